From an optimization exercise on the open Yosys and OpenROAD flow, aimed at small area, a short achievable clock period and few clock cycles; shortcuts taken in it are not production practice. RTL that was checked went through simulation tests only; none was proved equivalent to the original. The runs stand in the order in which they began. Some may have run side by side, so a run need not build on the results above it, and the first need not be the original design. The series may have gaps, and a smaller design here may also do less where the tests do not look. Function not checked in runs 2 to 7, 10, 11, 17, 19, 21 and 27: the RTL went through the layout flow alone.

==> design/flow/config.mk <==
export PLATFORM = sky130hd
export DESIGN_NAME = top
export DESIGN_NICKNAME = top
export VERILOG_FILES = /design/flow/design.v
export SDC_FILE = /design/flow/constraint.sdc
export NUM_CORES = 4
export LEC_CHECK = 0
export CAP_MARGIN = 20
export CORE_MARGIN = 2
export CORE_UTILIZATION = 40
export PLACE_DENSITY = 0.45
export SLEW_MARGIN = 20
==> design/flow/constraint.sdc <==
create_clock -name core_clock -period 10.0 [get_ports {clk}]
set_input_delay 2.0000 -clock core_clock [delete_from_list [all_inputs] [get_ports {clk}]]
set_output_delay 2.0000 -clock core_clock [all_outputs]
set_load 0.01 [all_outputs]
==> design/flow/design.v <==
`timescale 1ns / 1ps
module data_memory(
    input clk,
    input signed [1:0] wrdata,
    input [8:0] wraddr,
	input [8:0] rdaddr,
    input we,
    input rd,
    output signed [1:0] rddata
    );
    reg signed [1:0] mem [0:255];
    always @(posedge clk)
    begin
        if (we)
           mem[wraddr] <= wrdata;
    end
    assign rddata = (rd)?mem[rdaddr]:2'b00;
endmodule
`timescale 1ns / 1ps
module b12_memory(
    input clk,
    input signed [15:0] b12_wrdata,
    input [4:0] wr_b12addr,
	input [4:0] rd_b12addr,
    input we,
    input rd,
    output signed [15:0] b12_rddata 
    );
    reg signed [15:0] mem [0:19];
    always @(posedge clk)
    begin
        if (we)
           mem[wr_b12addr] <= b12_wrdata;
    end
    assign b12_rddata = (rd)?mem[rd_b12addr]:16'h0000;
endmodule
`timescale 1ns / 1ps
module b23_memory(
    input clk,
    input signed [15:0] b23_wrdata,
    input [3:0] wr_b23addr,
	input [3:0] rd_b23addr,
    input we,
    input rd,
    output signed [15:0] b23_rddata
    );
    reg signed [15:0] mem [0:9];
    always @(posedge clk)
    begin
        if (we)
           mem[wr_b23addr] <= b23_wrdata;
    end
    assign b23_rddata = (rd)?mem[rd_b23addr]:16'h0000;
endmodule
`timescale 1ns / 1ps
module adder(
    input signed[15:0] a,
    input signed[15:0] b,
    output signed[15:0] out
    );
    assign out = a+b;
endmodule
`timescale 1ns / 1ps
module adder32bit(
    input signed [31:0] a,
    input signed [15:0] b,
    output signed [31:0] out
    );
    wire signed [25:0] z;
    wire signed [31:0] k;
    assign z = {b,10'b0};
    assign k = {{6{z[25]}},z};
    assign out = a+k;
endmodule
`timescale 1ns / 1ps
module leakyrelu(
    input signed [15:0] a,
    output reg signed [15:0] out
    );
    always @(a)
    begin
        if(a[15])
           out = a>>>3;
        else
           out = a;
    end
endmodule
`timescale 1ns / 1ps
module leakyrelu32bit(
    input signed [31:0] a,
    output reg signed [31:0] out
    );
    always @(a)
    begin
        if(a[31])
           out = a>>>3;
        else
           out = a;
    end
endmodule
`timescale 1ns / 1ps
module stage1(
input clk,  
input reset,
input start,
input signed [15:0] w12_rddata,  
output [12:0] w12_rdaddr,  
input [4:0] wr_b12addr,  
input [8:0] wraddr,  
input signed [15:0] b12_wrdata,  
input signed [1:0] wrdata,  
input we_data,  
input we_b12,  
output [319:0] stage2_in_bus,  
output reg stage1_done  
);
reg signed [15:0] stage2_in [0:19];
reg signed [15:0] z2 [0:19];  
reg signed [15:0] hidlayer_out;  
reg signed [1:0]  data;  
reg signed [15:0] w12 [0:19];  
reg signed [15:0] b12;
wire signed [15:0] stage1_out;  
parameter RESET = 1'b0;
parameter MULT  = 1'b1;
parameter ADD_RESET = 1'b0;
parameter ADD = 1'b1;
reg state;  
reg add_state;
reg stage1_mac_done;  
reg stage1_mac_delay;  
wire signed [15:0] w12wire;
wire signed [15:0] b12wire;
wire signed [1:0] data_i;
reg [8:0] i; 
reg [4:0] k; 
reg [4:0] l; 
wire [12:0] b12_addr;
integer j;
always @(posedge clk)
begin
    if (reset)
    begin
        i <= 9'b0;   
        k <= 5'b0;   
		for (j = 0; j < 20; j = j + 1) begin
               z2[j] <= 16'b0;   
        end
        state <= RESET;
        stage1_mac_done <= 1'b0;
    end
    else begin
    case(state)       
        RESET:begin
           if(start)
            begin
				i <= 9'b0;   
				k <= 5'b0;   
				for (j = 0; j < 20; j = j + 1) begin
					z2[j] <= 16'b0;   
				end
                state <= MULT;
				stage1_mac_done<=1'b0;
            end 
        end
        MULT:begin
            if(i[8]==1'b1)   
            begin
                stage1_mac_done <= 1'b1;
                state <= RESET;
            end
            else if(k==5'b10100)  
            begin
                z2[0] <= data*w12[0]+z2[0];   
                z2[1] <= data*w12[1]+z2[1];
                z2[2] <= data*w12[2]+z2[2];
                z2[3] <= data*w12[3]+z2[3];
                z2[4] <= data*w12[4]+z2[4];
                z2[5] <= data*w12[5]+z2[5];
                z2[6] <= data*w12[6]+z2[6];
                z2[7] <= data*w12[7]+z2[7];
                z2[8] <= data*w12[8]+z2[8];
                z2[9] <= data*w12[9]+z2[9];
                z2[10] <= data*w12[10]+z2[10];
                z2[11] <= data*w12[11]+z2[11];
                z2[12] <= data*w12[12]+z2[12];
                z2[13] <= data*w12[13]+z2[13];
                z2[14] <= data*w12[14]+z2[14];
                z2[15] <= data*w12[15]+z2[15];
                z2[16] <= data*w12[16]+z2[16];
                z2[17] <= data*w12[17]+z2[17];
                z2[18] <= data*w12[18]+z2[18];
                z2[19] <= data*w12[19]+z2[19];
                i <= i+1'b1;
                k <= 5'b0;
            end
            else
            begin
                w12[k] <= w12wire;  
                data <= data_i;  
                k <= k+1'b1;  
            end
        end
    endcase
  end
 end
assign b12_addr = 13'b0000100000000*k+i;  
assign w12_rdaddr = b12_addr;  
assign w12wire = w12_rddata;
data_memory a2 (clk,wrdata,wraddr, i,we_data,1'b1,data_i);  
  always @(posedge clk)
  begin
     if (reset)
        stage1_mac_delay <= 1'b0;
    else
        stage1_mac_delay <= stage1_mac_done;
 end
b12_memory a3 (clk,b12_wrdata,wr_b12addr,l,we_b12,1'b1,b12wire);  
always @(posedge clk)   
begin
    if (reset)
    begin
        l <= 5'b0;
        add_state <= ADD_RESET;
        stage1_done <= 1'b0;
    end
    else begin
    case (add_state)
    ADD_RESET: begin
        if(!stage1_mac_delay && stage1_mac_done)
        begin
			l <= 5'b0;
            stage1_done <= 1'b0;
            add_state <= ADD;
        end
    end
    ADD: begin
        if (l==5'b10100)
            begin
                stage1_done <= 1'b1;
                add_state <= ADD_RESET;
            end
        else
            begin
                l <= l+1'b1;
            end
    end
    endcase
    end
end
 adder u1 (z2[l], b12wire, stage1_out);  
leakyrelu u2 (stage1_out, hidlayer_out);  
always @(posedge clk)
 begin
    if (reset)
    begin
        for (j = 0; j < 20; j = j + 1) begin
             stage2_in[j] <= 16'b0;
        end
    end
    else
      stage2_in[l] <= hidlayer_out;   
 end
genvar g;
generate
  for (g = 0; g < 20; g = g + 1) begin : g_out
    assign stage2_in_bus[16*g+15:16*g] = stage2_in[g];
  end
endgenerate
endmodule
`timescale 1ns / 1ps
module inhiddenout(
input clk,  
input reset,
input [319:0] stage2_in_bus,  
input stage1_done,  
input [3:0] wr_b23addr,  
input signed [15:0] b23_wrdata,  
input b23_we,  
output [7:0] w23_rdaddr,  
input signed [15:0] w23_rddata,  
output [319:0] finalout_bus,  
output reg stage2_done  
);
wire signed [15:0] stage2_in [0:19];
reg signed [31:0] finalout [0:9];
reg signed [31:0] z3 [0:9];  
reg signed [15:0] w23 [0:9];  
reg signed [15:0] hid;  
parameter S2_RESET = 2'b00;
parameter S2_MULT = 2'b01;
parameter S2_ADD = 2'b10;
reg [1:0] state;
reg stage1_done_delay;
reg [4:0] j;  
reg [3:0] k;  
reg [3:0] n;  
wire signed [15:0] b23wire;
wire signed [31:0] sum_out;
wire signed [31:0] relu_out;
integer m;
genvar g;
generate
  for (g = 0; g < 20; g = g + 1) begin : g_in
    assign stage2_in[g] = stage2_in_bus[16*g+15:16*g];
  end
  for (g = 0; g < 10; g = g + 1) begin : g_out
    assign finalout_bus[32*g+31:32*g] = finalout[g];
  end
endgenerate
assign w23_rdaddr = 8'd20*k+j;  
always @(posedge clk)
begin
    if (reset)
        stage1_done_delay <= 1'b0;
    else
        stage1_done_delay <= stage1_done;
end
b23_memory a4 (clk,b23_wrdata,wr_b23addr,n,b23_we,1'b1,b23wire);  
adder32bit u3 (z3[n], b23wire, sum_out);  
leakyrelu32bit u4 (sum_out, relu_out);  
always @(posedge clk)
begin
    if (reset)
    begin
        j <= 5'b0;
        k <= 4'b0;
        n <= 4'b0;
        state <= S2_RESET;
        stage2_done <= 1'b0;
        for (m = 0; m < 10; m = m + 1) begin
            z3[m] <= 32'b0;
            finalout[m] <= 32'b0;
        end
    end
    else begin
    case (state)
    S2_RESET: begin
        if (!stage1_done_delay && stage1_done)
        begin
            j <= 5'b0;
            k <= 4'b0;
            n <= 4'b0;
            for (m = 0; m < 10; m = m + 1) begin
                z3[m] <= 32'b0;
            end
            stage2_done <= 1'b0;
            state <= S2_MULT;
        end
    end
    S2_MULT: begin
        if (j == 5'b10100)  
        begin
            n <= 4'b0;
            state <= S2_ADD;
        end
        else if (k == 4'b1010)  
        begin
            for (m = 0; m < 10; m = m + 1) begin
                z3[m] <= hid*w23[m] + z3[m];
            end
            j <= j + 1'b1;
            k <= 4'b0;
        end
        else
        begin
            w23[k] <= w23_rddata;
            hid <= stage2_in[j];
            k <= k + 1'b1;
        end
    end
    S2_ADD: begin
        if (n == 4'b1010)
        begin
            stage2_done <= 1'b1;
            state <= S2_RESET;
        end
        else
        begin
            finalout[n] <= relu_out;
            n <= n + 1'b1;
        end
    end
    default: state <= S2_RESET;
    endcase
    end
end
endmodule
`timescale 1ns / 1ps
module finalstage(
input clk,  
input reset,
input start,  
input [319:0] stage3_in_bus,  
input stage2_done,  
output reg done,  
output reg [9:0] onehot_enc  
);
reg signed [31:0] final_out; 
wire signed [31:0] stage3_in [0:9];
genvar g;
generate
  for (g = 0; g < 10; g = g + 1) begin : g_in
    assign stage3_in[g] = stage3_in_bus[32*g+31:32*g];
  end
endgenerate
reg stage3_maxval_state;
reg stage2_done_delay;
parameter STAGE3_RESET = 1'b0;
parameter STAGE3_MAXVAL = 1'b1;
reg [3:0] z;
reg [3:0] max_out;
 always @(posedge clk)
 begin
    if (reset)
        stage2_done_delay <= 1'b0;
    else
        stage2_done_delay <= stage2_done;
 end
 always @(posedge clk) 
 begin
    if(reset)
    begin
        stage3_maxval_state <= STAGE3_RESET;
		z<=4'b0;		
        max_out <= 4'b0;
        onehot_enc <= 10'b0;
        done <= 1'b0;
    end
    else begin
    case (stage3_maxval_state)
    STAGE3_RESET:begin
        if(!stage2_done_delay && stage2_done)
        begin
			z<=4'b0;		
			max_out <= 4'b0;
            done <= 1'b0;
            stage3_maxval_state <= STAGE3_MAXVAL;
        end
        else if(start)
            done <= 1'b0;
    end
    STAGE3_MAXVAL:begin
       if(z==4'b1010)
        begin
            done <= 1'b1;
            onehot_enc <= 10'b0000000001<<max_out;
            stage3_maxval_state <= STAGE3_RESET;
        end
        else
        begin
		    if(stage3_in[z]>stage3_in[max_out])
		    begin
		      max_out <= z;
		    end
            z<= z+1'b1;
        end
    end
   endcase
   end
 end
endmodule
`timescale 1ns / 1ps
module top(
input clk,
input reset,
input start,
input signed [1:0] wrdata,
input signed [15:0] b12_wrdata,
input signed [15:0] b23_wrdata,
input [4:0] wr_b12addr,  
input [8:0] wraddr,  
input [3:0] wr_b23addr,  
input we_data,
input we_b12,
input b23_we,
output [12:0] w12_rdaddr,  
input signed [15:0] w12_rddata,  
output [7:0] w23_rdaddr,  
input signed [15:0] w23_rddata,  
output done,
output [9:0] onehot_enc 
);
wire [319:0] stage2_in;
wire [319:0] finalout;
wire stage1_done,stage2_done;
stage1 c1 (clk,reset,start,w12_rddata,w12_rdaddr,wr_b12addr,wraddr,b12_wrdata,wrdata,we_data,we_b12,stage2_in,stage1_done);
inhiddenout c2 (clk,reset,stage2_in,stage1_done,wr_b23addr,b23_wrdata,b23_we,w23_rdaddr,w23_rddata,finalout,stage2_done);
finalstage  c3 (clk,reset,start,finalout,stage2_done,done,onehot_enc);
endmodule
==> design/flow/run.sh <==
#!/bin/bash
# synth_recipe.tcl (not shown) runs the flow's synth.tcl, then flattens the netlist and writes it again
# the make line also repeats each setting of config.mk as NAME=value (left out here)
make -C /OpenROAD-flow-scripts/flow DESIGN_CONFIG=/design/flow/config.mk WORK_HOME=/design/flow/orfs CLKGATE_MAP_FILE= SYNTH_SCRIPT=/design/flow/synth_recipe.tcl finish
==> reports/metrics.yaml, run 1 <==
finalCritPeriodShare_pct: 83.0
avgSynthCellArea_um2: 10.6
synth_edf_count: 2130
ys_async_sr_fraction_pct: 0
clk_pin_slew_ns: 0.06
worst_slew_pin_slew_ns: 1.25
vias_per_cell: 5.40
setup_viol: 0
synth-simple-area-share_pct: 11.9
crit_start: "c2.n[1]"
track_usage_pct: 26.4
max_clock_freq_mhz: 120
antenna_left: 0
fin_nets: 27900
use_met3_pct: 3.09
die_y_um: 791
area_growth_pct: 9.16
tns_ns: 0
grt_pass1_wl_um: 1220000
synth_top_family_by_area: "adder cells"
ys_seq_area_share_pct: 31.5
finalHoldViolations: 0
grt_max_degree: 155
syn_inst: 23400
drive_above_1_share_pct: 6.74
io_buffers: 120
ctsRootBufferMaster: "clkbuf_16"
reg2reg_depth: 17
crit_end: "c2.finalout[8][30]"
met2_usage_pct: 43.5
worst_clock_skew_ns: 0.0575
synth_mux_area_share_pct: 3.41
cts.sinks: 2841
cts_buffer_depth: 4
fp.dieArea_mm2: 0.626
drtIter0Drc: 13400
max_cap_violations: 0
drv_slew: 0
ys.flop_type: "edfxtp_1"
mostFrequentLayoutCells: "inv_1, fa_1, nand2_1"
end_kind: "register"
arrival_ns: 9.00
ff2ff_setup_slack_ns: 1.70
cts_tree: "done"
busiest_layer: "met2"
via_count: 171000
cts_setup_buffers: 0
layout_commonest_cell: "inv_1"
wl_per_cell_um: 26.0
initial_core_util_pct: 40.1
gr-total-overflow: 0
worstPathRequired_ns: 10.70
synth-compound-area-share_pct: 9.16
drc: 0
numCtsBuffers: 357
grt_setup_unrepaired: "no"
reg2reg_to: "c2.finalout[8][30]"
yosys.area_share.xor_xnor_pct: 2.56
gp_congestion: 0.878
worst-setup-path-type: "reg -> reg"
io_pins: 122
h-tree-depth: 5
fin_crit_ns: 8.30
nFillCells: 59500
cts_hold_buffers: 0
dp_hpwl_um: 583000
synth_fp_nets: 28200
antenna_found_initial: 58
synth-adder-area-share_pct: 33.2
min_path_type: "reg -> reg"
multi_input_area_mm2: 0.150
ys_warn_count: 12
dieWidth_um: 791
grt_pass1_vias: 179000
seqCellArea_mm2: 0.0782
insertion_delay_ns: 1.01
critical_path_peak_fanout: 28
critPathLaunchType: "register"
ys_ff_latch: 2841
met1_usage_pct: 37.1
first_pass_iters: 9
ys_types: 95
reg2reg_from: "c2.n[1]"
totalWireLength_um: 823000
ctsResizeCount: 0
slew_headroom_pct: 16.4
status: "finished clean"
core_mm2: 0.618
fp-row-count: 289
syn_area_mm2: 0.248
-- per-stage QoR --
step | utilization [%] | cells | hold slack [ns] | worst slack, ns | cell area, µm²
6_report | 43.8 | 31700 | 0.448 | 1.70 | 271000
5_1_grt | 43.8 | 31600 | 0.463 | 1.62 | 271000
4_1_cts | 43.8 | 31600 | 0.445 | 1.93 | 271000
3_5_place_dp | 41.9 | 31000 | 0.432 | 1.97 | 259000
3_3_place_gp | 41.9 | 31000 | 0.425 | 1.78 | 259000
2_1_floorplan | - | 23400 | 0.412 | 3.19 | 248000
-- worst min-delay path by stage --
stage	startpoint	end	slack, ns	depth (start not counted)
2_1_floorplan	c1.z2[0][15]	c1.z2[0][15]	0.41	1
3_3_place_gp	c1.z2[0][15]	c1.z2[0][15]	0.43	1
3_5_place_dp	c1.z2[0][15]	c1.z2[0][15]	0.43	1
4_1_cts	c1.z2[0][15]	c1.z2[0][15]	0.45	1
5_1_grt	c3.onehot_enc[9]	c3.onehot_enc[9]	0.46	2
6_report	c1.z2[0][15]	c1.z2[0][15]	0.45	1
-- layer usage --
layer | share of wire, % | vias to the layer above
met1 | 44 | 89100
met4 | 3.0 | 16
li1 | - | 76700
met3 | 5.5 | 866
met5 | 0.013 | -
met2 | 47 | 4461
-- worst max-delay path, cell delays in order (launching register included) --
cell      delay, ns
dfxtp_1        0.52
inv_1          0.14
ha_1           0.49
and2_2         0.32
buf_4          0.28
a22oi_1        0.94
nand2_1        0.39
a221oi_1       0.81
nand3_1        0.55
ha_1           0.45
or2_2          0.30
or4b_1         0.53
and3_1         0.21
o311ai_2       0.35
a21oi_1        0.13
o41ai_2        0.50
xor2_2         0.84
a21oi_1        0.15
-- logic make-up (layout without fill, tap and decap cells) --
kind of cell | Yosys count | count (layout)
flip-flops | 2841 | 2841
adder cells (fa/ha/maj) | 4643 | 4643
buffers and inverters | 5438 | 5477
AO/OA/AOI/OAI | 3315 | 3315
multiplexers | 465 | 465
XOR/XNOR | 725 | 725
AND/OR/NAND/NOR | 6021 | 6021
other | 0 | 31
-- synth_stat cells (all sizes together) (30+ instances only) --
| cell | instances | area, µm² |
|---|---|---|
| mux2 | 50 | 563 |
| o22ai | 253 | 1580 |
| or3 | 88 | 551 |
| a22o | 208 | 1820 |
| a222oi | 121 | 1210 |
| mux2i | 117 | 1170 |
| nor2b | 90 | 563 |
| o22a | 30 | 263 |
| o21a | 65 | 488 |
| a21o | 225 | 1690 |
| and3 | 86 | 538 |
| dfxtp | 711 | 14200 |
| o21ai | 557 | 2840 |
| nor3 | 324 | 1710 |
| nand2 | 2325 | 8730 |
| and2 | 1305 | 8160 |
| nor4 | 33 | 206 |
| ha | 1419 | 17800 |
| nand2b | 447 | 2800 |
| buf | 124 | 623 |
| o31ai | 66 | 495 |
| a31oi | 71 | 444 |
| nand3 | 282 | 1470 |
| inv | 4296 | 16100 |
| clkbuf | 1018 | 3820 |
| a211oi | 111 | 838 |
| a21oi | 753 | 3900 |
| or2 | 52 | 325 |
| xnor2 | 457 | 4000 |
| edfxtp | 2130 | 64000 |
| fa | 3224 | 64500 |
| a22oi | 305 | 2290 |
| a221oi | 159 | 1390 |
| o211ai | 63 | 478 |
| o32ai | 33 | 289 |
| nand4 | 87 | 544 |
| xor2 | 268 | 2350 |
| o21bai | 41 | 308 |
| nor2 | 806 | 3030 |
| mux4 | 298 | 6710 |
-- sequential cells by signal (all words and copies together) (netlist names), 9 cells and up, named ones only --
name and count:
c1.stage2_in 320, c2.a4.mem 160, c2.z3 320, c2.hid 16, c2.w23 160, c1.z2 320, c1.a2.mem 512, c1.a3.mem 320
c2.finalout 320, c1.i 9, c1.w12 320, c3.onehot_enc 10
-- cell type report --
type,count,share of cell area [%]
Clock buffer,471,3.62
Clock inverter,184,0.673
Inverter,4296,5.96
Multi-Input combinational cell,15200,55.4
Antenna cell,31,0.0287
Tap cell,8148,3.77
Timing Repair Buffer,526,1.70
Sequential cell,2841,28.9
Testbench counts, summed over its fixed seeds: cycles 283,248.
Power of run 1 is not shown: the default activity estimate is doubtful for this run.
==> run 2, diff against run 1 <==
==> design/flow/design.v (replaced) <==
`timescale 1ns / 1ps
module top(
input clk,
input reset,
input start,
input signed [1:0] wrdata,
input signed [15:0] b12_wrdata,
input signed [15:0] b23_wrdata,
input [4:0] wr_b12addr,
input [8:0] wraddr,
input [3:0] wr_b23addr,
input we_data,
input we_b12,
input b23_we,
output [12:0] w12_rdaddr,
input signed [15:0] w12_rddata,
output [7:0] w23_rdaddr,
input signed [15:0] w23_rddata,
output reg done,
output reg [9:0] onehot_enc
);
genvar gi;
integer j;
wire [511:0] imgv;
generate for (gi = 0; gi < 256; gi = gi + 1) begin : g_img
  reg [1:0] px;
  always @(posedge clk)
    if (we_data && wraddr[7:0] == gi) px <= wrdata;
  assign imgv[2*gi+1:2*gi] = px;
end endgenerate
wire [319:0] b12v;
generate for (gi = 0; gi < 20; gi = gi + 1) begin : g_b12
  reg [15:0] e;
  always @(posedge clk)
    if (we_b12 && wr_b12addr == gi) e <= b12_wrdata;
  assign b12v[16*gi+15:16*gi] = e;
end endgenerate
wire [159:0] b23v;
generate for (gi = 0; gi < 10; gi = gi + 1) begin : g_b23
  reg [15:0] e;
  always @(posedge clk)
    if (b23_we && wr_b23addr == gi) e <= b23_wrdata;
  assign b23v[16*gi+15:16*gi] = e;
end endgenerate
function [3:0] enc16(input [15:0] oh);
  integer q;
  begin
    enc16 = 4'd0;
    for (q = 0; q < 16; q = q + 1)
      if (oh[q]) enc16 = enc16 | q[3:0];
  end
endfunction
function [15:0] relu16(input [15:0] s);
  relu16 = s[15] ? {{3{1'b1}}, s[15:3]} : s;
endfunction
function [31:0] relu32(input [31:0] s);
  relu32 = s[31] ? {{3{1'b1}}, s[31:3]} : s;
endfunction
reg factive;       
reg [4:0] fh;      
reg ffirst;        
reg [3:0] grp;     
reg [31:0] rem;    
reg outstanding;   
wire [15:0] gnz;
generate for (gi = 0; gi < 16; gi = gi + 1) begin : g_gnz
  assign gnz[gi] = |imgv[32*gi+31:32*gi];
end endgenerate
wire [15:0] gfirst_oh = gnz & (~gnz + 16'd1);
wire [15:0] gm = gnz & (16'hFFFE << grp);
wire has_ng = |gm;
wire [15:0] gnext_oh = gm & (~gm + 16'd1);
wire [15:0] gsel_oh = (factive && has_ng) ? gnext_oh : gfirst_oh;
wire [3:0] gsel_idx = enc16(gsel_oh);
reg [31:0] gsel_data;
always @* begin
  gsel_data = 32'd0;
  for (j = 0; j < 16; j = j + 1)
    gsel_data = gsel_data | ({32{gsel_oh[j]}} & imgv[32*j +: 32]);
end
wire [15:0] nzr;
wire [15:0] low;
wire [31:0] low2;
generate for (gi = 0; gi < 16; gi = gi + 1) begin : g_nzr
  assign nzr[gi] = rem[2*gi] | rem[2*gi+1];
  assign low2[2*gi+1:2*gi] = {2{low[gi]}};
end endgenerate
assign low = nzr & (~nzr + 16'd1);
wire lig = ~|(nzr & ~low);              
wire [3:0] pidx = enc16(low);
reg [1:0] xv;
always @* begin
  xv = 2'b00;
  for (j = 0; j < 16; j = j + 1)
    xv = xv | ({2{low[j]}} & rem[2*j +: 2]);
end
wire tok_last = lig & ~has_ng;          
wire emit = factive & ~(tok_last & outstanding);
wire take;                              
always @(posedge clk) begin
  if (reset) begin
    factive <= 1'b0;
  end else if (start) begin
    factive <= 1'b1;
    fh <= 5'd0;
    ffirst <= 1'b1;
    grp <= gsel_idx;
    rem <= gsel_data;
  end else if (emit) begin
    if (lig) begin
      grp <= gsel_idx;
      rem <= gsel_data;
    end else
      rem <= rem & ~low2;
    ffirst <= tok_last;
    if (tok_last) begin
      fh <= fh + 5'd1;
      if (fh == 5'd19) factive <= 1'b0;
    end
  end
end
always @(posedge clk) begin
  if (reset || start) outstanding <= 1'b0;
  else if (emit && tok_last) outstanding <= 1'b1;
  else if (take) outstanding <= 1'b0;
end
reg [12:0] a12;
reg [1:0] x1, x2;
reg first1, last1, first2, last2, last3;
reg [4:0] h2;
reg [15:0] wq, acc, pending;
reg pend_v;
assign w12_rdaddr = a12;
always @(posedge clk) begin
  a12 <= {fh, grp, pidx};
  wq <= w12_rddata;
  h2 <= a12[12:8];
  x2 <= x1;
  if (reset) begin
    x1 <= 2'b00; first1 <= 1'b0; last1 <= 1'b0;
    first2 <= 1'b0; last2 <= 1'b0; last3 <= 1'b0;
  end else begin
    x1 <= emit ? xv : 2'b00;
    first1 <= emit & ffirst;
    last1 <= emit & tok_last;
    first2 <= first1;
    last2 <= last1;
    last3 <= last2;
  end
end
wire [15:0] b12sel = b12v[16*h2 +: 16];
wire [15:0] tsel = x2[0] ? wq : {wq[14:0], 1'b0};
wire [15:0] term = (x2 == 2'b00) ? 16'd0 : (x2[1] ? ~tsel : tsel);
always @(posedge clk)
  acc <= (first2 ? b12sel : acc) + term + {15'd0, x2[1]};
always @(posedge clk) begin
  if (last3) pending <= relu16(acc);
  if (reset || start) pend_v <= 1'b0;
  else if (last3) pend_v <= 1'b1;
  else if (take) pend_v <= 1'b0;
end
reg [3:0] na;         
reg busy;             
reg [1:0] kc;         
reg [4:0] fh2;        
reg [7:0] a23;
reg [15:0] cur;       
reg [4:0] chq;
reg vB, initB, finalB, initC, finalC, finalD;
reg [1:0] kB, kC;
reg [19:0] prodq;
reg [31:0] accr [0:9];
reg [31:0] best;
assign w23_rdaddr = a23;
wire wrap = (na == 4'd9);
wire [3:0] na_n = wrap ? 4'd0 : na + 4'd1;
wire cont = busy && (kc != 2'd3);
assign take = wrap && !cont && pend_v && !reset && !start;
wire [4:0] fh2_n = (reset || start) ? 5'd31 : (take ? fh2 + 5'd1 : fh2);
function [7:0] times20(input [3:0] n);
  times20 = {n, 4'b0} + {2'b0, n, 2'b0};
endfunction
always @(posedge clk) begin
  if (reset) na <= 4'd0;
  else na <= na_n;
  fh2 <= fh2_n;
  a23 <= times20(na_n) + {3'b0, fh2_n};
  if (reset || start) begin
    busy <= 1'b0;
  end else if (wrap) begin
    if (cont) kc <= kc + 2'd1;
    else if (pend_v) begin busy <= 1'b1; kc <= 2'd0; end
    else busy <= 1'b0;
  end
  if (busy && kc == 2'd0 && na == 4'd0) cur <= pending;
end
always @(posedge clk) begin
  case (kc)
    2'd0: chq <= {w23_rddata[3:0], 1'b0};
    2'd1: chq <= w23_rddata[7:3];
    2'd2: chq <= w23_rddata[11:7];
    default: chq <= w23_rddata[15:11];
  endcase
  kB <= kc;
  if (reset) begin
    vB <= 1'b0; initB <= 1'b0; finalB <= 1'b0;
  end else begin
    vB <= busy;
    initB <= busy && fh2 == 5'd0 && kc == 2'd0;
    finalB <= busy && fh2 == 5'd19 && kc == 2'd3;
  end
end
function [19:0] booth2(input [15:0] a, input [4:0] c);
  reg [17:0] ae, p0, p1;
  reg s10, s20, s11, s21;
  begin
    ae = {{2{a[15]}}, a};
    s10 = c[1] ^ c[0];
    s20 = (c[2] & ~c[1] & ~c[0]) | (~c[2] & c[1] & c[0]);
    s11 = c[3] ^ c[2];
    s21 = (c[4] & ~c[3] & ~c[2]) | (~c[4] & c[3] & c[2]);
    p0 = ({18{s10}} & ae) | ({18{s20}} & {ae[16:0], 1'b0});
    p1 = ({18{s11}} & ae) | ({18{s21}} & {ae[16:0], 1'b0});
    if (c[2]) p0 = ~p0;
    if (c[4]) p1 = ~p1;
    booth2 = {{2{p0[17]}}, p0} + {p1, 2'b00} + {19'd0, c[2]} + {17'd0, c[4], 2'b00};
  end
endfunction
always @(posedge clk) begin
  prodq <= vB ? booth2(cur, chq) : 20'd0;
  kC <= kB;
  if (reset) begin
    initC <= 1'b0; finalC <= 1'b0;
  end else begin
    initC <= initB;
    finalC <= finalB;
  end
end
wire [3:0] nC = (na >= 4'd2) ? na - 4'd2 : na + 4'd8;
wire [15:0] b23sel = b23v[16*nC +: 16];
wire [31:0] addA = initC ? {{6{b23sel[15]}}, b23sel, 10'd0} : accr[0];
wire [31:0] pext = {{12{prodq[19]}}, prodq};
wire [31:0] addB = pext << {kC, 2'b00};
always @(posedge clk) begin
  for (j = 0; j < 9; j = j + 1) accr[j] <= accr[j+1];
  accr[9] <= addA + addB;
end
wire [3:0] nD = (na >= 4'd3) ? na - 4'd3 : na + 4'd7;
wire [31:0] fo = relu32(accr[9]);
always @(posedge clk) begin
  if (reset) finalD <= 1'b0;
  else finalD <= finalC;
  if (reset || start) done <= 1'b0;
  else if (finalD) begin
    if (nD == 4'd0 || $signed(fo) > $signed(best)) begin
      best <= fo;
      onehot_enc <= 10'd1 << nD;
    end
    if (nD == 4'd9) done <= 1'b1;
  end
end
endmodule
==> reports/metrics.yaml, run 2 <==
largest_register_ff_count: 512
numCtsBuffers: 168
vias_per_cell: 5.67
worst-setup-path-type: "reg -> reg"
synth_top_area_share_pct: 53.7
syn_inst: 4484
worstPathRequired_ns: 10.58
drtIter0Drc: 4033
arrival_ns: 6.28
cts_hold_buffers: 0
ys_ff_latch: 1544
grt_max_degree: 202
worst_slew_pin_slew_ns: 1.21
synth_edf_count: 1110
ys_types: 95
ctsRootBufferMaster: "clkbuf_16"
cts.sinks: 1544
slew_headroom_pct: 19.2
dp_hpwl_um: 121000
gp_congestion: 0.911
ys_top_cells_by_area: "edfxtp_1, dfxtp_1, mux4_2"
fp-row-count: 144
gr-total-overflow: 0
clk_pin_slew_ns: 0.06
end_kind: "register"
synth_fp_nets: 4714
mostFrequentLayoutCells: "edfxtp_1, nor2_1, dfxtp_1"
io_buffers: 120
totalWireLength_um: 177000
avgSynthCellArea_um2: 13.8
setup_viol: 0
area_growth_pct: 14.9
cts_tree: "done"
antenna_left: 0
yosysMostFrequentCell: "edfxtp_1"
ctsResizeCount: 0
finalHoldViolations: 0
fin_nets: 4862
via_count: 38700
fin_crit_ns: 5.71
cts_setup_buffers: 0
min_path_type: "reg -> reg"
fp.dieArea_mm2: 0.158
status: "finished clean"
layout_commonest_cell: "edfxtp_1"
critical_path_peak_fanout: 17
grt_pass1_wl_um: 259000
drv_slew: 0
synth_common_cells: "edfxtp_1, nor2_1, dfxtp_1"
cts_buffer_depth: 3
top_regs: "g_img.px: 512 flops, accr: 320 flops, g_b12.e: 320 flops"
dieWidth_um: 398
wl_per_cell_um: 26.0
grt_pass1_vias: 37900
ys_async_sr_fraction_pct: 0
syn_area_mm2: 0.0620
first_pass_iters: 8
ys.flop_type: "edfxtp_1"
antenna_found_initial: 6
ys_warn_count: 2
drc: 0
worst_clock_skew_ns: 0.0258
h-tree-depth: 4
critPathLaunchType: "register"
max_clock_freq_mhz: 175
drive_above_1_share_pct: 12.8
nFillCells: 13700
ys_seq_area_share_pct: 67.7
core_mm2: 0.154
die_y_um: 398
initial_core_util_pct: 40.3
top_register: "g_img.px"
insertion_delay_ns: 0.80
tns_ns: 0
yosys.area.top_type: "edfxtp_1"
max_cap_violations: 0
grt_setup_unrepaired: "no"
track_usage_pct: 22.2
io_pins: 122
finalCritPeriodShare_pct: 57.1
## run 2: area by class of cell
class,instances,area (µm²),share of cell area (%)
Antenna cell,1,2.50,0.00351
Multi-Input combinational cell,2609,18900,26.5
Clock buffer,213,4610,6.47
Clock inverter,92,925,1.30
Timing Repair Buffer,211,1910,2.69
Tap cell,2044,2560,3.59
Inverter,98,368,0.516
Sequential cell,1544,42000,59.0
## run 2: kinds of logic after synthesis
| family | after synthesis | share of synthesized area [%] |
|---|---|---|
| DFF | 1544 | 67.7 |
| and+or+nand+nor | 1340 | 10.4 |
| AOI/OAI and AO/OA | 819 | 9.22 |
| buffers and inverters | 331 | 2.13 |
| muxes | 212 | 6.15 |
| adders and majority gates | 170 | 3.37 |
| xor gates and xnor gates | 68 | 0.960 |
## run 2: layer usage
| metal | up-vias | track usage (%) | part of all wire, % |
|---|---|---|---|
| met4 | 2 | 5.84 | 2.4 |
| li1 | 17700 | - | - |
| met1 | 19500 | 31.5 | 45 |
| met2 | 1237 | 35.3 | 47 |
| met3 | 251 | 3.89 | 6.3 |
| met5 | - | 0 | 0.0073 |
## run 2: path summary, 6_finish.rpt
kind | startpoint | endpoint | slack [ns] | cells past startpoint
max | g_img[64].px[0] | rem[4] | 4.29 | 10
min reg2reg | accr[5][21] | accr[4][21] | 0.32 | 0
min | accr[5][21] | accr[4][21] | 0.32 | 0
max reg2reg | g_img[64].px[0] | rem[4] | 4.29 | 10
## run 2: worst max-delay path: stages (launching register included)
cell      delay [ns]
edfxtp_1        0.40
nor4_1          0.58
nand4_1         0.49
or4_1           0.82
nor4b_4         0.64
and2_1          0.26
nand3_2         0.14
o32ai_2         0.80
or2_1           0.74
a222oi_1        0.23
a31oi_1         0.38
## run 2: per-stage QoR
step	hold WS, ns	instances	setup slack [ns]	area (µm²)	util, %
floorplan	0.310	4484	4.41	62000	-
global placement	0.310	6502	4.08	65700	42.6
detailed placement	0.312	6504	4.08	65700	42.7
CTS	0.323	6809	4.22	71300	46.3
global route	0.327	6811	3.96	71300	46.3
finish	0.321	6812	4.29	71300	46.3
Power of run 2 is not shown: the default activity estimate is doubtful for this run.
==> run 3, diff against run 2 <==
--- a/design/flow/design.v
+++ b/design/flow/design.v
@@ -63,4 +63,6 @@
 reg [31:0] rem;    
 reg outstanding;   
+reg start_q;       
+always @(posedge clk) start_q <= start & ~reset;
 wire [15:0] gnz;
 generate for (gi = 0; gi < 16; gi = gi + 1) begin : g_gnz
@@ -101,5 +103,5 @@
   if (reset) begin
     factive <= 1'b0;
-  end else if (start) begin
+  end else if (start_q) begin
     factive <= 1'b1;
     fh <= 5'd0;
@@ -121,5 +123,5 @@
 end
 always @(posedge clk) begin
-  if (reset || start) outstanding <= 1'b0;
+  if (reset || start_q) outstanding <= 1'b0;
   else if (emit && tok_last) outstanding <= 1'b1;
   else if (take) outstanding <= 1'b0;
@@ -128,5 +130,5 @@
 reg [1:0] x1, x2;
 reg first1, last1, first2, last2, last3;
-reg [4:0] h2;
+reg [15:0] b12q;
 reg [15:0] wq, acc, pending;
 reg pend_v;
@@ -135,5 +137,5 @@
   a12 <= {fh, grp, pidx};
   wq <= w12_rddata;
-  h2 <= a12[12:8];
+  b12q <= b12v[16*a12[12:8] +: 16];
   x2 <= x1;
   if (reset) begin
@@ -149,12 +151,11 @@
   end
 end
-wire [15:0] b12sel = b12v[16*h2 +: 16];
 wire [15:0] tsel = x2[0] ? wq : {wq[14:0], 1'b0};
 wire [15:0] term = (x2 == 2'b00) ? 16'd0 : (x2[1] ? ~tsel : tsel);
 always @(posedge clk)
-  acc <= (first2 ? b12sel : acc) + term + {15'd0, x2[1]};
+  acc <= (first2 ? b12q : acc) + term + {15'd0, x2[1]};
 always @(posedge clk) begin
   if (last3) pending <= relu16(acc);
-  if (reset || start) pend_v <= 1'b0;
+  if (reset || start_q) pend_v <= 1'b0;
   else if (last3) pend_v <= 1'b1;
   else if (take) pend_v <= 1'b0;
@@ -176,6 +177,6 @@
 wire [3:0] na_n = wrap ? 4'd0 : na + 4'd1;
 wire cont = busy && (kc != 2'd3);
-assign take = wrap && !cont && pend_v && !reset && !start;
-wire [4:0] fh2_n = (reset || start) ? 5'd31 : (take ? fh2 + 5'd1 : fh2);
+assign take = wrap && !cont && pend_v;
+wire [4:0] fh2_t = take ? fh2 + 5'd1 : fh2;
 function [7:0] times20(input [3:0] n);
   times20 = {n, 4'b0} + {2'b0, n, 2'b0};
@@ -184,7 +185,7 @@
   if (reset) na <= 4'd0;
   else na <= na_n;
-  fh2 <= fh2_n;
-  a23 <= times20(na_n) + {3'b0, fh2_n};
-  if (reset || start) begin
+  fh2 <= (reset || start_q) ? 5'd31 : fh2_t;
+  a23 <= times20(na_n) + {3'b0, fh2_t};
+  if (reset || start_q) begin
     busy <= 1'b0;
   end else if (wrap) begin
@@ -237,7 +238,8 @@
   end
 end
-wire [3:0] nC = (na >= 4'd2) ? na - 4'd2 : na + 4'd8;
-wire [15:0] b23sel = b23v[16*nC +: 16];
-wire [31:0] addA = initC ? {{6{b23sel[15]}}, b23sel, 10'd0} : accr[0];
+reg [15:0] b23q;
+wire [3:0] nB = (na >= 4'd1) ? na - 4'd1 : 4'd9;
+always @(posedge clk) b23q <= b23v[16*nB +: 16];
+wire [31:0] addA = initC ? {{6{b23q[15]}}, b23q, 10'd0} : accr[0];
 wire [31:0] pext = {{12{prodq[19]}}, prodq};
 wire [31:0] addB = pext << {kC, 2'b00};
==> reports/metrics.yaml, run 3 <==
drtIter0Drc: 4435
status: "finished clean"
syn_area_mm2: 0.0629
fin_nets: 4938
hold_depth: 0
fp-row-count: 145
core_mm2: 0.156
min_from: "accr[8][16]"
cts_buffer_depth: 3
synth_common_cells: "edfxtp_1, dfxtp_1, nor2_1"
synth-simple-area-share_pct: 10.1
max_cap_violations: 0
ys_async_sr_fraction_pct: 0
grt_max_degree: 108
worst-setup-path-type: "reg -> reg"
reg2reg_depth: 12
drv_slew: 0
first_pass_iters: 8
worstPathRequired_ns: 10.61
grt_pass1_wl_um: 272000
synth_top_family_by_area: "simple AND/OR/NAND/NOR gates"
ff2ff_setup_slack_ns: 4.09
dieWidth_um: 401
tns_ns: 0
yosys.area.top_type: "edfxtp_1"
layout_commonest_cell: "edfxtp_1"
die_y_um: 401
dp_hpwl_um: 129000
synth_fp_nets: 4786
end_kind: "register"
cts_hold_buffers: 0
via_count: 39800
reg2reg_to: "rem[14]"
yosysMostFrequentCell: "edfxtp_1"
antenna_found_initial: 9
worst_slew_pin_slew_ns: 1.18
insertion_delay_ns: 0.79
min_path_type: "reg -> reg"
top_regs: "g_img.px: 512 flops, accr: 320 flops, g_b12.e: 320 flops"
seqCellArea_mm2: 0.0426
initial_core_util_pct: 40.3
ctsResizeCount: 0
cp_slowest_cell: "o21ai_0"
fp.dieArea_mm2: 0.161
setup_viol: 0
totalWireLength_um: 189000
arrival_ns: 6.52
nFillCells: 14000
ys_seq_area_share_pct: 67.7
worst_clock_skew_ns: 0.0515
track_usage_pct: 23.0
drc: 0
crit_path_max_incr_delay_ns: 0.96
gp_congestion: 0.918
fin_crit_ns: 5.91
cts_setup_buffers: 0
syn_inst: 4561
vias_per_cell: 5.75
avgSynthCellArea_um2: 13.8
clk_pin_slew_ns: 0.06
synth-adder-area-share_pct: 3.18
drive_above_1_share_pct: 12.6
h-tree-depth: 4
cts.sinks: 1574
io_pins: 122
ys_ff_latch: 1574
wl_per_cell_um: 27.3
gr-total-overflow: 0
synth_mux_area_share_pct: 6.65
antenna_left: 0
finalHoldViolations: 0
cts_tree: "done"
slew_headroom_pct: 21.6
placed_cells: 6599
ctsRootBufferMaster: "clkbuf_16"
synth_edf_count: 1110
ys_top_cells_by_area: "edfxtp_1, dfxtp_1, mux4_2"
mostFrequentLayoutCells: "edfxtp_1, dfxtp_1, nor2_1"
top_register: "g_img.px"
grt_pass1_vias: 39200
ys_types: 92
crit_chain: "nor4_1 -> nand4_1 -> o21ai_0 -> o2111ai_1 -> nor4_4 -> and2_1 -> nor3_1 -> nor3_4 -> buf_4 -> a222oi_1 -> and3_1 -> a41oi_1"
synth-compound-area-share_pct: 9.24
synth_top_area_share_pct: 53.0
io_buffers: 120
max_clock_freq_mhz: 169
yosys.area_share.xor_xnor_pct: 1.02
multi_input_area_mm2: 0.0193
finalNonFillerCells: 6917
numCtsBuffers: 169
ys.flop_type: "edfxtp_1"
critPathLaunchType: "register"
reg2reg_from: "g_img[80].px[1]"
hold_path_end: "accr[7][16]"
grt_setup_unrepaired: "no"
area_growth_pct: 14.4
largest_register_ff_count: 512
ys_warn_count: 2
finalCritPeriodShare_pct: 59.1
critical_path_peak_fanout: 18
-- run 3: per-stage QoR --
stage	hold WS, ns	instance area [µm²]	worst slack [ns]	util [%]
detailed placement	0.312	66700	4.37	42.7
global placement	0.310	66700	4.40	42.7
global route	0.319	72000	4.05	46.1
finish	0.320	72000	4.09	46.1
floorplan	0.310	62900	4.56	-
CTS	0.315	72000	4.31	46.1
-- run 3: routing by layer --
| metal | GRT usage (%) | wire length, µm |
|---|---|---|
| met1 | 32.0 | 82300 |
| met2 | 36.6 | 87400 |
| met3 | 4.75 | 13900 |
| met4 | 6.48 | 4950 |
| met5 | 0 | 26 |
-- run 3: logic make-up after synthesis --
| group | after synthesis |
|---|---|
| mux | 264 |
| simple gates | 1312 |
| fa+ha+maj | 163 |
| xor+xnor | 73 |
| flops | 1574 |
| compound gates | 845 |
| buf+inv | 330 |
-- run 3: worst max-delay path, delay by kind of cell, from the launching register on --
| family | cells | cell delay [ns] |
|---|---|---|
| flip-flops | 1 | 0.42 |
| AO/OA/AOI/OAI | 4 | 1.78 |
| buffers and inverters | 1 | 0.43 |
| AND/OR/NAND/NOR | 7 | 3.09 |
-- run 3: how the worst max path moves through the flow --
stage / start / end / slack [ns] / cells after the start
detailed placement: g_img[80].px[1] / rem[14] / 4.37 / 12
finish: g_img[80].px[1] / rem[14] / 4.09 / 12
floorplan: accr[9][31] / best[0] / 4.56 / 14
global placement: g_img[157].px[0] / rem[14] / 4.40 / 12
global route: g_img[80].px[1] / rem[13] / 4.05 / 12
CTS: g_img[157].px[0] / rem[14] / 4.31 / 12
-- run 3: final cells by class --
class,count,area share [%]
inverter,96,0.500
sequential,1574,59.2
multi-input combinational,2657,26.7
clock buffer,225,6.42
clock inverter,88,0.907
tap,2058,3.57
timing repair buffer,215,2.67
antenna,4,0.0139
Power of run 3 is not shown: the default activity estimate is doubtful for this run.
==> run 4, diff against run 3 <==
--- a/design/flow/config.mk
+++ b/design/flow/config.mk
@@ -6,7 +6,9 @@
 export NUM_CORES = 4
 export LEC_CHECK = 0
+export ABC_CLOCK_PERIOD_IN_PS = 3000
 export CAP_MARGIN = 20
 export CORE_MARGIN = 2
 export CORE_UTILIZATION = 40
 export PLACE_DENSITY = 0.45
+export SETUP_SLACK_MARGIN = 5
 export SLEW_MARGIN = 20
==> reports/metrics.yaml, run 4 <==
status: "finished clean"
io_buffers: 120
slew_headroom_pct: 27.6
syn_area_mm2: 0.0629
cts.sinks: 1574
drv_slew: 0
critical_path_peak_fanout: 34
yosysMostFrequentCell: "edfxtp_1"
cpLargestDelayFamily: "simple AND/OR/NAND/NOR gates"
min_from: "accr[7][4]"
layout_commonest_cell: "edfxtp_1"
grt_max_degree: 128
reg2reg_from: "g_img[3].px[0]"
antenna_found_initial: 8
initial_core_util_pct: 40.3
crit_path_max_incr_delay_ns: 0.76
setup_viol: 0
synth_edf_count: 1110
synth_fp_nets: 4786
mostFrequentLayoutCells: "edfxtp_1, dfxtp_1, nor2_1"
grt_setup_unrepaired: "yes"
ctsRootBufferMaster: "clkbuf_16"
arrival_ns: 5.56
worst_slew_pin_slew_ns: 1.08
ys_ff_latch: 1574
avgSynthCellArea_um2: 13.8
synth_mux_area_share_pct: 6.65
grt_pass1_wl_um: 271000
drc: 0
fin_crit_ns: 5.07
track_usage_pct: 22.9
synth_top_area_share_pct: 53.0
reg2reg_depth: 11
first_pass_iters: 8
clk_pin_slew_ns: 0.06
finalHoldViolations: 0
ys_types: 92
via_count: 39800
critPathLaunchType: "register"
gr-total-overflow: 0
max_clock_freq_mhz: 197
seqCellArea_mm2: 0.0426
finalCritPeriodShare_pct: 50.7
die_y_um: 401
crit_buf_inv: 1
yosys.area_share.xor_xnor_pct: 1.02
largest_register_ff_count: 512
top_register: "g_img.px"
worst_path_most_repeated_cell: "nand4_1"
worst_clock_skew_ns: 0.0341
worstPathRequired_ns: 10.49
ys_top_cells_by_area: "edfxtp_1, dfxtp_1, mux4_2"
fp.dieArea_mm2: 0.161
ff2ff_setup_slack_ns: 4.93
hold_depth: 0
cp_slowest_cell: "nor4_1"
synth_common_cells: "edfxtp_1, dfxtp_1, nor2_1"
numCtsBuffers: 171
vias_per_cell: 5.74
fp-row-count: 145
tns_ns: 0
min_path_type: "reg -> reg"
worst-setup-path-type: "reg -> reg"
syn_inst: 4561
multi_input_area_mm2: 0.0194
insertion_delay_ns: 0.79
wl_per_cell_um: 27.0
yosys.area.top_type: "edfxtp_1"
gp_congestion: 0.890
reg2reg_to: "rem[0]"
io_pins: 122
drtIter0Drc: 4459
ys_seq_area_share_pct: 67.7
core_mm2: 0.156
ys_warn_count: 2
synth-simple-area-share_pct: 10.1
ys.flop_type: "edfxtp_1"
fin_nets: 4950
ys_async_sr_fraction_pct: 0
antenna_left: 0
area_growth_pct: 15.2
end_kind: "register"
synth-compound-area-share_pct: 9.24
hold_path_end: "accr[6][4]"
drive_above_1_share_pct: 13.4
crit_chain: "nor4_1 -> nand4_1 -> nor2_1 -> nand3_1 -> nor3_1 -> nand4_1 -> a221oi_4 -> buf_4 -> a22oi_1 -> and3_1 -> a41oi_1"
timing.hold.ws_ns: 0.315
dp_hpwl_um: 128000
totalWireLength_um: 187000
top_regs: "g_img.px: 512 flops, accr: 320 flops, g_b12.e: 320 flops"
cts_tree: "done"
nFillCells: 14000
h-tree-depth: 4
synth-adder-area-share_pct: 3.18
synth_top_family_by_area: "simple AND/OR/NAND/NOR gates"
grt_pass1_vias: 39200
max_cap_violations: 0
worst-path-stages: 11
cts_buffer_depth: 3
dieWidth_um: 401
-- run 4: area by class of cell --
| type | count | share of cell area [%] |
|---|---|---|
| flip-flops and latches | 1574 | 58.8 |
| repair buffers | 225 | 2.76 |
| inverters | 96 | 0.497 |
| diodes | 3 | 0.0104 |
| multi-input cells | 2657 | 26.7 |
| clock inverters | 72 | 0.989 |
| clock buffers | 237 | 6.70 |
| well taps | 2058 | 3.55 |
-- run 4: cells by family (layout without fill, tap and decap cells) --
logic type      count (synthesis)  count (layout)
compound gates                845             845
xor+xnor                       73              73
fa+ha+maj                     163             163
buf+inv                       330             630
flops                        1574            1574
mux                           264             264
other cells                     0               3
simple gates                 1312            1312
-- run 4: metrics by stage --
step / setup WS (ns) / instance area, µm² / util, % / instances
CTS: 5.01 / 72400 / 46.4 / 6916
global route: 5.00 / 72500 / 46.4 / 6919
finish: 4.93 / 72500 / 46.4 / 6922
detailed placement: 4.23 / 66700 / 42.7 / 6602
floorplan: 5.49 / 63000 / - / 4561
global placement: 4.26 / 66700 / 42.7 / 6602
-- run 4: worst max-delay path by stage --
stage	startpoint	endpoint	slack (ns)
after floorplan	accr[9][31]	best[0]	5.49
after global placement	g_img[64].px[1]	rem[14]	4.26
after detailed placement	g_img[64].px[1]	rem[14]	4.23
after CTS	g_img[168].px[0]	rem[22]	5.01
after global routing	g_img[56].px[0]	rem[0]	5.00
final	g_img[3].px[0]	rem[0]	4.93
-- run 4: metal layers --
layer	share of wire [%]	vias to the layer above	global-route usage (%)	wire [µm]
li1	-	18000	-	-
met1	44	20000	32.2	81900
met2	46	1493	36.0	85600
met3	7.4	307	4.42	13800
met4	3.0	0	7.09	5600
met5	0	-	0	0
-- run 4: what timing repair did --
item,in CTS,in global routing
hold endpoints to repair,0,0
gates resized for setup,19,9
setup endpoints to repair,34,25
hold buffers,0,0
pin swaps,2,3
setup buffers,5,3
-- run 4: worst register-to-register path, cell delays in order, from the launching register on --
cell      delay (ns)
edfxtp_1        0.47
nor4_1          0.76
nand4_1         0.24
nor2_1          0.45
nand3_1         0.35
nor3_1          0.56
nand4_1         0.24
a221oi_4        0.28
buf_4           0.51
a22oi_1         0.23
and3_1          0.23
a41oi_1         0.46
Power of run 4 is not shown: the default activity estimate is doubtful for this run.
==> run 5, diff against run 4 <==
--- a/design/flow/design.v
+++ b/design/flow/design.v
@@ -51,4 +51,38 @@
   end
 endfunction
+function [15:0] lowest16(input [15:0] v);
+  reg [15:0] below;
+  integer q, d;
+  begin
+    below = {v[14:0], 1'b0};
+    for (d = 1; d < 16; d = d * 2)
+      for (q = 15; q >= 0; q = q - 1)
+        if (q >= d) below[q] = below[q] | below[q-d];
+    lowest16 = v & ~below;
+  end
+endfunction
+function [32:0] ksadd(input [31:0] a, input [31:0] b, input cin);
+  reg [31:0] g, p, gg, pp, ng, np;
+  integer q, d;
+  begin
+    p = a ^ b;
+    g = a & b;
+    g[0] = g[0] | (p[0] & cin);
+    gg = g;
+    pp = p;
+    for (d = 1; d < 32; d = d * 2) begin
+      ng = gg;
+      np = pp;
+      for (q = 0; q < 32; q = q + 1)
+        if (q >= d) begin
+          ng[q] = gg[q] | (pp[q] & gg[q-d]);
+          np[q] = pp[q] & pp[q-d];
+        end
+      gg = ng;
+      pp = np;
+    end
+    ksadd = {gg[31], p ^ {gg[30:0], cin}};
+  end
+endfunction
 function [15:0] relu16(input [15:0] s);
   relu16 = s[15] ? {{3{1'b1}}, s[15:3]} : s;
@@ -62,22 +96,27 @@
 reg [3:0] grp;     
 reg [31:0] rem;    
+reg cur_last;      
+reg [15:0] gnx;    
+reg [15:0] gpend;  
+reg [15:0] gnz_q;  
 reg outstanding;   
-reg start_q;       
-always @(posedge clk) start_q <= start & ~reset;
+reg start_q, start_qq;
+always @(posedge clk) begin
+  start_q <= start & ~reset;
+  start_qq <= start_q & ~reset;
+end
 wire [15:0] gnz;
 generate for (gi = 0; gi < 16; gi = gi + 1) begin : g_gnz
   assign gnz[gi] = |imgv[32*gi+31:32*gi];
 end endgenerate
-wire [15:0] gfirst_oh = gnz & (~gnz + 16'd1);
-wire [15:0] gm = gnz & (16'hFFFE << grp);
-wire has_ng = |gm;
-wire [15:0] gnext_oh = gm & (~gm + 16'd1);
-wire [15:0] gsel_oh = (factive && has_ng) ? gnext_oh : gfirst_oh;
-wire [3:0] gsel_idx = enc16(gsel_oh);
-reg [31:0] gsel_data;
+always @(posedge clk) gnz_q <= gnz;
+wire [15:0] gfirst = lowest16(gnz_q);
+wire [15:0] gplow = lowest16(gpend);
+wire has_ng = |gpend;
+reg [31:0] gnx_data;
 always @* begin
-  gsel_data = 32'd0;
+  gnx_data = 32'd0;
   for (j = 0; j < 16; j = j + 1)
-    gsel_data = gsel_data | ({32{gsel_oh[j]}} & imgv[32*j +: 32]);
+    gnx_data = gnx_data | ({32{gnx[j]}} & imgv[32*j +: 32]);
 end
 wire [15:0] nzr;
@@ -88,5 +127,5 @@
   assign low2[2*gi+1:2*gi] = {2{low[gi]}};
 end endgenerate
-assign low = nzr & (~nzr + 16'd1);
+assign low = lowest16(nzr);
 wire lig = ~|(nzr & ~low);              
 wire [3:0] pidx = enc16(low);
@@ -97,22 +136,33 @@
     xv = xv | ({2{low[j]}} & rem[2*j +: 2]);
 end
-wire tok_last = lig & ~has_ng;          
+wire tok_last = lig & cur_last;         
 wire emit = factive & ~(tok_last & outstanding);
+wire load = start_qq | (emit & lig);    
 wire take;                              
+always @(posedge clk) begin
+  if (load) begin
+    grp <= enc16(gnx);
+    rem <= gnx_data;
+    cur_last <= ~has_ng;
+  end else if (emit)
+    rem <= rem & ~low2;
+  if (load ? has_ng : factive) begin
+    if (load) begin
+      gnx <= gplow;
+      gpend <= gpend & ~gplow;
+    end
+  end else begin
+    gnx <= gfirst;
+    gpend <= gnz_q & ~gfirst;
+  end
+end
 always @(posedge clk) begin
   if (reset) begin
     factive <= 1'b0;
-  end else if (start_q) begin
+  end else if (start_qq) begin
     factive <= 1'b1;
     fh <= 5'd0;
     ffirst <= 1'b1;
-    grp <= gsel_idx;
-    rem <= gsel_data;
   end else if (emit) begin
-    if (lig) begin
-      grp <= gsel_idx;
-      rem <= gsel_data;
-    end else
-      rem <= rem & ~low2;
     ffirst <= tok_last;
     if (tok_last) begin
@@ -154,5 +204,5 @@
 wire [15:0] term = (x2 == 2'b00) ? 16'd0 : (x2[1] ? ~tsel : tsel);
 always @(posedge clk)
-  acc <= (first2 ? b12q : acc) + term + {15'd0, x2[1]};
+  acc <= ksadd({16'd0, first2 ? b12q : acc}, {16'd0, term}, x2[1]);
 always @(posedge clk) begin
   if (last3) pending <= relu16(acc);
@@ -215,4 +265,6 @@
   reg [17:0] ae, p0, p1;
   reg s10, s20, s11, s21;
+  reg [19:0] o0, o1, o2, sv, cv;
+  reg [32:0] sum;
   begin
     ae = {{2{a[15]}}, a};
@@ -225,5 +277,11 @@
     if (c[2]) p0 = ~p0;
     if (c[4]) p1 = ~p1;
-    booth2 = {{2{p0[17]}}, p0} + {p1, 2'b00} + {19'd0, c[2]} + {17'd0, c[4], 2'b00};
+    o0 = {{2{p0[17]}}, p0};
+    o1 = {p1, 2'b00};
+    o2 = {17'd0, c[4], 1'b0, c[2]};
+    sv = o0 ^ o1 ^ o2;
+    cv = (o0 & o1) | (o0 & o2) | (o1 & o2);
+    sum = ksadd({12'd0, sv}, {12'd0, cv[18:0], 1'b0}, 1'b0);
+    booth2 = sum[19:0];
   end
 endfunction
@@ -244,10 +302,13 @@
 wire [31:0] pext = {{12{prodq[19]}}, prodq};
 wire [31:0] addB = pext << {kC, 2'b00};
+wire [32:0] sum_c = ksadd(addA, addB, 1'b0);
 always @(posedge clk) begin
   for (j = 0; j < 9; j = j + 1) accr[j] <= accr[j+1];
-  accr[9] <= addA + addB;
+  accr[9] <= sum_c[31:0];
 end
 wire [3:0] nD = (na >= 4'd3) ? na - 4'd3 : na + 4'd7;
 wire [31:0] fo = relu32(accr[9]);
+wire [32:0] cmp = ksadd({~best[31], best[30:0]}, ~{~fo[31], fo[30:0]}, 1'b1);
+wire gt = ~cmp[32];
 always @(posedge clk) begin
   if (reset) finalD <= 1'b0;
@@ -255,5 +316,5 @@
   if (reset || start) done <= 1'b0;
   else if (finalD) begin
-    if (nD == 4'd0 || $signed(fo) > $signed(best)) begin
+    if (nD == 4'd0 || gt) begin
       best <= fo;
       onehot_enc <= 10'd1 << nD;
--- a/design/flow/config.mk
+++ b/design/flow/config.mk
@@ -6,5 +6,4 @@
 export NUM_CORES = 4
 export LEC_CHECK = 0
-export ABC_CLOCK_PERIOD_IN_PS = 3000
 export CAP_MARGIN = 20
 export CORE_MARGIN = 2
==> reports/metrics.yaml, run 5 <==
top_register: "g_img.px"
fin_nets: 5037
antenna_left: 0
track_usage_pct: 22.3
via_count: 39600
drive_above_1_share_pct: 11.6
fp-row-count: 146
worst_slew_pin_slew_ns: 1.05
io_buffers: 120
tns_ns: 0
reg2reg_depth: 11
grt_pass1_wl_um: 266000
syn_inst: 4669
ctsRootBufferMaster: "clkbuf_16"
initial_core_util_pct: 40.2
finalHoldViolations: 0
yosysMostFrequentCell: "edfxtp_1"
drtIter0Drc: 3729
end_kind: "register"
numCtsBuffers: 173
reg2reg_to: "gnx[2]"
totalWireLength_um: 184000
hold_depth: 0
slew_headroom_pct: 29.2
critPathLaunchType: "register"
avgSynthCellArea_um2: 13.6
area_growth_pct: 14.7
synth_fp_nets: 4893
synth_common_cells: "edfxtp_1, nor2_1, dfxtp_1"
ys_top_cells_by_area: "edfxtp_1, dfxtp_1, mux4_2"
dieWidth_um: 403
ys_async_sr_fraction_pct: 0
arrival_ns: 5.09
worstPathRequired_ns: 10.46
mostFrequentLayoutCells: "edfxtp_1, dfxtp_1, nor2_1"
first_pass_iters: 5
worst_clock_skew_ns: 0.0300
ys_ff_latch: 1623
max_clock_freq_mhz: 216
io_pins: 122
insertion_delay_ns: 0.81
synth_mux_area_share_pct: 5.80
cts_tree: "done"
cts.sinks: 1623
drc: 0
antenna_found_initial: 5
finalCritPeriodShare_pct: 46.3
grt_setup_unrepaired: "yes"
die_y_um: 403
grt_pass1_vias: 38500
synth_top_family_by_area: "simple AND/OR/NAND/NOR gates"
h-tree-depth: 4
synth_top_area_share_pct: 53.9
critical_path_peak_fanout: 34
wl_per_cell_um: 26.2
largest_register_ff_count: 512
ff2ff_setup_slack_ns: 5.37
yosys.area.top_type: "edfxtp_1"
cts_hold_buffers: 0
hold_path_end: "accr[0][21]"
ys_types: 81
core_mm2: 0.158
fp.dieArea_mm2: 0.162
reg2reg_from: "rem[3]"
clk_pin_slew_ns: 0.06
synth-adder-area-share_pct: 2.93
syn_area_mm2: 0.0636
status: "finished clean"
worst-setup-path-type: "reg -> reg"
fin_crit_ns: 4.63
synth-simple-area-share_pct: 10.7
min_path_type: "reg -> reg"
yosys.area_share.xor_xnor_pct: 0.977
synth-compound-area-share_pct: 8.53
top_regs: "g_img.px: 512 flops, accr: 320 flops, g_b12.e: 320 flops"
ys_seq_area_share_pct: 69.0
gp_congestion: 0.891
vias_per_cell: 5.63
dp_hpwl_um: 120000
setup_viol: 0
grt_max_degree: 136
drv_slew: 0
ys.flop_type: "edfxtp_1"
synth_edf_count: 1142
ys_warn_count: 2
min_from: "accr[1][21]"
gr-total-overflow: 0
layout_commonest_cell: "edfxtp_1"
max_cap_violations: 0
cts_buffer_depth: 3
[run 5: changes by cell type after synthesis, sizes merged, moves of 27 or more]
cell,before,now
a222oi,67,4
a22oi,85,158
mux2,73,42
nand3,79,177
mux2i,76,126
nor2,459,486
a21oi,197,133
mux4,115,87
edfxtp,1110,1142
[run 5: area by class of cell]
| type | instances | area [µm²] |
|---|---|---|
| diodes | 2 | 5.00 |
| clock buffers | 229 | 4820 |
| clock inverters | 94 | 774 |
| fillers | 14200 | 85200 |
| inverters | 98 | 368 |
| multi-input cells | 2700 | 18600 |
| flip-flops and latches | 1623 | 43900 |
| well taps | 2072 | 2590 |
| repair buffers | 217 | 1940 |
[run 5: worst max-delay path, stage by stage, from the launching register on]
cell and delay (ns):
edfxtp_1 0.46, nor4_1 0.66, nand3_1 0.34, nor3_2 0.35, a21oi_1 0.19, nor4b_1 0.60
a21boi_0 0.24, buf_4 0.23, a21oi_2 0.07, buf_4 0.27, nand2_1 0.47, buf_4 0.39
[run 5: how the worst max path moves through the flow]
| stage | start | end | cells after the start |
|---|---|---|---|
| 6_report | rem[3] | gnx[2] | 11 |
| 5_1_grt | chq[0] | prodq[18] | 15 |
| 4_1_cts | accr[9][31] | best[20] | 13 |
| 3_5_place_dp | reset | best[1] | 9 |
| 3_3_place_gp | reset | best[1] | 9 |
| 2_1_floorplan | reset | best[0] | 6 |
[run 5: cell families (layout without fill, tap and decap cells)]
logic type               after synthesis  in the layout
XOR/XNOR                              71             71
adder cells (fa/ha/maj)              149            149
buffers and inverters                346            638
multiplexers                         255            255
AND/OR/NAND/NOR                     1421           1421
other                                  0              2
AO/OA/AOI/OAI                        804            804
flip-flops                          1623           1623
[run 5: metal layers]
layer  vias up  global-route usage, %  wire (µm)
met2      1389                   34.8      83800
li1      18100                      -          -
met3       319                   4.30      12600
met4         4                   8.29       7010
met1     19700                   30.9      80900
met5         -                  0.416        104
[run 5: through the flow]
step	cells	utilization, %	hold WS (ns)	worst slack, ns	cell area, µm²
floorplan	4669	-	0.310	5.51	63700
global placement	6707	42.6	0.310	4.91	67400
detailed placement	6709	42.6	0.312	4.93	67400
CTS	7032	46.1	0.309	5.14	73000
global route	7033	46.2	0.315	4.98	73000
finish	7035	46.2	0.311	5.37	73000
[run 5: timing repair]
item | in CTS | in global routing
resized for setup | 0 | 3
endpoints found under the setup margin | 0 | 57
setup buffers | 0 | 0
Power of run 5 is not shown: the default activity estimate is doubtful for this run.
==> run 6, diff against run 5 <==
--- a/design/flow/design.v
+++ b/design/flow/design.v
@@ -36,11 +36,4 @@
   assign b12v[16*gi+15:16*gi] = e;
 end endgenerate
-wire [159:0] b23v;
-generate for (gi = 0; gi < 10; gi = gi + 1) begin : g_b23
-  reg [15:0] e;
-  always @(posedge clk)
-    if (b23_we && wr_b23addr == gi) e <= b23_wrdata;
-  assign b23v[16*gi+15:16*gi] = e;
-end endgenerate
 function [3:0] enc16(input [15:0] oh);
   integer q;
@@ -94,29 +87,15 @@
 reg [4:0] fh;      
 reg ffirst;        
-reg [3:0] grp;     
+reg [15:0] goh;    
 reg [31:0] rem;    
-reg cur_last;      
-reg [15:0] gnx;    
-reg [15:0] gpend;  
-reg [15:0] gnz_q;  
 reg outstanding;   
-reg start_q, start_qq;
-always @(posedge clk) begin
-  start_q <= start & ~reset;
-  start_qq <= start_q & ~reset;
-end
-wire [15:0] gnz;
-generate for (gi = 0; gi < 16; gi = gi + 1) begin : g_gnz
-  assign gnz[gi] = |imgv[32*gi+31:32*gi];
-end endgenerate
-always @(posedge clk) gnz_q <= gnz;
-wire [15:0] gfirst = lowest16(gnz_q);
-wire [15:0] gplow = lowest16(gpend);
-wire has_ng = |gpend;
+reg start_q;
+always @(posedge clk) start_q <= start & ~reset;
+wire [15:0] gnext = {goh[14:0], goh[15]};
 reg [31:0] gnx_data;
 always @* begin
   gnx_data = 32'd0;
   for (j = 0; j < 16; j = j + 1)
-    gnx_data = gnx_data | ({32{gnx[j]}} & imgv[32*j +: 32]);
+    gnx_data = gnx_data | ({32{gnext[j]}} & imgv[32*j +: 32]);
 end
 wire [15:0] nzr;
@@ -130,4 +109,5 @@
 wire lig = ~|(nzr & ~low);              
 wire [3:0] pidx = enc16(low);
+wire [3:0] grp = enc16(goh);
 reg [1:0] xv;
 always @* begin
@@ -136,23 +116,17 @@
     xv = xv | ({2{low[j]}} & rem[2*j +: 2]);
 end
-wire tok_last = lig & cur_last;         
+wire tok_last = lig & goh[15];          
 wire emit = factive & ~(tok_last & outstanding);
-wire load = start_qq | (emit & lig);    
 wire take;                              
 always @(posedge clk) begin
-  if (load) begin
-    grp <= enc16(gnx);
-    rem <= gnx_data;
-    cur_last <= ~has_ng;
-  end else if (emit)
-    rem <= rem & ~low2;
-  if (load ? has_ng : factive) begin
-    if (load) begin
-      gnx <= gplow;
-      gpend <= gpend & ~gplow;
-    end
-  end else begin
-    gnx <= gfirst;
-    gpend <= gnz_q & ~gfirst;
+  if (start) begin
+    goh <= 16'd1;
+    rem <= imgv[31:0];
+  end else if (emit) begin
+    if (lig) begin
+      goh <= gnext;
+      rem <= gnx_data;
+    end else
+      rem <= rem & ~low2;
   end
 end
@@ -160,5 +134,5 @@
   if (reset) begin
     factive <= 1'b0;
-  end else if (start_qq) begin
+  end else if (start) begin
     factive <= 1'b1;
     fh <= 5'd0;
@@ -296,8 +270,15 @@
   end
 end
-reg [15:0] b23q;
-wire [3:0] nB = (na >= 4'd1) ? na - 4'd1 : 4'd9;
-always @(posedge clk) b23q <= b23v[16*nB +: 16];
-wire [31:0] addA = initC ? {{6{b23q[15]}}, b23q, 10'd0} : accr[0];
+reg [15:0] b23r [0:9];
+reg [3:0] wofs;       
+always @(posedge clk)
+  if (reset) wofs <= 4'd1;
+  else wofs <= (wofs == 4'd0) ? 4'd9 : wofs - 4'd1;
+wire [4:0] wsum = {1'b0, wr_b23addr} + {1'b0, wofs};
+wire [3:0] wslot = (wsum >= 5'd10) ? wsum[3:0] - 4'd10 : wsum[3:0];
+always @(posedge clk)
+  for (j = 0; j < 10; j = j + 1)
+    b23r[j] <= (b23_we && wslot == j) ? b23_wrdata : b23r[(j + 1) % 10];
+wire [31:0] addA = initC ? {{6{b23r[0][15]}}, b23r[0], 10'd0} : accr[0];
 wire [31:0] pext = {{12{prodq[19]}}, prodq};
 wire [31:0] addB = pext << {kC, 2'b00};
==> reports/metrics.yaml, run 6 <==
grt_setup_unrepaired: "yes"
avgSynthCellArea_um2: 14.0
cts.sinks: 1574
setup_viol: 0
ys_ff_latch: 1574
end_kind: "register"
max_cap_violations: 0
drive_above_1_share_pct: 15.3
wl_per_cell_um: 23.6
critical_path_peak_fanout: 16
tns_ns: 0
reg2reg_depth: 10
ys_top_cells_by_area: "edfxtp_1, dfxtp_1, mux2_2"
antenna_left: 0
ys_async_sr_fraction_pct: 0
drc: 0
cts_setup_buffers: 0
ctsRootBufferMaster: "clkbuf_16"
worst-setup-path-type: "in -> reg"
slew_headroom_pct: 29.9
grt_pass1_vias: 34900
cp_slowest_cell: "nand2_1"
clk_pin_slew_ns: 0.06
syn_inst: 4268
ys_warn_count: 3
track_usage_pct: 19.9
vias_per_cell: 5.42
drv_slew: 0
finalHoldViolations: 0
totalWireLength_um: 152000
dp_hpwl_um: 90800
hold_path_end: "accr[7][17]"
fin_crit_ns: 4.88
synth_edf_count: 946
gp_congestion: 0.790
yosysMostFrequentCell: "edfxtp_1"
cpLargestDelayFamily: "simple AND/OR/NAND/NOR gates"
initial_core_util_pct: 40.4
top_regs: "g_img.px: 512 flops, accr: 320 flops, g_b12.e: 320 flops"
finalCritPeriodShare_pct: 48.8
synth_top_area_share_pct: 47.5
mostFrequentLayoutCells: "edfxtp_1, dfxtp_1, nor2_1"
core_mm2: 0.148
h-tree-depth: 4
first_pass_iters: 6
fp.dieArea_mm2: 0.153
nFillCells: 13300
fin_nets: 4595
io_buffers: 120
crit_path_max_incr_delay_ns: 0.58
insertion_delay_ns: 0.77
synth_fp_nets: 4499
yosys.area.top_type: "edfxtp_1"
numCtsBuffers: 168
min_path_type: "reg -> reg"
arrival_ns: 5.53
layout_commonest_cell: "edfxtp_1"
crit_chain: "clkdlybuf4s50_1 -> ha_1 -> inv_1 -> fa_1 -> xnor2_1 -> inv_1 -> ha_1 -> o21ai_0 -> a21oi_1 -> o22ai_1 -> and3_1 -> nand2_1 -> mux2_2"
ys_seq_area_share_pct: 68.5
via_count: 34900
max_clock_freq_mhz: 205
die_y_um: 391
gr-total-overflow: 0
ys.flop_type: "edfxtp_1"
ff2ff_setup_slack_ns: 5.30
worstPathRequired_ns: 10.65
crit_buf_inv: 3
critPathLaunchType: "primary input"
synth_common_cells: "edfxtp_1, dfxtp_1, nor2_1"
drtIter0Drc: 2668
fp-row-count: 141
cts_hold_buffers: 0
grt_pass1_wl_um: 227000
cts_tree: "done"
top_register: "g_img.px"
grt_max_degree: 116
largest_register_ff_count: 512
antenna_found_initial: 2
reg2reg_to: "rem[25]"
io_pins: 122
ys_types: 78
syn_area_mm2: 0.0598
area_growth_pct: 14.9
min_from: "accr[8][17]"
dieWidth_um: 391
reg2reg_from: "rem[2]"
hold_depth: 0
worst_clock_skew_ns: 0.0416
status: "finished clean"
ctsResizeCount: 2
worst_slew_pin_slew_ns: 1.05
cts_buffer_depth: 3
[run 6: cell count changes in the layout (fill, tap and decap cells not counted), sizes merged, moves of 31 or more]
cell | previous run | this run
nor4 | 142 | 11
mux2i | 126 | 95
a22o | 51 | 113
edfxtp | 1142 | 946
buf | 99 | 65
dfxtp | 481 | 628
o21ai | 153 | 117
nand4 | 81 | 38
a22oi | 158 | 34
a221oi | 68 | 149
nor2 | 486 | 454
nand3 | 177 | 55
mux2 | 42 | 202
nand2 | 275 | 170
[run 6: area by class of cell]
cell class / count / area, µm² / share of cell area [%]
tap: 1930 / 2410 / 3.51
clock inverter: 73 / 795 / 1.16
antenna: 1 / 2.50 / 0.00364
sequential: 1574 / 41000 / 59.7
multi-input combinational: 2318 / 17600 / 25.6
timing repair buffer: 182 / 1670 / 2.43
clock buffer: 234 / 4780 / 6.95
inverter: 120 / 450 / 0.655
[run 6: worst max path at each step]
stage                  start     endpoint  slack (ns)  depth (start not counted)
6_report       wr_b23addr[0]   b23r[5][7]        5.12                         13
5_1_grt        wr_b23addr[0]   b23r[5][1]        4.86                         13
4_1_cts        wr_b23addr[0]   b23r[2][7]        5.05                         14
3_5_place_dp   wr_b23addr[0]  b23r[7][10]        4.13                         13
3_3_place_gp   wr_b23addr[0]   b23r[7][0]        4.16                         13
2_1_floorplan  wr_b23addr[0]  b23r[2][10]        5.13                         15
[run 6: layer usage]
layer  wire (µm)  up-vias  share of wire, %  global-route usage [%]
li1            -    16300                 -                       -
met2       71900      755                47                    32.1
met4        3650        2               2.4                    5.52
met3        6810      216               4.5                    3.20
met5          18        -             0.012                       0
met1       69500    17600                46                    27.8
[run 6: worst reg2reg max path: cells and delay by family, from the launching register on]
kind,cells,cell delay (ns)
compound gates,1,0.41
flops,1,0.49
simple gates,9,3.36
[run 6: metrics by stage]
stage	instances	setup WS [ns]	hold slack, ns	instance area [µm²]	utilization (%)
after CTS	6431	5.05	0.289	68700	46.4
after detailed placement	6124	4.13	0.312	63100	42.6
after floorplan	4268	5.13	0.310	59900	-
after global routing	6432	4.86	0.292	68700	46.4
after global placement	6123	4.16	0.310	63100	42.6
final	6432	5.12	0.289	68700	46.4
[run 6: logic make-up (layout without fill, tap and decap cells)]
logic type,Yosys count,in the layout,synth area share (%)
DFF,1574,1574,68.5
and+or+nand+nor,941,941,7.14
AOI/OAI and AO/OA,765,765,9.02
muxes,384,384,8.66
buffers and inverters,376,609,2.38
adders and majority gates,157,157,3.29
xor gates and xnor gates,71,71,1.04
other,0,1,0
Power of run 6 is not shown: the default activity estimate is doubtful for this run.
==> run 7, diff against run 6 <==
--- a/design/flow/design.v
+++ b/design/flow/design.v
@@ -151,5 +151,6 @@
   else if (take) outstanding <= 1'b0;
 end
-reg [12:0] a12;
+reg [12:0] a12;      
+reg [4:0] hp;        
 reg [1:0] x1, x2;
 reg first1, last1, first2, last2, last3;
@@ -161,5 +162,6 @@
   a12 <= {fh, grp, pidx};
   wq <= w12_rddata;
-  b12q <= b12v[16*a12[12:8] +: 16];
+  if (emit) hp <= fh;
+  b12q <= b12v[16*hp +: 16];
   x2 <= x1;
   if (reset) begin
@@ -191,5 +193,6 @@
 reg [7:0] a23;
 reg [15:0] cur;       
-reg [4:0] chq;
+reg [3:0] chq;
+reg [17:0] cur3;      
 reg vB, initB, finalB, initC, finalC, finalD;
 reg [1:0] kB, kC;
@@ -210,5 +213,5 @@
   else na <= na_n;
   fh2 <= (reset || start_q) ? 5'd31 : fh2_t;
-  a23 <= times20(na_n) + {3'b0, fh2_t};
+  a23 <= wrap ? {3'b0, fh2_t} : a23 + 8'd20;
   if (reset || start_q) begin
     busy <= 1'b0;
@@ -218,12 +221,15 @@
     else busy <= 1'b0;
   end
-  if (busy && kc == 2'd0 && na == 4'd0) cur <= pending;
+  if (busy && kc == 2'd0 && na == 4'd0) begin
+    cur <= pending;
+    cur3 <= ksadd({{16{pending[15]}}, pending}, {{15{pending[15]}}, pending, 1'b0}, 1'b0);
+  end
 end
 always @(posedge clk) begin
   case (kc)
-    2'd0: chq <= {w23_rddata[3:0], 1'b0};
-    2'd1: chq <= w23_rddata[7:3];
-    2'd2: chq <= w23_rddata[11:7];
-    default: chq <= w23_rddata[15:11];
+    2'd0: chq <= w23_rddata[3:0];
+    2'd1: chq <= w23_rddata[7:4];
+    2'd2: chq <= w23_rddata[11:8];
+    default: chq <= w23_rddata[15:12];
   endcase
   kB <= kc;
@@ -236,30 +242,32 @@
   end
 end
-function [19:0] booth2(input [15:0] a, input [4:0] c);
-  reg [17:0] ae, p0, p1;
-  reg s10, s20, s11, s21;
-  reg [19:0] o0, o1, o2, sv, cv;
+function [19:0] mul4(input [17:0] c1, input [17:0] c3, input [3:0] ch, input sgn);
+  reg [17:0] c2, m0, m1;
+  reg [19:0] o0, o1;
+  reg neg;
   reg [32:0] sum;
   begin
-    ae = {{2{a[15]}}, a};
-    s10 = c[1] ^ c[0];
-    s20 = (c[2] & ~c[1] & ~c[0]) | (~c[2] & c[1] & c[0]);
-    s11 = c[3] ^ c[2];
-    s21 = (c[4] & ~c[3] & ~c[2]) | (~c[4] & c[3] & c[2]);
-    p0 = ({18{s10}} & ae) | ({18{s20}} & {ae[16:0], 1'b0});
-    p1 = ({18{s11}} & ae) | ({18{s21}} & {ae[16:0], 1'b0});
-    if (c[2]) p0 = ~p0;
-    if (c[4]) p1 = ~p1;
-    o0 = {{2{p0[17]}}, p0};
-    o1 = {p1, 2'b00};
-    o2 = {17'd0, c[4], 1'b0, c[2]};
-    sv = o0 ^ o1 ^ o2;
-    cv = (o0 & o1) | (o0 & o2) | (o1 & o2);
-    sum = ksadd({12'd0, sv}, {12'd0, cv[18:0], 1'b0}, 1'b0);
-    booth2 = sum[19:0];
+    c2 = {c1[16:0], 1'b0};
+    case (ch[1:0])
+      2'd0: m0 = 18'd0;
+      2'd1: m0 = c1;
+      2'd2: m0 = c2;
+      default: m0 = c3;
+    endcase
+    neg = sgn & ch[3];
+    case (ch[3:2])
+      2'd0: m1 = 18'd0;
+      2'd1: m1 = c1;
+      2'd2: m1 = sgn ? ~c2 : c2;
+      default: m1 = sgn ? ~c1 : c3;
+    endcase
+    o0 = {{2{m0[17]}}, m0};
+    o1 = {m1, neg, neg};
+    sum = ksadd({12'd0, o0}, {12'd0, o1}, neg);
+    mul4 = sum[19:0];
   end
 endfunction
 always @(posedge clk) begin
-  prodq <= vB ? booth2(cur, chq) : 20'd0;
+  prodq <= vB ? mul4({{2{cur[15]}}, cur}, cur3, chq, kB == 2'd3) : 20'd0;
   kC <= kB;
   if (reset) begin
@@ -289,5 +297,5 @@
 end
 wire [3:0] nD = (na >= 4'd3) ? na - 4'd3 : na + 4'd7;
-wire [31:0] fo = relu32(accr[9]);
+wire [31:0] fo = {accr[9][31:3], accr[9][2:0] & {3{~accr[9][31]}}};
 wire [32:0] cmp = ksadd({~best[31], best[30:0]}, ~{~fo[31], fo[30:0]}, 1'b1);
 wire gt = ~cmp[32];
==> reports/metrics.yaml, run 7 <==
io_pins: 122
grt_pass1_vias: 35000
arrival_ns: 5.15
setup_viol: 0
worst_path_most_repeated_cell: "nor4_4"
drtIter0Drc: 2187
max_cap_violations: 0
worst-setup-path-type: "reg -> reg"
first_pass_iters: 5
crit_path_max_incr_delay_ns: 0.88
end_kind: "register"
dieWidth_um: 393
worst_slew_pin_slew_ns: 1.05
status: "finished clean"
ys_async_sr_fraction_pct: 0
tns_ns: 0
grt_max_degree: 96
cts_buffer_depth: 3
cts_hold_buffers: 0
grt_setup_unrepaired: "no"
numCtsBuffers: 174
synth_edf_count: 969
worstPathRequired_ns: 10.41
antenna_left: 0
crit_chain: "or4_1 -> nor4_4 -> nand3_2 -> maj3_2 -> nor4_4 -> buf_4 -> nand4b_1 -> a21oi_1"
cpLargestDelayFamily: "simple AND/OR/NAND/NOR gates"
avgSynthCellArea_um2: 14.2
top_register: "g_img.px"
crit_buf_inv: 1
initial_core_util_pct: 40.3
totalWireLength_um: 153000
largest_register_ff_count: 512
antenna_found_initial: 4
finalCritPeriodShare_pct: 47.4
layout_commonest_cell: "edfxtp_1"
clk_pin_slew_ns: 0.06
dp_hpwl_um: 94100
synth_top_area_share_pct: 48.2
core_mm2: 0.150
ys_ff_latch: 1594
area_growth_pct: 15.3
cp_slowest_cell: "a21oi_1"
vias_per_cell: 5.29
syn_area_mm2: 0.0604
gp_congestion: 0.814
fin_crit_ns: 4.74
cts_setup_buffers: 0
io_buffers: 120
drc: 0
track_usage_pct: 19.8
ys.flop_type: "edfxtp_1"
fin_nets: 4621
grt_pass1_wl_um: 227000
worst_clock_skew_ns: 0.0296
cts.sinks: 1594
slew_headroom_pct: 30.0
drive_above_1_share_pct: 15.5
yosysMostFrequentCell: "edfxtp_1"
wl_per_cell_um: 23.3
h-tree-depth: 4
ys_warn_count: 3
yosys.area.top_type: "edfxtp_1"
drv_slew: 0
critical_path_peak_fanout: 27
die_y_um: 393
critPathLaunchType: "register"
ys_types: 71
fp.dieArea_mm2: 0.154
finalHoldViolations: 0
synth_fp_nets: 4478
ys_seq_area_share_pct: 68.9
mostFrequentLayoutCells: "edfxtp_1, dfxtp_1, nor2_1"
min_path_type: "reg -> reg"
syn_inst: 4256
via_count: 34700
top_regs: "g_img.px: 512 flops, accr: 320 flops, g_b12.e: 320 flops"
ctsRootBufferMaster: "clkbuf_16"
fp-row-count: 142
cts_tree: "done"
ys_top_cells_by_area: "edfxtp_1, dfxtp_1, mux2_2"
max_clock_freq_mhz: 211
gr-total-overflow: 0
insertion_delay_ns: 0.79
synth_common_cells: "edfxtp_1, dfxtp_1, nor2_1"
-- run 7: timing repair --
item                                    CTS  global route
endpoints found under the setup margin    0            52
resized for setup                         0             4
endpoints found under the hold margin     0             0
-- run 7: kinds of logic (layout without fill, tap and decap cells) --
group / count (synthesis) / after routing / synth area share (%)
adder cells (fa/ha/maj): 134 / 134 / 2.83
AND/OR/NAND/NOR: 964 / 964 / 7.54
AO/OA/AOI/OAI: 755 / 755 / 8.86
flip-flops: 1594 / 1594 / 68.9
other: 0 / 2 / 0
multiplexers: 372 / 372 / 8.41
XOR/XNOR: 90 / 90 / 1.31
buffers and inverters: 347 / 629 / 2.16
-- run 7: worst register-to-register path: cells and delay by family, from the launching register on --
family / cells / cell delay [ns]
compound gates: 1 / 0.88
simple gates: 5 / 2.09
buf+inv: 1 / 0.42
fa+ha+maj: 1 / 0.44
flops: 1 / 0.52
-- run 7: worst paths after layout --
check / startpoint / end / slack [ns] / cells past startpoint
hold reg to reg: accr[5][27] / accr[4][27] / 0.30 / 0
hold / removal: accr[5][27] / accr[4][27] / 0.30 / 0
setup reg to reg: rem[6] / fh[0] / 5.26 / 8
setup / recovery: rem[6] / fh[0] / 5.26 / 8
-- run 7: metal layers --
metal,GRT usage [%],wire [µm]
met2,31.9,72000
met5,0,13
met3,3.27,6950
met4,5.29,3390
met1,27.7,70700
-- run 7: final cells by class --
| type | count | area (µm²) |
|---|---|---|
| Tap cell | 2016 | 2520 |
| Clock buffer | 257 | 4960 |
| Inverter | 119 | 447 |
| Multi-Input combinational cell | 2315 | 17600 |
| Antenna cell | 2 | 5.00 |
| Timing Repair Buffer | 195 | 1790 |
| Clock inverter | 58 | 681 |
| Sequential cell | 1594 | 41600 |
| Fill cell | 13400 | 80300 |
-- run 7: through the flow --
stage               instance area (µm²)  hold slack, ns  setup WS [ns]  cells  utilization [%]
global placement                  63900           0.310           4.27   6237             42.6
detailed placement                63900           0.312           4.21   6237             42.6
finish                            69600           0.305           5.26   6556             46.4
global route                      69600           0.322           5.03   6555             46.4
CTS                               69600           0.304           5.12   6552             46.4
floorplan                         60400           0.310           5.02   4256                -
Power of run 7 is not shown: the default activity estimate is doubtful for this run.
==> run 8, diff against run 7 <==
--- a/design/flow/design.v
+++ b/design/flow/design.v
@@ -21,5 +21,5 @@
 );
 genvar gi;
-integer j;
+integer j, k;
 wire [511:0] imgv;
 generate for (gi = 0; gi < 256; gi = gi + 1) begin : g_img
@@ -55,4 +55,47 @@
   end
 endfunction
+function amo16(input [15:0] v);
+  reg [7:0] a1, o1;
+  reg [3:0] a2, o2;
+  reg [1:0] a3, o3;
+  integer q;
+  begin
+    for (q = 0; q < 8; q = q + 1) begin
+      a1[q] = ~(v[2*q] & v[2*q+1]);
+      o1[q] = v[2*q] | v[2*q+1];
+    end
+    for (q = 0; q < 4; q = q + 1) begin
+      a2[q] = a1[2*q] & a1[2*q+1] & ~(o1[2*q] & o1[2*q+1]);
+      o2[q] = o1[2*q] | o1[2*q+1];
+    end
+    for (q = 0; q < 2; q = q + 1) begin
+      a3[q] = a2[2*q] & a2[2*q+1] & ~(o2[2*q] & o2[2*q+1]);
+      o3[q] = o2[2*q] | o2[2*q+1];
+    end
+    amo16 = a3[0] & a3[1] & ~(o3[0] & o3[1]);
+  end
+endfunction
+function sgt32(input [31:0] a, input [31:0] b);
+  reg [31:0] g, e;
+  reg [31:0] ng, ne;
+  integer q, w;
+  begin
+    g = a & ~b;
+    e = ~(a ^ b);
+    g[31] = ~a[31] & b[31];
+    for (w = 1; w < 32; w = w * 2) begin
+      ng = g;
+      ne = e;
+      for (q = 0; q < 32; q = q + 2 * w)
+        if (q + w < 32) begin
+          ng[q] = g[q+w] | (e[q+w] & g[q]);
+          ne[q] = e[q+w] & e[q];
+        end
+      g = ng;
+      e = ne;
+    end
+    sgt32 = g[0];
+  end
+endfunction
 function [32:0] ksadd(input [31:0] a, input [31:0] b, input cin);
   reg [31:0] g, p, gg, pp, ng, np;
@@ -107,5 +150,5 @@
 end endgenerate
 assign low = lowest16(nzr);
-wire lig = ~|(nzr & ~low);              
+wire lig = amo16(nzr);                  
 wire [3:0] pidx = enc16(low);
 wire [3:0] grp = enc16(goh);
@@ -279,13 +322,22 @@
 end
 reg [15:0] b23r [0:9];
-reg [3:0] wofs;       
+reg [9:0] wrot;
 always @(posedge clk)
-  if (reset) wofs <= 4'd1;
-  else wofs <= (wofs == 4'd0) ? 4'd9 : wofs - 4'd1;
-wire [4:0] wsum = {1'b0, wr_b23addr} + {1'b0, wofs};
-wire [3:0] wslot = (wsum >= 5'd10) ? wsum[3:0] - 4'd10 : wsum[3:0];
+  if (reset) wrot <= 10'd2;
+  else wrot <= {wrot[0], wrot[9:1]};
+reg [9:0] wdec, wsel;
+always @* begin
+  for (j = 0; j < 10; j = j + 1)
+    wdec[j] = (wr_b23addr == j);
+  for (j = 0; j < 10; j = j + 1) begin
+    wsel[j] = 1'b0;
+    for (k = 0; k < 10; k = k + 1)
+      wsel[j] = wsel[j] | (wdec[k] & wrot[(j - k + 10) % 10]);
+    wsel[j] = wsel[j] & b23_we;
+  end
+end
 always @(posedge clk)
   for (j = 0; j < 10; j = j + 1)
-    b23r[j] <= (b23_we && wslot == j) ? b23_wrdata : b23r[(j + 1) % 10];
+    b23r[j] <= wsel[j] ? b23_wrdata : b23r[(j + 1) % 10];
 wire [31:0] addA = initC ? {{6{b23r[0][15]}}, b23r[0], 10'd0} : accr[0];
 wire [31:0] pext = {{12{prodq[19]}}, prodq};
@@ -298,6 +350,5 @@
 wire [3:0] nD = (na >= 4'd3) ? na - 4'd3 : na + 4'd7;
 wire [31:0] fo = {accr[9][31:3], accr[9][2:0] & {3{~accr[9][31]}}};
-wire [32:0] cmp = ksadd({~best[31], best[30:0]}, ~{~fo[31], fo[30:0]}, 1'b1);
-wire gt = ~cmp[32];
+wire gt = sgt32(fo, best);
 always @(posedge clk) begin
   if (reset) finalD <= 1'b0;
==> design/flow/flow/run.sh (new file) <==
#!/bin/bash
set -euo pipefail
MARGIN=6.5
sed "s/ CLKGATE_MAP_FILE= / CLKGATE_MAP_FILE= SETUP_SLACK_MARGIN=$MARGIN /" standard.sh > standard_margin.sh
grep -q "SETUP_SLACK_MARGIN=$MARGIN" standard_margin.sh
bash standard_margin.sh > standard_margin.log 2>&1
==> design/flow/standard.sh (new file) <==
#!/bin/bash
# synth_recipe.tcl (not shown) runs the flow's synth.tcl, then flattens the netlist and writes it again
# the make line also repeats each setting of config.mk as NAME=value (left out here)
make -C /OpenROAD-flow-scripts/flow DESIGN_CONFIG=/design/flow/config.mk WORK_HOME=/design/flow/orfs CLKGATE_MAP_FILE= SYNTH_SCRIPT=/design/flow/synth_recipe.tcl "${@:-finish}"
--- a/design/flow/config.mk
+++ b/design/flow/config.mk
@@ -10,4 +10,3 @@
 export CORE_UTILIZATION = 40
 export PLACE_DENSITY = 0.45
-export SETUP_SLACK_MARGIN = 5
 export SLEW_MARGIN = 20
removed: design/flow/run.sh
==> reports/metrics.yaml, run 8 <==
status: "finished clean"
worstPathRequired_ns: 10.45
synth_fp_nets: 4486
synth_common_cells: "edfxtp_1, dfxtp_1, nor2_1"
crit_start: "wraddr[1]"
via_count: 35700
antenna_found_initial: 6
largest_register_ff_count: 512
min_from: "accr[6][28]"
ys_seq_area_share_pct: 69.0
worst_slew_pin_slew_ns: 1.21
arrival_ns: 4.06
slew_headroom_pct: 19.5
max_cap_violations: 0
critical_path_peak_fanout: 15
io_pins: 122
worst-setup-path-type: "in -> reg"
grt_pass1_vias: 35500
initial_core_util_pct: 40.3
first_pass_iters: 7
finalCritPeriodShare_pct: 36.0
insertion_delay_ns: 0.78
ys_warn_count: 3
ys_top_cells_by_area: "edfxtp_1, dfxtp_1, mux2_2"
h-tree-depth: 4
numCtsBuffers: 172
mostFrequentLayoutCells: "edfxtp_1, dfxtp_1, nor2_1"
wl_per_cell_um: 23.9
ys_ff_latch: 1600
cts_buffer_depth: 3
area_growth_pct: 19.0
crit_end: "g_img[150].px[0]"
syn_inst: 4271
clk_pin_slew_ns: 0.06
grt_pass1_wl_um: 232000
tns_ns: 0
drv_slew: 0
synth_edf_count: 969
fp-row-count: 142
diodes: 0
setup_viol: 0
yosys.area.top_type: "edfxtp_1"
fp.dieArea_mm2: 0.154
ys_types: 72
min_path_type: "reg -> reg"
antenna_left: 0
cts_hold_buffers: 0
drtIter0Drc: 2670
worst_clock_skew_ns: 0.0292
totalWireLength_um: 158000
layout_commonest_cell: "edfxtp_1"
yosysMostFrequentCell: "edfxtp_1"
drc: 0
top_register: "g_img.px"
io_buffers: 120
gp_congestion: 0.826
dp_hpwl_um: 93000
fin_nets: 4685
syn_area_mm2: 0.0605
core_mm2: 0.150
ys.flop_type: "edfxtp_1"
fin_crit_ns: 3.60
track_usage_pct: 20.3
gr-total-overflow: 0
cts.sinks: 1600
end_kind: "register"
critPathLaunchType: "primary input"
grt_setup_unrepaired: "yes"
die_y_um: 393
reg2reg_to: "accr[9][30]"
ys_async_sr_fraction_pct: 0
top_regs: "g_img.px: 512 flops, accr: 320 flops, g_b12.e: 320 flops"
reg2reg_depth: 14
ctsRootBufferMaster: "clkbuf_16"
grt_max_degree: 100
avgSynthCellArea_um2: 14.2
max_clock_freq_mhz: 278
nFillCells: 13200
dieWidth_um: 393
vias_per_cell: 5.38
cts_tree: "done"
reg2reg_from: "kC[1]"
finalHoldViolations: 0
ff2ff_setup_slack_ns: 6.49
synth_top_area_share_pct: 48.1
drive_above_1_share_pct: 19.8
==> run 8: worst min-delay path by stage <==
stage	end	slack, ns	cells past startpoint
finish	accr[5][28]	0.32	0
CTS	accr[1][13]	0.32	0
global route	accr[3][5]	0.33	0
global placement	accr[4][4]	0.31	0
floorplan	accr[0][0]	0.31	0
detailed placement	accr[0][19]	0.31	0
==> run 8: critical path: stages <==
cell	delay, ns
clkdlybuf4s15_1	0.71
nor2b_1	0.41
nand2_1	0.54
nor2_1	0.38
==> run 8: logic make-up (layout without fill, tap and decap cells) <==
kind of cell / after synthesis / count (layout) / share of synthesized area, %
buffers and inverters: 353 / 694 / 2.21
DFF: 1600 / 1600 / 69.0
and+or+nand+nor: 968 / 968 / 7.37
xor gates and xnor gates: 90 / 90 / 1.30
AOI/OAI and AO/OA: 779 / 780 / 9.36
adders and majority gates: 125 / 125 / 2.64
muxes: 356 / 356 / 8.14
==> run 8: what timing repair did <==
action / in CTS / in global routing
pin swaps: 22 / 48
gates resized for setup: 181 / 107
cloned: 6 / 4
buffers inserted: 37 / 31
endpoints found under the setup margin: 859 / 615
==> run 8: layer usage <==
metal	track usage (%)	share of wire (%)	routed length (µm)
met5	0	0.0082	13
met1	28.5	46	72800
met3	3.54	4.7	7460
met4	5.52	2.4	3810
met2	32.3	47	74300
==> run 8: cell type report <==
class | count | area (µm²) | share of cell area (%)
Clock inverter | 70 | 529 | 0.735
Sequential cell | 1600 | 41800 | 58.1
Multi-Input combinational cell | 2319 | 19100 | 26.5
Tap cell | 2016 | 2520 | 3.51
Inverter | 116 | 439 | 0.610
Clock buffer | 247 | 4910 | 6.83
Timing Repair Buffer | 261 | 2690 | 3.74
==> run 8: per-stage QoR <==
step                hold WS [ns]  setup WS, ns  instances  util [%]  cell area (µm²)
floorplan                  0.310          6.24       4271         -            61600
detailed placement         0.312          5.13       6234      43.1            64700
global placement           0.310          5.14       6234      43.1            64700
finish                     0.319          6.40       6629      48.0            72000
CTS                        0.320          6.30       6594      47.4            71100
global route               0.327          6.38       6629      48.0            72000
Testbench counts for the RTL of run 8, summed over its fixed seeds: cycles 98,484.
Power of run 8 is not shown: the default activity estimate is doubtful for this run.
==> run 9, diff against run 8 <==
--- a/design/flow/config.mk
+++ b/design/flow/config.mk
@@ -9,4 +9,7 @@
 export CORE_MARGIN = 2
 export CORE_UTILIZATION = 40
+export CTS_BUF_LIST = sky130_fd_sc_hd__clkbuf_8
+export CTS_CLUSTER_DIAMETER = 60
+export CTS_CLUSTER_SIZE = 20
 export PLACE_DENSITY = 0.45
 export SLEW_MARGIN = 20
==> reports/metrics.yaml, run 9 <==
critical_path_peak_fanout: 16
io_pins: 122
numCtsBuffers: 137
arrival_ns: 4.31
max_cap_violations: 0
antenna_left: 0
grt_pass1_vias: 35100
gr-total-overflow: 0
initial_core_util_pct: 40.3
max_clock_freq_mhz: 266
critPathLaunchType: "primary input"
crit_chain: "clkdlybuf4s50_1 -> nor2b_1 -> nand3_4 -> nor2_1"
syn_area_mm2: 0.0605
totalWireLength_um: 157000
end_kind: "register"
ys_ff_latch: 1600
slew_headroom_pct: 29.7
drc: 0
area_growth_pct: 14.6
ys_seq_area_share_pct: 69.0
worstPathRequired_ns: 10.55
yosys.area.top_type: "edfxtp_1"
largest_register_ff_count: 512
synth_edf_count: 969
ys_types: 72
top_register: "g_img.px"
setup_viol: 0
ys.flop_type: "edfxtp_1"
cpLargestDelayFamily: "simple AND/OR/NAND/NOR gates"
min_path_type: "reg -> reg"
h-tree-depth: 4
first_pass_iters: 5
top_regs: "g_img.px: 512 flops, accr: 320 flops, g_b12.e: 320 flops"
vias_per_cell: 5.40
grt_pass1_wl_um: 231000
cp_slowest_cell: "clkdlybuf4s50_1"
synth_fp_nets: 4486
syn_inst: 4271
yosysMostFrequentCell: "edfxtp_1"
cts.sinks: 1600
tns_ns: 0
fp.dieArea_mm2: 0.154
ctsRootBufferMaster: "clkbuf_8"
drv_slew: 0
finalCritPeriodShare_pct: 37.5
mostFrequentLayoutCells: "edfxtp_1, dfxtp_1, nor2_1"
finalHoldViolations: 0
die_y_um: 393
crit_path_max_incr_delay_ns: 0.68
track_usage_pct: 20.2
via_count: 35300
cts_tree: "done"
layout_commonest_cell: "edfxtp_1"
insertion_delay_ns: 0.88
grt_max_degree: 100
nFillCells: 13500
dieWidth_um: 393
worst_slew_pin_slew_ns: 1.05
synth_top_area_share_pct: 48.1
fin_crit_ns: 3.75
gp_congestion: 0.826
fp-row-count: 142
worst-setup-path-type: "in -> reg"
worst_clock_skew_ns: 0.0451
grt_setup_unrepaired: "yes"
ys_async_sr_fraction_pct: 0
core_mm2: 0.150
avgSynthCellArea_um2: 14.2
fin_nets: 4636
io_buffers: 120
synth_common_cells: "edfxtp_1, dfxtp_1, nor2_1"
drtIter0Drc: 2732
crit_buf_inv: 1
placed_cells: 6234
cts_buffer_depth: 3
dp_hpwl_um: 93000
ys_top_cells_by_area: "edfxtp_1, dfxtp_1, mux2_2"
drive_above_1_share_pct: 19.9
wl_per_cell_um: 24.1
status: "finished clean"
antenna_found_initial: 6
clk_pin_slew_ns: 0.12
ys_warn_count: 3
finalNonFillerCells: 6546
run 9: layout make-up:
class	count	area, µm²	area share [%]
flip-flops and latches	1600	41800	60.3
multi-input cells	2319	19000	27.4
well taps	2016	2520	3.64
repair buffers	247	2330	3.37
clock buffers	146	2010	2.90
clock inverters	99	1190	1.72
inverters	116	439	0.634
diodes	3	7.51	0.0108
run 9: through the flow:
step	util (%)	hold WS, ns	area [µm²]	setup WS [ns]
5_1_grt	46.2	0.328	69300	6.21
2_1_floorplan	-	0.310	61600	6.24
4_1_cts	45.7	0.327	68600	6.29
6_report	46.2	0.322	69300	6.25
3_3_place_gp	43.1	0.310	64700	5.14
3_5_place_dp	43.1	0.312	64700	5.13
run 9: worst register-to-register path, cell delays in order, from the launching register on:
cell	delay (ns)
dfxtp_2	0.36
buf_12	0.14
buf_8	0.13
buf_6	0.12
a211oi_4	0.24
a21oi_4	0.06
ha_4	0.26
and4_4	0.18
nand2_1	0.10
a211oi_2	0.05
o31a_1	0.32
o41a_1	0.38
a41o_1	0.23
a311o_1	0.36
nor4b_4	0.17
or3_1	0.30
run 9: worst paths after layout:
check,startpoint,endpoint,depth (start not counted),slack [ns]
min,accr[2][4],accr[1][4],0,0.32
max reg2reg,kC[1],accr[9][30],15,6.51
max,wraddr[7],g_img[189].px[1],4,6.25
min reg2reg,accr[2][4],accr[1][4],0,0.32
run 9: per-layer routing:
layer	vias up	share of wire (%)	global-route usage, %
met5	-	0	0
met4	0	2.3	5.27
met3	228	4.5	3.18
met2	753	47	32.3
met1	17900	46	28.5
li1	16400	-	-
run 9: kinds of logic after synthesis:
family / Yosys count / synth area share [%]
buffers and inverters: 353 / 2.21
adders and majority gates: 125 / 2.64
AOI/OAI and AO/OA: 779 / 9.36
xor gates and xnor gates: 90 / 1.30
muxes: 356 / 8.14
DFF: 1600 / 69.0
and+or+nand+nor: 968 / 7.37
run 9: what timing repair did:
action,CTS,global route
cloned,4,5
endpoints found under the setup margin,586,515
pin swaps,19,39
setup buffers,33,22
gates resized for setup,260,90
hold buffers,0,0
Power of run 9 is not shown: the default activity estimate is doubtful for this run.
==> run 10, diff against run 9 <==
--- a/design/flow/design.v
+++ b/design/flow/design.v
@@ -22,9 +22,19 @@
 genvar gi;
 integer j, k;
+reg wv_img, wv_b12, wv_b23;
+reg [7:0] wa;
+reg [15:0] wd;
+always @(posedge clk) begin
+  wv_img <= we_data;
+  wv_b12 <= we_b12;
+  wv_b23 <= b23_we;
+  wa <= we_data ? wraddr[7:0] : (we_b12 ? {3'b0, wr_b12addr} : {4'b0, wr_b23addr});
+  wd <= we_data ? {{14{wrdata[1]}}, wrdata} : (we_b12 ? b12_wrdata : b23_wrdata);
+end
 wire [511:0] imgv;
 generate for (gi = 0; gi < 256; gi = gi + 1) begin : g_img
   reg [1:0] px;
   always @(posedge clk)
-    if (we_data && wraddr[7:0] == gi) px <= wrdata;
+    if (wv_img && wa == gi) px <= wd[1:0];
   assign imgv[2*gi+1:2*gi] = px;
 end endgenerate
@@ -33,5 +43,5 @@
   reg [15:0] e;
   always @(posedge clk)
-    if (we_b12 && wr_b12addr == gi) e <= b12_wrdata;
+    if (wv_b12 && wa[4:0] == gi) e <= wd;
   assign b12v[16*gi+15:16*gi] = e;
 end endgenerate
@@ -163,5 +173,5 @@
 wire take;                              
 always @(posedge clk) begin
-  if (start) begin
+  if (start_q) begin
     goh <= 16'd1;
     rem <= imgv[31:0];
@@ -177,5 +187,5 @@
   if (reset) begin
     factive <= 1'b0;
-  end else if (start) begin
+  end else if (start_q) begin
     factive <= 1'b1;
     fh <= 5'd0;
@@ -329,15 +339,15 @@
 always @* begin
   for (j = 0; j < 10; j = j + 1)
-    wdec[j] = (wr_b23addr == j);
+    wdec[j] = (wa[3:0] == j);
   for (j = 0; j < 10; j = j + 1) begin
     wsel[j] = 1'b0;
     for (k = 0; k < 10; k = k + 1)
       wsel[j] = wsel[j] | (wdec[k] & wrot[(j - k + 10) % 10]);
-    wsel[j] = wsel[j] & b23_we;
+    wsel[j] = wsel[j] & wv_b23;
   end
 end
 always @(posedge clk)
   for (j = 0; j < 10; j = j + 1)
-    b23r[j] <= wsel[j] ? b23_wrdata : b23r[(j + 1) % 10];
+    b23r[j] <= wsel[j] ? wd : b23r[(j + 1) % 10];
 wire [31:0] addA = initC ? {{6{b23r[0][15]}}, b23r[0], 10'd0} : accr[0];
 wire [31:0] pext = {{12{prodq[19]}}, prodq};
--- a/design/flow/config.mk
+++ b/design/flow/config.mk
@@ -9,7 +9,7 @@
 export CORE_MARGIN = 2
 export CORE_UTILIZATION = 40
-export CTS_BUF_LIST = sky130_fd_sc_hd__clkbuf_8
-export CTS_CLUSTER_DIAMETER = 60
-export CTS_CLUSTER_SIZE = 20
+export CTS_BUF_LIST = sky130_fd_sc_hd__clkbuf_16
+export CTS_CLUSTER_DIAMETER = 100
+export CTS_CLUSTER_SIZE = 30
 export PLACE_DENSITY = 0.45
 export SLEW_MARGIN = 20
==> reports/metrics.yaml, run 10 <==
core_mm2: 0.152
worst_clock_skew_ns: 0.0396
numCtsBuffers: 67
ys.flop_type: "edfxtp_1"
syn_inst: 4380
grt_pass1_vias: 35400
cts_buffer_depth: 3
synth_edf_count: 969
io_buffers: 120
drv_slew: 0
drive_above_1_share_pct: 14.4
synth_top_area_share_pct: 47.3
dp_hpwl_um: 98800
wl_per_cell_um: 25.1
ys_warn_count: 3
totalWireLength_um: 164000
syn_area_mm2: 0.0615
avgSynthCellArea_um2: 14.1
ys_seq_area_share_pct: 68.7
initial_core_util_pct: 40.4
synth_mux_area_share_pct: 8.36
area_growth_pct: 10.6
mostFrequentLayoutCells: "edfxtp_1, dfxtp_1, nor2_1"
synth_common_cells: "edfxtp_1, dfxtp_1, nor2_1"
max_cap_violations: 0
max_clock_freq_mhz: 290
dieWidth_um: 396
worstPathRequired_ns: 10.58
fp-row-count: 143
via_count: 35700
top_register: "g_img.px"
grt_pass1_wl_um: 240000
vias_per_cell: 5.47
gp_congestion: 0.822
min_path_type: "reg -> reg"
critical_path_peak_fanout: 7
antenna_found_initial: 2
setup_viol: 0
h-tree-depth: 3
synth_fp_nets: 4595
yosys.area_share.xor_xnor_pct: 1.17
worst-setup-path-type: "reg -> reg"
cts_tree: "done"
ys_async_sr_fraction_pct: 0
synth-compound-area-share_pct: 9.45
die_y_um: 396
drc: 0
gr-total-overflow: 0
slew_headroom_pct: 17.7
insertion_delay_ns: 0.71
antenna_left: 0
ys_top_cells_by_area: "edfxtp_1, dfxtp_1, mux2_2"
clk_pin_slew_ns: 0.11
yosys.area.top_type: "edfxtp_1"
yosysMostFrequentCell: "edfxtp_1"
arrival_ns: 4.02
synth-simple-area-share_pct: 7.49
tns_ns: 0
finish.utilization_pct: 44.7
fp.dieArea_mm2: 0.157
finalCritPeriodShare_pct: 34.4
fin_nets: 4657
ys_ff_latch: 1627
end_kind: "register"
grt_setup_unrepaired: "yes"
fin_crit_ns: 3.44
ys_types: 73
finalHoldViolations: 0
cts.sinks: 1627
io_pins: 122
critPathLaunchType: "register"
first_pass_iters: 6
largest_register_ff_count: 512
synth_top_family_by_area: "compound AO/OA/AOI/OAI gates"
grt_max_degree: 204
layout_commonest_cell: "edfxtp_1"
cts_hold_buffers: 0
status: "finished clean"
top_regs: "g_img.px: 512 flops, accr: 320 flops, g_b12.e: 320 flops"
worst_slew_pin_slew_ns: 1.23
synth-adder-area-share_pct: 2.61
track_usage_pct: 20.5
ctsRootBufferMaster: "clkbuf_16"
drtIter0Drc: 2912
timing.hold.ws_ns: 0.321
run 10: cell types whose count changed after synthesis, sizes merged, moves of 13 or more:
| cell | change |
|---|---|
| nor2b | +26 |
| a211oi | +13 |
| o21ai | +26 |
| nor3 | -21 |
| nor2 | +40 |
| dfxtp | +27 |
| mux2i | +22 |
run 10: final timing paths:
kind                             startpoint          end  slack, ns  cells past startpoint
worst max-delay path                  kC[1]  accr[9][28]       6.56                     15
worst min-delay path            accr[1][10]  accr[0][10]       0.32                      0
worst max register to register        kC[1]  accr[9][28]       6.56                     15
worst min register to register  accr[1][10]  accr[0][10]       0.32                      0
run 10: final cells by class:
| cell class | instances | area (µm²) |
|---|---|---|
| antenna | 3 | 7.51 |
| sequential | 1627 | 42300 |
| clock buffer | 74 | 1850 |
| multi-input combinational | 2393 | 18300 |
| inverter | 106 | 398 |
| clock inverter | 48 | 273 |
| timing repair buffer | 247 | 2380 |
| fill | 13900 | 84400 |
| tap | 2030 | 2540 |
run 10: cell families after synthesis:
group | Yosys count
AO/OA/AOI/OAI | 807
AND/OR/NAND/NOR | 999
buffers and inverters | 361
multiplexers | 378
XOR/XNOR | 82
adder cells (fa/ha/maj) | 126
flip-flops | 1627
run 10: timing repair:
| item | CTS | global route |
|---|---|---|
| pin swaps | 6 | 16 |
| buffers inserted | 2 | 39 |
| endpoints found under the setup margin | 147 | 233 |
| resized for setup | 78 | 73 |
| cloned | 2 | 5 |
run 10: worst max-delay path, cell delays in order, from the launching register on:
cell and delay, ns:
dfxtp_4 0.37, buf_12 0.14, buf_6 0.14, buf_4 0.14, a211oi_2 0.16, a21oi_1 0.08
ha_2 0.21, a211o_1 0.29, a2111oi_4 0.38, o21a_1 0.22, o22a_1 0.14, o31a_1 0.20
a21oi_2 0.08, a41o_1 0.28, o41ai_2 0.39, xnor2_1 0.11
run 10: metal layers:
metal,vias to the layer above,part of all wire (%),track usage (%)
li1,16500,-,-
met1,18200,46,29.4
met2,846,48,33.8
met3,143,4.4,2.51
met4,0,1.7,3.77
met5,-,0,0
run 10: stage by stage:
step | setup slack (ns) | cell area, µm² | std cells
final | 6.56 | 68100 | 6528
after global routing | 6.34 | 68100 | 6525
after CTS | 6.50 | 67300 | 6480
after detailed placement | 5.33 | 65000 | 6354
after global placement | 5.34 | 65000 | 6354
after floorplan | 6.50 | 61600 | 4380
Power of run 10 is not shown: the default activity estimate is doubtful for this run.
==> run 11, diff against run 10 <==
--- a/design/flow/config.mk
+++ b/design/flow/config.mk
@@ -9,7 +9,4 @@
 export CORE_MARGIN = 2
 export CORE_UTILIZATION = 40
-export CTS_BUF_LIST = sky130_fd_sc_hd__clkbuf_16
-export CTS_CLUSTER_DIAMETER = 100
-export CTS_CLUSTER_SIZE = 30
 export PLACE_DENSITY = 0.45
 export SLEW_MARGIN = 20
==> reports/metrics.yaml, run 11 <==
yosysMostFrequentCell: "edfxtp_1"
antenna_left: 0
track_usage_pct: 20.8
finalNonFillerCells: 6729
dieWidth_um: 396
yosys.area.top_type: "edfxtp_1"
ys_top_cells_by_area: "edfxtp_1, dfxtp_1, mux2_2"
io_pins: 122
vias_per_cell: 5.41
placed_cells: 6354
synth_fp_nets: 4595
fp.dieArea_mm2: 0.157
mostFrequentLayoutCells: "edfxtp_1, dfxtp_1, nor2_1"
core_mm2: 0.152
syn_area_mm2: 0.0615
top_register: "g_img.px"
min_from: "accr[2][19]"
ys.flop_type: "edfxtp_1"
avgSynthCellArea_um2: 14.1
area_growth_pct: 16.3
layout_commonest_cell: "edfxtp_1"
reg2reg_to: "accr[9][28]"
initial_core_util_pct: 40.4
cts_hold_buffers: 0
status: "finished clean"
slew_headroom_pct: 22.9
top_regs: "g_img.px: 512 flops, accr: 320 flops, g_b12.e: 320 flops"
setup_viol: 0
largest_register_ff_count: 512
fin_crit_ns: 3.48
syn_inst: 4380
grt_setup_unrepaired: "yes"
worst-setup-path-type: "reg -> reg"
dp_hpwl_um: 98800
fin_nets: 4760
finalCritPeriodShare_pct: 34.8
ys_ff_latch: 1627
io_buffers: 120
finalHoldViolations: 0
gr-total-overflow: 0
reg2reg_depth: 15
ys_warn_count: 3
clk_pin_slew_ns: 0.06
hold_path_end: "accr[1][19]"
cts.sinks: 1627
first_pass_iters: 6
drc: 0
end_kind: "register"
max_cap_violations: 0
fp-row-count: 143
synth_top_area_share_pct: 47.3
reg2reg_from: "kC[1]"
worst_clock_skew_ns: 0.0243
arrival_ns: 4.14
drv_slew: 0
hold_depth: 0
totalWireLength_um: 166000
numCtsBuffers: 174
grt_pass1_wl_um: 244000
ys_async_sr_fraction_pct: 0
worst_slew_pin_slew_ns: 1.16
nFillCells: 13600
tns_ns: 0
critPathLaunchType: "register"
ctsRootBufferMaster: "clkbuf_16"
die_y_um: 396
max_clock_freq_mhz: 288
min_path_type: "reg -> reg"
synth_edf_count: 969
wl_per_cell_um: 24.7
antenna_found_initial: 3
via_count: 36400
gp_congestion: 0.822
ys_types: 73
worstPathRequired_ns: 10.66
synth_common_cells: "edfxtp_1, dfxtp_1, nor2_1"
critical_path_peak_fanout: 7
drive_above_1_share_pct: 17.3
h-tree-depth: 4
drtIter0Drc: 2916
ff2ff_setup_slack_ns: 6.52
insertion_delay_ns: 0.79
cts_buffer_depth: 3
grt_pass1_vias: 36500
cts_tree: "done"
grt_max_degree: 204
ys_seq_area_share_pct: 68.7
-- run 11: cell counts after synthesis --
No cell type changed its count.
-- run 11: cell type report --
type                    count  area, µm²  area share, %
clock buffers             268       5160           7.21
repair buffers            243       2350           3.29
diodes                      2       5.00        0.00699
multi-input cells        2393      18300           25.5
well taps                2030       2540           3.55
inverters                 106        398          0.556
flip-flops and latches   1627      42300           59.1
clock inverters            60        534          0.746
-- run 11: per-stage QoR --
stage | cell area [µm²] | util (%) | setup slack, ns | hold slack (ns)
2_1_floorplan | 61600 | - | 6.50 | 0.310
3_3_place_gp | 65000 | 42.7 | 5.34 | 0.310
3_5_place_dp | 65000 | 42.7 | 5.33 | 0.312
4_1_cts | 70900 | 46.5 | 6.50 | 0.308
5_1_grt | 71600 | 47.0 | 6.35 | 0.325
6_report | 71600 | 47.0 | 6.52 | 0.317
-- run 11: cells by family after synthesis --
logic type,after synthesis,synth area share (%)
AO/OA/AOI/OAI,807,9.45
buffers and inverters,361,2.25
multiplexers,378,8.36
flip-flops,1627,68.7
XOR/XNOR,82,1.17
AND/OR/NAND/NOR,999,7.49
adder cells (fa/ha/maj),126,2.61
-- run 11: worst max-delay path: stages (launching register included) --
cell,delay (ns)
dfxtp_4,0.35
buf_12,0.14
buf_6,0.12
nor2b_4,0.13
nand2_1,0.08
o21ai_2,0.08
ha_1,0.27
a211o_1,0.36
a2111oi_4,0.38
o21a_1,0.23
o22a_1,0.17
o31a_1,0.20
a21oi_2,0.08
a41o_1,0.27
o41ai_2,0.38
xnor2_1,0.11
-- run 11: repair_timing --
action | in CTS | in global routing
setup endpoints to repair | 143 | 259
pin swaps | 4 | 19
buffers inserted | 1 | 36
gates resized for setup | 88 | 77
gates cloned | 1 | 6
-- run 11: metal layers --
metal	up-vias	track usage (%)	wire length, µm
li1	16800	-	-
met1	18500	29.2	76800
met2	892	33.9	77900
met3	247	3.29	7720
met4	0	5.09	3880
met5	-	0	0
-- run 11: worst max path at each step --
stage / start / endpoint / slack [ns] / cells past startpoint
floorplan: reset / best[0] / 6.50 / 4
global placement: reset / best[12] / 5.34 / 6
detailed placement: reset / best[12] / 5.33 / 6
CTS: a23[4] / w23_rdaddr[4] / 6.50 / 1
global route: kC[1] / accr[9][28] / 6.35 / 15
finish: kC[1] / accr[9][28] / 6.52 / 15
Power of run 11 is not shown: the default activity estimate is doubtful for this run.
==> run 12, diff against run 11 <==
--- a/design/flow/design.v
+++ b/design/flow/design.v
@@ -39,11 +39,14 @@
   assign imgv[2*gi+1:2*gi] = px;
 end endgenerate
-wire [319:0] b12v;
-generate for (gi = 0; gi < 20; gi = gi + 1) begin : g_b12
-  reg [15:0] e;
-  always @(posedge clk)
-    if (wv_b12 && wa[4:0] == gi) e <= wd;
-  assign b12v[16*gi+15:16*gi] = e;
-end endgenerate
+reg [15:0] b12r [0:19];
+reg [4:0] r20;
+always @(posedge clk)
+  if (reset) r20 <= 5'd0;
+  else r20 <= (r20 == 5'd19) ? 5'd0 : r20 + 5'd1;
+wire [5:0] b12d = {1'b0, wa[4:0]} - {1'b0, r20} - 6'd1;
+wire [4:0] b12slot = b12d[5] ? b12d[4:0] + 5'd20 : b12d[4:0];
+always @(posedge clk)
+  for (j = 0; j < 20; j = j + 1)
+    b12r[j] <= (wv_b12 && b12slot == j) ? wd : b12r[(j + 1) % 20];
 function [3:0] enc16(input [15:0] oh);
   integer q;
@@ -170,5 +173,6 @@
 end
 wire tok_last = lig & goh[15];          
-wire emit = factive & ~(tok_last & outstanding);
+wire bnv_ok;                            
+wire emit = factive & ~(tok_last & outstanding) & ~(ffirst & ~bnv_ok);
 wire take;                              
 always @(posedge clk) begin
@@ -205,5 +209,6 @@
 end
 reg [12:0] a12;      
-reg [4:0] hp;        
+reg [15:0] bnext;    
+reg bnv;             
 reg [1:0] x1, x2;
 reg first1, last1, first2, last2, last3;
@@ -215,6 +220,5 @@
   a12 <= {fh, grp, pidx};
   wq <= w12_rddata;
-  if (emit) hp <= fh;
-  b12q <= b12v[16*hp +: 16];
+  b12q <= bnext;
   x2 <= x1;
   if (reset) begin
@@ -230,4 +234,11 @@
   end
 end
+wire [4:0] bp = ~factive ? 5'd0 : (ffirst ? fh : fh + 5'd1);
+assign bnv_ok = bnv;
+always @(posedge clk) begin
+  if (reset || wv_b12 || (emit && ffirst)) bnv <= 1'b0;
+  else if (~first1 && r20 == bp) bnv <= 1'b1;
+  if (~bnv && ~first1 && r20 == bp) bnext <= b12r[0];
+end
 wire [15:0] tsel = x2[0] ? wq : {wq[14:0], 1'b0};
 wire [15:0] term = (x2 == 2'b00) ? 16'd0 : (x2[1] ? ~tsel : tsel);
==> reports/metrics.yaml, run 12 <==
status: "finished clean"
numCtsBuffers: 173
ctsRootBufferMaster: "clkbuf_16"
crit_start: "a12[7]"
core_mm2: 0.152
syn_area_mm2: 0.0608
crit_buf_inv: 1
drtIter0Drc: 2518
gr-total-overflow: 0
wl_per_cell_um: 23.0
avgSynthCellArea_um2: 13.0
io_buffers: 120
synth_edf_count: 660
critical_path_peak_fanout: 1
crit_chain: "clkdlybuf4s15_1"
synth_fp_nets: 4902
fin_crit_ns: 3.41
totalWireLength_um: 160000
initial_core_util_pct: 40.2
tns_ns: 0
synth_top_area_share_pct: 32.6
nFillCells: 13900
end_kind: "output pin"
finalCritPeriodShare_pct: 34.1
top_register: "g_img.px"
cp_slowest_cell: "dfxtp_1"
setup_viol: 0
min_path_type: "reg -> reg"
cts_buffer_depth: 3
fin_nets: 5011
crit_path_max_incr_delay_ns: 0.37
drv_slew: 0
mostFrequentLayoutCells: "dfxtp_1, edfxtp_1, mux2_2"
yosys.area.top_type: "edfxtp_1"
max_clock_freq_mhz: 293
gp_congestion: 0.824
min_from: "accr[6][17]"
arrival_ns: 1.41
cts_tree: "done"
slew_headroom_pct: 29.8
io_pins: 122
cpLargestDelayFamily: "flip-flops"
fp.dieArea_mm2: 0.155
first_pass_iters: 5
dp_hpwl_um: 97300
ys.flop_type: "dfxtp_1"
track_usage_pct: 20.4
cts.sinks: 1644
drive_above_1_share_pct: 21.0
h-tree-depth: 4
clk_pin_slew_ns: 0.06
ys_warn_count: 4
die_y_um: 394
antenna_left: 0
fp-row-count: 143
yosysMostFrequentCell: "dfxtp_1"
vias_per_cell: 5.25
max_cap_violations: 0
grt_max_degree: 176
ys_types: 88
worstPathRequired_ns: 8.00
top_regs: "g_img.px: 512 flops, accr: 320 flops, b12r: 320 flops"
worst-setup-path-type: "reg -> out"
worst_clock_skew_ns: 0.0255
finalHoldViolations: 0
dieWidth_um: 394
reg2reg_from: "wa[1]"
antenna_found_initial: 1
insertion_delay_ns: 0.79
area_growth_pct: 15.8
worst_slew_pin_slew_ns: 1.05
grt_pass1_vias: 36700
syn_inst: 4679
synth_common_cells: "dfxtp_1, edfxtp_1, mux2_2"
via_count: 36600
critPathLaunchType: "register"
grt_pass1_wl_um: 240000
ys_seq_area_share_pct: 64.9
ys_ff_latch: 1644
layout_commonest_cell: "dfxtp_1"
ys_async_sr_fraction_pct: 0
drc: 0
ys_top_cells_by_area: "edfxtp_1, dfxtp_1, mux2_2"
diodes: 0
grt_setup_unrepaired: "yes"
largest_register_ff_count: 512
## run 12: cell count changes in the layout (fill, tap and decap cells not counted), sizes merged, moves of 51 or more
cell	previous run	this run
mux4	87	7
a221oi	145	59
dfxtp	658	984
a22oi	64	194
a22o	152	85
edfxtp	969	660
nor2	463	412
mux2	216	536
## run 12: area by class of cell
| class | count | area (µm²) | area share [%] |
|---|---|---|---|
| clock buffer | 249 | 5030 | 7.14 |
| clock inverter | 72 | 682 | 0.967 |
| inverter | 100 | 379 | 0.538 |
| multi-input combinational | 2657 | 20200 | 28.6 |
| sequential | 1644 | 39600 | 56.1 |
| tap | 2030 | 2540 | 3.60 |
| timing repair buffer | 212 | 2120 | 3.00 |
## run 12: cells by family after synthesis
group | share of synthesized area, %
flops | 64.9
buf+inv | 2.54
mux | 10.7
fa+ha+maj | 2.81
xor+xnor | 1.48
compound gates | 9.37
simple gates | 8.10
## run 12: worst paths after layout
check / end / slack (ns) / depth (start not counted)
setup / recovery: w12_rdaddr[7] / 6.59 / 1
hold / removal: accr[5][17] / 0.32 / 0
setup reg to reg: b12r[2][5] / 6.64 / 15
hold reg to reg: accr[5][17] / 0.32 / 0
## run 12: through the flow
| stage | std cells | hold slack (ns) | worst slack [ns] | instance area (µm²) | utilization [%] |
|---|---|---|---|---|---|
| after floorplan | 4679 | 0.310 | 6.51 | 60900 | - |
| after global placement | 6612 | 0.310 | 5.86 | 64000 | 42.2 |
| after detailed placement | 6612 | 0.312 | 5.81 | 64000 | 42.2 |
| after CTS | 6951 | 0.316 | 6.50 | 70200 | 46.3 |
| after global routing | 6964 | 0.325 | 6.36 | 70500 | 46.5 |
| final | 6964 | 0.317 | 6.59 | 70500 | 46.5 |
## run 12: repair_timing
action,in CTS,in global routing
hold buffers,0,0
pin swaps,16,9
buffers inserted,17,12
endpoints found under the setup margin,604,471
cloned,1,0
gates resized for setup,113,47
## run 12: per-layer routing
layer / share of wire [%] / global-route usage [%] / up-vias
met3: 5.2 / 3.63 / 193
met5: 0 / 0 / -
met2: 45 / 31.6 / 882
met1: 48 / 29.7 / 18200
met4: 1.8 / 4.81 / 0
li1: - / - / 17300
Testbench counts for the RTL of run 12, summed over its fixed seeds: cycles 98,484.
Power of run 12 is not shown: the default activity estimate is doubtful for this run.
==> run 13, diff against run 12 <==
==> design/flow/flow/run.sh (replaced) <==
#!/bin/bash
set -euo pipefail
MARGIN=7.0
sed "s/ CLKGATE_MAP_FILE= / CLKGATE_MAP_FILE= SETUP_SLACK_MARGIN=$MARGIN /" standard.sh > standard_margin.sh
grep -q "SETUP_SLACK_MARGIN=$MARGIN" standard_margin.sh
bash standard_margin.sh > standard_margin.log 2>&1
==> reports/metrics.yaml, run 13 <==
status: "finished clean"
yosysMostFrequentCell: "dfxtp_1"
crit_chain: "buf_2"
critPathLaunchType: "register"
ys_types: 88
largest_register_ff_count: 512
area_growth_pct: 22.9
setup_viol: 0
yosys.area.top_type: "edfxtp_1"
synth_top_area_share_pct: 32.6
worst_slew_pin_slew_ns: 1.12
ys_ff_latch: 1644
die_y_um: 394
top_register: "g_img.px"
insertion_delay_ns: 0.80
synth_common_cells: "dfxtp_1, edfxtp_1, mux2_2"
syn_area_mm2: 0.0608
max_cap_violations: 0
fp-row-count: 143
numCtsBuffers: 174
io_pins: 122
slew_headroom_pct: 25.5
gp_congestion: 0.833
crit_path_max_incr_delay_ns: 0.37
drc: 0
multi_input_area_mm2: 0.0222
fin_crit_ns: 3.29
max_clock_freq_mhz: 304
h-tree-depth: 4
avgSynthCellArea_um2: 13.0
drive_above_1_share_pct: 28.1
ys_warn_count: 4
mostFrequentLayoutCells: "dfxtp_1, edfxtp_1, nor2_1"
grt_pass1_wl_um: 248000
crit_buf_inv: 1
ys_seq_area_share_pct: 64.9
ys_async_sr_fraction_pct: 0
vias_per_cell: 5.27
core_mm2: 0.152
seqCellArea_mm2: 0.0396
dp_hpwl_um: 97700
grt_setup_unrepaired: "yes"
worst-setup-path-type: "reg -> out"
worst_clock_skew_ns: 0.0286
syn_inst: 4679
ctsRootBufferMaster: "clkbuf_16"
arrival_ns: 1.29
ys.flop_type: "dfxtp_1"
track_usage_pct: 21.2
cts_buffer_depth: 3
totalWireLength_um: 168000
wl_per_cell_um: 23.5
worstPathRequired_ns: 8.00
antenna_found_initial: 7
synth_fp_nets: 4902
cpLargestDelayFamily: "flip-flops"
first_pass_iters: 7
fin_nets: 5210
top_regs: "g_img.px: 512 flops, accr: 320 flops, b12r: 320 flops"
via_count: 37800
grt_max_degree: 94
cp_slowest_cell: "edfxtp_1"
clk_pin_slew_ns: 0.06
fp.dieArea_mm2: 0.155
finalCritPeriodShare_pct: 32.9
nFillCells: 13300
end_kind: "output pin"
min_path_type: "reg -> reg"
synth_edf_count: 660
grt_pass1_vias: 37500
drtIter0Drc: 2525
cts_tree: "done"
antenna_left: 0
finalHoldViolations: 0
io_buffers: 120
drv_slew: 0
gr-total-overflow: 0
initial_core_util_pct: 40.2
layout_commonest_cell: "dfxtp_1"
dieWidth_um: 394
tns_ns: 0
critical_path_peak_fanout: 1
cts.sinks: 1644
ys_top_cells_by_area: "edfxtp_1, dfxtp_1, mux2_2"
## run 13: changes by cell type in the layout (fill, tap and decap cells not counted), moves of 32 or more
cell    change
mux2_2    -162
ha_1       -34
buf_6      +47
buf_12     +32
mux2_4    +168
buf_4      +99
ha_4       +32
## run 13: cell type report
class / count / area share (%)
Antenna cell: 3 / 0.0100
Clock buffer: 255 / 6.58
Clock inverter: 70 / 0.794
Inverter: 100 / 0.515
Multi-Input combinational cell: 2665 / 29.7
Sequential cell: 1644 / 53.0
Tap cell: 2030 / 3.40
Timing Repair Buffer: 402 / 6.06
## run 13: metal layers
metal | vias up | global-route usage (%) | routed length [µm]
met5 | - | 0 | 0
met4 | 0 | 5.73 | 3910
met3 | 231 | 3.49 | 7960
met2 | 897 | 33.4 | 76700
met1 | 18900 | 30.3 | 79800
li1 | 17800 | - | -
## run 13: cells by family (layout without fill, tap and decap cells)
logic type               after synthesis  in the layout  synth area share, %
multiplexers                         570            570                 10.7
adder cells (fa/ha/maj)              134            134                 2.81
AO/OA/AOI/OAI                        821            821                 9.37
other                                  0              3                    0
buffers and inverters                379            827                 2.54
flip-flops                          1644           1644                 64.9
AND/OR/NAND/NOR                     1028           1037                 8.10
XOR/XNOR                             103            103                 1.48
## run 13: path summary, 6_finish.rpt
| check | endpoint | from | slack (ns) | depth (start not counted) |
|---|---|---|---|---|
| worst max-delay path | onehot_enc[5] | onehot_enc[5] | 6.71 | 1 |
| worst min-delay path | accr[5][22] | accr[6][22] | 0.31 | 0 |
| worst max register to register | b12r[6][14] | wa[1] | 6.73 | 19 |
| worst min register to register | accr[5][22] | accr[6][22] | 0.31 | 0 |
## run 13: repair_timing
item                                    4_1_cts  5_1_grt
endpoints found under the setup margin      872      629
cloned                                       28        7
hold buffers                                  0        0
gates resized for setup                     584      162
pin swaps                                    83      101
setup buffers                               125       66
## run 13: metrics by stage
step | std cells | utilization [%] | instance area [µm²] | hold WS [ns] | setup WS [ns]
6_report | 7169 | 49.4 | 74800 | 0.313 | 6.71
5_1_grt | 7166 | 49.4 | 74800 | 0.328 | 6.62
4_1_cts | 7093 | 48.4 | 73300 | 0.313 | 6.63
3_5_place_dp | 6615 | 42.3 | 64200 | 0.312 | 5.87
3_3_place_gp | 6615 | 42.3 | 64200 | 0.310 | 5.87
2_1_floorplan | 4679 | - | 61100 | 0.310 | 6.56
Power of run 13 is not shown: the default activity estimate is doubtful for this run.
==> run 14, diff against run 13 <==
==> design/flow/flow/run.sh (replaced) <==
#!/bin/bash
set -euo pipefail
MARGIN=6.5
sed "s/ CLKGATE_MAP_FILE= / CLKGATE_MAP_FILE= SETUP_SLACK_MARGIN=$MARGIN /" standard.sh > standard_margin.sh
grep -q "SETUP_SLACK_MARGIN=$MARGIN" standard_margin.sh
bash standard_margin.sh > standard_margin.log 2>&1
--- a/design/flow/config.mk
+++ b/design/flow/config.mk
@@ -9,4 +9,7 @@
 export CORE_MARGIN = 2
 export CORE_UTILIZATION = 40
+export CTS_BUF_LIST = sky130_fd_sc_hd__clkbuf_16
+export CTS_CLUSTER_DIAMETER = 90
+export CTS_CLUSTER_SIZE = 26
 export PLACE_DENSITY = 0.45
 export SLEW_MARGIN = 20
==> reports/metrics.yaml, run 14 <==
status: "finished clean"
ff2ff_setup_slack_ns: 6.62
cts_tree: "done"
syn_area_mm2: 0.0608
avgSynthCellArea_um2: 13.0
setup_slack_ns: 6.61
worst_slew_pin_slew_ns: 1.08
crit_chain: "dlygate4sd2_1"
max_cap_violations: 0
dieWidth_um: 394
pre_cts_ws_ns: 5.81
area_growth_pct: 10.4
antenna_found_initial: 1
fin_crit_ns: 3.39
finalHoldViolations: 0
fp-row-count: 143
crit_buf_inv: 1
antenna_left: 0
grt_setup_unrepaired: "yes"
timing.hold.ws_ns: 0.327
first_pass_iters: 6
min_from: "accr[7][10]"
slew_headroom_pct: 27.7
h-tree-depth: 3
die_y_um: 394
ys_ff_latch: 1644
synth_top_area_share_pct: 32.6
yosysMostFrequentCell: "dfxtp_1"
reg2reg_from: "wa[3]"
gp_congestion: 0.824
drv_slew: 0
reg2reg_depth: 9
cp_slowest_cell: "dfxtp_1"
cpLargestDelayFamily: "flip-flops"
syn_inst: 4679
nFillCells: 14100
insertion_delay_ns: 0.71
ys_seq_area_share_pct: 64.9
worst-setup-path-type: "reg -> out"
fin_nets: 4920
multi_input_area_mm2: 0.0202
dp_hpwl_um: 97300
numCtsBuffers: 77
fp.dieArea_mm2: 0.155
end_kind: "output pin"
wl_per_cell_um: 23.4
gr-total-overflow: 0
arrival_ns: 1.39
cts_buffer_depth: 3
worstPathRequired_ns: 8.00
grt_pass1_vias: 35700
ys.flop_type: "dfxtp_1"
largest_register_ff_count: 512
min_path_type: "reg -> reg"
hold_depth: 0
cts_hold_buffers: 0
grt_pass1_wl_um: 236000
synth_edf_count: 660
core_mm2: 0.152
worst_clock_skew_ns: 0.0408
max_clock_freq_mhz: 295
layout_commonest_cell: "dfxtp_1"
critical_path_peak_fanout: 1
drtIter0Drc: 2711
vias_per_cell: 5.32
clk_pin_slew_ns: 0.10
totalWireLength_um: 159000
top_register: "g_img.px"
finish.utilization_pct: 44.3
ys_top_cells_by_area: "edfxtp_1, dfxtp_1, mux2_2"
ys_types: 88
initial_core_util_pct: 40.2
grt_max_degree: 176
io_buffers: 120
hold_path_end: "accr[6][10]"
ys_warn_count: 4
yosys.area.top_type: "edfxtp_1"
cts.sinks: 1644
setup_viol: 0
tns_ns: 0
synth_fp_nets: 4902
track_usage_pct: 20.0
reg2reg_to: "b23r[9][7]"
diodes: 0
drive_above_1_share_pct: 18.4
mostFrequentLayoutCells: "dfxtp_1, edfxtp_1, mux2_2"
seqCellArea_mm2: 0.0396
via_count: 36100
crit_path_max_incr_delay_ns: 0.39
ctsRootBufferMaster: "clkbuf_16"
finalCritPeriodShare_pct: 33.9
ys_async_sr_fraction_pct: 0
io_pins: 122
synth_common_cells: "dfxtp_1, edfxtp_1, mux2_2"
drc: 0
top_regs: "g_img.px: 512 flops, accr: 320 flops, b12r: 320 flops"
critPathLaunchType: "register"
run 14: final cells by class:
class,instances,area share (%)
Multi-Input combinational cell,2657,30.0
Clock inverter,54,0.559
Tap cell,2030,3.78
Clock buffer,80,2.98
Timing Repair Buffer,217,3.22
Inverter,100,0.564
Sequential cell,1644,58.9
run 14: worst max path at each step:
stage | to | cells past startpoint | startpoint | slack [ns]
after floorplan | best[0] | 4 | reset | 6.51
after global placement | b12r[2][15] | 10 | wa[1] | 5.86
after detailed placement | b12r[2][2] | 13 | wa[1] | 5.81
after CTS | b12r[3][10] | 16 | wa[0] | 6.48
after global routing | prodq[19] | 17 | kB[1] | 6.37
final | w12_rdaddr[6] | 1 | a12[6] | 6.61
run 14: what timing repair did:
action	CTS	global route
setup endpoints to repair	605	486
pin swaps	15	7
endpoints found under the hold margin	0	0
setup buffers	17	15
gates cloned	1	2
gates resized for setup	99	43
run 14: metrics by stage:
step,cell area (µm²),instances
after global routing,67200,6782
after global placement,64000,6612
final,67200,6782
after CTS,66900,6764
after floorplan,60900,4679
after detailed placement,64000,6612
run 14: worst register-to-register path: cells and delay by family, from the launching register on:
kind | cells | cell delay (ns)
AND/OR/NAND/NOR | 4 | 1.55
multiplexers | 1 | 0.43
AO/OA/AOI/OAI | 2 | 0.47
buffers and inverters | 2 | 0.51
flip-flops | 1 | 0.33
run 14: per-layer routing:
metal,share of wire (%),global-route usage [%]
met1,49,29.6
met2,45,31.4
met3,5.1,2.72
met4,1.4,3.96
met5,0,0
run 14: cell families after synthesis:
| kind of cell | Yosys count | share of synthesized area [%] |
|---|---|---|
| simple gates | 1028 | 8.10 |
| fa+ha+maj | 134 | 2.81 |
| xor+xnor | 103 | 1.48 |
| mux | 570 | 10.7 |
| buf+inv | 379 | 2.54 |
| flops | 1644 | 64.9 |
| compound gates | 821 | 9.37 |
Power of run 14 is not shown: the default activity estimate is doubtful for this run.
==> run 15, diff against run 14 <==
--- a/design/flow/config.mk
+++ b/design/flow/config.mk
@@ -8,8 +8,8 @@
 export CAP_MARGIN = 20
 export CORE_MARGIN = 2
-export CORE_UTILIZATION = 40
+export CORE_UTILIZATION = 65
 export CTS_BUF_LIST = sky130_fd_sc_hd__clkbuf_16
 export CTS_CLUSTER_DIAMETER = 90
 export CTS_CLUSTER_SIZE = 26
-export PLACE_DENSITY = 0.45
+export PLACE_DENSITY = 0.72
 export SLEW_MARGIN = 20
==> reports/metrics.yaml, run 15 <==
critPathLaunchType: "register"
drive_above_1_share_pct: 17.4
nFillCells: 6659
dieWidth_um: 310
mostFrequentLayoutCells: "dfxtp_1, edfxtp_1, mux2_2"
largest_register_ff_count: 512
min_path_type: "reg -> reg"
cp_slowest_cell: "nor3_2"
via_count: 36500
grt_pass1_wl_um: 206000
critical_path_peak_fanout: 16
h-tree-depth: 3
ys_top_cells_by_area: "edfxtp_1, dfxtp_1, mux2_2"
fp.dieArea_mm2: 0.0961
worst_slew_pin_slew_ns: 1.09
antenna_left: 0
max_cap_violations: 0
drtIter0Drc: 3897
clk_pin_slew_ns: 0.10
dp_hpwl_um: 84800
initial_core_util_pct: 65.4
worstPathRequired_ns: 10.56
synth_fp_nets: 4902
grt_pass1_vias: 34600
ys_async_sr_fraction_pct: 0
worst-setup-path-type: "reg -> reg"
finalCritPeriodShare_pct: 35.3
crit_chain: "nand2b_1 -> nor3_2 -> a22o_1 -> a221oi_1 -> nand4_1 -> nand2_1 -> mux2_2"
vias_per_cell: 6.10
numCtsBuffers: 74
antenna_found_initial: 1
drv_slew: 0
ys_types: 88
top_register: "g_img.px"
first_pass_iters: 9
die_y_um: 310
fin_nets: 4908
status: "finished clean"
arrival_ns: 4.09
totalWireLength_um: 136000
layout_commonest_cell: "dfxtp_1"
yosys.area.top_type: "edfxtp_1"
syn_inst: 4679
track_usage_pct: 28.2
ff2ff_setup_slack_ns: 6.47
fin_crit_ns: 3.53
yosysMostFrequentCell: "dfxtp_1"
grt_setup_unrepaired: "yes"
max_clock_freq_mhz: 283
tns_ns: 0
gr-total-overflow: 0
crit_buf_inv: 0
ys_ff_latch: 1644
gp_congestion: 0.941
setup_viol: 0
io_buffers: 120
synth_top_area_share_pct: 32.6
cpLargestDelayFamily: "simple AND/OR/NAND/NOR gates"
wl_per_cell_um: 22.8
cts_buffer_depth: 3
area_growth_pct: 7.98
cts_tree: "done"
ctsRootBufferMaster: "clkbuf_16"
end_kind: "register"
io_pins: 122
synth_edf_count: 660
ys_warn_count: 4
fp-row-count: 112
syn_area_mm2: 0.0608
insertion_delay_ns: 0.69
cts_hold_buffers: 0
ys.flop_type: "dfxtp_1"
ys_seq_area_share_pct: 64.9
avgSynthCellArea_um2: 13.0
grt_max_degree: 116
finalHoldViolations: 0
worst_clock_skew_ns: 0.0420
synth_common_cells: "dfxtp_1, edfxtp_1, mux2_2"
core_mm2: 0.0930
slew_headroom_pct: 27.4
cts.sinks: 1644
diodes: 0
top_regs: "g_img.px: 512 flops, accr: 320 flops, b12r: 320 flops"
drc: 0
crit_path_max_incr_delay_ns: 0.92
[run 15: routing by layer]
| metal | share of wire, % | GRT usage, % | vias up |
|---|---|---|---|
| met4 | 3.0 | 7.84 | 0 |
| met5 | 0 | 0 | - |
| met3 | 8.4 | 4.13 | 229 |
| met1 | 43 | 41.5 | 17800 |
| li1 | - | - | 17000 |
| met2 | 45 | 44.0 | 1464 |
[run 15: cell families (layout without fill, tap and decap cells)]
kind of cell / count (synthesis) / in the layout / share of synthesized area, %
muxes: 570 / 570 / 10.7
xor gates and xnor gates: 103 / 103 / 1.48
adders and majority gates: 134 / 134 / 2.81
AOI/OAI and AO/OA: 821 / 821 / 9.37
and+or+nand+nor: 1028 / 1030 / 8.10
DFF: 1644 / 1644 / 64.9
buffers and inverters: 379 / 427 / 2.54
[run 15: final timing paths]
check	startpoint	end	depth (start not counted)
setup / recovery	wa[3]	b23r[9][5]	7
setup reg to reg	wa[3]	b23r[9][5]	7
hold reg to reg	accr[8][23]	accr[7][23]	0
hold / removal	accr[8][23]	accr[7][23]	0
[run 15: final cells by class]
| type | instances | area, µm² | area share [%] |
|---|---|---|---|
| inverters | 100 | 375 | 0.571 |
| flip-flops and latches | 1644 | 39600 | 60.2 |
| well taps | 1254 | 1570 | 2.39 |
| clock inverters | 44 | 221 | 0.337 |
| clock buffers | 76 | 1900 | 2.89 |
| multi-input cells | 2658 | 20100 | 30.6 |
| repair buffers | 207 | 1980 | 3.02 |
[run 15: metrics by stage]
stage	hold WS [ns]	utilization (%)	cell area (µm²)	worst slack, ns	cells
2_1_floorplan	0.310	-	60900	6.51	4679
3_3_place_gp	0.310	67.7	63000	5.63	5836
3_5_place_dp	0.312	67.7	63000	5.54	5836
4_1_cts	0.327	70.4	65500	6.50	5976
5_1_grt	0.337	70.6	65700	6.42	5983
6_report	0.318	70.6	65700	6.47	5983
[run 15: what timing repair did]
| item | in CTS | in global routing |
|---|---|---|
| endpoints found under the setup margin | 672 | 433 |
| buffers inserted | 18 | 6 |
| endpoints found under the hold margin | 0 | 0 |
| pin swaps | 13 | 6 |
| resized for setup | 85 | 38 |
| gates cloned | 2 | 0 |
[run 15: worst reg2reg max path, cell delays in order (launching register included)]
cell,delay [ns]
dfxtp_2,0.49
nand2b_1,0.48
nor3_2,0.92
a22o_1,0.27
a221oi_1,0.05
nand4_1,0.14
nand2_1,0.57
mux2_2,0.52
Power of run 15 is not shown: the default activity estimate is doubtful for this run.
==> run 16, diff against run 15 <==
--- a/design/flow/config.mk
+++ b/design/flow/config.mk
@@ -8,8 +8,8 @@
 export CAP_MARGIN = 20
 export CORE_MARGIN = 2
-export CORE_UTILIZATION = 65
+export CORE_UTILIZATION = 55
 export CTS_BUF_LIST = sky130_fd_sc_hd__clkbuf_16
-export CTS_CLUSTER_DIAMETER = 90
-export CTS_CLUSTER_SIZE = 26
-export PLACE_DENSITY = 0.72
+export CTS_CLUSTER_DIAMETER = 100
+export CTS_CLUSTER_SIZE = 32
+export PLACE_DENSITY = 0.6
 export SLEW_MARGIN = 20
==> reports/metrics.yaml, run 16 <==
status: "finished clean"
synth-compound-area-share_pct: 9.37
gr-total-overflow: 0
end_kind: "output pin"
cpLargestDelayFamily: "flip-flops"
syn_area_mm2: 0.0608
fp.dieArea_mm2: 0.113
fp-row-count: 122
layout_commonest_cell: "dfxtp_1"
dieWidth_um: 337
cts_hold_buffers: 0
ys_top_cells_by_area: "edfxtp_1, dfxtp_1, mux2_2"
top_register: "g_img.px"
min_path_type: "reg -> reg"
ys_async_sr_fraction_pct: 0
area_growth_pct: 8.27
mostFrequentLayoutCells: "dfxtp_1, edfxtp_1, mux2_2"
max_cap_violations: 0
top_regs: "g_img.px: 512 flops, accr: 320 flops, b12r: 320 flops"
ys.flop_type: "dfxtp_1"
grt_pass1_vias: 34900
crit_path_max_incr_delay_ns: 0.42
worst-setup-path-type: "reg -> out"
h-tree-depth: 2
ys_ff_latch: 1644
track_usage_pct: 24.8
drtIter0Drc: 3379
syn_inst: 4679
avgSynthCellArea_um2: 13.0
worst-path-stages: 1
ys_seq_area_share_pct: 64.9
via_count: 36100
ys_types: 88
numCtsBuffers: 59
slew_headroom_pct: 21.6
wl_per_cell_um: 22.8
io_buffers: 120
clk_pin_slew_ns: 0.11
drive_above_1_share_pct: 17.7
critPathLaunchType: "register"
yosys.area.top_type: "edfxtp_1"
synth_mux_area_share_pct: 10.7
synth-simple-area-share_pct: 8.10
hold_depth: 0
first_pass_iters: 6
vias_per_cell: 5.81
tns_ns: 0
antenna_left: 0
fin_crit_ns: 3.43
setup_viol: 0
grt_setup_unrepaired: "yes"
finalCritPeriodShare_pct: 34.3
cts_buffer_depth: 3
multi_input_area_mm2: 0.0202
totalWireLength_um: 141000
arrival_ns: 1.43
grt_max_degree: 116
nFillCells: 9048
max_clock_freq_mhz: 292
cts_tree: "done"
reg2reg_depth: 11
core_mm2: 0.110
dp_hpwl_um: 88600
crit_buf_inv: 1
synth_common_cells: "dfxtp_1, edfxtp_1, mux2_2"
worstPathRequired_ns: 8.00
synth_top_family_by_area: "multiplexers"
antenna_found_initial: 0
synth_edf_count: 660
ys_warn_count: 4
ctsRootBufferMaster: "clkbuf_16"
yosys.area_share.xor_xnor_pct: 1.48
grt_pass1_wl_um: 214000
io_pins: 122
worst_slew_pin_slew_ns: 1.17
fin_nets: 4904
insertion_delay_ns: 0.73
yosysMostFrequentCell: "dfxtp_1"
cts.sinks: 1644
synth-adder-area-share_pct: 2.81
drv_slew: 0
synth_top_area_share_pct: 32.6
synth_fp_nets: 4902
cp_slowest_cell: "dfxtp_4"
critical_path_peak_fanout: 1
seqCellArea_mm2: 0.0396
worst_clock_skew_ns: 0.0376
die_y_um: 337
drc: 0
largest_register_ff_count: 512
gp_congestion: 0.904
crit_chain: "dlygate4sd2_1"
initial_core_util_pct: 55.2
finalHoldViolations: 0
[run 16: changes by cell type in the layout (fill, tap and decap cells not counted), moves of 3 or more]
cell	delta
buf_4	+8
nand2_8	+3
nor3_1	-5
inv_1	-9
nor3_2	+4
nor2_1	-3
dfxtp_1	+4
buf_6	+4
clkbuf_16	-14
[run 16: metrics by stage]
step / hold slack [ns] / cells / instance area, µm² / setup WS, ns / util, %
2_1_floorplan: 0.310 / 4679 / 60900 / 6.51 / -
3_3_place_gp: 0.310 / 6078 / 63300 / 5.65 / 57.5
3_5_place_dp: 0.312 / 6078 / 63400 / 5.61 / 57.5
4_1_cts: 0.331 / 6192 / 65600 / 6.46 / 59.5
5_1_grt: 0.331 / 6207 / 65900 / 6.37 / 59.8
6_report: 0.325 / 6208 / 65900 / 6.57 / 59.8
[run 16: final timing paths]
check | to | slack, ns | startpoint
hold reg to reg | accr[1][16] | 0.33 | accr[2][16]
setup reg to reg | b12r[2][3] | 6.63 | wa[1]
hold / removal | accr[1][16] | 0.33 | accr[2][16]
setup / recovery | w12_rdaddr[9] | 6.57 | a12[9]
[run 16: what timing repair did]
item / 4_1_cts / 5_1_grt
setup buffers: 14 / 15
setup endpoints to repair: 610 / 517
gates cloned: 1 / 0
resized for setup: 100 / 41
pin swaps: 15 / 10
[run 16: final cells by class]
type                       count  share of cell area (%)
inverter                     100                   0.575
antenna                        1                 0.00380
clock buffer                  62                    2.36
multi-input combinational   2657                    30.7
tap                         1488                    2.83
clock inverter                37                   0.349
sequential                  1644                    60.1
timing repair buffer         219                    3.17
[run 16: metal layers]
metal / vias to the layer above / track usage (%) / share of wire [%]
met5: - / 0 / 0
met4: 0 / 5.36 / 1.9
met3: 142 / 3.80 / 7.3
met2: 1122 / 39.2 / 45
met1: 17800 / 36.4 / 45
li1: 17000 / - / -
[run 16: logic make-up (layout without fill, tap and decap cells)]
logic type               count (synthesis)  count (layout)
AO/OA/AOI/OAI                          821             821
XOR/XNOR                               103             103
adder cells (fa/ha/maj)                134             134
buffers and inverters                  379             418
flip-flops                            1644            1644
multiplexers                           570             570
other                                    0               1
AND/OR/NAND/NOR                       1028            1029
Power of run 16 is not shown: the default activity estimate is doubtful for this run.
==> run 17, diff against run 16 <==
--- a/design/flow/design.v
+++ b/design/flow/design.v
@@ -137,7 +137,4 @@
   relu16 = s[15] ? {{3{1'b1}}, s[15:3]} : s;
 endfunction
-function [31:0] relu32(input [31:0] s);
-  relu32 = s[31] ? {{3{1'b1}}, s[31:3]} : s;
-endfunction
 reg factive;       
 reg [4:0] fh;      
@@ -257,6 +254,6 @@
 reg [7:0] a23;
 reg [15:0] cur;       
-reg [3:0] chq;
-reg [17:0] cur3;      
+reg [5:0] chq;        
+reg [4:0] chunk;
 reg vB, initB, finalB, initC, finalC, finalD;
 reg [1:0] kB, kC;
@@ -270,7 +267,4 @@
 assign take = wrap && !cont && pend_v;
 wire [4:0] fh2_t = take ? fh2 + 5'd1 : fh2;
-function [7:0] times20(input [3:0] n);
-  times20 = {n, 4'b0} + {2'b0, n, 2'b0};
-endfunction
 always @(posedge clk) begin
   if (reset) na <= 4'd0;
@@ -287,14 +281,16 @@
   if (busy && kc == 2'd0 && na == 4'd0) begin
     cur <= pending;
-    cur3 <= ksadd({{16{pending[15]}}, pending}, {{15{pending[15]}}, pending, 1'b0}, 1'b0);
   end
 end
-always @(posedge clk) begin
+always @* begin
   case (kc)
-    2'd0: chq <= w23_rddata[3:0];
-    2'd1: chq <= w23_rddata[7:4];
-    2'd2: chq <= w23_rddata[11:8];
-    default: chq <= w23_rddata[15:12];
+    2'd0: chunk = {w23_rddata[3:0], 1'b0};
+    2'd1: chunk = w23_rddata[7:3];
+    2'd2: chunk = w23_rddata[11:7];
+    default: chunk = w23_rddata[15:11];
   endcase
+end
+always @(posedge clk) begin
+  chq <= {bsel(chunk[4:2]), bsel(chunk[2:0])};
   kB <= kc;
   if (reset) begin
@@ -306,32 +302,27 @@
   end
 end
-function [19:0] mul4(input [17:0] c1, input [17:0] c3, input [3:0] ch, input sgn);
-  reg [17:0] c2, m0, m1;
-  reg [19:0] o0, o1;
-  reg neg;
+function [19:0] booth2(input [15:0] a, input [5:0] d);
+  reg [17:0] ae, p0, p1;
+  reg [19:0] o0, o1, o2, sv, cv;
   reg [32:0] sum;
   begin
-    c2 = {c1[16:0], 1'b0};
-    case (ch[1:0])
-      2'd0: m0 = 18'd0;
-      2'd1: m0 = c1;
-      2'd2: m0 = c2;
-      default: m0 = c3;
-    endcase
-    neg = sgn & ch[3];
-    case (ch[3:2])
-      2'd0: m1 = 18'd0;
-      2'd1: m1 = c1;
-      2'd2: m1 = sgn ? ~c2 : c2;
-      default: m1 = sgn ? ~c1 : c3;
-    endcase
-    o0 = {{2{m0[17]}}, m0};
-    o1 = {m1, neg, neg};
-    sum = ksadd({12'd0, o0}, {12'd0, o1}, neg);
-    mul4 = sum[19:0];
+    ae = {{2{a[15]}}, a};
+    p0 = ({18{d[0]}} & ae) | ({18{d[1]}} & {ae[16:0], 1'b0});
+    p1 = ({18{d[3]}} & ae) | ({18{d[4]}} & {ae[16:0], 1'b0});
+    if (d[2]) p0 = ~p0;
+    if (d[5]) p1 = ~p1;
+    o0 = {{2{p0[17]}}, p0};
+    o1 = {p1, 1'b0, d[2]};
+    sv = o0 ^ o1;
+    cv = o0 & o1;
+    sum = ksadd({12'd0, sv}, {12'd0, cv[18:0], 1'b0} | {29'd0, d[5], 2'b00}, 1'b0);
+    booth2 = sum[19:0];
   end
 endfunction
+function [2:0] bsel(input [2:0] c);
+  bsel = {c[2], (c[2] & ~c[1] & ~c[0]) | (~c[2] & c[1] & c[0]), c[1] ^ c[0]};
+endfunction
 always @(posedge clk) begin
-  prodq <= vB ? mul4({{2{cur[15]}}, cur}, cur3, chq, kB == 2'd3) : 20'd0;
+  prodq <= vB ? booth2(cur, chq) : 20'd0;
   kC <= kB;
   if (reset) begin
--- a/design/flow/config.mk
+++ b/design/flow/config.mk
@@ -10,6 +10,6 @@
 export CORE_UTILIZATION = 55
 export CTS_BUF_LIST = sky130_fd_sc_hd__clkbuf_16
-export CTS_CLUSTER_DIAMETER = 100
-export CTS_CLUSTER_SIZE = 32
+export CTS_CLUSTER_DIAMETER = 90
+export CTS_CLUSTER_SIZE = 26
 export PLACE_DENSITY = 0.6
 export SLEW_MARGIN = 20
==> reports/metrics.yaml, run 17 <==
status: "finished clean"
fin_nets: 4749
top_regs: "g_img.px: 512 flops, accr: 320 flops, b12r: 320 flops"
vias_per_cell: 5.84
max_clock_freq_mhz: 291
initial_core_util_pct: 55.6
io_pins: 122
crit_buf_inv: 0
cp_slowest_cell: "edfxtp_1"
worstPathRequired_ns: 10.42
core_mm2: 0.107
nFillCells: 8560
grt_max_degree: 231
critical_path_peak_fanout: 33
tns_ns: 0
gr-total-overflow: 0
crit_path_max_incr_delay_ns: 0.54
drive_above_1_share_pct: 18.1
numCtsBuffers: 73
worst-setup-path-type: "reg -> reg"
finalHoldViolations: 0
die_y_um: 333
fp.dieArea_mm2: 0.111
fin_crit_ns: 3.43
synth_top_area_share_pct: 33.1
arrival_ns: 3.86
ys_async_sr_fraction_pct: 0
dp_hpwl_um: 85400
track_usage_pct: 24.5
yosysMostFrequentCell: "dfxtp_1"
slew_headroom_pct: 24.8
area_growth_pct: 8.78
worst_path_most_repeated_cell: "nand3_2"
ys.flop_type: "dfxtp_1"
fp-row-count: 120
min_path_type: "reg -> reg"
yosys.area.top_type: "dfxtp_1"
grt_pass1_vias: 33500
ys_seq_area_share_pct: 65.5
top_register: "g_img.px"
synth_fp_nets: 4743
insertion_delay_ns: 0.69
crit_chain: "nor4_4 -> nand3_2 -> or3_4 -> o21ai_2 -> nand3_2 -> nor2_1 -> a21oi_1 -> or2_4 -> nor2b_1"
ys_top_cells_by_area: "dfxtp_1, edfxtp_1, mux2_2"
antenna_left: 0
first_pass_iters: 6
ys_types: 85
ys_warn_count: 4
ys_ff_latch: 1630
drv_slew: 0
cts_buffer_depth: 3
totalWireLength_um: 139000
grt_setup_unrepaired: "yes"
dieWidth_um: 333
syn_area_mm2: 0.0597
ctsRootBufferMaster: "clkbuf_16"
worst_clock_skew_ns: 0.0307
largest_register_ff_count: 512
h-tree-depth: 3
critPathLaunchType: "register"
avgSynthCellArea_um2: 13.2
io_buffers: 120
setup_viol: 0
syn_inst: 4517
drtIter0Drc: 3315
via_count: 34900
cts.sinks: 1630
grt_pass1_wl_um: 207000
cpLargestDelayFamily: "simple AND/OR/NAND/NOR gates"
drc: 0
clk_pin_slew_ns: 0.10
layout_commonest_cell: "dfxtp_1"
mostFrequentLayoutCells: "dfxtp_1, edfxtp_1, mux2_2"
antenna_found_initial: 1
worst_slew_pin_slew_ns: 1.13
finalCritPeriodShare_pct: 34.3
cts_tree: "done"
max_cap_violations: 0
synth_common_cells: "dfxtp_1, edfxtp_1, mux2_2"
end_kind: "register"
gp_congestion: 0.884
synth_edf_count: 644
wl_per_cell_um: 23.2
## run 17: timing repair
action	in CTS	in global routing
gates cloned	0	3
resized for setup	93	54
setup endpoints to repair	373	412
pin swaps	7	14
setup buffers	10	11
hold buffers	0	0
## run 17: through the flow
step	area [µm²]	utilization (%)	worst slack [ns]	hold WS, ns	std cells
2_1_floorplan	59700	-	6.53	0.310	4517
3_3_place_gp	62100	57.8	5.77	0.310	5827
3_5_place_dp	62100	57.8	5.76	0.312	5827
4_1_cts	64500	60.1	6.35	0.326	5959
5_1_grt	64900	60.5	6.44	0.335	5973
6_report	64900	60.5	6.57	0.319	5974
## run 17: cell families (layout without fill, tap and decap cells)
| kind of cell | count (synthesis) | after routing | share of synthesized area, % |
|---|---|---|---|
| XOR/XNOR | 121 | 121 | 1.78 |
| buffers and inverters | 378 | 430 | 2.52 |
| AND/OR/NAND/NOR | 939 | 940 | 7.46 |
| adder cells (fa/ha/maj) | 137 | 137 | 2.93 |
| AO/OA/AOI/OAI | 739 | 739 | 8.90 |
| other | 0 | 1 | 0 |
| flip-flops | 1630 | 1630 | 65.5 |
| multiplexers | 573 | 573 | 10.9 |
## run 17: worst reg2reg max path: stages (launching register included)
cell and delay [ns]:
edfxtp_1 0.54, nor4_4 0.46, nand3_2 0.25, or3_4 0.47, o21ai_2 0.09, nand3_2 0.11
nor2_1 0.40, a21oi_1 0.19, or2_4 0.46, nor2b_1 0.22
## run 17: final timing paths
| check | to | slack (ns) | from | cells after the start |
|---|---|---|---|---|
| setup reg to reg | ffirst | 6.57 | rem[2] | 9 |
| hold reg to reg | accr[6][19] | 0.32 | accr[7][19] | 0 |
| setup / recovery | ffirst | 6.57 | rem[2] | 9 |
| hold / removal | accr[6][19] | 0.32 | accr[7][19] | 0 |
## run 17: metal layers
layer	GRT usage [%]	vias to the layer above	part of all wire, %
li1	-	16400	-
met1	35.8	17100	46
met2	37.7	1190	44
met3	4.31	173	7.7
met4	6.75	0	2.6
met5	0	-	0
## run 17: layout make-up
type,instances,area (µm²),share of cell area (%)
Sequential cell,1630,39100,60.3
Multi-Input combinational cell,2510,19500,30.0
Clock buffer,79,1980,3.05
Timing Repair Buffer,206,1970,3.04
Tap cell,1403,1760,2.70
Inverter,102,387,0.596
Clock inverter,43,208,0.320
Antenna cell,1,2.50,0.00386
Power of run 17 is not shown: the default activity estimate is doubtful for this run.
==> run 18, diff against run 17 <==
==> design/flow/design.v: back to that of run 12 <==
==> reports/metrics.yaml, run 18 <==
mostFrequentLayoutCells: "dfxtp_1, edfxtp_1, mux2_2"
finalCritPeriodShare_pct: 33.7
initial_core_util_pct: 55.2
area_growth_pct: 8.77
ys_warn_count: 4
worst_clock_skew_ns: 0.0401
drtIter0Drc: 3587
avgSynthCellArea_um2: 13.0
ys_seq_area_share_pct: 64.9
numCtsBuffers: 74
arrival_ns: 3.94
min_path_type: "reg -> reg"
critPathLaunchType: "register"
insertion_delay_ns: 0.68
fp-row-count: 122
drc: 0
syn_inst: 4679
slew_headroom_pct: 21.3
fin_crit_ns: 3.37
cts.sinks: 1644
die_y_um: 337
totalWireLength_um: 142000
tns_ns: 0
timing.hold.ws_ns: 0.315
syn_area_mm2: 0.0608
dieWidth_um: 337
track_usage_pct: 25.0
drt-met1-wl_um: 63900
vias_per_cell: 5.80
cts_hold_buffers: 0
ys_ff_latch: 1644
ys_top_cells_by_area: "edfxtp_1, dfxtp_1, mux2_2"
worstPathRequired_ns: 10.57
fin_nets: 4921
core_mm2: 0.110
worst-setup-path-type: "reg -> reg"
io_pins: 122
ys.flop_type: "dfxtp_1"
largest_register_ff_count: 512
met2WireLength_um: 63700
gp_congestion: 0.904
ctsRootBufferMaster: "clkbuf_16"
yosys.area.top_type: "edfxtp_1"
crit_chain: "buf_6 -> clkinvlp_4 -> fa_1 -> xnor2_2 -> ha_1 -> nor2_2 -> o21ai_0 -> nand3b_1 -> a21o_2 -> o31ai_4 -> nor3_4 -> buf_12 -> nand3_4 -> buf_12 -> mux2_4"
antenna_left: 0
ff2ff_setup_slack_ns: 6.63
drv_slew: 0
worst_slew_pin_slew_ns: 1.18
io_buffers: 120
crit_path_max_incr_delay_ns: 0.49
crit_buf_inv: 4
cts_tree: "done"
yosysMostFrequentCell: "dfxtp_1"
top_regs: "g_img.px: 512 flops, accr: 320 flops, b12r: 320 flops"
cts_buffer_depth: 3
grt_setup_unrepaired: "yes"
cpLargestDelayFamily: "buffers and inverters"
top_register: "g_img.px"
h-tree-depth: 3
grt_max_degree: 116
max_cap_violations: 0
status: "finished clean"
synth_fp_nets: 4902
dp_hpwl_um: 88600
antenna_found_initial: 1
grt_pass1_wl_um: 215000
layout_commonest_cell: "dfxtp_1"
clk_pin_slew_ns: 0.10
cp_slowest_cell: "fa_1"
worst_path_most_repeated_cell: "buf_12"
synth_edf_count: 660
max_clock_freq_mhz: 297
critical_path_peak_fanout: 16
synth_common_cells: "dfxtp_1, edfxtp_1, mux2_2"
setup_viol: 0
drive_above_1_share_pct: 17.8
fp.dieArea_mm2: 0.113
first_pass_iters: 6
route.met3.wl_um: 11200
end_kind: "register"
wl_per_cell_um: 22.8
grt_pass1_vias: 35000
gr-total-overflow: 0
synth_top_area_share_pct: 32.6
finalHoldViolations: 0
ys_async_sr_fraction_pct: 0
top_layer: "met4"
via_count: 36100
ys_types: 88
[run 18: repair_timing]
action	in CTS	in global routing
gates resized for setup	103	30
setup buffers	15	15
gates cloned	2	0
pin swaps	17	6
endpoints found under the setup margin	598	516
[run 18: routing by layer]
layer  GRT usage, %  up-vias
met3           5.00      181
met1           36.0    17700
met5              0        -
met4           6.11        0
li1               -    17000
met2           39.0     1199
[run 18: path summary, 6_finish.rpt]
check	cells after the start	from	end
max	15	wa[1]	b12r[6][8]
min	0	accr[2][4]	accr[1][4]
max reg2reg	15	wa[1]	b12r[6][8]
min reg2reg	0	accr[2][4]	accr[1][4]
[run 18: area by class of cell]
cell class / instances / area (µm²)
Antenna cell: 1 / 2.50
Clock buffer: 76 / 1900
Clock inverter: 44 / 225
Fill cell: 9015 / 44000
Inverter: 100 / 379
Multi-Input combinational cell: 2657 / 20100
Sequential cell: 1644 / 39600
Tap cell: 1488 / 1860
Timing Repair Buffer: 221 / 2100
[run 18: through the flow]
step | worst slack [ns] | utilization [%] | std cells | instance area, µm²
3_3_place_gp | 5.65 | 57.5 | 6078 | 63300
5_1_grt | 6.38 | 60.0 | 6230 | 66200
4_1_cts | 6.44 | 59.8 | 6215 | 65900
3_5_place_dp | 5.61 | 57.5 | 6078 | 63400
6_report | 6.63 | 60.1 | 6231 | 66200
2_1_floorplan | 6.51 | - | 4679 | 60900
[run 18: logic make-up after synthesis]
group	after synthesis	synth area share, %
XOR/XNOR	103	1.48
flip-flops	1644	64.9
multiplexers	570	10.7
AO/OA/AOI/OAI	821	9.37
buffers and inverters	379	2.54
AND/OR/NAND/NOR	1028	8.10
adder cells (fa/ha/maj)	134	2.81
Testbench counts for the RTL of run 18, summed over its fixed seeds: cycles 98,484.
Power of run 18 is not shown: the default activity estimate is doubtful for this run.
==> run 19, diff against run 18 <==
--- a/design/flow/design.v
+++ b/design/flow/design.v
@@ -29,8 +29,10 @@
   wv_b12 <= we_b12;
   wv_b23 <= b23_we;
-  wa <= we_data ? wraddr[7:0] : (we_b12 ? {3'b0, wr_b12addr} : {4'b0, wr_b23addr});
+  wa <= we_data ? wraddr[7:0] : (we_b12 ? {3'b0, wr_b12addr[0], wr_b12addr[4:1]} : {4'b0, wr_b23addr});
   wd <= we_data ? {{14{wrdata[1]}}, wrdata} : (we_b12 ? b12_wrdata : b23_wrdata);
 end
 wire [511:0] imgv;
+reg [15:0] b12e [0:9];    
+reg [15:0] b12o [0:9];
 generate for (gi = 0; gi < 256; gi = gi + 1) begin : g_img
   reg [1:0] px;
@@ -39,14 +41,4 @@
   assign imgv[2*gi+1:2*gi] = px;
 end endgenerate
-reg [15:0] b12r [0:19];
-reg [4:0] r20;
-always @(posedge clk)
-  if (reset) r20 <= 5'd0;
-  else r20 <= (r20 == 5'd19) ? 5'd0 : r20 + 5'd1;
-wire [5:0] b12d = {1'b0, wa[4:0]} - {1'b0, r20} - 6'd1;
-wire [4:0] b12slot = b12d[5] ? b12d[4:0] + 5'd20 : b12d[4:0];
-always @(posedge clk)
-  for (j = 0; j < 20; j = j + 1)
-    b12r[j] <= (wv_b12 && b12slot == j) ? wd : b12r[(j + 1) % 20];
 function [3:0] enc16(input [15:0] oh);
   integer q;
@@ -113,5 +105,5 @@
 function [32:0] ksadd(input [31:0] a, input [31:0] b, input cin);
   reg [31:0] g, p, gg, pp, ng, np;
-  integer q, d;
+  integer q, d, src;
   begin
     p = a ^ b;
@@ -124,7 +116,8 @@
       np = pp;
       for (q = 0; q < 32; q = q + 1)
-        if (q >= d) begin
-          ng[q] = gg[q] | (pp[q] & gg[q-d]);
-          np[q] = pp[q] & pp[q-d];
+        if ((q / d) % 2 == 1) begin
+          src = (q / d) * d - 1;
+          ng[q] = gg[q] | (pp[q] & gg[src]);
+          np[q] = pp[q] & pp[src];
         end
       gg = ng;
@@ -137,7 +130,4 @@
   relu16 = s[15] ? {{3{1'b1}}, s[15:3]} : s;
 endfunction
-function [31:0] relu32(input [31:0] s);
-  relu32 = s[31] ? {{3{1'b1}}, s[31:3]} : s;
-endfunction
 reg factive;       
 reg [4:0] fh;      
@@ -174,4 +164,5 @@
 wire tok_last = lig & goh[15];          
 wire bnv_ok;                            
+wire bhit;                              
 wire emit = factive & ~(tok_last & outstanding) & ~(ffirst & ~bnv_ok);
 wire take;                              
@@ -238,6 +229,6 @@
 always @(posedge clk) begin
   if (reset || wv_b12 || (emit && ffirst)) bnv <= 1'b0;
-  else if (~first1 && r20 == bp) bnv <= 1'b1;
-  if (~bnv && ~first1 && r20 == bp) bnext <= b12r[0];
+  else if (~first1 && bhit) bnv <= 1'b1;
+  if (~bnv && ~first1 && bhit) bnext <= bp[0] ? b12o[0] : b12e[0];
 end
 wire [15:0] tsel = x2[0] ? wq : {wq[14:0], 1'b0};
@@ -257,6 +248,6 @@
 reg [7:0] a23;
 reg [15:0] cur;       
-reg [3:0] chq;
-reg [17:0] cur3;      
+reg [5:0] chq;        
+reg [4:0] chunk;
 reg vB, initB, finalB, initC, finalC, finalD;
 reg [1:0] kB, kC;
@@ -270,7 +261,4 @@
 assign take = wrap && !cont && pend_v;
 wire [4:0] fh2_t = take ? fh2 + 5'd1 : fh2;
-function [7:0] times20(input [3:0] n);
-  times20 = {n, 4'b0} + {2'b0, n, 2'b0};
-endfunction
 always @(posedge clk) begin
   if (reset) na <= 4'd0;
@@ -287,14 +275,16 @@
   if (busy && kc == 2'd0 && na == 4'd0) begin
     cur <= pending;
-    cur3 <= ksadd({{16{pending[15]}}, pending}, {{15{pending[15]}}, pending, 1'b0}, 1'b0);
   end
 end
-always @(posedge clk) begin
+always @* begin
   case (kc)
-    2'd0: chq <= w23_rddata[3:0];
-    2'd1: chq <= w23_rddata[7:4];
-    2'd2: chq <= w23_rddata[11:8];
-    default: chq <= w23_rddata[15:12];
+    2'd0: chunk = {w23_rddata[3:0], 1'b0};
+    2'd1: chunk = w23_rddata[7:3];
+    2'd2: chunk = w23_rddata[11:7];
+    default: chunk = w23_rddata[15:11];
   endcase
+end
+always @(posedge clk) begin
+  chq <= {bsel(chunk[4:2]), bsel(chunk[2:0])};
   kB <= kc;
   if (reset) begin
@@ -306,32 +296,27 @@
   end
 end
-function [19:0] mul4(input [17:0] c1, input [17:0] c3, input [3:0] ch, input sgn);
-  reg [17:0] c2, m0, m1;
-  reg [19:0] o0, o1;
-  reg neg;
+function [19:0] booth2(input [15:0] a, input [5:0] d);
+  reg [17:0] ae, p0, p1;
+  reg [19:0] o0, o1, o2, sv, cv;
   reg [32:0] sum;
   begin
-    c2 = {c1[16:0], 1'b0};
-    case (ch[1:0])
-      2'd0: m0 = 18'd0;
-      2'd1: m0 = c1;
-      2'd2: m0 = c2;
-      default: m0 = c3;
-    endcase
-    neg = sgn & ch[3];
-    case (ch[3:2])
-      2'd0: m1 = 18'd0;
-      2'd1: m1 = c1;
-      2'd2: m1 = sgn ? ~c2 : c2;
-      default: m1 = sgn ? ~c1 : c3;
-    endcase
-    o0 = {{2{m0[17]}}, m0};
-    o1 = {m1, neg, neg};
-    sum = ksadd({12'd0, o0}, {12'd0, o1}, neg);
-    mul4 = sum[19:0];
+    ae = {{2{a[15]}}, a};
+    p0 = ({18{d[0]}} & ae) | ({18{d[1]}} & {ae[16:0], 1'b0});
+    p1 = ({18{d[3]}} & ae) | ({18{d[4]}} & {ae[16:0], 1'b0});
+    if (d[2]) p0 = ~p0;
+    if (d[5]) p1 = ~p1;
+    o0 = {{2{p0[17]}}, p0};
+    o1 = {p1, 1'b0, d[2]};
+    sv = o0 ^ o1;
+    cv = o0 & o1;
+    sum = ksadd({12'd0, sv}, {12'd0, cv[18:0], 1'b0} | {29'd0, d[5], 2'b00}, 1'b0);
+    booth2 = sum[19:0];
   end
 endfunction
+function [2:0] bsel(input [2:0] c);
+  bsel = {c[2], (c[2] & ~c[1] & ~c[0]) | (~c[2] & c[1] & c[0]), c[1] ^ c[0]};
+endfunction
 always @(posedge clk) begin
-  prodq <= vB ? mul4({{2{cur[15]}}, cur}, cur3, chq, kB == 2'd3) : 20'd0;
+  prodq <= vB ? booth2(cur, chq) : 20'd0;
   kC <= kB;
   if (reset) begin
@@ -355,10 +340,14 @@
     for (k = 0; k < 10; k = k + 1)
       wsel[j] = wsel[j] | (wdec[k] & wrot[(j - k + 10) % 10]);
-    wsel[j] = wsel[j] & wv_b23;
   end
 end
 always @(posedge clk)
-  for (j = 0; j < 10; j = j + 1)
-    b23r[j] <= wsel[j] ? wd : b23r[(j + 1) % 10];
+  for (j = 0; j < 10; j = j + 1) begin
+    b23r[j] <= (wv_b23 & wsel[j]) ? wd : b23r[(j + 1) % 10];
+    b12e[j] <= (wv_b12 & ~wa[4] & wsel[j]) ? wd : b12e[(j + 1) % 10];
+    b12o[j] <= (wv_b12 & wa[4] & wsel[j]) ? wd : b12o[(j + 1) % 10];
+  end
+wire [3:0] nhead = (na >= 4'd2) ? na - 4'd2 : na + 4'd8;
+assign bhit = (nhead == bp[4:1]);
 wire [31:0] addA = initC ? {{6{b23r[0][15]}}, b23r[0], 10'd0} : accr[0];
 wire [31:0] pext = {{12{prodq[19]}}, prodq};
==> reports/metrics.yaml, run 19 <==
status: "finished clean"
cts_buffer_depth: 3
setup_viol: 0
reg2reg_to: "b12o[3][5]"
reg2reg_depth: 8
cts.sinks: 1625
syn_area_mm2: 0.0590
min_path_type: "reg -> reg"
synth_common_cells: "dfxtp_1, edfxtp_1, mux2_2"
tns_ns: 0
critical_path_peak_fanout: 16
initial_core_util_pct: 55.2
top_register: "g_img.px"
dp_hpwl_um: 84000
ys_seq_area_share_pct: 66.1
h-tree-depth: 3
synth_edf_count: 644
synth_top_family_by_area: "multiplexers"
pre_cts_ws_ns: 5.89
hold_path_end: "accr[1][18]"
max_cap_violations: 0
hold_depth: 0
finalCritPeriodShare_pct: 34.1
drv_slew: 0
fp-row-count: 120
ctsRootBufferMaster: "clkbuf_16"
ys_types: 68
yosys.area.top_type: "dfxtp_1"
setup_slack_ns: 6.59
slew_headroom_pct: 17.2
grt_pass1_vias: 32400
die_y_um: 331
antenna_left: 0
min_from: "accr[2][18]"
synth-compound-area-share_pct: 8.24
critPathLaunchType: "register"
max_clock_freq_mhz: 293
drtIter0Drc: 3263
end_kind: "register"
syn_inst: 4396
fin_crit_ns: 3.41
ys_top_cells_by_area: "dfxtp_1, edfxtp_1, mux2_2"
largest_register_ff_count: 512
grt_max_degree: 202
avgSynthCellArea_um2: 13.4
ff2ff_setup_slack_ns: 6.59
seqCellArea_mm2: 0.0390
synth_mux_area_share_pct: 11.2
first_pass_iters: 8
drc: 0
multi_input_area_mm2: 0.0187
grt_setup_unrepaired: "no"
diodes: 0
insertion_delay_ns: 0.69
synth_fp_nets: 4627
ys_async_sr_fraction_pct: 0
io_buffers: 120
core_mm2: 0.107
fin_nets: 4583
mostFrequentLayoutCells: "dfxtp_1, edfxtp_1, mux2_2"
dieWidth_um: 331
ys_ff_latch: 1625
worstPathRequired_ns: 10.57
worst_slew_pin_slew_ns: 1.24
cts_hold_buffers: 0
via_count: 33900
worst-setup-path-type: "reg -> reg"
yosys.area_share.xor_xnor_pct: 1.56
gr-total-overflow: 0
fp.dieArea_mm2: 0.110
numCtsBuffers: 73
grt_pass1_wl_um: 206000
vias_per_cell: 5.85
ys.flop_type: "dfxtp_1"
synth_top_area_share_pct: 33.3
track_usage_pct: 24.7
drive_above_1_share_pct: 18.3
clk_pin_slew_ns: 0.10
layout_commonest_cell: "dfxtp_1"
io_pins: 122
reg2reg_from: "wa[2]"
area_growth_pct: 8.21
arrival_ns: 3.99
ys_warn_count: 5
synth-adder-area-share_pct: 3.20
yosysMostFrequentCell: "dfxtp_1"
antenna_found_initial: 3
finalHoldViolations: 0
totalWireLength_um: 138000
cts_tree: "done"
synth-simple-area-share_pct: 6.91
wl_per_cell_um: 23.7
timing.hold.ws_ns: 0.324
nFillCells: 8630
top_regs: "g_img.px: 512 flops, accr: 320 flops"
worst_clock_skew_ns: 0.0221
gp_congestion: 0.878
run 19: changes by cell type in the layout (fill, tap and decap cells not counted), moves of 32 or more:
cell and change:
a221oi_1 +80, a21oi_1 -75, o21ai_0 -50, a22oi_1 -86, nor2_1 -40, buf_4 -32
nand2_1 -62
run 19: metal layers:
| metal | GRT usage [%] | part of all wire, % | routed length, µm |
|---|---|---|---|
| met2 | 36.5 | 43 | 58800 |
| met4 | 4.68 | 1.7 | 2390 |
| met5 | 0 | 0 | 0 |
| met3 | 4.51 | 8.1 | 11200 |
| met1 | 38.2 | 47 | 65300 |
run 19: logic make-up (layout without fill, tap and decap cells):
family	Yosys count	in the layout
buf+inv	427	428
simple gates	858	858
xor+xnor	105	105
flops	1625	1625
compound gates	650	651
fa+ha+maj	143	143
mux	588	588
run 19: worst max path at each step:
stage / from / to / cells past startpoint
final: wa[2] / b12o[3][5] / 8
after global routing: rem[19] / fh[1] / 9
after CTS: wa[1] / b12o[3][5] / 7
after detailed placement: rem[2] / goh[6] / 9
after global placement: reset / best[22] / 4
after floorplan: chq[5] / prodq[17] / 13
run 19: timing repair:
action	CTS	global route
gates resized for setup	79	31
gates cloned	0	2
endpoints found under the setup margin	552	491
pin swaps	3	5
hold endpoints to repair	0	0
setup buffers	4	9
run 19: critical path: stages (launching register included):
cell and delay [ns]:
dfxtp_1 0.75, nand2b_1 0.46, nor3_1 0.10, buf_4 0.20, a22o_1 0.18, a221oi_1 0.32
and3_1 0.31, or2_2 0.54, mux2_2 0.41
run 19: final cells by class:
class,instances,share of cell area [%]
clock buffer,77,3.02
clock inverter,44,0.322
inverter,126,0.741
multi-input combinational,2345,29.3
sequential,1625,61.2
tap,1403,2.75
timing repair buffer,181,2.72
run 19: stage by stage:
stage	std cells	instance area, µm²	util, %
final	5801	63800	59.8
after global routing	5801	63800	59.8
after CTS	5788	63500	59.5
after detailed placement	5663	61200	57.4
after global placement	5663	61200	57.4
after floorplan	4396	59000	-
Power of run 19 is not shown: the default activity estimate is doubtful for this run.
==> run 20, diff against run 19 <==
--- a/design/flow/design.v
+++ b/design/flow/design.v
@@ -105,5 +105,5 @@
 function [32:0] ksadd(input [31:0] a, input [31:0] b, input cin);
   reg [31:0] g, p, gg, pp, ng, np;
-  integer q, d, src;
+  integer q, d;
   begin
     p = a ^ b;
@@ -116,8 +116,7 @@
       np = pp;
       for (q = 0; q < 32; q = q + 1)
-        if ((q / d) % 2 == 1) begin
-          src = (q / d) * d - 1;
-          ng[q] = gg[q] | (pp[q] & gg[src]);
-          np[q] = pp[q] & pp[src];
+        if (q >= d) begin
+          ng[q] = gg[q] | (pp[q] & gg[q-d]);
+          np[q] = pp[q] & pp[q-d];
         end
       gg = ng;
==> reports/metrics.yaml, run 20 <==
status: "finished clean"
area_growth_pct: 8.01
insertion_delay_ns: 0.68
crit_chain: "buf_12 -> mux4_2 -> ha_2 -> and4_1 -> nand2_1 -> nor2_1 -> o211ai_1 -> buf_4 -> a31o_2 -> o31ai_4 -> a211o_1 -> a21oi_1 -> xnor2_1"
cp_slowest_cell: "mux4_2"
cts_tree: "done"
min_from: "accr[1][15]"
dieWidth_um: 333
layout_commonest_cell: "dfxtp_1"
gp_congestion: 0.894
synth_top_area_share_pct: 33.1
ys_top_cells_by_area: "dfxtp_1, edfxtp_1, mux2_2"
worst_clock_skew_ns: 0.0311
ys.flop_type: "dfxtp_1"
synth_common_cells: "dfxtp_1, edfxtp_1, mux2_2"
fp.dieArea_mm2: 0.111
reg2reg_from: "kC[0]"
top_register: "g_img.px"
io_buffers: 120
arrival_ns: 3.93
die_y_um: 333
dp_hpwl_um: 85500
via_count: 34400
wl_per_cell_um: 23.2
initial_core_util_pct: 55.5
drc: 0
syn_inst: 4487
largest_register_ff_count: 512
crit_buf_inv: 2
cts_buffer_depth: 3
mostFrequentLayoutCells: "dfxtp_1, edfxtp_1, mux2_2"
fin_crit_ns: 3.36
synth-simple-area-share_pct: 7.35
ctsRootBufferMaster: "clkbuf_16"
cpLargestDelayFamily: "compound AO/OA/AOI/OAI gates"
ys_seq_area_share_pct: 65.6
end_kind: "register"
hold_path_end: "accr[0][15]"
seqCellArea_mm2: 0.0390
track_usage_pct: 24.5
vias_per_cell: 5.85
max_clock_freq_mhz: 298
grt_max_degree: 208
ys_types: 68
setup_viol: 0
ys_warn_count: 5
h-tree-depth: 3
synth-compound-area-share_pct: 8.62
top_regs: "g_img.px: 512 flops, accr: 320 flops"
worstPathRequired_ns: 10.58
grt_pass1_vias: 33100
reg2reg_depth: 13
critPathLaunchType: "register"
first_pass_iters: 6
cts.sinks: 1625
yosysMostFrequentCell: "dfxtp_1"
yosys.area_share.xor_xnor_pct: 1.67
totalWireLength_um: 137000
min_path_type: "reg -> reg"
synth_top_family_by_area: "multiplexers"
drtIter0Drc: 3197
io_pins: 122
finalCritPeriodShare_pct: 33.6
crit_path_max_incr_delay_ns: 0.55
reg2reg_to: "accr[9][31]"
cts_hold_buffers: 0
clk_pin_slew_ns: 0.10
worst-path-stages: 13
tns_ns: 0
antenna_found_initial: 5
syn_area_mm2: 0.0594
gr-total-overflow: 0
drive_above_1_share_pct: 17.9
numCtsBuffers: 73
multi_input_area_mm2: 0.0191
critical_path_peak_fanout: 17
grt_pass1_wl_um: 207000
nFillCells: 8658
core_mm2: 0.107
timing.hold.ws_ns: 0.310
yosys.area.top_type: "dfxtp_1"
slew_headroom_pct: 28.3
ff2ff_setup_slack_ns: 6.64
drv_slew: 0
synth_fp_nets: 4710
ys_async_sr_fraction_pct: 0
hold_depth: 0
synth_mux_area_share_pct: 11.2
fin_nets: 4666
synth-adder-area-share_pct: 2.85
max_cap_violations: 0
synth_edf_count: 644
avgSynthCellArea_um2: 13.2
grt_setup_unrepaired: "no"
worst_slew_pin_slew_ns: 1.07
worst-setup-path-type: "reg -> reg"
fp-row-count: 120
ys_ff_latch: 1625
antenna_left: 0
finalHoldViolations: 0
==> run 20: changes by cell type after synthesis, moves of 10 or more <==
cell	before	now
a221oi_1	140	117
inv_1	126	95
a31oi_1	6	24
xnor2_1	76	87
a211oi_1	23	37
clkbuf_1	263	227
o21ai_0	68	113
fa_1	14	4
and3_1	15	28
nand3_1	64	54
nor2_1	361	385
buf_2	13	52
nand2_1	122	163
==> run 20: metrics by stage <==
step | util [%] | cell area, µm² | setup slack, ns | instances
after floorplan | - | 59400 | 6.52 | 4487
after global placement | 57.5 | 61600 | 5.67 | 5761
after detailed placement | 57.6 | 61600 | 5.69 | 5762
after CTS | 59.7 | 63900 | 6.44 | 5880
after global routing | 59.9 | 64100 | 6.49 | 5889
final | 59.9 | 64100 | 6.64 | 5890
==> run 20: layer usage <==
metal | wire length, µm | global-route usage, % | up-vias | share of wire (%)
met5 | 13 | 0 | - | 0.0095
met2 | 59700 | 36.9 | 1022 | 44
li1 | - | - | 16200 | -
met4 | 2950 | 5.93 | 2 | 2.2
met1 | 64800 | 36.5 | 17100 | 47
met3 | 9450 | 4.77 | 180 | 6.9
==> run 20: logic make-up (layout without fill, tap and decap cells) <==
group | count (synthesis) | count (layout)
AO/OA/AOI/OAI | 707 | 707
multiplexers | 589 | 589
other | 0 | 1
AND/OR/NAND/NOR | 925 | 925
XOR/XNOR | 113 | 113
adder cells (fa/ha/maj) | 133 | 133
buffers and inverters | 395 | 394
flip-flops | 1625 | 1625
==> run 20: final cells by class <==
class                           instances  share of cell area, %
Tap cell                             1403                   2.74
Clock buffer                           79                   3.08
Multi-Input combinational cell       2467                   29.7
Sequential cell                      1625                   60.9
Antenna cell                            1                0.00390
Clock inverter                         39                  0.326
Timing Repair Buffer                  181                   2.68
Inverter                               95                  0.556
==> run 20: how the worst max path moves through the flow <==
stage	start	end	slack, ns
after floorplan	reset	best[0]	6.52
after global placement	we_data	wd[7]	5.67
after detailed placement	we_data	wd[7]	5.69
after CTS	kC[1]	accr[9][30]	6.44
after global routing	kC[1]	accr[9][31]	6.49
final	kC[0]	accr[9][31]	6.64
==> run 20: repair_timing <==
| action | in CTS | in global routing |
|---|---|---|
| cloned | 0 | 1 |
| pin swaps | 0 | 3 |
| buffers inserted | 0 | 7 |
| setup endpoints to repair | 397 | 196 |
| gates resized for setup | 72 | 42 |
Testbench counts for the RTL of run 20, summed over its fixed seeds: cycles 98,484.
Power of run 20 is not shown: the default activity estimate is doubtful for this run.
==> run 21, diff against run 20 <==
--- a/design/flow/design.v
+++ b/design/flow/design.v
@@ -203,5 +203,4 @@
 reg [1:0] x1, x2;
 reg first1, last1, first2, last2, last3;
-reg [15:0] b12q;
 reg [15:0] wq, acc, pending;
 reg pend_v;
@@ -210,5 +209,4 @@
   a12 <= {fh, grp, pidx};
   wq <= w12_rddata;
-  b12q <= bnext;
   x2 <= x1;
   if (reset) begin
@@ -234,5 +232,5 @@
 wire [15:0] term = (x2 == 2'b00) ? 16'd0 : (x2[1] ? ~tsel : tsel);
 always @(posedge clk)
-  acc <= ksadd({16'd0, first2 ? b12q : acc}, {16'd0, term}, x2[1]);
+  acc <= ksadd({16'd0, first2 ? bnext : acc}, {16'd0, term}, x2[1]);
 always @(posedge clk) begin
   if (last3) pending <= relu16(acc);
==> reports/metrics.yaml, run 21 <==
ctsRootBufferMaster: "clkbuf_16"
cts.sinks: 1609
cts_tree: "done"
reg2reg_depth: 7
reg2reg_from: "wa[2]"
grt_setup_unrepaired: "no"
drive_above_1_share_pct: 17.9
antenna_found_initial: 3
cts_hold_buffers: 0
fp.dieArea_mm2: 0.111
ys_top_cells_by_area: "edfxtp_1, dfxtp_1, mux2_2"
ff2ff_setup_slack_ns: 6.63
critPathLaunchType: "register"
ys_seq_area_share_pct: 64.7
cpLargestDelayFamily: "simple AND/OR/NAND/NOR gates"
totalWireLength_um: 143000
nFillCells: 8672
max_cap_violations: 0
gr-total-overflow: 0
area_growth_pct: 7.71
yosysMostFrequentCell: "dfxtp_1"
finalCritPeriodShare_pct: 33.7
initial_core_util_pct: 55.6
top_regs: "g_img.px: 512 flops, accr: 320 flops"
worst_clock_skew_ns: 0.0227
io_buffers: 120
crit_chain: "nand2b_1 -> nor2_2 -> a22o_1 -> a221oi_1 -> and3_1 -> or2_2 -> mux2_1"
synth_common_cells: "dfxtp_1, edfxtp_1, mux2_2"
track_usage_pct: 25.5
dieWidth_um: 334
drc: 0
max_clock_freq_mhz: 297
min_path_type: "reg -> reg"
arrival_ns: 3.92
min_from: "accr[6][8]"
crit_buf_inv: 0
ys_async_sr_fraction_pct: 0
via_count: 34900
antenna_left: 0
ys.flop_type: "dfxtp_1"
top_register: "g_img.px"
syn_inst: 4523
drv_slew: 0
hold_path_end: "accr[5][8]"
dp_hpwl_um: 88600
status: "finished clean"
cp_slowest_cell: "dfxtp_1"
cts_buffer_depth: 3
syn_area_mm2: 0.0597
grt_pass1_wl_um: 214000
fin_nets: 4697
io_pins: 122
reg2reg_to: "b12o[8][5]"
worstPathRequired_ns: 10.55
slew_headroom_pct: 24.8
drtIter0Drc: 2715
setup_viol: 0
yosys.area.top_type: "edfxtp_1"
grt_max_degree: 256
setup_slack_ns: 6.63
grt_pass1_vias: 33700
numCtsBuffers: 73
layout_commonest_cell: "dfxtp_1"
finalHoldViolations: 0
vias_per_cell: 5.88
mostFrequentLayoutCells: "dfxtp_1, edfxtp_1, mux2_2"
wl_per_cell_um: 24.2
critical_path_peak_fanout: 16
ys_warn_count: 5
end_kind: "register"
worst-setup-path-type: "reg -> reg"
synth_fp_nets: 4746
worst_slew_pin_slew_ns: 1.13
first_pass_iters: 6
fp-row-count: 120
fin_crit_ns: 3.37
ys_ff_latch: 1609
crit_path_max_incr_delay_ns: 0.69
avgSynthCellArea_um2: 13.2
pre_cts_ws_ns: 5.47
core_mm2: 0.107
ys_types: 91
gp_congestion: 0.874
synth_edf_count: 644
synth_top_area_share_pct: 32.4
h-tree-depth: 3
clk_pin_slew_ns: 0.10
insertion_delay_ns: 0.67
die_y_um: 334
largest_register_ff_count: 512
tns_ns: 0
hold_depth: 0
-- run 21: logic make-up (layout without fill, tap and decap cells) --
family | after synthesis | count (layout) | share of synthesized area, %
adder cells (fa/ha/maj) | 133 | 133 | 2.84
AND/OR/NAND/NOR | 931 | 931 | 7.56
AO/OA/AOI/OAI | 739 | 739 | 9.01
buffers and inverters | 409 | 408 | 3.02
XOR/XNOR | 107 | 107 | 1.59
multiplexers | 595 | 595 | 11.3
flip-flops | 1609 | 1609 | 64.7
other | 0 | 3 | 0
-- run 21: cell type report --
class                           instances  area [µm²]  share of cell area, %
Antenna cell                            3        7.51                 0.0117
Clock buffer                           79        1980                   3.07
Timing Repair Buffer                  180        1700                   2.65
Sequential cell                      1609       38700                   60.2
Clock inverter                         44         235                  0.366
Multi-Input combinational cell       2505       19600                   30.4
Inverter                              105         394                  0.613
Tap cell                             1403        1760                   2.73
-- run 21: worst reg2reg max path, delay by kind of cell, from the launching register on --
| kind | cells | cell delay (ns) |
|---|---|---|
| multiplexers | 1 | 0.40 |
| flip-flops | 1 | 0.69 |
| AO/OA/AOI/OAI | 2 | 0.26 |
| AND/OR/NAND/NOR | 4 | 1.89 |
-- run 21: timing repair --
item                       in CTS  in global routing
setup buffers                   1                  3
gates cloned                    0                  1
setup endpoints to repair     554                221
pin swaps                       1                  9
resized for setup              75                 46
-- run 21: worst max path at each step --
stage                start           to  cells after the start
global placement     reset     best[22]                      7
finish               wa[2]   b12o[8][5]                      7
detailed placement   reset     best[23]                      7
global route        cur[2]    prodq[16]                     11
floorplan            start      best[0]                      4
CTS                  wa[3]  b12o[8][11]                      7
-- run 21: per-stage QoR --
step                      instance area [µm²]  hold WS (ns)  util (%)  cells
after floorplan                         59800         0.310         -   4523
after global placement                  61800         0.310      57.6   5796
after detailed placement                61800         0.312      57.6   5796
after CTS                               64100         0.312      59.7   5920
after global routing                    64300         0.310      59.9   5925
final                                   64300         0.311      59.9   5928
-- run 21: per-layer routing --
metal / share of wire [%] / global-route usage, %
met3: 5.5 / 3.04
met1: 44 / 35.1
met5: 0 / 0
met4: 2.0 / 5.98
met2: 49 / 43.0
Power of run 21 is not shown: the default activity estimate is doubtful for this run.
==> run 22, diff against run 21 <==
--- a/design/flow/design.v
+++ b/design/flow/design.v
@@ -203,4 +203,5 @@
 reg [1:0] x1, x2;
 reg first1, last1, first2, last2, last3;
+reg [15:0] b12q;
 reg [15:0] wq, acc, pending;
 reg pend_v;
@@ -209,4 +210,5 @@
   a12 <= {fh, grp, pidx};
   wq <= w12_rddata;
+  b12q <= bnext;
   x2 <= x1;
   if (reset) begin
@@ -232,5 +234,5 @@
 wire [15:0] term = (x2 == 2'b00) ? 16'd0 : (x2[1] ? ~tsel : tsel);
 always @(posedge clk)
-  acc <= ksadd({16'd0, first2 ? bnext : acc}, {16'd0, term}, x2[1]);
+  acc <= ksadd({16'd0, first2 ? b12q : acc}, {16'd0, term}, x2[1]);
 always @(posedge clk) begin
   if (last3) pending <= relu16(acc);
==> design/flow/flow/run.sh (replaced) <==
#!/bin/bash
set -euo pipefail
MARGIN=6.3
sed "s/ CLKGATE_MAP_FILE= / CLKGATE_MAP_FILE= SETUP_SLACK_MARGIN=$MARGIN /" standard.sh > standard_margin.sh
grep -q "SETUP_SLACK_MARGIN=$MARGIN" standard_margin.sh
bash standard_margin.sh > standard_margin.log 2>&1
==> reports/metrics.yaml, run 22 <==
fin_crit_ns: 3.62
insertion_delay_ns: 0.70
clk_pin_slew_ns: 0.10
cts.sinks: 1625
fp-row-count: 120
track_usage_pct: 24.6
synth_fp_nets: 4710
cp_slowest_cell: "clkdlybuf4s50_1"
finalInstanceArea_mm2: 0.0640
pre_cts_ws_ns: 5.47
top_regs: "g_img.px: 512 flops, accr: 320 flops"
ctsRootBufferMaster: "clkbuf_16"
drc: 0
top_register: "g_img.px"
arrival_ns: 1.62
yosysMostFrequentCell: "dfxtp_1"
max_clock_freq_mhz: 277
io_buffers: 120
ys_async_sr_fraction_pct: 0
finalCritPeriodShare_pct: 36.2
die_y_um: 333
grt_pass1_vias: 33300
vias_per_cell: 5.88
worst_clock_skew_ns: 0.0289
antenna_left: 0
max_cap_violations: 0
status: "finished clean"
ff2ff_setup_slack_ns: 6.48
crit_buf_inv: 1
ys_warn_count: 5
syn_area_mm2: 0.0594
initial_core_util_pct: 55.5
critical_path_peak_fanout: 3
antenna_found_initial: 2
io_pins: 122
grt_pass1_wl_um: 208000
finalNonFillerCells: 5889
numCtsBuffers: 74
end_kind: "output pin"
setup_viol: 0
dp_hpwl_um: 84800
min_path_type: "reg -> reg"
critPathLaunchType: "register"
first_pass_iters: 7
core_mm2: 0.107
ys_top_cells_by_area: "dfxtp_1, edfxtp_1, mux2_2"
synth_common_cells: "dfxtp_1, edfxtp_1, mux2_2"
dieWidth_um: 333
ys_ff_latch: 1625
ys.flop_type: "dfxtp_1"
ys_seq_area_share_pct: 65.6
largest_register_ff_count: 512
mostFrequentLayoutCells: "dfxtp_1, edfxtp_1, mux2_2"
wl_per_cell_um: 23.4
fp.dieArea_mm2: 0.111
setup_slack_ns: 6.38
synth_edf_count: 644
drive_above_1_share_pct: 17.6
worst-setup-path-type: "reg -> out"
crit_chain: "clkdlybuf4s50_1"
grt_setup_unrepaired: "yes"
placed_cells: 5761
area_growth_pct: 7.79
avgSynthCellArea_um2: 13.2
yosys.area.top_type: "dfxtp_1"
cts_buffer_depth: 3
fin_nets: 4661
grt_max_degree: 210
worstPathRequired_ns: 8.00
tns_ns: 0
via_count: 34600
drv_slew: 0
place_area_mm2: 0.0616
slew_headroom_pct: 28.0
drtIter0Drc: 2969
h-tree-depth: 3
totalWireLength_um: 138000
worst_slew_pin_slew_ns: 1.08
cts_tree: "done"
finalHoldViolations: 0
gp_congestion: 0.871
cpLargestDelayFamily: "buffers and inverters"
cts_hold_buffers: 0
synth_top_area_share_pct: 33.1
crit_path_max_incr_delay_ns: 0.55
ys_types: 68
layout_commonest_cell: "dfxtp_1"
gr-total-overflow: 0
syn_inst: 4487
==> run 22: final cells by class <==
type                       count  area [µm²]
clock buffer                  74        1850
tap                         1403        1760
fill                        8652       43100
antenna                        1        2.50
timing repair buffer         175        1670
clock inverter                49         335
sequential                  1625       39000
multi-input combinational   2467       19000
inverter                      95         357
==> run 22: metrics by stage <==
step                      utilization (%)  hold WS (ns)
after global placement               57.5         0.310
after detailed placement             57.5         0.312
after CTS                            59.7         0.330
final                                59.8         0.320
after floorplan                         -         0.310
after global routing                 59.8         0.337
==> run 22: repair_timing <==
action,in CTS,in global routing
buffers inserted,1,3
setup endpoints to repair,422,115
gates resized for setup,30,32
pin swaps,1,2
endpoints found under the hold margin,0,0
==> run 22: path summary, 6_finish.rpt <==
kind,cells after the start,endpoint,start
max,1,w23_rdaddr[6],a23[6]
min,0,accr[6][24],accr[7][24]
max reg2reg,12,onehot_enc[9],accr[9][31]
min reg2reg,0,accr[6][24],accr[7][24]
==> run 22: cells by family (layout without fill, tap and decap cells) <==
logic type      Yosys count  count (layout)  share of synthesized area [%]
flops                  1625            1625                           65.6
simple gates            925             925                           7.35
compound gates          707             707                           8.62
mux                     589             589                           11.2
buf+inv                 395             393                           2.64
fa+ha+maj               133             133                           2.85
xor+xnor                113             113                           1.67
other cells               0               1                              0
==> run 22: metal layers <==
metal  track usage, %  share of wire, %  routed length (µm)  up-vias
li1                 -                 -                   -    16200
met1             37.5                47               65300    17200
met2             37.2                44               60100     1146
met3             3.82               7.2                9940      141
met4             5.04               1.7                2400        0
met5                0                 0                   0        -
Testbench counts for the RTL of run 22, summed over its fixed seeds: cycles 98,484.
Power of run 22 is not shown: the default activity estimate is doubtful for this run.
==> run 23, diff against run 22 <==
==> design/flow/flow/run.sh (replaced) <==
#!/bin/bash
set -euo pipefail
MARGIN=6.5
sed "s/ CLKGATE_MAP_FILE= / CLKGATE_MAP_FILE= SETUP_SLACK_MARGIN=$MARGIN /" standard.sh > standard_margin.sh
grep -q "SETUP_SLACK_MARGIN=$MARGIN" standard_margin.sh
bash standard_margin.sh > standard_margin.log 2>&1
--- a/design/flow/config.mk
+++ b/design/flow/config.mk
@@ -8,8 +8,8 @@
 export CAP_MARGIN = 20
 export CORE_MARGIN = 2
-export CORE_UTILIZATION = 55
+export CORE_UTILIZATION = 50
 export CTS_BUF_LIST = sky130_fd_sc_hd__clkbuf_16
 export CTS_CLUSTER_DIAMETER = 90
-export CTS_CLUSTER_SIZE = 26
-export PLACE_DENSITY = 0.6
+export CTS_CLUSTER_SIZE = 28
+export PLACE_DENSITY = 0.55
 export SLEW_MARGIN = 20
==> reports/metrics.yaml, run 23 <==
yosysMostFrequentCell: "dfxtp_1"
syn_area_mm2: 0.0594
ys.flop_type: "dfxtp_1"
wl_per_cell_um: 23.3
fp-row-count: 126
finalCritPeriodShare_pct: 33.4
ctsRootBufferMaster: "clkbuf_16"
grt_pass1_wl_um: 209000
clk_pin_slew_ns: 0.11
ys_ff_latch: 1625
initial_core_util_pct: 50.3
insertion_delay_ns: 0.70
totalWireLength_um: 140000
ys_seq_area_share_pct: 65.6
crit_path_max_incr_delay_ns: 0.39
critical_path_peak_fanout: 1
vias_per_cell: 5.71
synth_common_cells: "dfxtp_1, edfxtp_1, mux2_2"
cts_tree: "done"
mostFrequentLayoutCells: "dfxtp_1, edfxtp_1, mux2_2"
drv_slew: 0
met2WireLength_um: 62000
yosys.area.top_type: "dfxtp_1"
gp_congestion: 0.920
fp.dieArea_mm2: 0.122
antenna_left: 0
fin_nets: 4654
end_kind: "output pin"
worst_clock_skew_ns: 0.0357
crit_buf_inv: 1
dieWidth_um: 349
syn_inst: 4487
antenna_found_initial: 5
ys_warn_count: 5
via_count: 34400
io_pins: 122
grt_setup_unrepaired: "yes"
layout_commonest_cell: "dfxtp_1"
drc: 0
cts.sinks: 1625
grt_pass1_vias: 33200
grt_max_degree: 112
synth_fp_nets: 4710
numCtsBuffers: 69
cpLargestDelayFamily: "flip-flops"
first_pass_iters: 6
crit_chain: "dlygate4sd2_1"
dp_hpwl_um: 86900
critPathLaunchType: "register"
drtIter0Drc: 2947
avgSynthCellArea_um2: 13.2
status: "finished clean"
max_clock_freq_mhz: 299
die_y_um: 349
cp_slowest_cell: "edfxtp_1"
setup_viol: 0
area_growth_pct: 7.95
synth_top_area_share_pct: 33.1
cts_buffer_depth: 3
tns_ns: 0
worst-setup-path-type: "reg -> out"
max_cap_violations: 0
largest_register_ff_count: 512
io_buffers: 120
top_register: "g_img.px"
fin_crit_ns: 3.34
drt-met1-wl_um: 65500
route.met3.wl_um: 9620
core_mm2: 0.118
arrival_ns: 1.34
top_regs: "g_img.px: 512 flops, accr: 320 flops"
track_usage_pct: 22.8
finalHoldViolations: 0
ys_types: 68
cts_hold_buffers: 0
synth_edf_count: 644
gr-total-overflow: 0
worst_slew_pin_slew_ns: 1.11
ys_top_cells_by_area: "dfxtp_1, edfxtp_1, mux2_2"
ys_async_sr_fraction_pct: 0
top_layer: "met5"
h-tree-depth: 3
slew_headroom_pct: 23.8
worstPathRequired_ns: 8.00
min_path_type: "reg -> reg"
drive_above_1_share_pct: 18.0
==> run 23: path summary, 6_finish.rpt <==
kind                 start             to  slack [ns]  cells past startpoint
max          onehot_enc[7]  onehot_enc[7]        6.66                      1
min            accr[2][20]    accr[1][20]        0.31                      0
min reg2reg    accr[2][20]    accr[1][20]        0.31                      0
max reg2reg          kC[0]    accr[9][29]        6.66                     11
==> run 23: layer usage <==
layer,up-vias,GRT usage (%)
met1,17000,33.4
met2,1039,35.1
met3,168,4.16
met4,2,5.42
li1,16100,-
met5,-,0
==> run 23: repair_timing <==
item                                    in CTS  in global routing
resized for setup                           79                 40
pin swaps                                    2                  2
hold endpoints to repair                     0                  0
endpoints found under the setup margin     576                528
buffers inserted                             2                  5
==> run 23: cell type report <==
class	count	area, µm²
Timing Repair Buffer	173	1620
Inverter	95	357
Clock inverter	45	230
Sequential cell	1625	39000
Clock buffer	72	1800
Multi-Input combinational cell	2467	19100
Tap cell	1536	1920
Antenna cell	1	2.50
Fill cell	10100	53800
==> run 23: kinds of logic (layout without fill, tap and decap cells) <==
family / count (synthesis) / after routing / share of synthesized area, %
other: 0 / 1 / 0
buffers and inverters: 395 / 385 / 2.64
adder cells (fa/ha/maj): 133 / 133 / 2.85
flip-flops: 1625 / 1625 / 65.6
AND/OR/NAND/NOR: 925 / 925 / 7.35
XOR/XNOR: 113 / 113 / 1.67
multiplexers: 589 / 589 / 11.2
AO/OA/AOI/OAI: 707 / 707 / 8.62
==> run 23: metrics by stage <==
step | std cells | utilization, % | hold slack, ns | cell area (µm²) | setup slack [ns]
global placement | 5889 | 52.3 | 0.310 | 61700 | 5.70
detailed placement | 5889 | 52.3 | 0.312 | 61700 | 5.70
CTS | 6008 | 54.2 | 0.308 | 63900 | 6.45
floorplan | 4487 | - | 0.310 | 59400 | 6.52
finish | 6014 | 54.4 | 0.310 | 64100 | 6.66
global route | 6013 | 54.3 | 0.326 | 64100 | 6.40
Power of run 23 is not shown: the default activity estimate is doubtful for this run.
==> run 24, diff against run 23 <==
==> design/flow/flow/run.sh (replaced) <==
#!/bin/bash
set -euo pipefail
MARGIN=6.7
sed "s/ CLKGATE_MAP_FILE= / CLKGATE_MAP_FILE= SETUP_SLACK_MARGIN=$MARGIN /" standard.sh > standard_margin.sh
grep -q "SETUP_SLACK_MARGIN=$MARGIN" standard_margin.sh
bash standard_margin.sh > standard_margin.log 2>&1
--- a/design/flow/config.mk
+++ b/design/flow/config.mk
@@ -8,8 +8,8 @@
 export CAP_MARGIN = 20
 export CORE_MARGIN = 2
-export CORE_UTILIZATION = 50
+export CORE_UTILIZATION = 55
 export CTS_BUF_LIST = sky130_fd_sc_hd__clkbuf_16
 export CTS_CLUSTER_DIAMETER = 90
-export CTS_CLUSTER_SIZE = 28
-export PLACE_DENSITY = 0.55
+export CTS_CLUSTER_SIZE = 26
+export PLACE_DENSITY = 0.6
 export SLEW_MARGIN = 20
==> reports/metrics.yaml, run 24 <==
critPathLaunchType: "register"
drc: 0
cpLargestDelayFamily: "flip-flops"
totalWireLength_um: 140000
avgSynthCellArea_um2: 13.2
yosysMostFrequentCell: "dfxtp_1"
synth_mux_area_share_pct: 11.2
grt_max_degree: 110
io_buffers: 120
cts_hold_buffers: 0
slew_headroom_pct: 26.3
drtIter0Drc: 3084
cts_buffer_depth: 3
worst-setup-path-type: "reg -> out"
end_kind: "output pin"
status: "finished clean"
nFillCells: 8681
arrival_ns: 1.25
ys_async_sr_fraction_pct: 0
ys_warn_count: 5
gr-total-overflow: 0
top_regs: "g_img.px: 512 flops, accr: 320 flops"
grt_pass1_wl_um: 209000
track_usage_pct: 24.9
synth-simple-area-share_pct: 7.35
syn_area_mm2: 0.0594
via_count: 34800
vias_per_cell: 5.87
worst_clock_skew_ns: 0.0238
synth_common_cells: "dfxtp_1, edfxtp_1, mux2_2"
ys_seq_area_share_pct: 65.6
synth_top_family_by_area: "multiplexers"
crit_path_max_incr_delay_ns: 0.31
ys_types: 68
synth-adder-area-share_pct: 2.85
finalCritPeriodShare_pct: 32.5
core_mm2: 0.107
antenna_found_initial: 4
crit_chain: "dlygate4sd2_1"
synth_top_area_share_pct: 33.1
syn_inst: 4487
min_path_type: "reg -> reg"
grt_pass1_vias: 33300
clk_pin_slew_ns: 0.10
die_y_um: 333
initial_core_util_pct: 55.5
use_met3_pct: 3.51
drv_slew: 0
wl_per_cell_um: 23.6
crit_buf_inv: 1
yosys.area_share.xor_xnor_pct: 1.67
fin_nets: 4706
ctsRootBufferMaster: "clkbuf_16"
worst_slew_pin_slew_ns: 1.10
met1_usage_pct: 36.5
tns_ns: 0
met2_usage_pct: 39.6
fin_crit_ns: 3.25
cts.sinks: 1625
synth-compound-area-share_pct: 8.62
drive_above_1_share_pct: 19.9
fp.dieArea_mm2: 0.111
cp_slowest_cell: "dfxtp_1"
dieWidth_um: 333
grt_setup_unrepaired: "yes"
h-tree-depth: 3
synth_fp_nets: 4710
layout_commonest_cell: "dfxtp_1"
largest_register_ff_count: 512
dp_hpwl_um: 85400
finalHoldViolations: 0
critical_path_peak_fanout: 1
setup_viol: 0
ys_top_cells_by_area: "dfxtp_1, edfxtp_1, mux2_2"
numCtsBuffers: 73
mostFrequentLayoutCells: "dfxtp_1, edfxtp_1, mux2_2"
top_register: "g_img.px"
first_pass_iters: 5
max_clock_freq_mhz: 308
insertion_delay_ns: 0.67
area_growth_pct: 8.86
ys.flop_type: "dfxtp_1"
cts_tree: "done"
worstPathRequired_ns: 8.00
fp-row-count: 120
ys_ff_latch: 1625
yosys.area.top_type: "dfxtp_1"
synth_edf_count: 644
gp_congestion: 0.896
io_pins: 122
busiest_layer: "met2"
max_cap_violations: 0
antenna_left: 0
run 24: cell counts after synthesis:
No cell type changed its count.
run 24: worst paths after layout:
kind / start / end / slack [ns] / depth (start not counted)
worst max-delay path: a12[4] / w12_rdaddr[4] / 6.75 / 1
worst min register to register: accr[2][2] / accr[1][2] / 0.32 / 0
worst max register to register: kC[0] / accr[9][31] / 6.76 / 16
worst min-delay path: accr[2][2] / accr[1][2] / 0.32 / 0
run 24: metal layers:
layer,up-vias,routed length (µm)
met5,-,0
met1,17300,64300
met4,0,2500
li1,16300,-
met3,141,9520
met2,1062,63800
run 24: through the flow:
stage                     cell area [µm²]  hold WS, ns  worst slack (ns)  instances  util [%]
after floorplan                     59400        0.310              6.57       4487         -
after detailed placement            61600        0.312              5.64       5765      57.6
final                               64600        0.321              6.75       5929      60.4
after global placement              61600        0.310              5.68       5765      57.6
after CTS                           64000        0.324              6.51       5892      59.8
after global routing                64600        0.330              6.56       5927      60.4
run 24: final cells by class:
class / instances / area [µm²] / share of cell area [%]
flip-flops and latches: 1625 / 39000 / 60.4
multi-input cells: 2467 / 19400 / 29.9
clock inverters: 41 / 198 / 0.306
well taps: 1403 / 1760 / 2.72
repair buffers: 221 / 2040 / 3.16
inverters: 95 / 357 / 0.552
diodes: 2 / 5.00 / 0.00774
clock buffers: 75 / 1880 / 2.90
run 24: cells by family (layout without fill, tap and decap cells):
kind of cell / Yosys count / after routing
flip-flops: 1625 / 1625
AND/OR/NAND/NOR: 925 / 925
AO/OA/AOI/OAI: 707 / 707
multiplexers: 589 / 589
buffers and inverters: 395 / 432
adder cells (fa/ha/maj): 133 / 133
XOR/XNOR: 113 / 113
other: 0 / 2
run 24: timing repair:
item,CTS,global route
buffers inserted,9,34
gates cloned,2,1
endpoints found under the setup margin,535,534
pin swaps,5,30
gates resized for setup,173,78
Power of run 24 is not shown: the default activity estimate is doubtful for this run.
==> run 25, diff against run 24 <==
==> design/flow/flow/run.sh (replaced) <==
#!/bin/bash
set -euo pipefail
MARGIN=7.0
sed "s/ CLKGATE_MAP_FILE= / CLKGATE_MAP_FILE= SETUP_SLACK_MARGIN=$MARGIN /" standard.sh > standard_margin.sh
grep -q "SETUP_SLACK_MARGIN=$MARGIN" standard_margin.sh
bash standard_margin.sh > standard_margin.log 2>&1
--- a/design/flow/config.mk
+++ b/design/flow/config.mk
@@ -8,8 +8,8 @@
 export CAP_MARGIN = 20
 export CORE_MARGIN = 2
-export CORE_UTILIZATION = 55
+export CORE_UTILIZATION = 50
 export CTS_BUF_LIST = sky130_fd_sc_hd__clkbuf_16
 export CTS_CLUSTER_DIAMETER = 90
-export CTS_CLUSTER_SIZE = 26
-export PLACE_DENSITY = 0.6
+export CTS_CLUSTER_SIZE = 28
+export PLACE_DENSITY = 0.55
 export SLEW_MARGIN = 20
==> reports/metrics.yaml, run 25 <==
drtIter0Drc: 2694
critical_path_peak_fanout: 1
fp-row-count: 126
ff2ff_setup_slack_ns: 6.76
finalInstanceArea_mm2: 0.0661
synth_common_cells: "dfxtp_1, edfxtp_1, mux2_2"
hold_depth: 0
worstPathRequired_ns: 8.00
clk_pin_slew_ns: 0.11
ys_async_sr_fraction_pct: 0
cts_tree: "done"
setup_viol: 0
area_growth_pct: 11.3
cp_slowest_cell: "edfxtp_1"
synth_fp_nets: 4710
critPathLaunchType: "register"
crit_chain: "buf_2"
core_mm2: 0.118
reg2reg_depth: 13
nFillCells: 9834
ys.flop_type: "dfxtp_1"
ys_warn_count: 5
largest_register_ff_count: 512
seqCellArea_mm2: 0.0391
gr-total-overflow: 0
track_usage_pct: 24.0
worst_slew_pin_slew_ns: 1.34
cts.sinks: 1625
dp_hpwl_um: 90600
avgSynthCellArea_um2: 13.2
cts_hold_buffers: 0
drv_slew: 0
drive_above_1_share_pct: 23.1
via_count: 34700
tns_ns: 0
numCtsBuffers: 70
synth_edf_count: 644
worst-setup-path-type: "reg -> out"
multi_input_area_mm2: 0.0199
vias_per_cell: 5.68
first_pass_iters: 8
status: "finished clean"
fin_nets: 4763
mostFrequentLayoutCells: "dfxtp_1, edfxtp_1, mux2_2"
finalCritPeriodShare_pct: 32.4
ys_seq_area_share_pct: 65.6
ctsRootBufferMaster: "clkbuf_16"
route.met3.wl_um: 6910
top_layer: "met4"
antenna_found_initial: 4
reg2reg_from: "cur[2]"
h-tree-depth: 3
ys_types: 68
layout_commonest_cell: "dfxtp_1"
io_buffers: 120
yosys.area.top_type: "dfxtp_1"
grt_pass1_wl_um: 219000
met2WireLength_um: 70300
finalHoldViolations: 0
drt-met1-wl_um: 66700
top_register: "g_img.px"
crit_path_max_incr_delay_ns: 0.41
min_path_type: "reg -> reg"
totalWireLength_um: 148000
fp.dieArea_mm2: 0.122
grt_max_degree: 227
max_clock_freq_mhz: 308
crit_buf_inv: 1
ys_top_cells_by_area: "dfxtp_1, edfxtp_1, mux2_2"
min_from: "accr[1][22]"
wl_per_cell_um: 24.2
reg2reg_to: "prodq[15]"
hold_path_end: "accr[0][22]"
worst_clock_skew_ns: 0.0266
yosysMostFrequentCell: "dfxtp_1"
syn_inst: 4487
top_regs: "g_img.px: 512 flops, accr: 320 flops"
place_area_mm2: 0.0619
worst-path-stages: 1
io_pins: 122
gp_congestion: 0.883
insertion_delay_ns: 0.70
ys_ff_latch: 1625
cpLargestDelayFamily: "flip-flops"
synth_top_area_share_pct: 33.1
max_cap_violations: 0
fin_crit_ns: 3.24
slew_headroom_pct: 10.4
arrival_ns: 1.24
cts_buffer_depth: 3
antenna_left: 0
grt_setup_unrepaired: "yes"
drc: 0
die_y_um: 349
end_kind: "output pin"
syn_area_mm2: 0.0594
initial_core_util_pct: 50.3
dieWidth_um: 349
grt_pass1_vias: 33900
-- run 25: metal layers --
| metal | global-route usage [%] | up-vias |
|---|---|---|
| li1 | - | 16400 |
| met1 | 33.5 | 17300 |
| met2 | 39.5 | 857 |
| met3 | 2.86 | 190 |
| met4 | 6.71 | 0 |
| met5 | 0 | - |
-- run 25: layout make-up --
class	instances	area share, %
Clock inverter	37	0.375
Inverter	95	0.540
Antenna cell	3	0.0114
Timing Repair Buffer	281	4.19
Multi-Input combinational cell	2467	30.1
Clock buffer	73	2.77
Sequential cell	1625	59.2
Tap cell	1536	2.91
-- run 25: logic make-up (layout without fill, tap and decap cells) --
family | Yosys count | count (layout) | synth area share, %
other | 0 | 3 | 0
xor gates and xnor gates | 113 | 113 | 1.67
AOI/OAI and AO/OA | 707 | 707 | 8.62
DFF | 1625 | 1625 | 65.6
muxes | 589 | 589 | 11.2
adders and majority gates | 133 | 133 | 2.85
buffers and inverters | 395 | 486 | 2.64
and+or+nand+nor | 925 | 925 | 7.35
-- run 25: how the worst max path moves through the flow --
| stage | start | end |
|---|---|---|
| 3_5_place_dp | wa[2] | b23r[0][12] |
| 3_3_place_gp | wa[2] | b23r[0][6] |
| 5_1_grt | cur[2] | prodq[17] |
| 4_1_cts | onehot_enc[8] | onehot_enc[8] |
| 2_1_floorplan | reset | best[0] |
| 6_report | onehot_enc[8] | onehot_enc[8] |
-- run 25: per-stage QoR --
stage	worst slack [ns]	instances	hold WS (ns)	utilization, %
detailed placement	5.84	5899	0.312	52.5
global route	6.60	6114	0.327	56.0
CTS	6.70	6081	0.331	55.5
floorplan	6.57	4487	0.310	-
global placement	5.87	5897	0.310	52.5
finish	6.76	6117	0.327	56.0
-- run 25: worst reg2reg max path: stages (launching register included) --
cell	delay [ns]
edfxtp_1	0.48
a22oi_2	0.22
xnor2_1	0.14
ha_1	0.28
fa_2	0.37
a21oi_2	0.16
o21bai_2	0.08
a211o_1	0.27
o211ai_1	0.18
a2111o_1	0.28
a31oi_4	0.12
or2_4	0.26
xor2_2	0.15
and2_1	0.16
-- run 25: repair_timing --
| item | in CTS | in global routing |
|---|---|---|
| buffers inserted | 66 | 31 |
| pin swaps | 67 | 40 |
| endpoints found under the setup margin | 766 | 526 |
| gates cloned | 6 | 2 |
| gates resized for setup | 349 | 65 |
Power of run 25 is not shown: the default activity estimate is doubtful for this run.
==> run 26, diff against run 25 <==
==> design/flow/flow/run.sh (replaced) <==
#!/bin/bash
set -euo pipefail
MARGIN=6.8
sed "s/ CLKGATE_MAP_FILE= / CLKGATE_MAP_FILE= SETUP_SLACK_MARGIN=$MARGIN /" standard.sh > standard_margin.sh
grep -q "SETUP_SLACK_MARGIN=$MARGIN" standard_margin.sh
bash standard_margin.sh > standard_margin.log 2>&1
==> reports/metrics.yaml, run 26 <==
status: "finished clean"
cts.sinks: 1625
wl_per_cell_um: 23.8
synth_edf_count: 644
hold_path_end: "accr[0][11]"
cpLargestDelayFamily: "flip-flops"
avgSynthCellArea_um2: 13.2
tns_ns: 0
dieWidth_um: 349
setup_viol: 0
use_met3_pct: 3.31
cts_buffer_depth: 3
area_growth_pct: 10.1
grt_pass1_vias: 33600
drc: 0
gp_congestion: 0.877
io_buffers: 120
fp-row-count: 126
worst-setup-path-type: "reg -> out"
grt_setup_unrepaired: "yes"
arrival_ns: 1.22
min_path_type: "reg -> reg"
finalCritPeriodShare_pct: 32.2
met2_usage_pct: 37.1
yosys.area.top_type: "dfxtp_1"
reg2reg_to: "b12e[8][5]"
worstPathRequired_ns: 8.00
cts_hold_buffers: 0
worst_clock_skew_ns: 0.0365
gr-total-overflow: 0
core_mm2: 0.118
drv_slew: 0
fin_nets: 4743
cts_tree: "done"
fin_crit_ns: 3.22
clk_pin_slew_ns: 0.11
reg2reg_from: "wa[3]"
h-tree-depth: 3
dp_hpwl_um: 87600
synth_top_area_share_pct: 33.1
ys_warn_count: 5
grt_pass1_wl_um: 214000
ys_types: 68
top_regs: "g_img.px: 512 flops, accr: 320 flops"
busiest_layer: "met2"
end_kind: "output pin"
ys_seq_area_share_pct: 65.6
synth_fp_nets: 4710
initial_core_util_pct: 50.3
finalHoldViolations: 0
hold_depth: 0
ys.flop_type: "dfxtp_1"
drtIter0Drc: 3067
die_y_um: 349
insertion_delay_ns: 0.70
layout_commonest_cell: "dfxtp_1"
ff2ff_setup_slack_ns: 6.86
reg2reg_depth: 8
max_cap_violations: 0
crit_buf_inv: 1
yosysMostFrequentCell: "dfxtp_1"
grt_max_degree: 257
ys_async_sr_fraction_pct: 0
critPathLaunchType: "register"
cp_slowest_cell: "edfxtp_1"
ys_top_cells_by_area: "dfxtp_1, edfxtp_1, mux2_2"
mostFrequentLayoutCells: "dfxtp_1, edfxtp_1, mux2_2"
top_register: "g_img.px"
ys_ff_latch: 1625
antenna_left: 0
fp.dieArea_mm2: 0.122
synth_common_cells: "dfxtp_1, edfxtp_1, mux2_2"
ctsRootBufferMaster: "clkbuf_16"
max_clock_freq_mhz: 310
crit_path_max_incr_delay_ns: 0.40
antenna_found_initial: 4
first_pass_iters: 5
met1_usage_pct: 34.0
numCtsBuffers: 69
syn_inst: 4487
via_count: 34900
io_pins: 122
largest_register_ff_count: 512
crit_chain: "buf_2"
slew_headroom_pct: 29.0
track_usage_pct: 23.3
syn_area_mm2: 0.0594
critical_path_peak_fanout: 1
drive_above_1_share_pct: 21.7
min_from: "accr[1][11]"
worst_slew_pin_slew_ns: 1.06
totalWireLength_um: 145000
vias_per_cell: 5.72
==> run 26: cell counts after synthesis <==
No cell type changed its count.
==> run 26: how the worst max path moves through the flow <==
stage,cells after the start,to,slack (ns),start
after floorplan,4,best[0],6.57,reset
after global placement,3,wd[4],5.68,we_data
after detailed placement,3,wd[2],5.68,we_data
after CTS,1,onehot_enc[7],6.71,onehot_enc[7]
after global routing,1,onehot_enc[7],6.70,onehot_enc[7]
final,1,onehot_enc[7],6.78,onehot_enc[7]
==> run 26: per-layer routing <==
| metal | vias to the layer above | share of wire, % | routed length, µm |
|---|---|---|---|
| li1 | 16300 | - | - |
| met1 | 17400 | 46 | 66400 |
| met2 | 1017 | 46 | 66400 |
| met3 | 182 | 6.0 | 8720 |
| met4 | 0 | 2.3 | 3380 |
| met5 | - | 0 | 0 |
==> run 26: through the flow <==
| step | setup slack, ns | utilization (%) | std cells | hold slack, ns | cell area [µm²] |
|---|---|---|---|---|---|
| after floorplan | 6.57 | - | 4487 | 0.310 | 59500 |
| after detailed placement | 5.68 | 52.4 | 5902 | 0.312 | 61800 |
| final | 6.78 | 55.4 | 6099 | 0.328 | 65400 |
| after CTS | 6.71 | 54.6 | 6045 | 0.329 | 64400 |
| after global placement | 5.68 | 52.4 | 5902 | 0.310 | 61800 |
| after global routing | 6.70 | 55.4 | 6098 | 0.331 | 65400 |
==> run 26: final cells by class <==
cell class | count | area, µm²
inverter | 95 | 360
sequential | 1625 | 39100
clock inverter | 42 | 223
antenna | 1 | 2.50
timing repair buffer | 262 | 2430
clock buffer | 71 | 1780
tap | 1536 | 1920
fill | 9962 | 52600
multi-input combinational | 2467 | 19600
==> run 26: kinds of logic after synthesis <==
| logic type | count (synthesis) | share of synthesized area, % |
|---|---|---|
| buffers and inverters | 395 | 2.64 |
| adder cells (fa/ha/maj) | 133 | 2.85 |
| flip-flops | 1625 | 65.6 |
| multiplexers | 589 | 11.2 |
| AND/OR/NAND/NOR | 925 | 7.35 |
| XOR/XNOR | 113 | 1.67 |
| AO/OA/AOI/OAI | 707 | 8.62 |
==> run 26: what timing repair did <==
item                       CTS  global route
pin swaps                   20            44
gates cloned                 2             7
setup endpoints to repair  774           350
gates resized for setup    255            91
setup buffers               28            45
Power of run 26 is not shown: the default activity estimate is doubtful for this run.
==> run 27, diff against run 26 <==
--- a/design/flow/design.v
+++ b/design/flow/design.v
@@ -201,25 +201,18 @@
 reg [15:0] bnext;    
 reg bnv;             
-reg [1:0] x1, x2;
-reg first1, last1, first2, last2, last3;
-reg [15:0] b12q;
-reg [15:0] wq, acc, pending;
+reg [1:0] x1;
+reg first1, last1, last2;
+reg [15:0] acc, pending;
 reg pend_v;
 assign w12_rdaddr = a12;
 always @(posedge clk) begin
   a12 <= {fh, grp, pidx};
-  wq <= w12_rddata;
-  b12q <= bnext;
-  x2 <= x1;
   if (reset) begin
-    x1 <= 2'b00; first1 <= 1'b0; last1 <= 1'b0;
-    first2 <= 1'b0; last2 <= 1'b0; last3 <= 1'b0;
+    x1 <= 2'b00; first1 <= 1'b0; last1 <= 1'b0; last2 <= 1'b0;
   end else begin
     x1 <= emit ? xv : 2'b00;
     first1 <= emit & ffirst;
     last1 <= emit & tok_last;
-    first2 <= first1;
     last2 <= last1;
-    last3 <= last2;
   end
 end
@@ -231,12 +224,12 @@
   if (~bnv && ~first1 && bhit) bnext <= bp[0] ? b12o[0] : b12e[0];
 end
-wire [15:0] tsel = x2[0] ? wq : {wq[14:0], 1'b0};
-wire [15:0] term = (x2 == 2'b00) ? 16'd0 : (x2[1] ? ~tsel : tsel);
+wire [15:0] tsel = x1[0] ? w12_rddata : {w12_rddata[14:0], 1'b0};
+wire [15:0] term = (x1 == 2'b00) ? 16'd0 : (x1[1] ? ~tsel : tsel);
 always @(posedge clk)
-  acc <= ksadd({16'd0, first2 ? b12q : acc}, {16'd0, term}, x2[1]);
+  acc <= ksadd({16'd0, first1 ? bnext : acc}, {16'd0, term}, x1[1]);
 always @(posedge clk) begin
-  if (last3) pending <= relu16(acc);
+  if (last2) pending <= relu16(acc);
   if (reset || start_q) pend_v <= 1'b0;
-  else if (last3) pend_v <= 1'b1;
+  else if (last2) pend_v <= 1'b1;
   else if (take) pend_v <= 1'b0;
 end
==> reports/metrics.yaml, run 27 <==
status: "finished clean"
initial_core_util_pct: 50.2
fin_crit_ns: 3.42
worst-setup-path-type: "in -> reg"
slew_headroom_pct: 7.97
area_growth_pct: 9.69
cts_hold_buffers: 0
worst_clock_skew_ns: 0.0385
setup_viol: 0
ys.flop_type: "dfxtp_1"
critical_path_peak_fanout: 4
fp.dieArea_mm2: 0.121
drv_slew: 0
drive_above_1_share_pct: 21.6
ys_async_sr_fraction_pct: 0
clk_pin_slew_ns: 0.11
synth-compound-area-share_pct: 8.98
finalInstanceArea_mm2: 0.0649
ys_types: 82
synth-adder-area-share_pct: 2.89
finalHoldViolations: 0
syn_area_mm2: 0.0592
largest_register_ff_count: 512
drtIter0Drc: 2768
max_clock_freq_mhz: 292
cts.sinks: 1589
ctsRootBufferMaster: "clkbuf_16"
place_area_mm2: 0.0616
grt_pass1_vias: 34000
arrival_ns: 3.97
h-tree-depth: 3
gp_congestion: 0.864
finalCritPeriodShare_pct: 34.2
avgSynthCellArea_um2: 13.1
first_pass_iters: 5
track_usage_pct: 24.5
numCtsBuffers: 68
antenna_left: 0
synth_mux_area_share_pct: 11.3
wl_per_cell_um: 24.7
min_path_type: "reg -> reg"
ys_seq_area_share_pct: 64.7
grt_pass1_wl_um: 223000
grt_max_degree: 246
mostFrequentLayoutCells: "dfxtp_1, edfxtp_1, mux2_2"
synth_top_area_share_pct: 32.7
cts_buffer_depth: 3
fin_nets: 4739
finalNonFillerCells: 6102
dp_hpwl_um: 93800
placed_cells: 5917
yosys.area_share.xor_xnor_pct: 1.55
nFillCells: 9956
io_pins: 122
max_cap_violations: 0
syn_inst: 4511
synth_top_family_by_area: "multiplexers"
end_kind: "register"
antenna_found_initial: 3
synth_common_cells: "dfxtp_1, edfxtp_1, mux2_2"
vias_per_cell: 5.77
core_mm2: 0.118
worstPathRequired_ns: 10.55
synth-simple-area-share_pct: 7.86
grt_setup_unrepaired: "yes"
dieWidth_um: 348
drc: 0
synth_edf_count: 644
cts_tree: "done"
yosysMostFrequentCell: "dfxtp_1"
finish.utilization_pct: 55.1
io_buffers: 120
top_regs: "g_img.px: 512 flops, accr: 320 flops"
tns_ns: 0
critPathLaunchType: "primary input"
ys_top_cells_by_area: "edfxtp_1, dfxtp_1, mux2_2"
totalWireLength_um: 151000
die_y_um: 348
worst_slew_pin_slew_ns: 1.38
layout_commonest_cell: "dfxtp_1"
fp-row-count: 126
yosys.area.top_type: "edfxtp_1"
ys_ff_latch: 1589
ys_warn_count: 5
synth_fp_nets: 4734
gr-total-overflow: 0
insertion_delay_ns: 0.69
top_register: "g_img.px"
via_count: 35200
[run 27: cells by family (layout without fill, tap and decap cells)]
group | Yosys count | in the layout
flip-flops | 1589 | 1589
AND/OR/NAND/NOR | 965 | 965
AO/OA/AOI/OAI | 736 | 736
multiplexers | 594 | 594
buffers and inverters | 388 | 441
adder cells (fa/ha/maj) | 134 | 134
XOR/XNOR | 105 | 105
other | 0 | 2
[run 27: worst paths after layout]
check	startpoint	endpoint	slack [ns]	depth (start not counted)
worst max register to register	kC[0]	accr[9][28]	6.84	10
worst max-delay path	w12_rddata[13]	acc[15]	6.58	8
worst min-delay path	accr[7][18]	accr[6][18]	0.31	0
worst min register to register	accr[7][18]	accr[6][18]	0.31	0
[run 27: routing by layer]
layer | vias up | GRT usage (%) | wire length [µm] | part of all wire [%]
met4 | 0 | 5.19 | 3190 | 2.1
li1 | 16500 | - | - | -
met5 | - | 0 | 0 | 0
met2 | 818 | 40.6 | 71900 | 48
met1 | 17700 | 34.9 | 69500 | 46
met3 | 183 | 2.57 | 6280 | 4.2
[run 27: worst max-delay path: stages]
cell and delay, ns:
clkdlybuf4s50_1 0.58, nand2_1 0.10, nand3_1 0.10, o21ai_0 0.09, ha_1 0.39, or4_1 0.52
o311ai_0 0.11, nor3_1 0.08
[run 27: layout make-up]
cell class / instances / area (µm²) / area share [%]
sequential: 1589 / 38400 / 59.1
tap: 1536 / 1920 / 2.96
clock inverter: 46 / 251 / 0.388
clock buffer: 72 / 1800 / 2.78
antenna: 2 / 5.00 / 0.00771
timing repair buffer: 237 / 2200 / 3.38
multi-input combinational: 2534 / 20000 / 30.9
inverter: 86 / 323 / 0.498
[run 27: timing repair]
item / CTS / global route
pin swaps: 45 / 41
cloned: 3 / 0
gates resized for setup: 309 / 64
endpoints found under the setup margin: 860 / 250
setup buffers: 36 / 26
[run 27: through the flow]
stage	hold WS (ns)	setup WS [ns]
6_report	0.315	6.58
4_1_cts	0.317	6.55
2_1_floorplan	0.310	6.12
5_1_grt	0.330	6.50
3_3_place_gp	0.310	5.21
3_5_place_dp	0.312	5.20
Power of run 27 is not shown: the default activity estimate is doubtful for this run.

[separate check: timing with driven ports]
The flow's constraints put no driver on any port. The routed layouts listed below were extracted and timed again, unchanged, in two steps.
Step 1 sets driving cells, clkbuf_16 on the clock port and buf_2 on the other inputs (assumed; they add their load-dependent delay and slew).
Step 2 adds t to the input delays and takes it off the output delays; t is the mean of the earliest and latest rising clock arrival at the registers after step 1. Input paths then give back, and output paths get back, about the clock's delay inside the block.
Slacks: ideal ports / drivers / drivers and shift; pairs: ideal ports / drivers.
| run | t, ns | slack for setup (ns) | hold slack, ns | clock arrival spread, ns |
|---|---|---|---|---|
| run 1 | 1.124 | 1.697 / 1.697 / 1.697 | 0.448 / 0.448 / 0.448 | 0.072 / 0.072 |
| run 2 | 0.875 | 4.292 / 4.292 / 4.084 | 0.321 / 0.321 / 0.321 | 0.033 / 0.033 |
| run 3 | 0.855 | 4.089 / 4.089 / 4.089 | 0.320 / 0.320 / 0.320 | 0.057 / 0.057 |
| run 4 | 0.845 | 4.931 / 4.931 / 4.931 | 0.315 / 0.315 / 0.315 | 0.035 / 0.035 |
| run 5 | 0.874 | 5.371 / 5.371 / 4.925 | 0.311 / 0.311 / 0.311 | 0.042 / 0.042 |
| run 6 | 0.842 | 5.122 / 5.179 / 4.337 | 0.289 / 0.289 / 0.289 | 0.060 / 0.060 |
| run 7 | 0.859 | 5.260 / 5.260 / 4.458 | 0.305 / 0.305 / 0.305 | 0.036 / 0.037 |
| run 8 | 0.844 | 6.398 / 6.452 / 5.608 | 0.319 / 0.319 / 0.319 | 0.036 / 0.036 |
| run 9 | 0.943 | 6.247 / 6.298 / 5.355 | 0.322 / 0.322 / 0.322 | 0.067 / 0.068 |
| run 10 | 0.770 | 6.557 / 6.507 / 6.020 | 0.321 / 0.321 / 0.321 | 0.051 / 0.051 |
| run 11 | 0.861 | 6.523 / 6.503 / 6.029 | 0.317 / 0.317 / 0.317 | 0.030 / 0.030 |
| run 12 | 0.859 | 6.589 / 6.510 / 6.297 | 0.317 / 0.317 / 0.317 | 0.030 / 0.030 |
| run 13 | 0.867 | 6.706 / 6.623 / 6.391 | 0.313 / 0.313 / 0.313 | 0.030 / 0.030 |
| run 14 | 0.772 | 6.613 / 6.533 / 6.321 | 0.327 / 0.327 / 0.327 | 0.051 / 0.050 |
| run 15 | 0.747 | 6.466 / 6.466 / 6.100 | 0.318 / 0.318 / 0.318 | 0.042 / 0.042 |
| run 16 | 0.782 | 6.574 / 6.498 / 6.397 | 0.325 / 0.325 / 0.325 | 0.044 / 0.045 |
| run 17 | 0.746 | 6.567 / 6.541 / 6.374 | 0.319 / 0.319 / 0.319 | 0.036 / 0.037 |
| run 18 | 0.740 | 6.631 / 6.559 / 6.428 | 0.315 / 0.315 / 0.315 | 0.044 / 0.045 |
| run 19 | 0.743 | 6.587 / 6.567 / 6.098 | 0.324 / 0.324 / 0.324 | 0.035 / 0.034 |
| run 20 | 0.740 | 6.645 / 6.573 / 6.006 | 0.310 / 0.310 / 0.310 | 0.037 / 0.038 |
| run 21 | 0.728 | 6.635 / 6.576 / 5.996 | 0.311 / 0.311 / 0.311 | 0.022 / 0.022 |
| run 22 | 0.756 | 6.384 / 6.313 / 5.986 | 0.320 / 0.320 / 0.320 | 0.031 / 0.031 |
| run 23 | 0.755 | 6.655 / 6.580 / 6.143 | 0.310 / 0.310 / 0.310 | 0.038 / 0.038 |
| run 24 | 0.733 | 6.751 / 6.677 / 6.116 | 0.321 / 0.321 / 0.321 | 0.036 / 0.036 |
| run 25 | 0.753 | 6.758 / 6.680 / 6.379 | 0.327 / 0.327 / 0.327 | 0.042 / 0.042 |
| run 26 | 0.754 | 6.777 / 6.702 / 6.245 | 0.328 / 0.328 / 0.328 | 0.041 / 0.042 |
| run 27 | 0.744 | 6.579 / 6.590 / 5.853 | 0.315 / 0.315 / 0.315 | 0.046 / 0.046 |
After both steps every run listed still meets setup and hold. The setup slack of run 9, which loses most, moves by +0.051 ns with the drivers and by -0.892 ns with both steps.
